This design comes from an exercise in tuning for small area and a short achievable clock period on the open sky130 flow, not from production work. RTL that was checked went through simulation tests only; none was proved equivalent to the original. The runs stand in the order in which they began. Some may have run side by side, so a run need not build on the results above it, and the first need not be the original design. Not every run is shown, and edits may drop behaviour that the tests do not exercise. The RTL of runs 1 to 3, 5 to 11 and 13 was laid out without a check of its function.

### flow/config.mk
export PLATFORM = sky130hd
export DESIGN_NAME = TaskInjector
export DESIGN_NICKNAME = TaskInjector
export VERILOG_FILES = /design/flow/design.v
export SDC_FILE = /design/flow/constraint.sdc
export NUM_CORES = 4
export LEC_CHECK = 0
export CAP_MARGIN = 20
export CORE_MARGIN = 2
export CORE_UTILIZATION = 40
export SLEW_MARGIN = 20
### flow/constraint.sdc
create_clock -name core_clock -period 5.5 [get_ports {clk_i}]
set_input_delay 1.1000 -clock core_clock [delete_from_list [all_inputs] [get_ports {clk_i}]]
set_output_delay 1.1000 -clock core_clock [all_outputs]
set_load 0.01 [all_outputs]
### flow/design.v
package TaskInjectorPkg;
    parameter logic [7:0] NEW_APP                = 8'h00;
    parameter logic [7:0] APP_ALLOCATION_REQUEST = 8'h01;
    parameter logic [7:0] APP_MAPPING_COMPLETE   = 8'h02;
    parameter logic [7:0] TASK_TERMINATED        = 8'h06;
    parameter logic [7:0] REQUEST_FINISH         = 8'h10;
    parameter logic [7:0] DATA_AV          = 8'h40;
    parameter logic [7:0] MESSAGE_REQUEST  = 8'h41;
    parameter logic [7:0] TASK_ALLOCATION  = 8'h42;
    parameter logic [7:0] MESSAGE_DELIVERY = 8'h43;
    parameter logic [7:0] MIGRATION_DATA   = 8'h51;
endpackage
import TaskInjectorPkg::*;
module TaskInjector
#(
    parameter logic [31:0] INJECTOR_ADDRESS = 32'hE0000000,
    parameter              FLIT_SIZE        = 32,
    parameter              INJECT_MAPPER    = 0
)
(
    input  logic                     clk_i,
    input  logic                     rst_ni,
    input  logic                     src_eoa_i,
    input  logic                     src_rx_i,
    output logic                     src_credit_o,
    input  logic [(FLIT_SIZE - 1):0] src_data_i,
    input  logic [15:0]              mapper_address_i,
    output logic                     noc_tx_o,
    output logic                     noc_eop_o,
    input  logic                     noc_credit_i,
    output logic [(FLIT_SIZE - 1):0] noc_data_o,
    input  logic                     noc_rx_i,
    input  logic                     noc_eop_i,
    output logic                     noc_credit_o,
    input  logic [(FLIT_SIZE - 1):0] noc_data_i
);
    localparam MAX_IN_SIZE  = 260;  
    localparam MAX_OUT_SIZE = 9;  
    typedef enum logic [13:0] {
        INJECTOR_IDLE             = 14'b00000000000001,
        INJECTOR_RECEIVE_APP_HASH = 14'b00000000000010,
        INJECTOR_RECEIVE_TASK_CNT = 14'b00000000000100,
        INJECTOR_SEND_DESCRIPTOR  = 14'b00000000001000,
        INJECTOR_MAP              = 14'b00000000010000,
        INJECTOR_RECEIVE_TXT_SZ   = 14'b00000000100000,
        INJECTOR_RECEIVE_DATA_SZ  = 14'b00000001000000,
        INJECTOR_RECEIVE_BSS_SZ   = 14'b00000010000000,
        INJECTOR_RECEIVE_ENTRY    = 14'b00000100000000,
        INJECTOR_SEND_TASK        = 14'b00001000000000,
        INJECTOR_NEXT_TASK        = 14'b00010000000000,
        INJECTOR_WAIT_COMPLETE    = 14'b00100000000000,
        INJECTOR_SEND_EOA         = 14'b01000000000000,
        INJECTOR_FINISHED         = 14'b10000000000000
    } inject_fsm_t;
    inject_fsm_t inject_state;
    typedef enum logic [5:0] {
        SEND_IDLE         = 6'b000001,
        SEND_DATA_AV      = 6'b000010,
        SEND_REQUEST      = 6'b000100,
        SEND_WAIT_REQUEST = 6'b001000,
        SEND_PACKET       = 6'b010000,
        SEND_FINISHED     = 6'b100000
    } send_fsm_t;
    send_fsm_t send_state;
    logic [($clog2(MAX_OUT_SIZE+1)-1):0] out_header_idx;
    logic [($clog2(MAX_OUT_SIZE+1)-1):0] out_header_size;
    typedef enum logic [8:0] {
        RECEIVE_IDLE         = 9'b000000001,
        RECEIVE_PACKET       = 9'b000000010,
        RECEIVE_SERVICE      = 9'b000000100,
        RECEIVE_DELIVERY     = 9'b000001000,
        RECEIVE_DROP         = 9'b000010000,
        RECEIVE_WAIT_REQ     = 9'b000100000,
        RECEIVE_WAIT_DLVR    = 9'b001000000,
        RECEIVE_WAIT_ALLOC   = 9'b010000000,
        RECEIVE_MAP_COMPLETE = 9'b100000000 
    } receive_fsm_t;
    receive_fsm_t receive_state;
    /*verilator lint_off UNUSEDSIGNAL*/
    logic [(MAX_IN_SIZE * FLIT_SIZE - 1):0] in_buffer;
    logic [16:0] graph_size;
    logic [31:0] app_hash;
    logic [ 8:0] task_cnt;
    always_ff @(posedge clk_i or negedge rst_ni) begin
        if (!rst_ni) begin
            graph_size <= '0;
            task_cnt   <= '0;
        end
        else if (src_rx_i) begin
            case (inject_state)
                INJECTOR_IDLE:             graph_size <= src_data_i[16:0];
                INJECTOR_RECEIVE_TASK_CNT: task_cnt   <= src_data_i[8:0];
                default: ;
            endcase
        end
    end
    always_ff @(posedge clk_i) begin
        if (src_rx_i && inject_state == INJECTOR_RECEIVE_APP_HASH)
            app_hash <= src_data_i;
    end
    logic [7:0] current_task;
    always_ff @(posedge clk_i or negedge rst_ni) begin
        if (!rst_ni)
            current_task <= '0;
        else begin
            case (inject_state)
                INJECTOR_MAP:       current_task <= INJECT_MAPPER;
                INJECTOR_NEXT_TASK: current_task <= current_task + 1'b1;
                default: ;
            endcase
        end
    end
    inject_fsm_t inject_next_state;
    always_comb begin
        case (inject_state)
            INJECTOR_IDLE:
                inject_next_state = src_rx_i 
                    ? INJECTOR_RECEIVE_APP_HASH 
                    : src_eoa_i
                        ? INJECTOR_SEND_EOA
                        : INJECTOR_IDLE;
            INJECTOR_RECEIVE_APP_HASH:
                inject_next_state = src_rx_i 
                    ? INJECTOR_RECEIVE_TASK_CNT 
                    : INJECTOR_RECEIVE_APP_HASH;
            INJECTOR_RECEIVE_TASK_CNT:
                inject_next_state = src_rx_i 
                    ? INJECTOR_SEND_DESCRIPTOR 
                    : INJECTOR_RECEIVE_TASK_CNT;
            INJECTOR_SEND_DESCRIPTOR:
                inject_next_state = (send_state == SEND_FINISHED) 
                    ? INJECTOR_MAP 
                    : INJECTOR_SEND_DESCRIPTOR;
            INJECTOR_MAP:
                inject_next_state = !(receive_state == RECEIVE_WAIT_ALLOC) 
                    ? INJECTOR_MAP 
                    : (INJECT_MAPPER && task_cnt == 9'b1)
                        ? INJECTOR_WAIT_COMPLETE
                        : INJECTOR_RECEIVE_TXT_SZ;
            INJECTOR_RECEIVE_TXT_SZ:
                inject_next_state = src_rx_i 
                    ? INJECTOR_RECEIVE_DATA_SZ 
                    : INJECTOR_RECEIVE_TXT_SZ;
            INJECTOR_RECEIVE_DATA_SZ:
                inject_next_state = src_rx_i 
                    ? INJECTOR_RECEIVE_BSS_SZ 
                    : INJECTOR_RECEIVE_DATA_SZ;
            INJECTOR_RECEIVE_BSS_SZ:
                inject_next_state = src_rx_i 
                    ? INJECTOR_RECEIVE_ENTRY 
                    : INJECTOR_RECEIVE_BSS_SZ;
            INJECTOR_RECEIVE_ENTRY:
                inject_next_state = src_rx_i 
                    ? INJECTOR_SEND_TASK 
                    : INJECTOR_RECEIVE_ENTRY;
            INJECTOR_SEND_TASK:
                inject_next_state = !(send_state == SEND_FINISHED) 
                    ? INJECTOR_SEND_TASK
                    : (INJECT_MAPPER && task_cnt == '0)
                        ? INJECTOR_IDLE 
                        : INJECTOR_NEXT_TASK;
            INJECTOR_NEXT_TASK:
                inject_next_state = (current_task == 8'(task_cnt - 1'b1)) 
                    ? INJECTOR_WAIT_COMPLETE 
                    : INJECTOR_RECEIVE_TXT_SZ;
            INJECTOR_WAIT_COMPLETE:
                inject_next_state = (receive_state == RECEIVE_MAP_COMPLETE) 
                    ? INJECTOR_IDLE 
                    : INJECTOR_WAIT_COMPLETE;
            INJECTOR_SEND_EOA:
                inject_next_state = (send_state == SEND_FINISHED)
                    ? INJECTOR_FINISHED
                    : INJECTOR_SEND_EOA;
            INJECTOR_FINISHED:
                inject_next_state = INJECTOR_FINISHED;
            default:
                inject_next_state = INJECTOR_IDLE;
        endcase
    end
    always_ff @(posedge clk_i or negedge rst_ni) begin
        if (!rst_ni)
            inject_state <= INJECT_MAPPER 
                ? INJECTOR_RECEIVE_TXT_SZ 
                : INJECTOR_IDLE;
        else
            inject_state <= inject_next_state;
    end
    always_comb begin
        if (send_state == SEND_PACKET) begin
            if (
                out_header_idx == out_header_size 
            )
                src_credit_o = noc_credit_i;
            else
                src_credit_o = 1'b0;
        end
        else begin
            src_credit_o = (
                inject_state == INJECTOR_IDLE             ||
                inject_state == INJECTOR_RECEIVE_APP_HASH ||
                inject_state == INJECTOR_RECEIVE_TXT_SZ   ||
                inject_state == INJECTOR_RECEIVE_DATA_SZ  ||
                inject_state == INJECTOR_RECEIVE_BSS_SZ   ||
                inject_state == INJECTOR_RECEIVE_ENTRY    ||
                inject_state == INJECTOR_RECEIVE_TASK_CNT
            );
        end
    end
    always_ff @(posedge clk_i or negedge rst_ni) begin
        if (!rst_ni) begin
            out_header_idx <= '0;
        end
        else begin
            if ((send_state == SEND_IDLE || send_state == SEND_WAIT_REQUEST))
                out_header_idx <= '0;
            else if ((noc_tx_o && noc_credit_i) && out_header_idx != out_header_size) begin
                out_header_idx <= out_header_idx + 1'b1;
            end
        end
    end
    logic [(FLIT_SIZE - 1):0] out_total_size;
    logic [(MAX_OUT_SIZE - 1):0][(FLIT_SIZE - 1):0] out_header;
    always_ff @(posedge clk_i or negedge rst_ni) begin
        if (!rst_ni) begin
            out_header      <= '0;
            out_header_size <= '0;
        end
        else begin
            if (receive_state == RECEIVE_WAIT_REQ) begin
                out_header_size <= 3;
                out_total_size  <= 3;
                out_header      <= '0;
                out_header[0]   <= {8'h00, MESSAGE_REQUEST, in_buffer[(1)*FLIT_SIZE + 0 +: 16]};  
                out_header[1]   <= INJECTOR_ADDRESS;                              
                out_header[2]   <= {in_buffer[(2)*FLIT_SIZE + 16 +: 16], 16'hFFFF};               
            end
            else begin
                case (inject_state)  
                    INJECTOR_RECEIVE_TXT_SZ: begin
                        out_header_size <= 7;
                        out_total_size  <= ((src_data_i + 32'h00000003) & 32'hFFFFFFFC);  
                        out_header      <= '0;
                        out_header[0]   <= (INJECT_MAPPER && task_cnt == '0)  
                            ? {8'h00, TASK_ALLOCATION, mapper_address_i}
                            : {8'h00, TASK_ALLOCATION, in_buffer[(current_task + 6)*FLIT_SIZE + 0 +: 16]};
                        out_header[2]   <= src_data_i;                        
                        out_header[5]   <= (INJECT_MAPPER && task_cnt == '0)  
                            ? {16'h0000, 16'hFFFF}
                            : {in_buffer[(5)*FLIT_SIZE + 24 +: 8], current_task[7:0], mapper_address_i};
                        out_header[6]   <= (INJECT_MAPPER && task_cnt == '0)  
                            ? {16'h0000, 8'h00, 8'hFF}
                            : {16'h0000, 8'h00, 8'h00};
                    end
                    INJECTOR_RECEIVE_DATA_SZ: begin
                        out_header[3] <= src_data_i;  
                        if (src_rx_i)
                            out_total_size <= out_total_size + ((src_data_i + 32'h00000003) & 32'hFFFFFFFC);
                    end
                    INJECTOR_RECEIVE_BSS_SZ: begin
                        out_header[4] <= src_data_i;  
                        if (src_rx_i)
                            out_total_size <= {2'b0, out_total_size[(FLIT_SIZE - 1):2]};
                    end
                    INJECTOR_RECEIVE_ENTRY: begin
                        out_header[1] <= src_data_i;  
                        if (src_rx_i)
                            out_total_size <= out_total_size + 7;
                    end
                    INJECTOR_SEND_DESCRIPTOR,
                    INJECTOR_SEND_EOA:          begin   
                        case (send_state)
                            SEND_IDLE: begin
                                out_header_size <= 3;
                                out_total_size  <= 3;
                                out_header      <= '0;
                                out_header[0]   <= {8'h00, DATA_AV, mapper_address_i};  
                                out_header[1]   <= INJECTOR_ADDRESS;                    
                                out_header[2]   <= {16'hFFFF, 16'h0000};                
                            end
                            SEND_WAIT_REQUEST: begin
                                out_header      <= '0;
                                out_header[0]   <= {8'h00, MESSAGE_DELIVERY, in_buffer[(1)*FLIT_SIZE + 0 +: 16]};  
                                out_header[1]   <= INJECTOR_ADDRESS;                               
                                out_header[2]   <= {16'hFFFF, in_buffer[(2)*FLIT_SIZE + 0 +: 16]};                 
                                case (inject_state)
                                    INJECTOR_SEND_DESCRIPTOR: begin
                                        out_header_size <= 8;
                                        out_total_size  <= (32'({task_cnt, 1'b0}) + 32'(graph_size) + 8);
                                        out_header[4]   <= {(30'({task_cnt, 1'b0}) + 30'(graph_size) + 30'h3), 2'b0};
                                        out_header[5]   <= {8'(task_cnt), NEW_APP, 16'h0000};
                                        out_header[6]   <= INJECTOR_ADDRESS;
                                        out_header[7]   <= app_hash;
                                    end
                                    INJECTOR_SEND_EOA: begin
                                        out_header_size <= 6;
                                        out_total_size  <= 6;
                                        out_header[4]   <= 32'h00000004;
                                        out_header[5]   <= {8'h00, REQUEST_FINISH, 16'h0000};
                                    end
                                    default: ;
                                endcase
                            end
                            default: ;
                        endcase
                    end
                    default: ;
                endcase
            end
        end
    end
    logic [(FLIT_SIZE - 1):0] out_sent_cnt;
    always_ff @(posedge clk_i or negedge rst_ni) begin
        if (!rst_ni) begin
            out_sent_cnt <= '0;
        end
        else begin
            if ((send_state == SEND_IDLE || send_state == SEND_WAIT_REQUEST))
                out_sent_cnt <= '0;
            else if (noc_tx_o && noc_credit_i)
                out_sent_cnt <= out_sent_cnt + 1'b1;
        end
    end
    logic sent;
    assign sent      = (noc_tx_o && noc_credit_i) && (out_sent_cnt == (out_total_size - 1));
    assign noc_eop_o = sent;
    send_fsm_t send_next_state;
    always_comb begin
        case (send_state)
            SEND_IDLE: begin
                if (receive_state == RECEIVE_WAIT_REQ) begin
                    send_next_state = SEND_REQUEST;
                end
                else begin
                    case (inject_state)
                        INJECTOR_SEND_DESCRIPTOR,
                        INJECTOR_SEND_EOA: 
                            send_next_state = SEND_DATA_AV;
                        INJECTOR_SEND_TASK:
                            send_next_state = SEND_PACKET;
                        default: 
                            send_next_state = SEND_IDLE;
                    endcase
                end
            end
            SEND_DATA_AV:
                send_next_state = sent ? SEND_WAIT_REQUEST : SEND_DATA_AV;
            SEND_REQUEST:
                send_next_state = sent ? SEND_FINISHED : SEND_REQUEST;
            SEND_WAIT_REQUEST: 
                send_next_state = (receive_state == RECEIVE_WAIT_DLVR) 
                    ? SEND_PACKET 
                    : SEND_WAIT_REQUEST;
            SEND_PACKET:
                send_next_state = sent ? SEND_FINISHED : SEND_PACKET;
            SEND_FINISHED:
                send_next_state = SEND_IDLE;
            default:
                send_next_state = SEND_IDLE;
        endcase
    end
    always_ff @(posedge clk_i or negedge rst_ni) begin
        if (!rst_ni)
            send_state <= SEND_IDLE;
        else
            send_state <= send_next_state;
    end
    always_comb begin
        if (send_state == SEND_PACKET) begin
            if (
                out_header_idx == out_header_size 
            )
                noc_tx_o = src_rx_i;
            else
                noc_tx_o = 1'b1;
        end
        else begin
            noc_tx_o = (send_state == SEND_DATA_AV || send_state == SEND_REQUEST);
        end
    end
    always_comb begin
        if (out_header_idx != out_header_size)
            noc_data_o = out_header[out_header_idx];
        else
            noc_data_o = src_data_i;
    end
    logic [($clog2(MAX_IN_SIZE)):0] in_buffer_idx;
    logic [($clog2(MAX_IN_SIZE)):0] in_buffer_size;
    always_ff @(posedge clk_i or negedge rst_ni) begin
        if (!rst_ni) begin
            in_buffer_idx <= '0;
        end
        else begin
            if (receive_state == RECEIVE_IDLE)
                in_buffer_idx <= '0;
            else if (receive_state == RECEIVE_PACKET && noc_rx_i && noc_credit_o)
                in_buffer_idx <= in_buffer_idx + 1'b1;
        end
    end
    for (genvar gi = 0; gi < MAX_IN_SIZE; gi++) begin : gen_in_buffer
        always_ff @(posedge clk_i) begin
            if (receive_state == RECEIVE_PACKET && noc_rx_i && noc_credit_o && 32'(in_buffer_idx) == gi) begin
                in_buffer[gi*FLIT_SIZE +: FLIT_SIZE] <= noc_data_i;
            end
        end
    end
    receive_fsm_t receive_next_state;
    always_comb begin
        case (receive_state)
            RECEIVE_IDLE: begin
                if (send_state == SEND_WAIT_REQUEST) begin
                    receive_next_state = RECEIVE_PACKET;
                end
                else begin
                    case (inject_state)
                        INJECTOR_MAP,
                        INJECTOR_WAIT_COMPLETE:
                            receive_next_state = RECEIVE_PACKET;
                        default:
                            receive_next_state = RECEIVE_IDLE;
                    endcase
                end
            end
            RECEIVE_PACKET: begin
                if (noc_rx_i) begin
                    if (noc_eop_i)
                        receive_next_state = RECEIVE_SERVICE;
                    else if (32'(in_buffer_idx) == (MAX_IN_SIZE - 1))
                        receive_next_state = RECEIVE_DROP;
                    else
                        receive_next_state = RECEIVE_PACKET;
                end
                else begin
                    receive_next_state = RECEIVE_PACKET;
                end
            end
            RECEIVE_SERVICE: begin
                case (in_buffer[(0)*FLIT_SIZE + 16 +: 8])
                    DATA_AV:          receive_next_state = RECEIVE_WAIT_REQ;
                    MESSAGE_REQUEST:  receive_next_state = RECEIVE_WAIT_DLVR;
                    MESSAGE_DELIVERY: receive_next_state = RECEIVE_DELIVERY;
                    default:          receive_next_state = RECEIVE_IDLE;       
                endcase
            end
            RECEIVE_DELIVERY: begin
                case (in_buffer[(5)*FLIT_SIZE + 16 +: 8])
                    APP_ALLOCATION_REQUEST: 
                        receive_next_state = RECEIVE_WAIT_ALLOC;
                    APP_MAPPING_COMPLETE:
                        receive_next_state = RECEIVE_MAP_COMPLETE;
                    default:
                        receive_next_state = RECEIVE_IDLE;          
                endcase
            end
            RECEIVE_DROP:
                receive_next_state = (noc_eop_i) 
                    ? RECEIVE_IDLE 
                    : RECEIVE_DROP;
            RECEIVE_WAIT_REQ:
                receive_next_state = (send_state == SEND_FINISHED) 
                    ? RECEIVE_IDLE 
                    : RECEIVE_WAIT_REQ;
            RECEIVE_WAIT_DLVR:
                receive_next_state = (send_state == SEND_FINISHED)
                    ? RECEIVE_IDLE 
                    : RECEIVE_WAIT_DLVR;
            RECEIVE_WAIT_ALLOC:
                receive_next_state = (inject_state == INJECTOR_WAIT_COMPLETE) 
                    ? RECEIVE_IDLE 
                    : RECEIVE_WAIT_ALLOC;
            RECEIVE_MAP_COMPLETE: 
                receive_next_state = RECEIVE_IDLE;
            default:
                receive_next_state = RECEIVE_IDLE;
        endcase
    end
    always_ff @(posedge clk_i or negedge rst_ni) begin
        if (!rst_ni)
            receive_state <= RECEIVE_IDLE;
        else
            receive_state <= receive_next_state;
    end
    assign noc_credit_o = (
        receive_state == RECEIVE_PACKET ||
        receive_state == RECEIVE_DROP
    );
endmodule
### flow/run.sh
#!/bin/bash
# synth_recipe.tcl (not shown) runs the flow's synth.tcl, then flattens the netlist and writes it again
# the make line also repeats each setting of config.mk as NAME=value (left out here)
make -C /OpenROAD-flow-scripts/flow DESIGN_CONFIG=/design/flow/config.mk WORK_HOME=/design/flow/orfs CLKGATE_MAP_FILE= SYNTH_SCRIPT=/design/flow/synth_recipe.tcl finish
==> summary.txt, run 1 <==
status=no timing/DRC/antenna violations; die area=463000 µm²; drt total wl=610 mm; via/cell ratio=6.25; Remaining DRCs=0; Worst-Margin Slew=1.26 ns; drt first pass iters=6; Gate Count Post-Synth=10100; crit-path cells=xor2_1 -> nor4_2 -> buf_4 -> or2_2 -> o21ai_0 -> clkdlybuf4s50_1; CTS tree=built; Final Net Count=11000; crit path launch type=register; number of fill cells=38100; core box area=456000 µm²; worst hold path class=register to register; post-synth cell types=90; max capacitance violation total=0; detailed placement HPWL=386 mm; Crit Path Category=register to output port; Peak Freq=184 MHz; Ports=123; pin count of the biggest net entering global routing=167; number of global-route vias before repair=105000; share of cells above drive strength 1=0.240; clock latency (worst-skew pair)=1.04 ns; GPL Wtd Cong=0.943; Post-synth top flop=edfxtp_1; row cnt=248; GRT Util Overall=0.259; number of synthesized flops with an enable pin=4200; clock buffer depth=4; synth warn=1; first-pass GRT wire length=843 mm; worst path required time=4.40 ns; WP buf/inv=2; Pins Over Slew Limit=0; Initial DRC Count=16900; CP top delay family=buffers and inverters; Syn Std Cell Area=183000 µm²; Die Wd=680 µm; Area Growth Syn to Fin=15.6%; final number of hold-violating endpoints=0; Synthesized Nets=10200; Synth Register Bits=4525; hold path depth=1; Clock transition at path regs=0.06 ns; Slew headroom=0.160; CTS buffer count=449; Levels on crit path=6; Congestion Overflow GR=0; count of final setup violators=0; critical path's largest stage delay=0.59 ns; initial core utilization=0.401; Fin Clk Skew=0.0563 ns; chip height=680 µm; total negative slack=0 ns; wire per inst=35.5 µm; sinks on the clock net=4525; initial antenna violation count=52; hold slack=0.460 ns; slowest CP cell=clkdlybuf4s50_1; Mean Syn Cell Area=18.2 µm²; antenna viol nets, final=0; Setup crit end kind=output port; Port Buf Inserts=122; CP Max Fanout=40; Async SR Flop Fraction=0.0718; final core utilization=0.464; H-tree depth=5; Arr. time, crit path=4.35 ns; Final min period=5.45 ns; period utilization=0.990; RSZ-0062 raised after global routing=false; post-synthesis sequential area ratio=0.734; via count=107000; CTS root buffer=clkbuf_16; R2R depth=9
state kept, by name, summed over array words and instances (netlist names), 9 cells and up:
signal,cells
in_buffer,4136
graph_size,17
in_buffer_idx,10
task_cnt,9
app_hash,32
receive_state,9
inject_state,14
out_sent_cnt,32
out_header,212
out_total_size,32
per-stage QoR:
stage          std cells  area (µm²)  setup slack [ns]
2_1_floorplan      10100      183000             0.595
3_3_place_gp       16300      197000            -0.138
3_5_place_dp       16300      197000            -0.186
4_1_cts            17200      211000             0.106
5_1_grt            17200      211000            0.0292
6_report           17200      211000            0.0524
path summary, 6_finish.rpt:
path | from | endpoint | slack, ns
max | out_header_idx[3]$_DFFE_PN0P_ | noc_data_o[1] | 0.05
min | app_hash[8]$_DFFE_PP_ | out_header[232]$_DFFE_PN0P_ | 0.46
max reg2reg | current_task[1]$_DFFE_PN0P_ | out_header[11]$_DFFE_PN0P_ | 0.57
min reg2reg | app_hash[8]$_DFFE_PP_ | out_header[232]$_DFFE_PN0P_ | 0.46
max in group asynchronous | rst_ni | current_task[5]$_DFFE_PN0P_ | 3.09
min in group asynchronous | rst_ni | out_header[96]$_DFFE_PN0P_ | 0.61
repair_timing:
item,in CTS,in global routing
gates cloned,1,0
pin swaps,4,0
buffers inserted,15,0
endpoints found under the hold margin,8,0
hold buffers,1,0
setup endpoints to repair,1,1
resized for setup,17,1
layout by cell type (no fill, tap or decap), drive strengths merged, types with 88 or more instances in the layout:
cell type	count
dfrtp	322
nor3	93
nor2	549
xor2	94
mux2	88
clkinv	197
clkbuf	568
o221ai	137
o22ai	150
a22o	95
a22oi	110
a21oi	252
mux2i	515
xnor2	94
nand3	153
mux4	867
clkdlybuf4s50	104
buf	827
o21ai	316
edfxtp	4200
nand2	442
cell usage after synthesis, types with 21 or more instances:
master	count	area [µm²]
a22oi_1	110	826
and3_1	62	388
dfrtp_1	322	8060
a21o_1	26	195
nor3_1	91	455
buf_2	128	641
nand4_1	54	338
o211ai_1	28	210
edfxtp_1	4200	126000
xor2_1	94	823
and2_1	47	294
clkbuf_1	413	1550
mux2i_1	515	5150
a311oi_1	21	184
o221ai_1	137	1200
nor2b_1	42	263
or3_1	28	175
mux2_2	88	991
nand3_1	153	766
mux4_2	867	19500
xnor2_1	94	823
a22o_1	95	832
ha_1	62	776
nor4_1	33	206
o22ai_1	150	938
a211oi_1	38	285
nand2b_1	21	131
inv_1	58	218
buf_1	100	375
a221oi_1	73	639
nor2_1	549	2060
a21oi_1	252	1260
o21ai_0	314	1570
nand2_1	442	1660
a31oi_1	62	388
per-layer routing:
metal	up-vias	part of all wire	routed length [µm]	track usage
met5	-	0.00084	512	0.00375
li1	42500	-	-	-
met4	32	0.057	34600	0.124
met3	1281	0.11	69300	0.0590
met1	56700	0.38	231000	0.352
met2	6881	0.45	275000	0.395
kinds of logic after synthesis:
kind of cell / synth area share
XOR/XNOR: 0.00900
flip-flops: 0.734
adder cells (fa/ha/maj): 0.00457
buffers and inverters: 0.0160
AO/OA/AOI/OAI: 0.0552
multiplexers: 0.140
AND/OR/NAND/NOR: 0.0411
final cells by class:
type                       instances  area, µm²  area share
sequential                      4525     134000       0.635
multi-input combinational       4825      46600       0.220
clock buffer                     566      11900      0.0562
timing repair buffer             936       8250      0.0390
tap                             6000       7510      0.0355
clock inverter                   259       2570      0.0122
inverter                          61        245     0.00116
antenna                           24       60.1    0.000284
Power of run 1 is not shown: the default activity estimate is doubtful for this run.
==> inputs of run 2 (changes only) <==
==> flow/design.v (replaced) <==
package TaskInjectorPkg;
    parameter logic [7:0] NEW_APP                = 8'h00;
    parameter logic [7:0] APP_ALLOCATION_REQUEST = 8'h01;
    parameter logic [7:0] APP_MAPPING_COMPLETE   = 8'h02;
    parameter logic [7:0] TASK_TERMINATED        = 8'h06;
    parameter logic [7:0] REQUEST_FINISH         = 8'h10;
    parameter logic [7:0] DATA_AV          = 8'h40;
    parameter logic [7:0] MESSAGE_REQUEST  = 8'h41;
    parameter logic [7:0] TASK_ALLOCATION  = 8'h42;
    parameter logic [7:0] MESSAGE_DELIVERY = 8'h43;
    parameter logic [7:0] MIGRATION_DATA   = 8'h51;
endpackage
import TaskInjectorPkg::*;
module TaskInjector
#(
    parameter logic [31:0] INJECTOR_ADDRESS = 32'hE0000000,
    parameter              FLIT_SIZE        = 32,
    parameter              INJECT_MAPPER    = 0
)
(
    input  logic                     clk_i,
    input  logic                     rst_ni,
    input  logic                     src_eoa_i,
    input  logic                     src_rx_i,
    output logic                     src_credit_o,
    input  logic [(FLIT_SIZE - 1):0] src_data_i,
    input  logic [15:0]              mapper_address_i,
    output logic                     noc_tx_o,
    output logic                     noc_eop_o,
    input  logic                     noc_credit_i,
    output logic [(FLIT_SIZE - 1):0] noc_data_o,
    input  logic                     noc_rx_i,
    input  logic                     noc_eop_i,
    output logic                     noc_credit_o,
    input  logic [(FLIT_SIZE - 1):0] noc_data_i
);
    localparam MAX_IN_SIZE = 260;   
    localparam ADDR_FIRST  = 6;     
    localparam N_ADDR      = MAX_IN_SIZE - ADDR_FIRST;
    typedef enum logic [13:0] {
        INJECTOR_IDLE             = 14'b00000000000001,
        INJECTOR_RECEIVE_APP_HASH = 14'b00000000000010,
        INJECTOR_RECEIVE_TASK_CNT = 14'b00000000000100,
        INJECTOR_SEND_DESCRIPTOR  = 14'b00000000001000,
        INJECTOR_MAP              = 14'b00000000010000,
        INJECTOR_RECEIVE_TXT_SZ   = 14'b00000000100000,
        INJECTOR_RECEIVE_DATA_SZ  = 14'b00000001000000,
        INJECTOR_RECEIVE_BSS_SZ   = 14'b00000010000000,
        INJECTOR_RECEIVE_ENTRY    = 14'b00000100000000,
        INJECTOR_SEND_TASK        = 14'b00001000000000,
        INJECTOR_NEXT_TASK        = 14'b00010000000000,
        INJECTOR_WAIT_COMPLETE    = 14'b00100000000000,
        INJECTOR_SEND_EOA         = 14'b01000000000000,
        INJECTOR_FINISHED         = 14'b10000000000000
    } inject_fsm_t;
    typedef enum logic [5:0] {
        SEND_IDLE         = 6'b000001,
        SEND_DATA_AV      = 6'b000010,
        SEND_REQUEST      = 6'b000100,
        SEND_WAIT_REQUEST = 6'b001000,
        SEND_PACKET       = 6'b010000,
        SEND_FINISHED     = 6'b100000
    } send_fsm_t;
    typedef enum logic [8:0] {
        RECEIVE_IDLE         = 9'b000000001,
        RECEIVE_PACKET       = 9'b000000010,
        RECEIVE_SERVICE      = 9'b000000100,
        RECEIVE_DELIVERY     = 9'b000001000,
        RECEIVE_DROP         = 9'b000010000,
        RECEIVE_WAIT_REQ     = 9'b000100000,
        RECEIVE_WAIT_DLVR    = 9'b001000000,
        RECEIVE_WAIT_ALLOC   = 9'b010000000,
        RECEIVE_MAP_COMPLETE = 9'b100000000
    } receive_fsm_t;
    inject_fsm_t  inject_state,  inject_next_state;
    send_fsm_t    send_state,    send_next_state;
    receive_fsm_t receive_state, receive_next_state;
    logic pass_q;     
    logic tx_q;       
    logic credit_q;   
    logic last_q;     
    logic rx_en_q;    
    logic [31:0] hdr_q;   
    assign noc_tx_o     = pass_q ? src_rx_i     : tx_q;
    assign src_credit_o = pass_q ? noc_credit_i : credit_q;
    assign noc_eop_o    = noc_credit_i & last_q;
    assign noc_data_o   = pass_q ? src_data_i   : hdr_q;
    assign noc_credit_o = rx_en_q;
    logic accept;
    logic sent;
    assign accept = noc_tx_o & noc_credit_i;
    assign sent   = accept & last_q;
    logic [8:0]  in_idx;
    logic        in_wr;
    assign in_wr = (receive_state == RECEIVE_PACKET) && noc_rx_i;
    always_ff @(posedge clk_i or negedge rst_ni) begin
        if (!rst_ni)
            in_idx <= '0;
        else if (receive_state == RECEIVE_IDLE)
            in_idx <= '0;
        else if (in_wr)
            in_idx <= in_idx + 1'b1;
    end
    logic [1:0]  svc0;       
    logic [1:0]  svc5;       
    logic [7:0]  app_id;     
    logic [15:0] in_f1;      
    logic [31:0] in_f2;      
    always_ff @(posedge clk_i) begin
        if (in_wr && in_idx == 9'd0) begin
            case (noc_data_i[23:16])
                DATA_AV:          svc0 <= 2'd1;
                MESSAGE_REQUEST:  svc0 <= 2'd2;
                MESSAGE_DELIVERY: svc0 <= 2'd3;
                default:          svc0 <= 2'd0;
            endcase
        end
        if (in_wr && in_idx == 9'd1)
            in_f1 <= noc_data_i[15:0];
        if (in_wr && in_idx == 9'd2)
            in_f2 <= noc_data_i;
        if (in_wr && in_idx == 9'd5) begin
            app_id <= noc_data_i[31:24];
            case (noc_data_i[23:16])
                APP_ALLOCATION_REQUEST: svc5 <= 2'd1;
                APP_MAPPING_COMPLETE:   svc5 <= 2'd2;
                default:                svc5 <= 2'd0;
            endcase
        end
    end
    logic [15:0] ring [N_ADDR];
    logic [7:0]  wr_pos;       
    logic [7:0]  fetch_pos;    
    logic [7:0]  current_task;
    logic [15:0] task_addr;
    logic        ring_wr;
    logic        ring_keep;
    logic        fetch_next;   
    assign ring_wr   = in_wr && (in_idx >= 9'(ADDR_FIRST));
    assign ring_keep = (receive_state != RECEIVE_IDLE);
    for (genvar gi = 0; gi < N_ADDR; gi++) begin : gen_ring
        logic we;
        assign we = ring_wr && (wr_pos == 8'(gi));
        always_ff @(posedge clk_i) begin
            ring[gi] <= (noc_data_i[15:0] & {16{we}})
                      | (ring[(gi + 1) % N_ADDR] & {16{ring_keep}});
        end
    end
    function automatic logic [7:0] ring_dec(input logic [7:0] pos);
        if (pos == 8'd0)
            ring_dec = 8'(N_ADDR - 1);
        else
            ring_dec = pos - 1'b1;
    endfunction
    always_ff @(posedge clk_i or negedge rst_ni) begin
        if (!rst_ni) begin
            wr_pos    <= '0;
            fetch_pos <= '0;
        end
        else begin
            wr_pos <= ring_wr ? wr_pos : ring_dec(wr_pos);
            if (ring_wr && in_idx == 9'(ADDR_FIRST))
                fetch_pos <= wr_pos;
            else if (!fetch_next)
                fetch_pos <= ring_dec(fetch_pos);
        end
    end
    logic [15:0] ring_tap;
    always_comb begin
        ring_tap = '0;
        for (int i = 0; i < N_ADDR; i += 8)
            ring_tap = ring_tap | (ring[i] & {16{fetch_pos[7:3] == 5'(i / 8)}});
    end
    always_ff @(posedge clk_i) begin
        if (ring_wr && in_idx == 9'(ADDR_FIRST))
            task_addr <= noc_data_i[15:0];
        else if (fetch_pos[2:0] == 3'd0)
            task_addr <= ring_tap;
    end
    always_comb begin
        case (receive_state)
            RECEIVE_IDLE:
                receive_next_state = (
                    send_state == SEND_WAIT_REQUEST ||
                    inject_state == INJECTOR_MAP ||
                    inject_state == INJECTOR_WAIT_COMPLETE
                ) ? RECEIVE_PACKET : RECEIVE_IDLE;
            RECEIVE_PACKET: begin
                if (noc_rx_i) begin
                    if (noc_eop_i)
                        receive_next_state = RECEIVE_SERVICE;
                    else if (in_idx == 9'(MAX_IN_SIZE - 1))
                        receive_next_state = RECEIVE_DROP;
                    else
                        receive_next_state = RECEIVE_PACKET;
                end
                else begin
                    receive_next_state = RECEIVE_PACKET;
                end
            end
            RECEIVE_SERVICE: begin
                case (svc0)
                    2'd1:    receive_next_state = RECEIVE_WAIT_REQ;
                    2'd2:    receive_next_state = RECEIVE_WAIT_DLVR;
                    2'd3:    receive_next_state = RECEIVE_DELIVERY;
                    default: receive_next_state = RECEIVE_IDLE;
                endcase
            end
            RECEIVE_DELIVERY: begin
                case (svc5)
                    2'd1:    receive_next_state = RECEIVE_WAIT_ALLOC;
                    2'd2:    receive_next_state = RECEIVE_MAP_COMPLETE;
                    default: receive_next_state = RECEIVE_IDLE;
                endcase
            end
            RECEIVE_DROP:
                receive_next_state = noc_eop_i ? RECEIVE_IDLE : RECEIVE_DROP;
            RECEIVE_WAIT_REQ,
            RECEIVE_WAIT_DLVR:
                receive_next_state = (send_state == SEND_FINISHED) ? RECEIVE_IDLE : receive_state;
            RECEIVE_WAIT_ALLOC:
                receive_next_state = (inject_state == INJECTOR_WAIT_COMPLETE) ? RECEIVE_IDLE : RECEIVE_WAIT_ALLOC;
            default:
                receive_next_state = RECEIVE_IDLE;
        endcase
    end
    always_ff @(posedge clk_i or negedge rst_ni) begin
        if (!rst_ni) begin
            receive_state <= RECEIVE_IDLE;
            rx_en_q       <= 1'b0;
        end
        else begin
            receive_state <= receive_next_state;
            rx_en_q       <= (receive_next_state == RECEIVE_PACKET || receive_next_state == RECEIVE_DROP);
        end
    end
    logic [7:0]  task_cnt;
    logic [31:0] txt_sz;      
    logic [31:0] data_sz;     
    logic [31:0] bss_sz;      
    logic [31:0] entry;       
    always_ff @(posedge clk_i) begin
        if (src_rx_i) begin
            case (inject_state)
                INJECTOR_IDLE:             data_sz[16:0] <= src_data_i[16:0];
                INJECTOR_RECEIVE_APP_HASH: entry         <= src_data_i;
                INJECTOR_RECEIVE_TASK_CNT: task_cnt      <= src_data_i[7:0];
                INJECTOR_RECEIVE_TXT_SZ:   txt_sz        <= src_data_i;
                INJECTOR_RECEIVE_DATA_SZ:  data_sz       <= src_data_i;
                INJECTOR_RECEIVE_BSS_SZ:   bss_sz        <= src_data_i;
                INJECTOR_RECEIVE_ENTRY:    entry         <= src_data_i;
                default: ;
            endcase
        end
    end
    always_ff @(posedge clk_i or negedge rst_ni) begin
        if (!rst_ni)
            current_task <= '0;
        else begin
            case (inject_state)
                INJECTOR_MAP:       current_task <= '0;
                INJECTOR_NEXT_TASK: current_task <= current_task + 1'b1;
                default: ;
            endcase
        end
    end
    always_comb begin
        case (inject_state)
            INJECTOR_IDLE:
                inject_next_state = src_rx_i
                    ? INJECTOR_RECEIVE_APP_HASH
                    : src_eoa_i
                        ? INJECTOR_SEND_EOA
                        : INJECTOR_IDLE;
            INJECTOR_RECEIVE_APP_HASH:
                inject_next_state = src_rx_i ? INJECTOR_RECEIVE_TASK_CNT : INJECTOR_RECEIVE_APP_HASH;
            INJECTOR_RECEIVE_TASK_CNT:
                inject_next_state = src_rx_i ? INJECTOR_SEND_DESCRIPTOR : INJECTOR_RECEIVE_TASK_CNT;
            INJECTOR_SEND_DESCRIPTOR:
                inject_next_state = (send_state == SEND_FINISHED) ? INJECTOR_MAP : INJECTOR_SEND_DESCRIPTOR;
            INJECTOR_MAP:
                inject_next_state = (receive_state == RECEIVE_WAIT_ALLOC) ? INJECTOR_RECEIVE_TXT_SZ : INJECTOR_MAP;
            INJECTOR_RECEIVE_TXT_SZ:
                inject_next_state = src_rx_i ? INJECTOR_RECEIVE_DATA_SZ : INJECTOR_RECEIVE_TXT_SZ;
            INJECTOR_RECEIVE_DATA_SZ:
                inject_next_state = src_rx_i ? INJECTOR_RECEIVE_BSS_SZ : INJECTOR_RECEIVE_DATA_SZ;
            INJECTOR_RECEIVE_BSS_SZ:
                inject_next_state = src_rx_i ? INJECTOR_RECEIVE_ENTRY : INJECTOR_RECEIVE_BSS_SZ;
            INJECTOR_RECEIVE_ENTRY:
                inject_next_state = src_rx_i ? INJECTOR_SEND_TASK : INJECTOR_RECEIVE_ENTRY;
            INJECTOR_SEND_TASK:
                inject_next_state = (send_state == SEND_FINISHED) ? INJECTOR_NEXT_TASK : INJECTOR_SEND_TASK;
            INJECTOR_NEXT_TASK:
                inject_next_state = (current_task == 8'(task_cnt - 1'b1))
                    ? INJECTOR_WAIT_COMPLETE
                    : INJECTOR_RECEIVE_TXT_SZ;
            INJECTOR_WAIT_COMPLETE:
                inject_next_state = (receive_state == RECEIVE_MAP_COMPLETE) ? INJECTOR_IDLE : INJECTOR_WAIT_COMPLETE;
            INJECTOR_SEND_EOA:
                inject_next_state = (send_state == SEND_FINISHED) ? INJECTOR_FINISHED : INJECTOR_SEND_EOA;
            INJECTOR_FINISHED:
                inject_next_state = INJECTOR_FINISHED;
            default:
                inject_next_state = INJECTOR_IDLE;
        endcase
    end
    always_ff @(posedge clk_i or negedge rst_ni) begin
        if (!rst_ni)
            inject_state <= INJECTOR_IDLE;
        else
            inject_state <= inject_next_state;
    end
    always_comb begin
        case (send_state)
            SEND_IDLE: begin
                if (receive_state == RECEIVE_WAIT_REQ)
                    send_next_state = SEND_REQUEST;
                else if (inject_state == INJECTOR_SEND_DESCRIPTOR || inject_state == INJECTOR_SEND_EOA)
                    send_next_state = SEND_DATA_AV;
                else if (inject_state == INJECTOR_SEND_TASK)
                    send_next_state = SEND_PACKET;
                else
                    send_next_state = SEND_IDLE;
            end
            SEND_DATA_AV:
                send_next_state = sent ? SEND_WAIT_REQUEST : SEND_DATA_AV;
            SEND_REQUEST:
                send_next_state = sent ? SEND_FINISHED : SEND_REQUEST;
            SEND_WAIT_REQUEST:
                send_next_state = (receive_state == RECEIVE_WAIT_DLVR) ? SEND_PACKET : SEND_WAIT_REQUEST;
            SEND_PACKET:
                send_next_state = sent ? SEND_FINISHED : SEND_PACKET;
            default:
                send_next_state = SEND_IDLE;
        endcase
    end
    logic [3:0] hdr_idx, hdr_idx_next;
    logic [3:0] hdr_size;
    always_comb begin
        case (inject_state)
            INJECTOR_SEND_DESCRIPTOR: hdr_size = 4'd8;
            INJECTOR_SEND_EOA:        hdr_size = 4'd6;
            default:                  hdr_size = 4'd7;
        endcase
    end
    logic in_body;
    assign in_body = (hdr_idx == hdr_size);
    always_comb begin
        if (send_state == SEND_IDLE || send_state == SEND_WAIT_REQUEST)
            hdr_idx_next = '0;
        else if (accept && !(send_state == SEND_PACKET && in_body))
            hdr_idx_next = hdr_idx + 1'b1;
        else
            hdr_idx_next = hdr_idx;
    end
    logic [17:0] remain, remain_next;
    logic [17:0] remain_dec;
    logic [17:0] task_len;
    logic [17:0] app_len;
    assign remain_dec = remain - 1'b1;
    assign task_len = 18'(txt_sz[15:2]) + 18'(data_sz[15:2])
                    + 18'(|txt_sz[1:0]) + 18'(|data_sz[1:0]) + 18'd6;
    assign app_len  = 18'(data_sz[16:0]) + 18'({task_cnt, 1'b0}) + 18'd7;
    always_comb begin
        remain_next = remain;
        if (send_state == SEND_IDLE || send_state == SEND_WAIT_REQUEST) begin
            if (receive_state == RECEIVE_WAIT_REQ)
                remain_next = 18'd2;
            else begin
                case (inject_state)
                    INJECTOR_RECEIVE_BSS_SZ,
                    INJECTOR_RECEIVE_ENTRY:
                        remain_next = task_len;
                    INJECTOR_SEND_DESCRIPTOR:
                        remain_next = (send_state == SEND_IDLE) ? 18'd2 : app_len;
                    INJECTOR_SEND_EOA:
                        remain_next = (send_state == SEND_IDLE) ? 18'd2 : 18'd5;
                    default: ;
                endcase
            end
        end
        else if (accept)
            remain_next = remain_dec;
    end
    logic [31:0] hdr_adv;    
    logic [31:0] hdr_next;
    always_comb begin
        hdr_adv = '0;
        case (send_state)
            SEND_DATA_AV: begin
                case (hdr_idx)
                    4'd0:    hdr_adv = INJECTOR_ADDRESS;
                    default: hdr_adv = {16'hFFFF, 16'h0000};
                endcase
            end
            SEND_REQUEST: begin
                case (hdr_idx)
                    4'd0:    hdr_adv = INJECTOR_ADDRESS;
                    default: hdr_adv = {in_f2[31:16], 16'hFFFF};
                endcase
            end
            default: begin
                if (inject_state == INJECTOR_SEND_TASK) begin
                    case (hdr_idx)
                        4'd0:    hdr_adv = entry;
                        4'd1:    hdr_adv = txt_sz;
                        4'd2:    hdr_adv = data_sz;
                        4'd3:    hdr_adv = bss_sz;
                        4'd4:    hdr_adv = {app_id, current_task, mapper_address_i};
                        default: hdr_adv = '0;
                    endcase
                end
                else begin
                    case (hdr_idx)
                        4'd0:    hdr_adv = INJECTOR_ADDRESS;
                        4'd1:    hdr_adv = {16'hFFFF, in_f2[15:0]};
                        4'd2:    hdr_adv = '0;
                        4'd3:    hdr_adv = (inject_state == INJECTOR_SEND_EOA)
                                    ? 32'h00000004
                                    : {12'h000, remain_dec, 2'b00};
                        4'd4:    hdr_adv = (inject_state == INJECTOR_SEND_EOA)
                                    ? {8'h00, REQUEST_FINISH, 16'h0000}
                                    : {task_cnt, NEW_APP, 16'h0000};
                        4'd5:    hdr_adv = INJECTOR_ADDRESS;
                        default: hdr_adv = entry;
                    endcase
                end
            end
        endcase
    end
    assign fetch_next = (send_state == SEND_IDLE) && (receive_state != RECEIVE_WAIT_REQ)
                     && (inject_state == INJECTOR_SEND_TASK);
    always_comb begin
        hdr_next = hdr_q;
        case (send_state)
            SEND_IDLE: begin
                if (receive_state == RECEIVE_WAIT_REQ)
                    hdr_next = {8'h00, MESSAGE_REQUEST, in_f1};
                else if (inject_state == INJECTOR_SEND_TASK)
                    hdr_next = {8'h00, TASK_ALLOCATION, task_addr};
                else
                    hdr_next = {8'h00, DATA_AV, mapper_address_i};
            end
            SEND_WAIT_REQUEST:
                hdr_next = {8'h00, MESSAGE_DELIVERY, in_f1};
            default:
                if (accept)
                    hdr_next = hdr_adv;
        endcase
    end
    always_ff @(posedge clk_i) begin
        hdr_q <= hdr_next;
    end
    always_ff @(posedge clk_i or negedge rst_ni) begin
        if (!rst_ni) begin
            send_state <= SEND_IDLE;
            hdr_idx    <= '0;
            remain     <= '0;
            pass_q     <= 1'b0;
            tx_q       <= 1'b0;
            credit_q   <= 1'b1;
            last_q     <= 1'b0;
        end
        else begin
            send_state <= send_next_state;
            hdr_idx    <= hdr_idx_next;
            remain     <= remain_next;
            pass_q     <= (send_next_state == SEND_PACKET) && (hdr_idx_next == hdr_size);
            tx_q       <= ((send_next_state == SEND_PACKET) && (hdr_idx_next != hdr_size))
                       || send_next_state == SEND_DATA_AV
                       || send_next_state == SEND_REQUEST;
            credit_q   <= (send_next_state != SEND_PACKET) && (
                              inject_next_state == INJECTOR_IDLE             ||
                              inject_next_state == INJECTOR_RECEIVE_APP_HASH ||
                              inject_next_state == INJECTOR_RECEIVE_TXT_SZ   ||
                              inject_next_state == INJECTOR_RECEIVE_DATA_SZ  ||
                              inject_next_state == INJECTOR_RECEIVE_BSS_SZ   ||
                              inject_next_state == INJECTOR_RECEIVE_ENTRY    ||
                              inject_next_state == INJECTOR_RECEIVE_TASK_CNT
                          );
            last_q     <= (remain_next == '0);
        end
    end
endmodule
==> run 2 against run 1 <==
Net effect:
- hold slack got worse by 0.23 ns
- cell area decreased by 22%
- core utilization decreased by 0.22 points
- flip-flop and latch count decreased by 128
- critical path depth increased by 5
- sequential share of layout area decreased by 8.2 points
- critical path type is now register to register
- critical endpoint is now last_q$_DFF_PN0_
- largest cell class unchanged
==> summary.txt, run 2 <==
row cnt=219 (was 248); die area=363000 µm² (was 463000 µm²); Fin Clk Skew=0.0713 ns (was 0.0563 ns); H-tree depth=5 (unchanged); Mean Syn Cell Area=12.2 µm² (was 18.2 µm²); critical path's largest stage delay=0.55 ns (was 0.59 ns); Largest register FFs=4064 (was 4136); Initial DRC Count=12100 (was 16900); clock buffer depth=4 (unchanged); Synthesized Nets=11900 (was 10200); worst hold path class=input port to asynchronous set/reset pin (was register to register); Clock transition at path regs=0.06 ns (about the same); Post-synth top cells=a22o_1 (4135), dfxtp_1 (4064), clkbuf_1 (1311) (was edfxtp_1 (4200), mux4_2 (867), nor2_1 (549)); critical path's most frequent cell=o21ai_0; Syn Std Cell Area=143000 µm² (was 183000 µm²); hold-fix buffers at CTS=0 (was 1); number of synthesized flops with an enable pin=244 (was 4200); Remaining DRCs=0 (unchanged); via/cell ratio=6.15 (was 6.25); Final Net Count=11500 (was 11000); CTS root buffer=clkbuf_16 (unchanged); Setup crit end kind=register (was output port); PostCTS Resize Cnt=0 (was 17); Worst-Margin Slew=1.31 ns (was 1.26 ns); CTS buffer count=430 (was 449); GRT Util Overall=0.276 (was 0.259); number of fill cells=31900 (was 38100); cell taking the most area after synthesis=dfxtp_1 (was edfxtp_1); number of global-route vias before repair=96000 (was 105000); count of final setup violators=0 (unchanged); chip height=603 µm (was 680 µm); CP Max Fanout=4 (was 40); post-synthesis sequential area ratio=0.634 (was 0.734); Top reg by flops=ring (was in_buffer); Port Buf Inserts=122 (unchanged); Arr. time, crit path=5.23 ns (was 4.35 ns); Final min period=4.30 ns (was 5.45 ns); period utilization=0.781 (was 0.990); synth warn=2 (was 1); initial core utilization=0.403 (was 0.401); most common cell after layout, fill and taps aside=a22o_1 (was edfxtp_1); placed cell areas=149000 µm² (was 197000 µm²); most common cell in the synthesized netlist=a22o_1 (was edfxtp_1); commonest non-fill, non-tap cells in the layout=a22o_1 (4135), dfxtp_1 (4064), clkbuf_16 (437) (was edfxtp_1 (4200), mux4_2 (867), buf_4 (746)); worst path required time=6.43 ns (was 4.40 ns); Simple-Gate Fraction of Synth Area=0.0330 (was 0.0411); # placed instances=15700 (was 16300); hold slack=0.234 ns (was 0.460 ns); Post-Synth Adder-Cell Area=0.00600 (was 0.00457); post-synthesis compound-gate area fraction=0.283 (was 0.0552); setup bufs post-CTS=0 (was 15); mux cell area share after synthesis=0.00311 (was 0.140); Crit Path Category=register to register (was register to output port); drt total wl=520 mm (was 610 mm); wire per inst=31.5 µm (was 35.5 µm); Gate Count Post-Synth=11700 (was 10100); Post-Synth XOR/XNOR Area=0.00440 (was 0.00900); clock latency (worst-skew pair)=1.01 ns (was 1.04 ns); detailed placement HPWL=341 mm (was 386 mm); slowest CP cell=or4_1 (was clkdlybuf4s50_1); Pins Over Slew Limit=0 (unchanged); CTS tree=built (unchanged); top cell type's share of synthesized area=0.567 (was 0.689); core box area=356000 µm² (was 456000 µm²); crit path launch type=register (unchanged); max capacitance violation total=0 (unchanged); Die Wd=603 µm (was 680 µm); drt first pass iters=6 (unchanged); antenna viol nets, final=0 (unchanged); pin count of the biggest net entering global routing=275 (was 167); multi-input logic area=47400 µm² (was 46600 µm²); Post-synth top flop=dfxtp_1 (was edfxtp_1); via count=101000 (was 107000); Crit. Startpoint=data_sz[0]$_DFFE_PP_ (was out_header_idx[3]$_DFFE_PN0P_); crit-path cells=or2_2 -> fa_1 -> ha_1 -> a211oi_1 -> o21ai_0 -> a31oi_1 -> xor2_1 -> o21ai_0 -> or4_1 -> nor4_1 -> and4_1 (was xor2_1 -> nor4_2 -> buf_4 -> or2_2 -> o21ai_0 -> clkdlybuf4s50_1); Slew headroom=0.128 (was 0.160); final number of hold-violating endpoints=0 (unchanged); post-synth cell types=87 (was 90); Non-Filler Instances=16500 (was 17200); Synth Register Bits=4397 (was 4525); RSZ-0062 raised after global routing=false (unchanged); Peak Freq=233 MHz (was 184 MHz); total negative slack=0 ns (unchanged); status=no timing/DRC/antenna violations (unchanged); Area Growth Syn to Fin=14.7% (was 15.6%); sinks on the clock net=4397 (was 4525); final instance area=164000 µm² (was 211000 µm²); GPL Wtd Cong=1.01 (was 0.943); Ports=123 (unchanged); FF-to-FF Start=data_sz[0]$_DFFE_PP_ (was current_task[1]$_DFFE_PN0P_); share of cells above drive strength 1=0.106 (was 0.240); main combinational cell family by area after synthesis=compound AO/OA/AOI/OAI gates (was multiplexers); register area=90900 µm² (was 134000 µm²); initial antenna violation count=44 (was 52); Congestion Overflow GR=0 (unchanged); Synth area leaders=dfxtp_1 (57%), a22o_1 (25%), edfxtp_1 (5.1%), clkbuf_1 (3.4%), dfrtp_1 (1.5%) (was edfxtp_1 (69%), mux4_2 (11%), dfrtp_1 (4.4%), mux2i_1 (2.8%), nor2_1 (1.1%)); first-pass GRT wire length=735 mm (was 843 mm); Async SR Flop Fraction=0.0202 (was 0.0718)
-- run 2: cell families after synthesis --
kind of cell / Yosys count
AOI/OAI and AO/OA: 4775
xor gates and xnor gates: 72
adders and majority gates: 67
buffers and inverters: 1362
DFF: 4397
muxes: 40
and+or+nand+nor: 1000
-- run 2: cell type report --
cell class                 instances  area share
tap                             4751      0.0361
timing repair buffer             547      0.0308
sequential                      4397       0.553
antenna                           15    0.000228
multi-input combinational       5954       0.288
clock inverter                   149      0.0131
inverter                          32    0.000730
clock buffer                     644      0.0777
-- run 2: metal layers --
layer | track usage | vias up | routed length (µm) | part of all wire
li1 | - | 43900 | - | -
met1 | 0.366 | 51900 | 219000 | 0.42
met2 | 0.411 | 4466 | 223000 | 0.43
met3 | 0.0588 | 1053 | 42300 | 0.081
met4 | 0.166 | 26 | 35800 | 0.069
met5 | 0 | - | 185 | 0.00036
-- run 2: path summary, 6_finish.rpt --
kind | endpoint | slack [ns] | cells past startpoint
setup / recovery | last_q$_DFF_PN0_ | 1.20 | 11
hold / removal | pass_q$_DFF_PN0_ | 0.23 | 1
setup reg to reg | last_q$_DFF_PN0_ | 1.20 | 11
hold reg to reg | ring[108][12]$_DFF_P_ | 0.40 | 1
max in group asynchronous | inject_state[0]$_DFF_PN1_ | 4.15 | 2
min in group core_clock | in_f1[4]$_DFFE_PP_ | 0.33 | 1
-- run 2: per-stage QoR --
step / setup WS (ns) / util
after floorplan: 1.72 / -
after global routing: 0.979 / 0.462
after detailed placement: 1.09 / 0.419
after CTS: 1.22 / 0.461
after global placement: 1.05 / 0.419
final: 1.20 / 0.462
-- run 2: worst max-delay path, delay by kind of cell (launching register included) --
| kind | cells | cell delay [ns] |
|---|---|---|
| DFF | 1 | 0.45 |
| AOI/OAI and AO/OA | 4 | 1.18 |
| and+or+nand+nor | 4 | 1.61 |
| xor gates and xnor gates | 1 | 0.18 |
| adders and majority gates | 2 | 0.81 |
Power of run 2 is not shown: the default activity estimate is doubtful for this run.
==> inputs of run 3 (changes only) <==
==> flow/design.v (replaced) <==
package TaskInjectorPkg;
    parameter logic [7:0] NEW_APP                = 8'h00;
    parameter logic [7:0] APP_ALLOCATION_REQUEST = 8'h01;
    parameter logic [7:0] APP_MAPPING_COMPLETE   = 8'h02;
    parameter logic [7:0] TASK_TERMINATED        = 8'h06;
    parameter logic [7:0] REQUEST_FINISH         = 8'h10;
    parameter logic [7:0] DATA_AV          = 8'h40;
    parameter logic [7:0] MESSAGE_REQUEST  = 8'h41;
    parameter logic [7:0] TASK_ALLOCATION  = 8'h42;
    parameter logic [7:0] MESSAGE_DELIVERY = 8'h43;
    parameter logic [7:0] MIGRATION_DATA   = 8'h51;
endpackage
import TaskInjectorPkg::*;
module TaskInjector
#(
    parameter logic [31:0] INJECTOR_ADDRESS = 32'hE0000000,
    parameter              FLIT_SIZE        = 32,
    parameter              INJECT_MAPPER    = 0
)
(
    input  logic                     clk_i,
    input  logic                     rst_ni,
    input  logic                     src_eoa_i,
    input  logic                     src_rx_i,
    output logic                     src_credit_o,
    input  logic [(FLIT_SIZE - 1):0] src_data_i,
    input  logic [15:0]              mapper_address_i,
    output logic                     noc_tx_o,
    output logic                     noc_eop_o,
    input  logic                     noc_credit_i,
    output logic [(FLIT_SIZE - 1):0] noc_data_o,
    input  logic                     noc_rx_i,
    input  logic                     noc_eop_i,
    output logic                     noc_credit_o,
    input  logic [(FLIT_SIZE - 1):0] noc_data_i
);
    localparam MAX_IN_SIZE = 260;   
    localparam ADDR_FIRST  = 6;     
    localparam N_ADDR      = MAX_IN_SIZE - ADDR_FIRST;
    localparam I_IDLE     = 0;
    localparam I_HASH     = 1;
    localparam I_TASK_CNT = 2;
    localparam I_SEND_DSC = 3;
    localparam I_MAP      = 4;
    localparam I_TXT_SZ   = 5;
    localparam I_DATA_SZ  = 6;
    localparam I_BSS_SZ   = 7;
    localparam I_ENTRY    = 8;
    localparam I_SEND_TSK = 9;
    localparam I_NEXT_TSK = 10;
    localparam I_WAIT_CMP = 11;
    localparam I_SEND_EOA = 12;
    localparam I_FINISHED = 13;
    localparam S_IDLE     = 0;
    localparam S_DATA_AV  = 1;
    localparam S_REQUEST  = 2;
    localparam S_WAIT_REQ = 3;
    localparam S_PACKET   = 4;
    localparam S_FINISHED = 5;
    localparam R_IDLE     = 0;
    localparam R_PACKET   = 1;
    localparam R_SERVICE  = 2;
    localparam R_DELIVERY = 3;
    localparam R_DROP     = 4;
    localparam R_WAIT_REQ = 5;
    localparam R_WAIT_DLV = 6;
    localparam R_WAIT_ALC = 7;
    localparam R_MAP_CMP  = 8;
    logic [13:0] is_q, is_d;
    logic [5:0]  ss_q, ss_d;
    logic [8:0]  rs_q, rs_d;
    logic pass_q;     
    logic pass_dq;    
    logic tx_q;       
    logic credit_q;   
    logic last_q;     
    logic rx_en_q;    
    logic [31:0] hdr_q;   
    assign noc_tx_o     = (pass_q & src_rx_i)     | tx_q;
    assign src_credit_o = (pass_q & noc_credit_i) | credit_q;
    assign noc_eop_o    = noc_credit_i & last_q;
    assign noc_data_o   = (src_data_i & {FLIT_SIZE{pass_dq}}) | hdr_q;
    assign noc_credit_o = rx_en_q;
    logic accept;
    logic sent;
    assign accept = noc_tx_o & noc_credit_i;
    assign sent   = accept & last_q;
    logic [8:0] in_idx, in_idx_d;
    logic       in_wr;
    assign in_wr = rs_q[R_PACKET] && noc_rx_i;
    always_comb begin
        if (rs_q[R_IDLE])
            in_idx_d = '0;
        else if (in_wr)
            in_idx_d = in_idx + 1'b1;
        else
            in_idx_d = in_idx;
    end
    logic        svc0_av, svc0_req, svc0_dlv;   
    logic        svc5_alc, svc5_cmp;            
    logic [7:0]  app_id;                        
    logic [15:0] in_f1;                         
    logic [31:0] in_f2;                         
    always_ff @(posedge clk_i) begin
        if (in_wr && in_idx == 9'd0) begin
            svc0_av  <= (noc_data_i[23:16] == DATA_AV);
            svc0_req <= (noc_data_i[23:16] == MESSAGE_REQUEST);
            svc0_dlv <= (noc_data_i[23:16] == MESSAGE_DELIVERY);
        end
        if (in_wr && in_idx == 9'd1)
            in_f1 <= noc_data_i[15:0];
        if (in_wr && in_idx == 9'd2)
            in_f2 <= noc_data_i;
        if (in_wr && in_idx == 9'd5) begin
            app_id   <= noc_data_i[31:24];
            svc5_alc <= (noc_data_i[23:16] == APP_ALLOCATION_REQUEST);
            svc5_cmp <= (noc_data_i[23:16] == APP_MAPPING_COMPLETE);
        end
    end
    logic [15:0] ring [N_ADDR];
    logic [7:0]  wr_pos;       
    logic [7:0]  fetch_pos;    
    logic [15:0] task_addr;
    logic        ring_wr;      
    logic        ring_wr_q;    
    logic        first_q;      
    logic        ring_clr_q;   
    logic        fetch_next;   
    logic [15:0] din, din_n;
    assign ring_wr = in_wr && (in_idx >= 9'(ADDR_FIRST));
    always_ff @(posedge clk_i) begin
        din   <=  noc_data_i[15:0];
        din_n <= ~noc_data_i[15:0];
    end
    for (genvar gi = 0; gi < N_ADDR; gi++) begin : gen_ring
        logic sel;
        assign sel = ring_wr_q && (wr_pos == 8'((gi + 1) % N_ADDR));
        if (gi % 2 == 0) begin : g_even
            always_ff @(posedge clk_i)
                ring[gi] <= ~((din & {16{sel}}) | ring[(gi + 1) % N_ADDR]);
        end
        else begin : g_odd
            always_ff @(posedge clk_i)
                ring[gi] <= ~(({16{ring_clr_q}} | ring[(gi + 1) % N_ADDR]) & ({16{~sel}} | din_n));
        end
    end
    function automatic logic [7:0] ring_dec(input logic [7:0] pos);
        if (pos == 8'd0)
            ring_dec = 8'(N_ADDR - 1);
        else
            ring_dec = pos - 1'b1;
    endfunction
    always_ff @(posedge clk_i or negedge rst_ni) begin
        if (!rst_ni) begin
            wr_pos     <= '0;
            fetch_pos  <= '0;
            ring_wr_q  <= 1'b0;
            first_q    <= 1'b0;
            ring_clr_q <= 1'b1;
        end
        else begin
            wr_pos     <= ring_wr ? wr_pos : ring_dec(wr_pos);
            if (first_q)
                fetch_pos <= ring_dec(wr_pos);
            else if (!fetch_next)
                fetch_pos <= ring_dec(fetch_pos);
            ring_wr_q  <= ring_wr;
            first_q    <= ring_wr && (in_idx == 9'(ADDR_FIRST));
            ring_clr_q <= rs_d[R_IDLE] || (rs_d[R_PACKET] && in_idx_d == '0);
        end
    end
    logic [15:0] ring_tap;
    always_comb begin
        ring_tap = '0;
        for (int i = 0; i < N_ADDR; i += 8)
            ring_tap = ring_tap | (~ring[i] & {16{fetch_pos[7:3] == 5'(i / 8)}});
    end
    always_ff @(posedge clk_i) begin
        if (first_q)
            task_addr <= din;
        else if (fetch_pos[2:0] == 3'd0)
            task_addr <= ring_tap;
    end
    logic in_last;    
    assign in_last = (in_idx == 9'(MAX_IN_SIZE - 1));
    logic rx_start;
    assign rx_start = ss_q[S_WAIT_REQ] || is_q[I_MAP] || is_q[I_WAIT_CMP];
    always_comb begin
        rs_d = '0;
        rs_d[R_IDLE]     = (rs_q[R_IDLE] && !rx_start)
                        || (rs_q[R_SERVICE] && !svc0_av && !svc0_req && !svc0_dlv)
                        || (rs_q[R_DELIVERY] && !svc5_alc && !svc5_cmp)
                        || (rs_q[R_DROP] && noc_eop_i)
                        || ((rs_q[R_WAIT_REQ] || rs_q[R_WAIT_DLV]) && ss_q[S_FINISHED])
                        || (rs_q[R_WAIT_ALC] && is_q[I_WAIT_CMP])
                        || rs_q[R_MAP_CMP];
        rs_d[R_PACKET]   = (rs_q[R_IDLE] && rx_start)
                        || (rs_q[R_PACKET] && !(noc_rx_i && (noc_eop_i || in_last)));
        rs_d[R_SERVICE]  = rs_q[R_PACKET] && noc_rx_i && noc_eop_i;
        rs_d[R_DELIVERY] = rs_q[R_SERVICE] && svc0_dlv;
        rs_d[R_DROP]     = (rs_q[R_PACKET] && noc_rx_i && !noc_eop_i && in_last)
                        || (rs_q[R_DROP] && !noc_eop_i);
        rs_d[R_WAIT_REQ] = (rs_q[R_SERVICE] && svc0_av)
                        || (rs_q[R_WAIT_REQ] && !ss_q[S_FINISHED]);
        rs_d[R_WAIT_DLV] = (rs_q[R_SERVICE] && svc0_req)
                        || (rs_q[R_WAIT_DLV] && !ss_q[S_FINISHED]);
        rs_d[R_WAIT_ALC] = (rs_q[R_DELIVERY] && svc5_alc)
                        || (rs_q[R_WAIT_ALC] && !is_q[I_WAIT_CMP]);
        rs_d[R_MAP_CMP]  = rs_q[R_DELIVERY] && svc5_cmp;
    end
    always_ff @(posedge clk_i or negedge rst_ni) begin
        if (!rst_ni) begin
            rs_q    <= 9'(1 << R_IDLE);
            in_idx  <= '0;
            rx_en_q <= 1'b0;
        end
        else begin
            rs_q    <= rs_d;
            in_idx  <= in_idx_d;
            rx_en_q <= rs_d[R_PACKET] || rs_d[R_DROP];
        end
    end
    logic [7:0]  task_cnt;
    logic [7:0]  current_task;
    logic [31:0] txt_sz;      
    logic [31:0] data_sz;     
    logic [31:0] bss_sz;      
    logic [31:0] entry;       
    always_ff @(posedge clk_i) begin
        if (src_rx_i) begin
            if (is_q[I_IDLE])     data_sz[16:0] <= src_data_i[16:0];
            if (is_q[I_HASH])     entry         <= src_data_i;
            if (is_q[I_TASK_CNT]) task_cnt      <= src_data_i[7:0];
            if (is_q[I_TXT_SZ])   txt_sz        <= src_data_i;
            if (is_q[I_DATA_SZ])  data_sz       <= src_data_i;
            if (is_q[I_BSS_SZ])   bss_sz        <= src_data_i;
            if (is_q[I_ENTRY])    entry         <= src_data_i;
        end
    end
    logic last_task;
    assign last_task = (current_task == task_cnt - 1'b1);
    always_comb begin
        is_d = '0;
        is_d[I_IDLE]     = (is_q[I_IDLE] && !src_rx_i && !src_eoa_i)
                        || (is_q[I_WAIT_CMP] && rs_q[R_MAP_CMP]);
        is_d[I_HASH]     = (is_q[I_IDLE] && src_rx_i) || (is_q[I_HASH] && !src_rx_i);
        is_d[I_TASK_CNT] = (is_q[I_HASH] && src_rx_i) || (is_q[I_TASK_CNT] && !src_rx_i);
        is_d[I_SEND_DSC] = (is_q[I_TASK_CNT] && src_rx_i) || (is_q[I_SEND_DSC] && !ss_q[S_FINISHED]);
        is_d[I_MAP]      = (is_q[I_SEND_DSC] && ss_q[S_FINISHED]) || (is_q[I_MAP] && !rs_q[R_WAIT_ALC]);
        is_d[I_TXT_SZ]   = (is_q[I_MAP] && rs_q[R_WAIT_ALC])
                        || (is_q[I_TXT_SZ] && !src_rx_i)
                        || (is_q[I_NEXT_TSK] && !last_task);
        is_d[I_DATA_SZ]  = (is_q[I_TXT_SZ] && src_rx_i) || (is_q[I_DATA_SZ] && !src_rx_i);
        is_d[I_BSS_SZ]   = (is_q[I_DATA_SZ] && src_rx_i) || (is_q[I_BSS_SZ] && !src_rx_i);
        is_d[I_ENTRY]    = (is_q[I_BSS_SZ] && src_rx_i) || (is_q[I_ENTRY] && !src_rx_i);
        is_d[I_SEND_TSK] = (is_q[I_ENTRY] && src_rx_i) || (is_q[I_SEND_TSK] && !ss_q[S_FINISHED]);
        is_d[I_NEXT_TSK] = is_q[I_SEND_TSK] && ss_q[S_FINISHED];
        is_d[I_WAIT_CMP] = (is_q[I_NEXT_TSK] && last_task) || (is_q[I_WAIT_CMP] && !rs_q[R_MAP_CMP]);
        is_d[I_SEND_EOA] = (is_q[I_IDLE] && !src_rx_i && src_eoa_i) || (is_q[I_SEND_EOA] && !ss_q[S_FINISHED]);
        is_d[I_FINISHED] = (is_q[I_SEND_EOA] && ss_q[S_FINISHED]) || is_q[I_FINISHED];
    end
    always_ff @(posedge clk_i or negedge rst_ni) begin
        if (!rst_ni) begin
            is_q         <= 14'(1 << I_IDLE);
            current_task <= '0;
        end
        else begin
            is_q <= is_d;
            if (is_q[I_MAP])
                current_task <= '0;
            else if (is_q[I_NEXT_TSK])
                current_task <= current_task + 1'b1;
        end
    end
    logic send_msg;    
    assign send_msg = is_q[I_SEND_DSC] || is_q[I_SEND_EOA];
    always_comb begin
        ss_d = '0;
        ss_d[S_IDLE]     = (ss_q[S_IDLE] && !rs_q[R_WAIT_REQ] && !send_msg && !is_q[I_SEND_TSK])
                        || ss_q[S_FINISHED];
        ss_d[S_DATA_AV]  = (ss_q[S_IDLE] && !rs_q[R_WAIT_REQ] && send_msg)
                        || (ss_q[S_DATA_AV] && !sent);
        ss_d[S_REQUEST]  = (ss_q[S_IDLE] && rs_q[R_WAIT_REQ])
                        || (ss_q[S_REQUEST] && !sent);
        ss_d[S_WAIT_REQ] = (ss_q[S_DATA_AV] && sent)
                        || (ss_q[S_WAIT_REQ] && !rs_q[R_WAIT_DLV]);
        ss_d[S_PACKET]   = (ss_q[S_IDLE] && !rs_q[R_WAIT_REQ] && !send_msg && is_q[I_SEND_TSK])
                        || (ss_q[S_WAIT_REQ] && rs_q[R_WAIT_DLV])
                        || (ss_q[S_PACKET] && !sent);
        ss_d[S_FINISHED] = (ss_q[S_REQUEST] || ss_q[S_PACKET]) && sent;
    end
    logic [3:0] hdr_idx, hdr_idx_d;
    logic [3:0] hdr_size;
    assign hdr_size = is_q[I_SEND_DSC] ? 4'd8 : is_q[I_SEND_EOA] ? 4'd6 : 4'd7;
    always_comb begin
        if (ss_q[S_IDLE] || ss_q[S_WAIT_REQ])
            hdr_idx_d = '0;
        else if (accept && !pass_q)
            hdr_idx_d = hdr_idx + 1'b1;
        else
            hdr_idx_d = hdr_idx;
    end
    logic [17:0] remain, remain_d;
    logic [17:0] remain_dec;
    assign remain_dec = remain - 1'b1;
    always_comb begin
        remain_d = remain;
        if (is_q[I_SEND_DSC] && ss_q[S_IDLE])
            remain_d = 18'(data_sz[16:0]) + 18'({task_cnt, 1'b0}) + 18'd7;
        else if (is_q[I_DATA_SZ])
            remain_d = 18'(txt_sz[17:2]) + 18'(|txt_sz[1:0]) + 18'd6;
        else if (is_q[I_BSS_SZ] && src_rx_i)
            remain_d = remain + 18'(data_sz[17:2]) + 18'(|data_sz[1:0]);
        else if (ss_q[S_PACKET] && accept)
            remain_d = remain_dec;
    end
    logic last_d;
    always_comb begin
        if (ss_d[S_DATA_AV] || ss_d[S_REQUEST])
            last_d = (hdr_idx_d == 4'd2);
        else if (is_q[I_SEND_EOA])
            last_d = (hdr_idx_d == 4'd5);
        else if (ss_q[S_PACKET] && accept)
            last_d = (remain == 18'd1);
        else
            last_d = (remain == 18'd0);
    end
    logic [31:0] hdr_adv;
    always_comb begin
        hdr_adv = '0;
        if (ss_q[S_DATA_AV]) begin
            case (hdr_idx)
                4'd0:    hdr_adv = INJECTOR_ADDRESS;
                default: hdr_adv = {16'hFFFF, 16'h0000};
            endcase
        end
        else if (ss_q[S_REQUEST]) begin
            case (hdr_idx)
                4'd0:    hdr_adv = INJECTOR_ADDRESS;
                default: hdr_adv = {in_f2[31:16], 16'hFFFF};
            endcase
        end
        else if (is_q[I_SEND_TSK]) begin
            case (hdr_idx)
                4'd0:    hdr_adv = entry;
                4'd1:    hdr_adv = txt_sz;
                4'd2:    hdr_adv = data_sz;
                4'd3:    hdr_adv = bss_sz;
                4'd4:    hdr_adv = {app_id, current_task, mapper_address_i};
                default: hdr_adv = '0;
            endcase
        end
        else begin
            case (hdr_idx)
                4'd0:    hdr_adv = INJECTOR_ADDRESS;
                4'd1:    hdr_adv = {16'hFFFF, in_f2[15:0]};
                4'd2:    hdr_adv = '0;
                4'd3:    hdr_adv = is_q[I_SEND_EOA]
                            ? 32'h00000004
                            : {12'h000, remain_dec, 2'b00};
                4'd4:    hdr_adv = is_q[I_SEND_EOA]
                            ? {8'h00, REQUEST_FINISH, 16'h0000}
                            : {task_cnt, NEW_APP, 16'h0000};
                4'd5:    hdr_adv = INJECTOR_ADDRESS;
                4'd6:    hdr_adv = entry;
                default: hdr_adv = '0;
            endcase
        end
    end
    assign fetch_next = ss_q[S_IDLE] && !rs_q[R_WAIT_REQ] && is_q[I_SEND_TSK];
    logic [31:0] hdr_d;
    always_comb begin
        hdr_d = hdr_q;
        if (ss_q[S_IDLE]) begin
            if (rs_q[R_WAIT_REQ])
                hdr_d = {8'h00, MESSAGE_REQUEST, in_f1};
            else if (is_q[I_SEND_TSK])
                hdr_d = {8'h00, TASK_ALLOCATION, task_addr};
            else
                hdr_d = {8'h00, DATA_AV, mapper_address_i};
        end
        else if (ss_q[S_WAIT_REQ])
            hdr_d = {8'h00, MESSAGE_DELIVERY, in_f1};
        else if (accept)
            hdr_d = hdr_adv;
    end
    logic pass_d;
    assign pass_d = ss_d[S_PACKET] && (hdr_idx_d == hdr_size);
    always_ff @(posedge clk_i) begin
        hdr_q   <= hdr_d;
        pass_dq <= pass_d;
    end
    always_ff @(posedge clk_i or negedge rst_ni) begin
        if (!rst_ni) begin
            ss_q     <= 6'(1 << S_IDLE);
            hdr_idx  <= '0;
            remain   <= '0;
            pass_q   <= 1'b0;
            tx_q     <= 1'b0;
            credit_q <= 1'b1;
            last_q   <= 1'b0;
        end
        else begin
            ss_q     <= ss_d;
            hdr_idx  <= hdr_idx_d;
            remain   <= remain_d;
            pass_q   <= pass_d;
            tx_q     <= (ss_d[S_PACKET] && (hdr_idx_d != hdr_size))
                     || ss_d[S_DATA_AV] || ss_d[S_REQUEST];
            credit_q <= !ss_d[S_PACKET] && (
                            is_d[I_IDLE]   || is_d[I_HASH]    || is_d[I_TASK_CNT] ||
                            is_d[I_TXT_SZ] || is_d[I_DATA_SZ] || is_d[I_BSS_SZ]   ||
                            is_d[I_ENTRY]
                        );
            last_q   <= last_d;
        end
    end
endmodule
--- a/flow/config.mk
+++ b/flow/config.mk
@@ -6,6 +6,10 @@
 export NUM_CORES = 4
 export LEC_CHECK = 0
+export ABC_CLOCK_PERIOD_IN_PS = 2800
 export CAP_MARGIN = 20
 export CORE_MARGIN = 2
-export CORE_UTILIZATION = 40
+export CORE_UTILIZATION = 55
+export CTS_CLUSTER_DIAMETER = 60
+export CTS_CLUSTER_SIZE = 25
+export SETUP_SLACK_MARGIN = 2.6
 export SLEW_MARGIN = 20
==> run 3 against run 2 <==
Net effect:
- still clean
- synthesized cell count fell by 1.7%
- critical path depth rose by 1
- clock skew fell by 0.0021 ns
- critical path type unchanged
- largest cell class unchanged
- highest routed layer unchanged
==> summary.txt, run 3 <==
Synth area leaders=dfxtp_1 (63%), o22ai_1 (11%), a21oi_1 (8.4%), edfxtp_1 (5.7%), clkbuf_1 (3.0%) (was dfxtp_1 (57%), a22o_1 (25%), edfxtp_1 (5.1%), clkbuf_1 (3.4%), dfrtp_1 (1.5%)); antenna viol nets, final=0 (unchanged); most common cell after layout, fill and taps aside=dfxtp_1 (was a22o_1); RSZ-0062 raised after global routing=true (was false); Non-Filler Instances=14400 (was 16500); via/cell ratio=6.84 (was 6.15); Remaining DRCs=0 (unchanged); pin count of the biggest net entering global routing=195 (was 275); total negative slack=0 ns (unchanged); GRT Util Overall=0.420 (was 0.276); period utilization=0.578 (was 0.781); CP Max Fanout=2 (was 4); Synthesized Nets=11700 (was 11900); # placed instances=13900 (was 15700); worst path required time=6.26 ns (was 6.43 ns); drt first pass iters=6 (unchanged); most common cell in the synthesized netlist=dfxtp_1 (was a22o_1); placed cell areas=134000 µm² (was 149000 µm²); drt total wl=526 mm (was 520 mm); clock buffer depth=3 (was 4); slowest CP cell=edfxtp_1 (was or4_1); number of global-route vias before repair=90500 (was 96000); Final min period=3.18 ns (was 4.30 ns); Post-synth top flop=dfxtp_1 (unchanged); initial core utilization=0.553 (was 0.403); clock latency (worst-skew pair)=0.93 ns (was 1.01 ns); Slew headroom=0.177 (was 0.128); Top Usage Layer GRT=met2 (unchanged); Arr. time, crit path=3.94 ns (was 5.23 ns); CTS buffer count=220 (was 430); wire per inst=36.6 µm (was 31.5 µm); hold slack=0.153 ns (was 0.234 ns); Peak Freq=314 MHz (was 233 MHz); number of synthesized flops with an enable pin=245 (was 244); Crit Path Category=register to register (unchanged); Die Wd=490 µm (was 603 µm); GPL Wtd Cong=1.05 (was 1.01); synth warn=2 (unchanged); detailed placement HPWL=339 mm (was 341 mm); Area Growth Syn to Fin=9.77% (was 14.7%); Synth Register Bits=4433 (was 4397); die area=240000 µm² (was 363000 µm²); final number of hold-violating endpoints=0 (unchanged); final instance area=143000 µm² (was 164000 µm²); sinks on the clock net=4433 (was 4397); count of final setup violators=0 (unchanged); core box area=235000 µm² (was 356000 µm²); initial antenna violation count=56 (was 44); GR met1 Demand/Resource=0.576 (was 0.366); met2 Use GR=0.591 (was 0.411); Syn Std Cell Area=130000 µm² (was 143000 µm²); met3 Usage GRT=0.126 (was 0.0588); max capacitance violation total=0 (unchanged); Mean Syn Cell Area=11.3 µm² (was 12.2 µm²); chip height=490 µm (was 603 µm); Clock transition at path regs=0.09 ns (was 0.06 ns); first-pass GRT wire length=721 mm (was 735 mm); Final Net Count=11200 (was 11500); row cnt=178 (was 219); Congestion Overflow GR=0 (unchanged); Gate Count Post-Synth=11500 (was 11700); Pins Over Slew Limit=0 (unchanged); H-tree depth=4 (was 5); top cell type's share of synthesized area=0.630 (was 0.567); CTS root buffer=clkbuf_16 (unchanged); status=no timing/DRC/antenna violations (unchanged); worst hold path class=input port to asynchronous set/reset pin (unchanged); commonest non-fill, non-tap cells in the layout=dfxtp_1 (4064), o22ai_1 (2246), a21oi_1 (2184) (was a22o_1 (4135), dfxtp_1 (4064), clkbuf_16 (437)); Async SR Flop Fraction=0.0205 (was 0.0202); Fin Clk Skew=0.0692 ns (was 0.0713 ns); Ports=123 (unchanged); Port Buf Inserts=122 (unchanged); post-synthesis sequential area ratio=0.704 (was 0.634); Post-synth top cells=dfxtp_1 (4097), o22ai_1 (2258), a21oi_1 (2191) (was a22o_1 (4135), dfxtp_1 (4064), clkbuf_1 (1311)); Setup crit end kind=register (unchanged); post-synth cell types=80 (was 87); Worst-Margin Slew=1.24 ns (was 1.31 ns); CTS tree=built (unchanged); Largest register FFs=4064 (unchanged); critical path's largest stage delay=0.40 ns (was 0.55 ns); critical path's most frequent cell=fa_2 (was o21ai_0); share of cells above drive strength 1=0.0923 (was 0.106); Top reg by flops=ring (unchanged); via count=98300 (was 101000); Initial DRC Count=13700 (was 12100); crit-path cells=or2_4 -> fa_2 -> fa_2 -> a21o_1 -> a221oi_4 -> buf_4 -> buf_6 -> o21ai_4 -> a31oi_2 -> xor2_1 -> nor2_1 -> o41a_1 (was or2_2 -> fa_1 -> ha_1 -> a211oi_1 -> o21ai_0 -> a31oi_1 -> xor2_1 -> o21ai_0 -> or4_1 -> nor4_1 -> and4_1); cell taking the most area after synthesis=dfxtp_1 (unchanged); crit path launch type=register (unchanged)
run 3: cell count changes after synthesis, sizes merged, moves of 34 or more:
cell	previous run	this run
a22o	4135	4
inv	32	86
clkbuf	1313	1048
nand2	197	267
nor2	430	300
a21oi	118	2191
a221oi	90	42
nor4	25	59
nand4	68	20
a22oi	172	50
o22ai	26	2258
run 3: logic make-up after synthesis:
group	Yosys count	share of synthesized area
compound gates	4845	0.216
flops	4433	0.704
buf+inv	1179	0.0344
simple gates	875	0.0313
xor+xnor	85	0.00572
fa+ha+maj	56	0.00556
mux	39	0.00305
run 3: per-stage QoR:
step / setup WS, ns / util
3_5_place_dp: 1.56 / 0.569
3_3_place_gp: 1.49 / 0.568
2_1_floorplan: 2.55 / -
5_1_grt: 2.24 / 0.607
6_report: 2.32 / 0.607
4_1_cts: 2.20 / 0.603
run 3: timing repair:
| action | 4_1_cts | 5_1_grt |
|---|---|---|
| endpoints found under the setup margin | 2723 | 1567 |
| setup buffers | 54 | 24 |
| resized for setup | 447 | 143 |
| hold buffers | 0 | 0 |
| pin swaps | 44 | 37 |
| gates cloned | 3 | 1 |
run 3: cell type report:
cell class | count | area, µm²
Antenna cell | 34 | 85.1
Clock buffer | 244 | 5680
Clock inverter | 80 | 1130
Fill cell | 19100 | 92300
Inverter | 86 | 328
Multi-Input combinational cell | 5900 | 35600
Sequential cell | 4433 | 91800
Tap cell | 3150 | 3940
Timing Repair Buffer | 438 | 4240
run 3: metal layers:
metal	wire length, µm	up-vias
met5	360	-
li1	-	41200
met4	35400	40
met1	211000	49600
met3	62500	1309
met2	217000	6161
run 3: critical path: cells and delay by family (launching register included):
family,cells,cell delay [ns]
AO/OA/AOI/OAI,5,1.12
XOR/XNOR,1,0.16
adder cells (fa/ha/maj),2,0.74
buffers and inverters,2,0.27
flip-flops,1,0.40
AND/OR/NAND/NOR,2,0.35
run 3: final timing paths:
kind / startpoint / endpoint / slack, ns / cells past startpoint
setup / recovery: data_sz[1]$_DFFE_PP_ / remain[10]$_DFFE_PN0P_ / 2.32 / 12
hold / removal: rst_ni / hdr_idx[3]$_DFF_PN0_ / 0.15 / 1
setup reg to reg: data_sz[1]$_DFFE_PP_ / remain[10]$_DFFE_PN0P_ / 2.32 / 12
hold reg to reg: ring[177][12]$_DFF_P_ / ring[176][12]$_DFF_P_ / 0.35 / 1
max in group asynchronous: rst_ni / remain[4]$_DFFE_PN0P_ / 4.45 / 2
min in group core_clock: ring[177][12]$_DFF_P_ / ring[176][12]$_DFF_P_ / 0.35 / 1
Power of run 3 is not shown: the default activity estimate is doubtful for this run.
==> inputs of run 4 (changes only) <==
==> flow/design.v (replaced) <==
package TaskInjectorPkg;
    parameter logic [7:0] NEW_APP                = 8'h00;
    parameter logic [7:0] APP_ALLOCATION_REQUEST = 8'h01;
    parameter logic [7:0] APP_MAPPING_COMPLETE   = 8'h02;
    parameter logic [7:0] TASK_TERMINATED        = 8'h06;
    parameter logic [7:0] REQUEST_FINISH         = 8'h10;
    parameter logic [7:0] DATA_AV          = 8'h40;
    parameter logic [7:0] MESSAGE_REQUEST  = 8'h41;
    parameter logic [7:0] TASK_ALLOCATION  = 8'h42;
    parameter logic [7:0] MESSAGE_DELIVERY = 8'h43;
    parameter logic [7:0] MIGRATION_DATA   = 8'h51;
endpackage
import TaskInjectorPkg::*;
module TaskInjector
#(
    parameter logic [31:0] INJECTOR_ADDRESS = 32'hE0000000,
    parameter              FLIT_SIZE        = 32,
    parameter              INJECT_MAPPER    = 0
)
(
    input  logic                     clk_i,
    input  logic                     rst_ni,
    input  logic                     src_eoa_i,
    input  logic                     src_rx_i,
    output logic                     src_credit_o,
    input  logic [(FLIT_SIZE - 1):0] src_data_i,
    input  logic [15:0]              mapper_address_i,
    output logic                     noc_tx_o,
    output logic                     noc_eop_o,
    input  logic                     noc_credit_i,
    output logic [(FLIT_SIZE - 1):0] noc_data_o,
    input  logic                     noc_rx_i,
    input  logic                     noc_eop_i,
    output logic                     noc_credit_o,
    input  logic [(FLIT_SIZE - 1):0] noc_data_i
);
    localparam MAX_IN_SIZE = 260;   
    localparam ADDR_FIRST  = 6;     
    localparam N_ADDR      = MAX_IN_SIZE - ADDR_FIRST;
    typedef enum logic [13:0] {
        INJECTOR_IDLE             = 14'b00000000000001,
        INJECTOR_RECEIVE_APP_HASH = 14'b00000000000010,
        INJECTOR_RECEIVE_TASK_CNT = 14'b00000000000100,
        INJECTOR_SEND_DESCRIPTOR  = 14'b00000000001000,
        INJECTOR_MAP              = 14'b00000000010000,
        INJECTOR_RECEIVE_TXT_SZ   = 14'b00000000100000,
        INJECTOR_RECEIVE_DATA_SZ  = 14'b00000001000000,
        INJECTOR_RECEIVE_BSS_SZ   = 14'b00000010000000,
        INJECTOR_RECEIVE_ENTRY    = 14'b00000100000000,
        INJECTOR_SEND_TASK        = 14'b00001000000000,
        INJECTOR_NEXT_TASK        = 14'b00010000000000,
        INJECTOR_WAIT_COMPLETE    = 14'b00100000000000,
        INJECTOR_SEND_EOA         = 14'b01000000000000,
        INJECTOR_FINISHED         = 14'b10000000000000
    } inject_fsm_t;
    typedef enum logic [5:0] {
        SEND_IDLE         = 6'b000001,
        SEND_DATA_AV      = 6'b000010,
        SEND_REQUEST      = 6'b000100,
        SEND_WAIT_REQUEST = 6'b001000,
        SEND_PACKET       = 6'b010000,
        SEND_FINISHED     = 6'b100000
    } send_fsm_t;
    typedef enum logic [8:0] {
        RECEIVE_IDLE         = 9'b000000001,
        RECEIVE_PACKET       = 9'b000000010,
        RECEIVE_SERVICE      = 9'b000000100,
        RECEIVE_DELIVERY     = 9'b000001000,
        RECEIVE_DROP         = 9'b000010000,
        RECEIVE_WAIT_REQ     = 9'b000100000,
        RECEIVE_WAIT_DLVR    = 9'b001000000,
        RECEIVE_WAIT_ALLOC   = 9'b010000000,
        RECEIVE_MAP_COMPLETE = 9'b100000000
    } receive_fsm_t;
    inject_fsm_t  inject_state,  inject_next_state;
    send_fsm_t    send_state,    send_next_state;
    receive_fsm_t receive_state, receive_next_state;
    logic pass_q;     
    logic tx_q;       
    logic credit_q;   
    logic last_q;     
    logic rx_en_q;    
    logic [31:0] hdr_q;   
    assign noc_tx_o     = pass_q ? src_rx_i     : tx_q;
    assign src_credit_o = pass_q ? noc_credit_i : credit_q;
    assign noc_eop_o    = noc_credit_i & last_q;
    assign noc_data_o   = pass_q ? src_data_i   : hdr_q;
    assign noc_credit_o = rx_en_q;
    logic accept;
    logic sent;
    assign accept = noc_tx_o & noc_credit_i;
    assign sent   = accept & last_q;
    logic [8:0]  in_idx;
    logic        in_wr;
    assign in_wr = (receive_state == RECEIVE_PACKET) && noc_rx_i;
    logic [8:0]  in_idx_next;
    always_comb begin
        if (receive_state == RECEIVE_IDLE)
            in_idx_next = '0;
        else if (in_wr)
            in_idx_next = in_idx + 1'b1;
        else
            in_idx_next = in_idx;
    end
    always_ff @(posedge clk_i or negedge rst_ni) begin
        if (!rst_ni)
            in_idx <= '0;
        else
            in_idx <= in_idx_next;
    end
    logic [1:0]  svc0;       
    logic [1:0]  svc5;       
    logic [7:0]  app_id;     
    logic [15:0] in_f1;      
    logic [31:0] in_f2;      
    always_ff @(posedge clk_i) begin
        if (in_wr && in_idx == 9'd0) begin
            case (noc_data_i[23:16])
                DATA_AV:          svc0 <= 2'd1;
                MESSAGE_REQUEST:  svc0 <= 2'd2;
                MESSAGE_DELIVERY: svc0 <= 2'd3;
                default:          svc0 <= 2'd0;
            endcase
        end
        if (in_wr && in_idx == 9'd1)
            in_f1 <= noc_data_i[15:0];
        if (in_wr && in_idx == 9'd2)
            in_f2 <= noc_data_i;
        if (in_wr && in_idx == 9'd5) begin
            app_id <= noc_data_i[31:24];
            case (noc_data_i[23:16])
                APP_ALLOCATION_REQUEST: svc5 <= 2'd1;
                APP_MAPPING_COMPLETE:   svc5 <= 2'd2;
                default:                svc5 <= 2'd0;
            endcase
        end
    end
    logic [15:0] ring [N_ADDR];
    logic [7:0]  wr_pos;       
    logic [7:0]  fetch_pos;    
    logic [7:0]  current_task;
    logic [15:0] task_addr;
    logic        ring_wr;      
    logic        ring_wr_q;    
    logic        first_q;      
    logic        ring_clr_q;   
    logic        fetch_next;   
    logic [15:0] din, din_n;
    assign ring_wr = in_wr && (in_idx >= 9'(ADDR_FIRST));
    always_ff @(posedge clk_i) begin
        din   <=  noc_data_i[15:0];
        din_n <= ~noc_data_i[15:0];
    end
    always_ff @(posedge clk_i or negedge rst_ni) begin
        if (!rst_ni) begin
            ring_wr_q <= 1'b0;
            first_q   <= 1'b0;
        end
        else begin
            ring_wr_q <= ring_wr;
            first_q   <= ring_wr && (in_idx == 9'(ADDR_FIRST));
        end
    end
    for (genvar gi = 0; gi < N_ADDR; gi++) begin : gen_ring
        logic sel;
        assign sel = ring_wr_q && (wr_pos == 8'((gi + 1) % N_ADDR));
        if (gi % 2 == 0) begin : g_even
            always_ff @(posedge clk_i)
                ring[gi] <= ~((din & {16{sel}}) | ring[(gi + 1) % N_ADDR]);
        end
        else begin : g_odd
            always_ff @(posedge clk_i)
                ring[gi] <= ~(({16{ring_clr_q}} | ring[(gi + 1) % N_ADDR]) & ({16{~sel}} | din_n));
        end
    end
    function automatic logic [7:0] ring_dec(input logic [7:0] pos);
        if (pos == 8'd0)
            ring_dec = 8'(N_ADDR - 1);
        else
            ring_dec = pos - 1'b1;
    endfunction
    always_ff @(posedge clk_i or negedge rst_ni) begin
        if (!rst_ni) begin
            wr_pos    <= '0;
            fetch_pos <= '0;
        end
        else begin
            wr_pos <= ring_wr ? wr_pos : ring_dec(wr_pos);
            if (first_q)
                fetch_pos <= ring_dec(wr_pos);
            else if (!fetch_next)
                fetch_pos <= ring_dec(fetch_pos);
        end
    end
    logic [15:0] ring_tap;
    always_comb begin
        ring_tap = '0;
        for (int i = 0; i < N_ADDR; i += 8)
            ring_tap = ring_tap | (~ring[i] & {16{fetch_pos[7:3] == 5'(i / 8)}});
    end
    always_ff @(posedge clk_i) begin
        if (first_q)
            task_addr <= din;
        else if (fetch_pos[2:0] == 3'd0)
            task_addr <= ring_tap;
    end
    always_comb begin
        case (receive_state)
            RECEIVE_IDLE:
                receive_next_state = (
                    send_state == SEND_WAIT_REQUEST ||
                    inject_state == INJECTOR_MAP ||
                    inject_state == INJECTOR_WAIT_COMPLETE
                ) ? RECEIVE_PACKET : RECEIVE_IDLE;
            RECEIVE_PACKET: begin
                if (noc_rx_i) begin
                    if (noc_eop_i)
                        receive_next_state = RECEIVE_SERVICE;
                    else if (in_idx == 9'(MAX_IN_SIZE - 1))
                        receive_next_state = RECEIVE_DROP;
                    else
                        receive_next_state = RECEIVE_PACKET;
                end
                else begin
                    receive_next_state = RECEIVE_PACKET;
                end
            end
            RECEIVE_SERVICE: begin
                case (svc0)
                    2'd1:    receive_next_state = RECEIVE_WAIT_REQ;
                    2'd2:    receive_next_state = RECEIVE_WAIT_DLVR;
                    2'd3:    receive_next_state = RECEIVE_DELIVERY;
                    default: receive_next_state = RECEIVE_IDLE;
                endcase
            end
            RECEIVE_DELIVERY: begin
                case (svc5)
                    2'd1:    receive_next_state = RECEIVE_WAIT_ALLOC;
                    2'd2:    receive_next_state = RECEIVE_MAP_COMPLETE;
                    default: receive_next_state = RECEIVE_IDLE;
                endcase
            end
            RECEIVE_DROP:
                receive_next_state = noc_eop_i ? RECEIVE_IDLE : RECEIVE_DROP;
            RECEIVE_WAIT_REQ,
            RECEIVE_WAIT_DLVR:
                receive_next_state = (send_state == SEND_FINISHED) ? RECEIVE_IDLE : receive_state;
            RECEIVE_WAIT_ALLOC:
                receive_next_state = (inject_state == INJECTOR_WAIT_COMPLETE) ? RECEIVE_IDLE : RECEIVE_WAIT_ALLOC;
            default:
                receive_next_state = RECEIVE_IDLE;
        endcase
    end
    always_ff @(posedge clk_i or negedge rst_ni) begin
        if (!rst_ni) begin
            receive_state <= RECEIVE_IDLE;
            rx_en_q       <= 1'b0;
            ring_clr_q    <= 1'b1;
        end
        else begin
            receive_state <= receive_next_state;
            rx_en_q       <= (receive_next_state == RECEIVE_PACKET || receive_next_state == RECEIVE_DROP);
            ring_clr_q    <= (receive_next_state == RECEIVE_IDLE)
                          || (receive_next_state == RECEIVE_PACKET && in_idx_next == '0);
        end
    end
    logic [7:0]  task_cnt;
    logic [31:0] txt_sz;      
    logic [31:0] data_sz;     
    logic [31:0] bss_sz;      
    logic [31:0] entry;       
    always_ff @(posedge clk_i) begin
        if (src_rx_i) begin
            case (inject_state)
                INJECTOR_IDLE:             data_sz[16:0] <= src_data_i[16:0];
                INJECTOR_RECEIVE_APP_HASH: entry         <= src_data_i;
                INJECTOR_RECEIVE_TASK_CNT: task_cnt      <= src_data_i[7:0];
                INJECTOR_RECEIVE_TXT_SZ:   txt_sz        <= src_data_i;
                INJECTOR_RECEIVE_DATA_SZ:  data_sz       <= src_data_i;
                INJECTOR_RECEIVE_BSS_SZ:   bss_sz        <= src_data_i;
                INJECTOR_RECEIVE_ENTRY:    entry         <= src_data_i;
                default: ;
            endcase
        end
    end
    always_ff @(posedge clk_i or negedge rst_ni) begin
        if (!rst_ni)
            current_task <= '0;
        else begin
            case (inject_state)
                INJECTOR_MAP:       current_task <= '0;
                INJECTOR_NEXT_TASK: current_task <= current_task + 1'b1;
                default: ;
            endcase
        end
    end
    always_comb begin
        case (inject_state)
            INJECTOR_IDLE:
                inject_next_state = src_rx_i
                    ? INJECTOR_RECEIVE_APP_HASH
                    : src_eoa_i
                        ? INJECTOR_SEND_EOA
                        : INJECTOR_IDLE;
            INJECTOR_RECEIVE_APP_HASH:
                inject_next_state = src_rx_i ? INJECTOR_RECEIVE_TASK_CNT : INJECTOR_RECEIVE_APP_HASH;
            INJECTOR_RECEIVE_TASK_CNT:
                inject_next_state = src_rx_i ? INJECTOR_SEND_DESCRIPTOR : INJECTOR_RECEIVE_TASK_CNT;
            INJECTOR_SEND_DESCRIPTOR:
                inject_next_state = (send_state == SEND_FINISHED) ? INJECTOR_MAP : INJECTOR_SEND_DESCRIPTOR;
            INJECTOR_MAP:
                inject_next_state = (receive_state == RECEIVE_WAIT_ALLOC) ? INJECTOR_RECEIVE_TXT_SZ : INJECTOR_MAP;
            INJECTOR_RECEIVE_TXT_SZ:
                inject_next_state = src_rx_i ? INJECTOR_RECEIVE_DATA_SZ : INJECTOR_RECEIVE_TXT_SZ;
            INJECTOR_RECEIVE_DATA_SZ:
                inject_next_state = src_rx_i ? INJECTOR_RECEIVE_BSS_SZ : INJECTOR_RECEIVE_DATA_SZ;
            INJECTOR_RECEIVE_BSS_SZ:
                inject_next_state = src_rx_i ? INJECTOR_RECEIVE_ENTRY : INJECTOR_RECEIVE_BSS_SZ;
            INJECTOR_RECEIVE_ENTRY:
                inject_next_state = src_rx_i ? INJECTOR_SEND_TASK : INJECTOR_RECEIVE_ENTRY;
            INJECTOR_SEND_TASK:
                inject_next_state = (send_state == SEND_FINISHED) ? INJECTOR_NEXT_TASK : INJECTOR_SEND_TASK;
            INJECTOR_NEXT_TASK:
                inject_next_state = (current_task == 8'(task_cnt - 1'b1))
                    ? INJECTOR_WAIT_COMPLETE
                    : INJECTOR_RECEIVE_TXT_SZ;
            INJECTOR_WAIT_COMPLETE:
                inject_next_state = (receive_state == RECEIVE_MAP_COMPLETE) ? INJECTOR_IDLE : INJECTOR_WAIT_COMPLETE;
            INJECTOR_SEND_EOA:
                inject_next_state = (send_state == SEND_FINISHED) ? INJECTOR_FINISHED : INJECTOR_SEND_EOA;
            INJECTOR_FINISHED:
                inject_next_state = INJECTOR_FINISHED;
            default:
                inject_next_state = INJECTOR_IDLE;
        endcase
    end
    always_ff @(posedge clk_i or negedge rst_ni) begin
        if (!rst_ni)
            inject_state <= INJECTOR_IDLE;
        else
            inject_state <= inject_next_state;
    end
    always_comb begin
        case (send_state)
            SEND_IDLE: begin
                if (receive_state == RECEIVE_WAIT_REQ)
                    send_next_state = SEND_REQUEST;
                else if (inject_state == INJECTOR_SEND_DESCRIPTOR || inject_state == INJECTOR_SEND_EOA)
                    send_next_state = SEND_DATA_AV;
                else if (inject_state == INJECTOR_SEND_TASK)
                    send_next_state = SEND_PACKET;
                else
                    send_next_state = SEND_IDLE;
            end
            SEND_DATA_AV:
                send_next_state = sent ? SEND_WAIT_REQUEST : SEND_DATA_AV;
            SEND_REQUEST:
                send_next_state = sent ? SEND_FINISHED : SEND_REQUEST;
            SEND_WAIT_REQUEST:
                send_next_state = (receive_state == RECEIVE_WAIT_DLVR) ? SEND_PACKET : SEND_WAIT_REQUEST;
            SEND_PACKET:
                send_next_state = sent ? SEND_FINISHED : SEND_PACKET;
            default:
                send_next_state = SEND_IDLE;
        endcase
    end
    logic [3:0] hdr_idx, hdr_idx_next;
    logic [3:0] hdr_size;
    always_comb begin
        case (inject_state)
            INJECTOR_SEND_DESCRIPTOR: hdr_size = 4'd8;
            INJECTOR_SEND_EOA:        hdr_size = 4'd6;
            default:                  hdr_size = 4'd7;
        endcase
    end
    logic in_body;
    assign in_body = (hdr_idx == hdr_size);
    always_comb begin
        if (send_state == SEND_IDLE || send_state == SEND_WAIT_REQUEST)
            hdr_idx_next = '0;
        else if (accept && !(send_state == SEND_PACKET && in_body))
            hdr_idx_next = hdr_idx + 1'b1;
        else
            hdr_idx_next = hdr_idx;
    end
    logic [17:0] remain, remain_next;
    logic [17:0] remain_dec;
    logic [17:0] task_len;
    logic [17:0] app_len;
    assign remain_dec = remain - 1'b1;
    assign task_len = 18'(txt_sz[15:2]) + 18'(data_sz[15:2])
                    + 18'(|txt_sz[1:0]) + 18'(|data_sz[1:0]) + 18'd6;
    assign app_len  = 18'(data_sz[16:0]) + 18'({task_cnt, 1'b0}) + 18'd7;
    logic remain_load;    
    always_comb begin
        remain_next = remain;
        remain_load = 1'b0;
        if (send_state == SEND_IDLE || send_state == SEND_WAIT_REQUEST) begin
            if (receive_state == RECEIVE_WAIT_REQ) begin
                remain_next = 18'd2;
                remain_load = 1'b1;
            end
            else begin
                case (inject_state)
                    INJECTOR_RECEIVE_BSS_SZ,
                    INJECTOR_RECEIVE_ENTRY: begin
                        remain_next = task_len;
                        remain_load = 1'b1;
                    end
                    INJECTOR_SEND_DESCRIPTOR: begin
                        remain_next = (send_state == SEND_IDLE) ? 18'd2 : app_len;
                        remain_load = 1'b1;
                    end
                    INJECTOR_SEND_EOA: begin
                        remain_next = (send_state == SEND_IDLE) ? 18'd2 : 18'd5;
                        remain_load = 1'b1;
                    end
                    default: ;
                endcase
            end
        end
        else if (accept)
            remain_next = remain_dec;
    end
    logic last_next;
    always_comb begin
        if (remain_load)
            last_next = 1'b0;
        else if ((send_state != SEND_IDLE && send_state != SEND_WAIT_REQUEST) && accept)
            last_next = (remain == 18'd1);
        else
            last_next = last_q;
    end
    logic [31:0] hdr_adv;    
    logic [31:0] hdr_next;
    always_comb begin
        hdr_adv = '0;
        case (send_state)
            SEND_DATA_AV: begin
                case (hdr_idx)
                    4'd0:    hdr_adv = INJECTOR_ADDRESS;
                    default: hdr_adv = {16'hFFFF, 16'h0000};
                endcase
            end
            SEND_REQUEST: begin
                case (hdr_idx)
                    4'd0:    hdr_adv = INJECTOR_ADDRESS;
                    default: hdr_adv = {in_f2[31:16], 16'hFFFF};
                endcase
            end
            default: begin
                if (inject_state == INJECTOR_SEND_TASK) begin
                    case (hdr_idx)
                        4'd0:    hdr_adv = entry;
                        4'd1:    hdr_adv = txt_sz;
                        4'd2:    hdr_adv = data_sz;
                        4'd3:    hdr_adv = bss_sz;
                        4'd4:    hdr_adv = {app_id, current_task, mapper_address_i};
                        default: hdr_adv = '0;
                    endcase
                end
                else begin
                    case (hdr_idx)
                        4'd0:    hdr_adv = INJECTOR_ADDRESS;
                        4'd1:    hdr_adv = {16'hFFFF, in_f2[15:0]};
                        4'd2:    hdr_adv = '0;
                        4'd3:    hdr_adv = (inject_state == INJECTOR_SEND_EOA)
                                    ? 32'h00000004
                                    : {12'h000, remain_dec, 2'b00};
                        4'd4:    hdr_adv = (inject_state == INJECTOR_SEND_EOA)
                                    ? {8'h00, REQUEST_FINISH, 16'h0000}
                                    : {task_cnt, NEW_APP, 16'h0000};
                        4'd5:    hdr_adv = INJECTOR_ADDRESS;
                        default: hdr_adv = entry;
                    endcase
                end
            end
        endcase
    end
    assign fetch_next = (send_state == SEND_IDLE) && (receive_state != RECEIVE_WAIT_REQ)
                     && (inject_state == INJECTOR_SEND_TASK);
    always_comb begin
        hdr_next = hdr_q;
        case (send_state)
            SEND_IDLE: begin
                if (receive_state == RECEIVE_WAIT_REQ)
                    hdr_next = {8'h00, MESSAGE_REQUEST, in_f1};
                else if (inject_state == INJECTOR_SEND_TASK)
                    hdr_next = {8'h00, TASK_ALLOCATION, task_addr};
                else
                    hdr_next = {8'h00, DATA_AV, mapper_address_i};
            end
            SEND_WAIT_REQUEST:
                hdr_next = {8'h00, MESSAGE_DELIVERY, in_f1};
            default:
                if (accept)
                    hdr_next = hdr_adv;
        endcase
    end
    always_ff @(posedge clk_i) begin
        hdr_q <= hdr_next;
    end
    always_ff @(posedge clk_i or negedge rst_ni) begin
        if (!rst_ni) begin
            send_state <= SEND_IDLE;
            hdr_idx    <= '0;
            remain     <= '0;
            pass_q     <= 1'b0;
            tx_q       <= 1'b0;
            credit_q   <= 1'b1;
            last_q     <= 1'b0;
        end
        else begin
            send_state <= send_next_state;
            hdr_idx    <= hdr_idx_next;
            remain     <= remain_next;
            pass_q     <= (send_next_state == SEND_PACKET) && (hdr_idx_next == hdr_size);
            tx_q       <= ((send_next_state == SEND_PACKET) && (hdr_idx_next != hdr_size))
                       || send_next_state == SEND_DATA_AV
                       || send_next_state == SEND_REQUEST;
            credit_q   <= (send_next_state != SEND_PACKET) && (
                              inject_next_state == INJECTOR_IDLE             ||
                              inject_next_state == INJECTOR_RECEIVE_APP_HASH ||
                              inject_next_state == INJECTOR_RECEIVE_TXT_SZ   ||
                              inject_next_state == INJECTOR_RECEIVE_DATA_SZ  ||
                              inject_next_state == INJECTOR_RECEIVE_BSS_SZ   ||
                              inject_next_state == INJECTOR_RECEIVE_ENTRY    ||
                              inject_next_state == INJECTOR_RECEIVE_TASK_CNT
                          );
            last_q     <= last_next;
        end
    end
endmodule
==> flow/config.mk (replaced) <==
export PLATFORM = sky130hd
export DESIGN_NAME = TaskInjector
export DESIGN_NICKNAME = TaskInjector
export VERILOG_FILES = /design/flow/design.v
export SDC_FILE = /design/flow/constraint.sdc
export NUM_CORES = 4
export LEC_CHECK = 0
export ABC_CLOCK_PERIOD_IN_PS = 3000
export CAP_MARGIN = 20
export CORE_MARGIN = 2
export CORE_UTILIZATION = 50
export SETUP_SLACK_MARGIN = 2.4
export SLEW_MARGIN = 20
==> run 4 against run 3 <==
Net effect:
- critical path type is now register to output port
- clock skew rose by 0.012 ns
- hold slack improved by 0.037 ns
- still clean on timing, DRC and antenna
- highest routed layer unchanged
- core utilization fell by 2.7 points
- register-to-register slack got worse by 0.17 ns
- synthesized cell count rose by 0.90%
- largest cell class unchanged
- die area rose by 10%
- maximum frequency fell by 6.4%
==> summary.txt, run 4 <==
count of final setup violators=0 (unchanged); clock latency (worst-skew pair)=1.00 ns (was 0.93 ns); Initial DRC Count=13400 (was 13700); Top reg by flops=ring (unchanged); initial antenna violation count=62 (was 56); drt total wl=541 mm (was 526 mm); Async SR Flop Fraction=0.0208 (was 0.0205); Syn Std Cell Area=131000 µm² (was 130000 µm²); most common cell after layout, fill and taps aside=dfxtp_1 (unchanged); most common cell in the synthesized netlist=dfxtp_1 (unchanged); H-tree depth=5 (was 4); clock buffer depth=4 (was 3); number of synthesized flops with an enable pin=244 (was 245); worst hold path class=input port to asynchronous set/reset pin (unchanged); drt first pass iters=9 (was 6); row cnt=187 (was 178); total negative slack=0 ns (unchanged); post-synth cell types=83 (was 80); initial core utilization=0.503 (was 0.553); RSZ-0062 raised after global routing=true (unchanged); crit path launch type=register (unchanged); CTS root buffer=clkbuf_16 (unchanged); max capacitance violation total=0 (unchanged); wire per inst=35.7 µm (was 36.6 µm); detailed placement HPWL=344 mm (was 339 mm); Post-synth top flop=dfxtp_1 (unchanged); Arr. time, crit path=2.30 ns (was 3.94 ns); Synthesized Nets=11800 (was 11700); GPL Wtd Cong=1.15 (was 1.05); Fin Clk Skew=0.0810 ns (was 0.0692 ns); Remaining DRCs=0 (unchanged); antenna viol nets, final=0 (unchanged); Port Buf Inserts=122 (unchanged); CTS tree=built (unchanged); pin count of the biggest net entering global routing=215 (was 195); chip height=515 µm (was 490 µm); Die Wd=515 µm (was 490 µm); final number of hold-violating endpoints=0 (unchanged); Ports=123 (unchanged); CP Max Fanout=8 (was 2); Worst-Margin Slew=1.31 ns (was 1.24 ns); cell taking the most area after synthesis=dfxtp_1 (unchanged); Gate Count Post-Synth=11600 (was 11500); Area Growth Syn to Fin=15.5% (was 9.77%); Congestion Overflow GR=0 (unchanged); share of cells above drive strength 1=0.117 (was 0.0923); Pins Over Slew Limit=0 (unchanged); Post-synth top cells=dfxtp_1 (4096), o22ai_1 (2221), a21oi_1 (2152) (was dfxtp_1 (4097), o22ai_1 (2258), a21oi_1 (2191)); CTS buffer count=421 (was 220); Setup crit end kind=output port (was register); synth warn=2 (unchanged); first-pass GRT wire length=742 mm (was 721 mm); post-synthesis sequential area ratio=0.702 (was 0.704); GRT Util Overall=0.394 (was 0.420); Final Net Count=11500 (was 11200); worst path required time=4.40 ns (was 6.26 ns); Slew headroom=0.127 (was 0.177); Final min period=3.40 ns (was 3.18 ns); status=no timing/DRC/antenna violations (unchanged); via/cell ratio=6.63 (was 6.84); via count=100000 (was 98300); number of global-route vias before repair=93800 (was 90500); Largest register FFs=4064 (unchanged); top cell type's share of synthesized area=0.628 (was 0.630); Synth area leaders=dfxtp_1 (63%), o22ai_1 (11%), a21oi_1 (8.2%), edfxtp_1 (5.6%), clkbuf_1 (3.1%) (was dfxtp_1 (63%), o22ai_1 (11%), a21oi_1 (8.4%), edfxtp_1 (5.7%), clkbuf_1 (3.0%)); core box area=260000 µm² (was 235000 µm²); Mean Syn Cell Area=11.2 µm² (was 11.3 µm²); sinks on the clock net=4432 (was 4433); die area=265000 µm² (was 240000 µm²); Crit Path Category=register to output port (was register to register); commonest non-fill, non-tap cells in the layout=dfxtp_1 (4064), o22ai_1 (2216), a21oi_1 (2146) (was dfxtp_1 (4064), o22ai_1 (2246), a21oi_1 (2184)); Synth Register Bits=4432 (was 4433); period utilization=0.618 (was 0.578); Peak Freq=294 MHz (was 314 MHz); Clock transition at path regs=0.06 ns (was 0.09 ns)
-- run 4: layer usage --
metal	GRT usage	vias up	routed length, µm
met1	0.505	50500	210000
met4	0.264	38	42800
li1	-	42200	-
met3	0.134	1612	64600
met2	0.560	6185	223000
met5	0.00292	-	344
-- run 4: repair_timing --
action	CTS	global route
buffers inserted	42	21
endpoints found under the setup margin	1514	1798
gates resized for setup	282	148
gates cloned	4	0
pin swaps	23	29
hold buffers	0	0
-- run 4: through the flow --
stage                     setup slack (ns)  hold slack [ns]  std cells  cell area, µm²   util
after floorplan                       2.41            0.365      11600          131000      -
after global placement                1.63            0.365      14300          134000  0.517
after detailed placement              1.63            0.368      14300          134000  0.517
after CTS                             2.03            0.307      15100          150000  0.577
after global routing                  2.07            0.239      15100          151000  0.580
final                                 2.10            0.189      15200          151000  0.581
-- run 4: final cells by class --
cell class,instances,area (µm²)
Multi-Input combinational cell,6020,35700
Tap cell,3402,4260
Sequential cell,4432,91800
Clock buffer,593,12300
Clock inverter,181,2280
Inverter,70,263
Antenna cell,45,113
Timing Repair Buffer,412,4120
Fill cell,21300,109000
-- run 4: worst paths after layout --
| kind | from | to | slack (ns) | depth (start not counted) |
|---|---|---|---|---|
| min | rst_ni | receive_state[2]$_DFF_PN0_ | 0.19 | 1 |
| max in group asynchronous | rst_ni | send_state[0]$_DFF_PN1_ | 4.36 | 2 |
| min reg2reg | ring[33][14]$_DFF_P_ | ring[32][14]$_DFF_P_ | 0.31 | 1 |
| max reg2reg | txt_sz[0]$_DFFE_PP_ | remain[6]$_DFFE_PN0P_ | 2.15 | 15 |
| min in group core_clock | ring[33][14]$_DFF_P_ | ring[32][14]$_DFF_P_ | 0.31 | 1 |
| max | pass_q$_DFF_PN0_ | noc_data_o[4] | 2.10 | 5 |
-- run 4: cell families (layout without fill, tap and decap cells) --
family | after synthesis | count (layout) | synth area share
buffers and inverters | 1167 | 1256 | 0.0336
adders and majority gates | 68 | 68 | 0.00669
xor gates and xnor gates | 70 | 70 | 0.00469
AOI/OAI and AO/OA | 4788 | 4788 | 0.212
other | 0 | 45 | 0
DFF | 4432 | 4432 | 0.702
muxes | 46 | 46 | 0.00386
and+or+nand+nor | 1045 | 1048 | 0.0375
-- run 4: critical path, cell delays in order, from the launching register on --
cell and delay, ns:
dfrtp_4 0.51, buf_6 0.15, buf_16 0.14, buf_12 0.14, mux2_2 0.27, buf_6 0.12
Power of run 4 is not shown: the default activity estimate is doubtful for this run.
==> inputs of run 5 (changes only) <==
==> flow/design.v (replaced) <==
package TaskInjectorPkg;
    parameter logic [7:0] NEW_APP                = 8'h00;
    parameter logic [7:0] APP_ALLOCATION_REQUEST = 8'h01;
    parameter logic [7:0] APP_MAPPING_COMPLETE   = 8'h02;
    parameter logic [7:0] TASK_TERMINATED        = 8'h06;
    parameter logic [7:0] REQUEST_FINISH         = 8'h10;
    parameter logic [7:0] DATA_AV          = 8'h40;
    parameter logic [7:0] MESSAGE_REQUEST  = 8'h41;
    parameter logic [7:0] TASK_ALLOCATION  = 8'h42;
    parameter logic [7:0] MESSAGE_DELIVERY = 8'h43;
    parameter logic [7:0] MIGRATION_DATA   = 8'h51;
endpackage
import TaskInjectorPkg::*;
module TaskInjector
#(
    parameter logic [31:0] INJECTOR_ADDRESS = 32'hE0000000,
    parameter              FLIT_SIZE        = 32,
    parameter              INJECT_MAPPER    = 0
)
(
    input  logic                     clk_i,
    input  logic                     rst_ni,
    input  logic                     src_eoa_i,
    input  logic                     src_rx_i,
    output logic                     src_credit_o,
    input  logic [(FLIT_SIZE - 1):0] src_data_i,
    input  logic [15:0]              mapper_address_i,
    output logic                     noc_tx_o,
    output logic                     noc_eop_o,
    input  logic                     noc_credit_i,
    output logic [(FLIT_SIZE - 1):0] noc_data_o,
    input  logic                     noc_rx_i,
    input  logic                     noc_eop_i,
    output logic                     noc_credit_o,
    input  logic [(FLIT_SIZE - 1):0] noc_data_i
);
    localparam MAX_IN_SIZE = 260;   
    localparam ADDR_FIRST  = 6;     
    localparam N_ADDR      = MAX_IN_SIZE - ADDR_FIRST;
    localparam I_IDLE     = 0;
    localparam I_HASH     = 1;
    localparam I_TASK_CNT = 2;
    localparam I_SEND_DSC = 3;
    localparam I_MAP      = 4;
    localparam I_TXT_SZ   = 5;
    localparam I_DATA_SZ  = 6;
    localparam I_BSS_SZ   = 7;
    localparam I_ENTRY    = 8;
    localparam I_SEND_TSK = 9;
    localparam I_NEXT_TSK = 10;
    localparam I_WAIT_CMP = 11;
    localparam I_SEND_EOA = 12;
    localparam I_FINISHED = 13;
    localparam S_IDLE     = 0;
    localparam S_DATA_AV  = 1;
    localparam S_REQUEST  = 2;
    localparam S_WAIT_REQ = 3;
    localparam S_PACKET   = 4;
    localparam S_FINISHED = 5;
    localparam R_IDLE     = 0;
    localparam R_PACKET   = 1;
    localparam R_SERVICE  = 2;
    localparam R_DELIVERY = 3;
    localparam R_DROP     = 4;
    localparam R_WAIT_REQ = 5;
    localparam R_WAIT_DLV = 6;
    localparam R_WAIT_ALC = 7;
    localparam R_MAP_CMP  = 8;
    logic [13:0] is_q, is_d;
    logic [5:0]  ss_q, ss_d;
    logic [8:0]  rs_q, rs_d;
    logic pass_q;     
    logic pass_dq;    
    logic tx_dq;
    logic tx_q;       
    logic credit_q;   
    logic last_q;     
    logic rx_en_q;    
    logic [31:0] hdr_q;   
    logic [31:0] pm_q;    
    assign noc_tx_o     = (pass_q & src_rx_i)     | tx_q;
    assign src_credit_o = (pass_q & noc_credit_i) | credit_q;
    assign noc_eop_o    = noc_credit_i & last_q;
    assign noc_data_o   = (src_data_i & pm_q) | hdr_q;
    assign noc_credit_o = rx_en_q;
    logic accept;
    logic sent;
    assign accept = ((pass_dq & src_rx_i) | tx_dq) & noc_credit_i;
    assign sent   = accept & last_q;
    logic [8:0] in_idx, in_idx_d;
    logic       in_wr;
    assign in_wr = rs_q[R_PACKET] && noc_rx_i;
    always_comb begin
        if (rs_q[R_IDLE])
            in_idx_d = '0;
        else if (in_wr)
            in_idx_d = in_idx + 1'b1;
        else
            in_idx_d = in_idx;
    end
    logic        svc0_av, svc0_req, svc0_dlv;   
    logic        svc5_alc, svc5_cmp;            
    logic [7:0]  app_id;                        
    logic [15:0] in_f1;                         
    logic [31:0] in_f2;                         
    always_ff @(posedge clk_i) begin
        if (in_wr && in_idx == 9'd0) begin
            svc0_av  <= (noc_data_i[23:16] == DATA_AV);
            svc0_req <= (noc_data_i[23:16] == MESSAGE_REQUEST);
            svc0_dlv <= (noc_data_i[23:16] == MESSAGE_DELIVERY);
        end
        if (in_wr && in_idx == 9'd1)
            in_f1 <= noc_data_i[15:0];
        if (in_wr && in_idx == 9'd2)
            in_f2 <= noc_data_i;
        if (in_wr && in_idx == 9'd5) begin
            app_id   <= noc_data_i[31:24];
            svc5_alc <= (noc_data_i[23:16] == APP_ALLOCATION_REQUEST);
            svc5_cmp <= (noc_data_i[23:16] == APP_MAPPING_COMPLETE);
        end
    end
    logic [15:0] ring [N_ADDR];
    logic [7:0]  wr_pos;       
    logic [7:0]  fetch_pos;    
    logic [15:0] task_addr;
    logic        ring_wr;      
    logic        ring_clr_q;   
    logic        fetch_next;   
    logic [15:0] din, din2;    
    logic        din_v, din_first;     
    logic        pend_q, pend_first;   
    logic [7:0]  pend_pos;             
    function automatic logic [7:0] ring_dec(input logic [7:0] pos);
        if (pos == 8'd0)
            ring_dec = 8'(N_ADDR - 1);
        else
            ring_dec = pos - 1'b1;
    endfunction
    logic [7:0]  din_pos;      
    logic        din_now;      
    logic [7:0]  w_pos;
    logic        w_en, w_first;
    logic [15:0] w_data;
    assign ring_wr = in_wr && (in_idx >= 9'(ADDR_FIRST));
    assign din_pos = ring_dec(wr_pos);
    assign din_now = din_v && !din_pos[0];
    assign w_en    = pend_q || din_now;
    assign w_pos   = pend_q ? pend_pos   : din_pos;
    assign w_data  = pend_q ? din2       : din;
    assign w_first = pend_q ? pend_first : din_first;
    always_ff @(posedge clk_i) begin
        din      <= noc_data_i[15:0];
        din2     <= din;
        pend_pos <= ring_dec(din_pos);
    end
    for (genvar gi = 0; gi < N_ADDR; gi++) begin : gen_ring
        if (gi % 2 == 0) begin : g_even
            logic sel;
            assign sel = w_en && (w_pos[7:1] == 7'(gi / 2));
            always_ff @(posedge clk_i)
                ring[gi] <= ~((w_data & {16{sel}}) | ring[(gi + 1) % N_ADDR]);
        end
        else begin : g_odd
            always_ff @(posedge clk_i)
                ring[gi] <= ~({16{ring_clr_q}} | ring[(gi + 1) % N_ADDR]);
        end
    end
    always_ff @(posedge clk_i or negedge rst_ni) begin
        if (!rst_ni) begin
            wr_pos     <= '0;
            fetch_pos  <= '0;
            din_v      <= 1'b0;
            din_first  <= 1'b0;
            pend_q     <= 1'b0;
            pend_first <= 1'b0;
            ring_clr_q <= 1'b1;
        end
        else begin
            wr_pos     <= ring_wr ? wr_pos : ring_dec(wr_pos);
            if (din_first)
                fetch_pos <= din_pos;
            else if (!fetch_next)
                fetch_pos <= ring_dec(fetch_pos);
            din_v      <= ring_wr;
            din_first  <= ring_wr && (in_idx == 9'(ADDR_FIRST));
            pend_q     <= din_v && din_pos[0];
            pend_first <= din_first;
            ring_clr_q <= rs_d[R_IDLE] || (rs_d[R_PACKET] && in_idx_d == '0);
        end
    end
    logic [15:0] ring_tap;
    always_comb begin
        ring_tap = '0;
        for (int i = 0; i < N_ADDR; i += 8)
            ring_tap = ring_tap | (~ring[i] & {16{fetch_pos[7:3] == 5'(i / 8)}});
    end
    always_ff @(posedge clk_i) begin
        if (w_en && w_first)
            task_addr <= w_data;
        else if (fetch_pos[2:0] == 3'd0)
            task_addr <= ring_tap;
    end
    logic in_last;    
    assign in_last = (in_idx == 9'(MAX_IN_SIZE - 1));
    logic rx_start;
    assign rx_start = ss_q[S_WAIT_REQ] || is_q[I_MAP] || is_q[I_WAIT_CMP];
    always_comb begin
        rs_d = '0;
        rs_d[R_IDLE]     = (rs_q[R_IDLE] && !rx_start)
                        || (rs_q[R_SERVICE] && !svc0_av && !svc0_req && !svc0_dlv)
                        || (rs_q[R_DELIVERY] && !svc5_alc && !svc5_cmp)
                        || (rs_q[R_DROP] && noc_eop_i)
                        || ((rs_q[R_WAIT_REQ] || rs_q[R_WAIT_DLV]) && ss_q[S_FINISHED])
                        || (rs_q[R_WAIT_ALC] && is_q[I_WAIT_CMP])
                        || rs_q[R_MAP_CMP];
        rs_d[R_PACKET]   = (rs_q[R_IDLE] && rx_start)
                        || (rs_q[R_PACKET] && !(noc_rx_i && (noc_eop_i || in_last)));
        rs_d[R_SERVICE]  = rs_q[R_PACKET] && noc_rx_i && noc_eop_i;
        rs_d[R_DELIVERY] = rs_q[R_SERVICE] && svc0_dlv;
        rs_d[R_DROP]     = (rs_q[R_PACKET] && noc_rx_i && !noc_eop_i && in_last)
                        || (rs_q[R_DROP] && !noc_eop_i);
        rs_d[R_WAIT_REQ] = (rs_q[R_SERVICE] && svc0_av)
                        || (rs_q[R_WAIT_REQ] && !ss_q[S_FINISHED]);
        rs_d[R_WAIT_DLV] = (rs_q[R_SERVICE] && svc0_req)
                        || (rs_q[R_WAIT_DLV] && !ss_q[S_FINISHED]);
        rs_d[R_WAIT_ALC] = (rs_q[R_DELIVERY] && svc5_alc)
                        || (rs_q[R_WAIT_ALC] && !is_q[I_WAIT_CMP]);
        rs_d[R_MAP_CMP]  = rs_q[R_DELIVERY] && svc5_cmp;
    end
    always_ff @(posedge clk_i or negedge rst_ni) begin
        if (!rst_ni) begin
            rs_q    <= 9'(1 << R_IDLE);
            in_idx  <= '0;
            rx_en_q <= 1'b0;
        end
        else begin
            rs_q    <= rs_d;
            in_idx  <= in_idx_d;
            rx_en_q <= rs_d[R_PACKET] || rs_d[R_DROP];
        end
    end
    logic [7:0]  task_cnt;
    logic [7:0]  current_task;
    logic [31:0] txt_sz;      
    logic [31:0] data_sz;     
    logic [31:0] bss_sz;      
    logic [31:0] entry;       
    always_ff @(posedge clk_i) begin
        if (src_rx_i) begin
            if (is_q[I_IDLE])     data_sz[16:0] <= src_data_i[16:0];
            if (is_q[I_HASH])     entry         <= src_data_i;
            if (is_q[I_TASK_CNT]) task_cnt      <= src_data_i[7:0];
            if (is_q[I_TXT_SZ])   txt_sz        <= src_data_i;
            if (is_q[I_DATA_SZ])  data_sz       <= src_data_i;
            if (is_q[I_BSS_SZ])   bss_sz        <= src_data_i;
            if (is_q[I_ENTRY])    entry         <= src_data_i;
        end
    end
    logic last_task;
    assign last_task = (current_task == task_cnt - 1'b1);
    always_comb begin
        is_d = '0;
        is_d[I_IDLE]     = (is_q[I_IDLE] && !src_rx_i && !src_eoa_i)
                        || (is_q[I_WAIT_CMP] && rs_q[R_MAP_CMP]);
        is_d[I_HASH]     = (is_q[I_IDLE] && src_rx_i) || (is_q[I_HASH] && !src_rx_i);
        is_d[I_TASK_CNT] = (is_q[I_HASH] && src_rx_i) || (is_q[I_TASK_CNT] && !src_rx_i);
        is_d[I_SEND_DSC] = (is_q[I_TASK_CNT] && src_rx_i) || (is_q[I_SEND_DSC] && !ss_q[S_FINISHED]);
        is_d[I_MAP]      = (is_q[I_SEND_DSC] && ss_q[S_FINISHED]) || (is_q[I_MAP] && !rs_q[R_WAIT_ALC]);
        is_d[I_TXT_SZ]   = (is_q[I_MAP] && rs_q[R_WAIT_ALC])
                        || (is_q[I_TXT_SZ] && !src_rx_i)
                        || (is_q[I_NEXT_TSK] && !last_task);
        is_d[I_DATA_SZ]  = (is_q[I_TXT_SZ] && src_rx_i) || (is_q[I_DATA_SZ] && !src_rx_i);
        is_d[I_BSS_SZ]   = (is_q[I_DATA_SZ] && src_rx_i) || (is_q[I_BSS_SZ] && !src_rx_i);
        is_d[I_ENTRY]    = (is_q[I_BSS_SZ] && src_rx_i) || (is_q[I_ENTRY] && !src_rx_i);
        is_d[I_SEND_TSK] = (is_q[I_ENTRY] && src_rx_i) || (is_q[I_SEND_TSK] && !ss_q[S_FINISHED]);
        is_d[I_NEXT_TSK] = is_q[I_SEND_TSK] && ss_q[S_FINISHED];
        is_d[I_WAIT_CMP] = (is_q[I_NEXT_TSK] && last_task) || (is_q[I_WAIT_CMP] && !rs_q[R_MAP_CMP]);
        is_d[I_SEND_EOA] = (is_q[I_IDLE] && !src_rx_i && src_eoa_i) || (is_q[I_SEND_EOA] && !ss_q[S_FINISHED]);
        is_d[I_FINISHED] = (is_q[I_SEND_EOA] && ss_q[S_FINISHED]) || is_q[I_FINISHED];
    end
    always_ff @(posedge clk_i or negedge rst_ni) begin
        if (!rst_ni) begin
            is_q         <= 14'(1 << I_IDLE);
            current_task <= '0;
        end
        else begin
            is_q <= is_d;
            if (is_q[I_MAP])
                current_task <= '0;
            else if (is_q[I_NEXT_TSK])
                current_task <= current_task + 1'b1;
        end
    end
    logic send_msg;    
    assign send_msg = is_q[I_SEND_DSC] || is_q[I_SEND_EOA];
    always_comb begin
        ss_d = '0;
        ss_d[S_IDLE]     = (ss_q[S_IDLE] && !rs_q[R_WAIT_REQ] && !send_msg && !is_q[I_SEND_TSK])
                        || ss_q[S_FINISHED];
        ss_d[S_DATA_AV]  = (ss_q[S_IDLE] && !rs_q[R_WAIT_REQ] && send_msg)
                        || (ss_q[S_DATA_AV] && !sent);
        ss_d[S_REQUEST]  = (ss_q[S_IDLE] && rs_q[R_WAIT_REQ])
                        || (ss_q[S_REQUEST] && !sent);
        ss_d[S_WAIT_REQ] = (ss_q[S_DATA_AV] && sent)
                        || (ss_q[S_WAIT_REQ] && !rs_q[R_WAIT_DLV]);
        ss_d[S_PACKET]   = (ss_q[S_IDLE] && !rs_q[R_WAIT_REQ] && !send_msg && is_q[I_SEND_TSK])
                        || (ss_q[S_WAIT_REQ] && rs_q[R_WAIT_DLV])
                        || (ss_q[S_PACKET] && !sent);
        ss_d[S_FINISHED] = (ss_q[S_REQUEST] || ss_q[S_PACKET]) && sent;
    end
    logic [3:0] hdr_idx, hdr_idx_d;
    logic [3:0] hdr_size;
    assign hdr_size = is_q[I_SEND_DSC] ? 4'd8 : is_q[I_SEND_EOA] ? 4'd6 : 4'd7;
    always_comb begin
        if (ss_q[S_IDLE] || ss_q[S_WAIT_REQ])
            hdr_idx_d = '0;
        else if (accept && !pass_q)
            hdr_idx_d = hdr_idx + 1'b1;
        else
            hdr_idx_d = hdr_idx;
    end
    logic [17:0] remain, remain_d;
    logic [17:0] remain_dec;
    assign remain_dec = remain - 1'b1;
    logic [18:0] txt_words_x, task_words_x;
    logic [17:0] txt_words, task_words;
    assign txt_words_x  = {txt_sz[17:2], (|txt_sz[1:0])} + {18'd6, (|txt_sz[1:0])};
    assign task_words_x = {remain, (|data_sz[1:0])} + {data_sz[17:2], (|data_sz[1:0])};
    assign txt_words    = txt_words_x[18:1];
    assign task_words   = task_words_x[18:1];
    always_comb begin
        remain_d = remain;
        if (is_q[I_SEND_DSC] && ss_q[S_IDLE])
            remain_d = 18'(data_sz[16:0]) + 18'({task_cnt, 1'b0}) + 18'd7;
        else if (is_q[I_DATA_SZ])
            remain_d = txt_words;
        else if (is_q[I_BSS_SZ] && src_rx_i)
            remain_d = task_words;
        else if (ss_q[S_PACKET] && accept)
            remain_d = remain_dec;
    end
    logic last_d;
    always_comb begin
        if (ss_d[S_DATA_AV] || ss_d[S_REQUEST])
            last_d = (hdr_idx_d == 4'd2);
        else if (is_q[I_SEND_EOA])
            last_d = (hdr_idx_d == 4'd5);
        else if (ss_q[S_PACKET] && accept)
            last_d = (remain == 18'd1);
        else
            last_d = (remain == 18'd0);
    end
    logic [31:0] hdr_adv;
    always_comb begin
        hdr_adv = '0;
        if (ss_q[S_DATA_AV]) begin
            case (hdr_idx)
                4'd0:    hdr_adv = INJECTOR_ADDRESS;
                default: hdr_adv = {16'hFFFF, 16'h0000};
            endcase
        end
        else if (ss_q[S_REQUEST]) begin
            case (hdr_idx)
                4'd0:    hdr_adv = INJECTOR_ADDRESS;
                default: hdr_adv = {in_f2[31:16], 16'hFFFF};
            endcase
        end
        else if (is_q[I_SEND_TSK]) begin
            case (hdr_idx)
                4'd0:    hdr_adv = entry;
                4'd1:    hdr_adv = txt_sz;
                4'd2:    hdr_adv = data_sz;
                4'd3:    hdr_adv = bss_sz;
                4'd4:    hdr_adv = {app_id, current_task, mapper_address_i};
                default: hdr_adv = '0;
            endcase
        end
        else begin
            case (hdr_idx)
                4'd0:    hdr_adv = INJECTOR_ADDRESS;
                4'd1:    hdr_adv = {16'hFFFF, in_f2[15:0]};
                4'd2:    hdr_adv = '0;
                4'd3:    hdr_adv = is_q[I_SEND_EOA]
                            ? 32'h00000004
                            : {12'h000, remain_dec, 2'b00};
                4'd4:    hdr_adv = is_q[I_SEND_EOA]
                            ? {8'h00, REQUEST_FINISH, 16'h0000}
                            : {task_cnt, NEW_APP, 16'h0000};
                4'd5:    hdr_adv = INJECTOR_ADDRESS;
                4'd6:    hdr_adv = entry;
                default: hdr_adv = '0;
            endcase
        end
    end
    assign fetch_next = ss_q[S_IDLE] && !rs_q[R_WAIT_REQ] && is_q[I_SEND_TSK];
    logic [31:0] hdr_d;
    always_comb begin
        hdr_d = hdr_q;
        if (ss_q[S_IDLE]) begin
            if (rs_q[R_WAIT_REQ])
                hdr_d = {8'h00, MESSAGE_REQUEST, in_f1};
            else if (is_q[I_SEND_TSK])
                hdr_d = {8'h00, TASK_ALLOCATION, task_addr};
            else
                hdr_d = {8'h00, DATA_AV, mapper_address_i};
        end
        else if (ss_q[S_WAIT_REQ])
            hdr_d = {8'h00, MESSAGE_DELIVERY, in_f1};
        else if (accept)
            hdr_d = hdr_adv;
    end
    logic pass_d, tx_d;
    assign pass_d = ss_d[S_PACKET] && (hdr_idx_d == hdr_size);
    assign tx_d   = (ss_d[S_PACKET] && (hdr_idx_d != hdr_size))
                 || ss_d[S_DATA_AV] || ss_d[S_REQUEST];
    always_ff @(posedge clk_i) begin
        hdr_q   <= hdr_d;
        pm_q    <= hdr_d | {32{pass_d}};
        pass_dq <= pass_d;
        tx_dq   <= tx_d;
    end
    always_ff @(posedge clk_i or negedge rst_ni) begin
        if (!rst_ni) begin
            ss_q     <= 6'(1 << S_IDLE);
            hdr_idx  <= '0;
            remain   <= '0;
            pass_q   <= 1'b0;
            tx_q     <= 1'b0;
            credit_q <= 1'b1;
            last_q   <= 1'b0;
        end
        else begin
            ss_q     <= ss_d;
            hdr_idx  <= hdr_idx_d;
            remain   <= remain_d;
            pass_q   <= pass_d;
            tx_q     <= tx_d;
            credit_q <= !ss_d[S_PACKET] && (
                            is_d[I_IDLE]   || is_d[I_HASH]    || is_d[I_TASK_CNT] ||
                            is_d[I_TXT_SZ] || is_d[I_DATA_SZ] || is_d[I_BSS_SZ]   ||
                            is_d[I_ENTRY]
                        );
            last_q   <= last_d;
        end
    end
endmodule
--- a/flow/config.mk
+++ b/flow/config.mk
@@ -6,8 +6,10 @@
 export NUM_CORES = 4
 export LEC_CHECK = 0
-export ABC_CLOCK_PERIOD_IN_PS = 3000
+export ABC_CLOCK_PERIOD_IN_PS = 2000
 export CAP_MARGIN = 20
 export CORE_MARGIN = 2
-export CORE_UTILIZATION = 50
-export SETUP_SLACK_MARGIN = 2.4
+export CORE_UTILIZATION = 55
+export CTS_CLUSTER_DIAMETER = 60
+export CTS_CLUSTER_SIZE = 25
+export SETUP_SLACK_MARGIN = 2.75
 export SLEW_MARGIN = 20
==> run 5 against run 4 <==
Net effect:
- register-to-register slack improved by 0.12 ns
- still clean
- global-route usage fell by 0.66 points
- critical endpoint is now task_addr[9]$_DFFE_PP_
- maximum frequency rose by 5.2%
- clock-buffer cell count is 338 lower
- clock skew fell by 0.052 ns
- cell area shrank 4.1%
- largest cell class unchanged
- highest routed layer unchanged
- wire length down 14%
- first-iteration DRC count is 21% lower
- via count fell by 14%
- cell count is 4.3% lower
==> summary.txt, run 5 <==
status=no timing/DRC/antenna violations (unchanged); count of final setup violators=0 (unchanged); initial core utilization=0.554 (was 0.503); crit path launch type=register (unchanged); detailed placement HPWL=287 mm (was 344 mm); row cnt=174 (was 187); Clock transition at path regs=0.10 ns (was 0.06 ns); post-synthesis sequential area ratio=0.740 (was 0.702); GR met1 Demand/Resource=0.527 (was 0.505); GPL Wtd Cong=1.07 (was 1.15); Arr. time, crit path=3.88 ns (was 2.30 ns); Mean Syn Cell Area=11.2 µm² (about the same); period utilization=0.587 (was 0.618); drt first pass iters=9 (unchanged); number of global-route vias before repair=78900 (was 93800); Fin Clk Skew=0.0293 ns (was 0.0810 ns); Synthesized Nets=11300 (was 11800); number of synthesized flops with an enable pin=213 (was 244); Top Usage Layer GRT=met2 (unchanged); Die Wd=480 µm (was 515 µm); die area=230000 µm² (was 265000 µm²); number of fill cells=17600 (was 21300); Worst-Margin Slew=1.19 ns (was 1.31 ns); Remaining DRCs=0 (unchanged); via/cell ratio=5.96 (was 6.63); cell taking the most area after synthesis=dfxtp_1 (unchanged); Async SR Flop Fraction=0.0208 (about the same); Post-synth top flop=dfxtp_1 (unchanged); total negative slack=0 ns (unchanged); CTS buffer count=219 (was 421); Ports=123 (unchanged); share of cells above drive strength 1=0.138 (was 0.117); post-synthesis compound-gate area fraction=0.124 (was 0.212); CTS tree=built (unchanged); Area Growth Syn to Fin=16.0% (was 15.5%); Slew headroom=0.208 (was 0.127); Synth Register Bits=4475 (was 4432); Top reg by flops=ring (unchanged); Largest register FFs=4064 (unchanged); met3 Usage GRT=0.110 (was 0.134); clock buffer depth=3 (was 4); met2 Use GR=0.555 (was 0.560); wire per inst=32.2 µm (was 35.7 µm); most common cell after layout, fill and taps aside=dfxtp_1 (unchanged); Gate Count Post-Synth=11100 (was 11600); top cell type's share of synthesized area=0.670 (was 0.628); Post-synth top cells=dfxtp_1 (4169), nor2_1 (2207), a21oi_1 (2125) (was dfxtp_1 (4096), o22ai_1 (2221), a21oi_1 (2152)); Peak Freq=310 MHz (was 294 MHz); Post-Synth Adder-Cell Area=0.00554 (was 0.00669); Setup crit end kind=register (was output port); pin count of the biggest net entering global routing=213 (was 215); Congestion Overflow GR=0 (unchanged); Synth area leaders=dfxtp_1 (67%), a21oi_1 (8.5%), nor2_1 (6.6%), edfxtp_1 (5.1%), clkbuf_1 (1.8%) (was dfxtp_1 (63%), o22ai_1 (11%), a21oi_1 (8.2%), edfxtp_1 (5.6%), clkbuf_1 (3.1%)); final number of hold-violating endpoints=0 (unchanged); Port Buf Inserts=122 (unchanged); Final min period=3.23 ns (was 3.40 ns); clock latency (worst-skew pair)=0.91 ns (was 1.00 ns); antenna viol nets, final=0 (unchanged); H-tree depth=4 (was 5); Pins Over Slew Limit=0 (unchanged); R2R depth=9 (was 15); initial antenna violation count=46 (was 62); Post-Synth XOR/XNOR Area=0.00590 (was 0.00469); via count=86400 (was 100000); synth warn=2 (unchanged); main combinational cell family by area after synthesis=compound AO/OA/AOI/OAI gates (unchanged); worst hold path class=input port to asynchronous set/reset pin (unchanged); GRT Util Overall=0.387 (was 0.394); first-pass GRT wire length=624 mm (was 742 mm); post-synth cell types=83 (unchanged); Simple-Gate Fraction of Synth Area=0.0947 (was 0.0375); sinks on the clock net=4475 (was 4432); worst path required time=6.15 ns (was 4.40 ns); most common cell in the synthesized netlist=dfxtp_1 (unchanged); Final Net Count=11500 (about the same); mux cell area share after synthesis=0.00568 (was 0.00386); CP Max Fanout=8 (unchanged); max capacitance violation total=0 (unchanged); CTS root buffer=clkbuf_16 (unchanged); Initial DRC Count=10600 (was 13400); chip height=480 µm (was 515 µm); core box area=225000 µm² (was 260000 µm²); RSZ-0062 raised after global routing=true (unchanged); drt total wl=467 mm (was 541 mm); commonest non-fill, non-tap cells in the layout=dfxtp_1 (4168), nor2_1 (2169), a21oi_1 (2021) (was dfxtp_1 (4064), o22ai_1 (2216), a21oi_1 (2146)); Syn Std Cell Area=125000 µm² (was 131000 µm²); Crit Path Category=register to register (was register to output port)
==> run 5: changes by cell type after synthesis, sizes merged, moves of 35 or more <==
cell / change
nand3: -41
o22ai: -1982
nor3: -53
nand2b: +35
a21o: +36
nand2: -67
buf: +104
clkbuf: -481
nor2: +1966
dfxtp: +73
==> run 5: kinds of logic after synthesis <==
group                      Yosys count
DFF                               4475
buffers and inverters              778
adders and majority gates           54
xor gates and xnor gates            84
and+or+nand+nor                   2860
AOI/OAI and AO/OA                 2809
muxes                               66
==> run 5: final timing paths <==
check	startpoint	to	slack [ns]
hold reg to reg	ring[86][6]$_DFF_P_	ring[85][6]$_DFF_P_	0.37
hold / removal	rst_ni	pass_q$_DFF_PN0_	0.28
max in group asynchronous	rst_ni	pend_q$_DFF_PN0_	4.02
min in group core_clock	ring[86][6]$_DFF_P_	ring[85][6]$_DFF_P_	0.37
setup reg to reg	fetch_pos[4]$_DFFE_PN0P_	task_addr[9]$_DFFE_PP_	2.27
setup / recovery	fetch_pos[4]$_DFFE_PN0P_	task_addr[9]$_DFFE_PP_	2.27
==> run 5: per-stage QoR <==
stage / cell area [µm²] / utilization / hold slack [ns] / std cells / setup WS, ns
after detailed placement: 129000 / 0.573 / 0.357 / 13700 / 1.56
after global routing: 145000 / 0.642 / 0.307 / 14500 / 2.39
after CTS: 140000 / 0.624 / 0.273 / 14300 / 2.46
after floorplan: 125000 / - / 0.327 / 11100 / 2.75
final: 145000 / 0.642 / 0.275 / 14500 / 2.27
after global placement: 129000 / 0.573 / 0.355 / 13700 / 1.46
==> run 5: repair_timing <==
action                     in CTS  in global routing
setup endpoints to repair    2193               1681
buffers inserted              187                178
hold buffers                    0                  0
pin swaps                     121                179
gates cloned                   27                 32
gates resized for setup       790                465
==> run 5: routing by layer <==
layer	vias to the layer above	share of wire	routed length [µm]
li1	37700	-	-
met1	43400	0.40	189000
met2	4251	0.42	195000
met3	1023	0.11	51600
met4	40	0.068	31800
met5	-	0.00069	323
==> run 5: area by class of cell <==
type                    instances  area (µm²)  share of cell area
inverters                      58         224             0.00155
flip-flops and latches       4475       92200               0.638
repair buffers                739        8210              0.0568
well taps                    2992        3740              0.0259
clock inverters                70         932             0.00645
diodes                         17        42.5            0.000294
multi-input cells            5900       33400               0.231
clock buffers                 255        5790              0.0401
==> run 5: critical path: stages (launching register included) <==
cell	delay (ns)
dfrtp_2	0.48
buf_4	0.16
nor2b_4	0.08
nand2_4	0.17
buf_6	0.20
o22ai_1	0.19
or4_4	0.48
nor4_4	0.17
nand4_1	0.54
mux2_4	0.49
Power of run 5 is not shown: the default activity estimate is doubtful for this run.
==> inputs of run 6 (changes only) <==
==> flow/flow/run.sh (new file) <==
#!/bin/bash
# The standard layout (standard.sh), unchanged except that the input and
# output port buffers are plain buffers (buf_4) instead of the delay buffer
# that buffer_ports picks on its own. The make output goes to standard_flow.log;
# ORFS keeps each step's log under orfs/logs/.
set -euo pipefail
export BUFFER_PORTS_ARGS="-buffer_cell sky130_fd_sc_hd__buf_4"
bash standard.sh > standard_flow.log 2>&1
==> flow/standard.sh (new file) <==
#!/bin/bash
# synth_recipe.tcl (not shown) runs the flow's synth.tcl, then flattens the netlist and writes it again
# the make line also repeats each setting of config.mk as NAME=value (left out here)
make -C /OpenROAD-flow-scripts/flow DESIGN_CONFIG=/design/flow/config.mk WORK_HOME=/design/flow/orfs CLKGATE_MAP_FILE= SYNTH_SCRIPT=/design/flow/synth_recipe.tcl "${@:-finish}"
removed: flow/run.sh
==> run 6 against run 5 <==
Net effect:
- maximum frequency up 0.96%
- register-to-register slack better by 0.03 ns
- setup slack better by 0.031 ns
- first-iteration DRC count up 0.23%
- critical path type unchanged
- critical endpoint is now task_addr[11]$_DFFE_PP_
- highest routed layer unchanged
==> summary.txt, run 6 <==
via/cell ratio=6.01 (was 5.96); most common cell after layout, fill and taps aside=dfxtp_1 (unchanged); Remaining DRCs=0 (unchanged); commonest non-fill, non-tap cells in the layout=dfxtp_1 (4169), nor2_1 (2158), a21oi_1 (1552) (was dfxtp_1 (4168), nor2_1 (2169), a21oi_1 (2021)); CTS root buffer=clkbuf_16 (unchanged); most common cell in the synthesized netlist=dfxtp_1 (unchanged); Die Wd=480 µm (unchanged); CP Max Fanout=8 (unchanged); worst hold path class=input port to asynchronous set/reset pin (unchanged); drt first pass iters=6 (was 9); clock latency (worst-skew pair)=0.93 ns (was 0.91 ns); chip height=480 µm (unchanged); total negative slack=0 ns (unchanged); slowest CP cell=nand4_1 (unchanged); Synthesized Nets=11300 (unchanged); final number of hold-violating endpoints=0 (unchanged); WP buf/inv=2 (unchanged); Syn Std Cell Area=125000 µm² (unchanged); top cell type's share of synthesized area=0.670 (unchanged); Top reg by flops=ring (unchanged); crit path launch type=register (unchanged); detailed placement HPWL=297 mm (was 287 mm); Setup crit end kind=register (unchanged); Synth Register Bits=4475 (unchanged); crit-path cells=and3b_2 -> buf_6 -> nand2_2 -> buf_4 -> o22ai_1 -> nor4_4 -> nand4_1 -> mux2_4 (was buf_4 -> nor2b_4 -> nand2_4 -> buf_6 -> o22ai_1 -> or4_4 -> nor4_4 -> nand4_1 -> mux2_4); Crit Path Category=register to register (unchanged); hold-fix buffers at CTS=0 (unchanged); Ports=123 (unchanged); sinks on the clock net=4475 (unchanged); share of cells above drive strength 1=0.182 (was 0.138); CP top delay family=simple AND/OR/NAND/NOR gates (unchanged); number of global-route vias before repair=79000 (was 78900); CTS tree=built (unchanged); Pins Over Slew Limit=0 (unchanged); clock buffer depth=3 (unchanged); critical path's largest stage delay=0.50 ns (was 0.54 ns); Final Net Count=11600 (was 11500); post-synthesis sequential area ratio=0.740 (unchanged); Largest register FFs=4064 (unchanged); initial core utilization=0.554 (unchanged); Fin Clk Skew=0.0502 ns (was 0.0293 ns); synth warn=2 (unchanged); Peak Freq=313 MHz (was 310 MHz); post-synth cell types=83 (unchanged); Synth area leaders=dfxtp_1 (67%), a21oi_1 (8.5%), nor2_1 (6.6%), edfxtp_1 (5.1%), clkbuf_1 (1.8%) (unchanged); Gate Count Post-Synth=11100 (unchanged); number of fill cells=17300 (was 17600); drt total wl=475 mm (was 467 mm); Initial DRC Count=10600 (about the same); via count=87400 (was 86400); status=no timing/DRC/antenna violations (unchanged); antenna viol nets, final=0 (unchanged); Levels on crit path=8 (was 9); Congestion Overflow GR=0 (unchanged); worst path required time=6.12 ns (was 6.15 ns); Post-synth top cells=dfxtp_1 (4169), nor2_1 (2207), a21oi_1 (2125) (unchanged); Final min period=3.20 ns (was 3.23 ns); CTS buffer count=220 (was 219); period utilization=0.581 (was 0.587); cell taking the most area after synthesis=dfxtp_1 (unchanged); H-tree depth=4 (unchanged); row cnt=174 (unchanged); initial antenna violation count=58 (was 46); Mean Syn Cell Area=11.2 µm² (unchanged); Slew headroom=0.213 (was 0.208); Arr. time, crit path=3.82 ns (was 3.88 ns); count of final setup violators=0 (unchanged); Async SR Flop Fraction=0.0208 (unchanged); die area=230000 µm² (unchanged); first-pass GRT wire length=617 mm (was 624 mm); R2R depth=8 (was 9); pin count of the biggest net entering global routing=158 (was 213); GPL Wtd Cong=1.09 (was 1.07); wire per inst=32.7 µm (was 32.2 µm); Clock transition at path regs=0.08 ns (was 0.10 ns); GRT Util Overall=0.381 (was 0.387); RSZ-0062 raised after global routing=true (unchanged); Port Buf Inserts=122 (unchanged); number of synthesized flops with an enable pin=213 (unchanged); core box area=225000 µm² (unchanged); Area Growth Syn to Fin=18.3% (was 16.0%); Post-synth top flop=dfxtp_1 (unchanged); Worst-Margin Slew=1.18 ns (was 1.19 ns); max capacitance violation total=0 (unchanged)
-- run 6: layout make-up --
| cell class | instances | area [µm²] | share of cell area |
|---|---|---|---|
| inverters | 58 | 226 | 0.00154 |
| clock inverters | 68 | 1010 | 0.00686 |
| diodes | 21 | 52.6 | 0.000356 |
| well taps | 2992 | 3740 | 0.0254 |
| multi-input cells | 5893 | 34700 | 0.236 |
| repair buffers | 786 | 9740 | 0.0661 |
| flip-flops and latches | 4475 | 92200 | 0.625 |
| clock buffers | 246 | 5720 | 0.0388 |
-- run 6: final timing paths --
path | from | end | slack, ns
max in group asynchronous | rst_ni | pend_q$_DFF_PN0_ | 4.00
setup reg to reg | fetch_pos[6]$_DFFE_PN0P_ | task_addr[11]$_DFFE_PP_ | 2.30
hold reg to reg | ring[207][2]$_DFF_P_ | ring[206][2]$_DFF_P_ | 0.36
min in group core_clock | noc_data_i[0] | din[0]$_DFF_P_ | 0.33
setup / recovery | fetch_pos[6]$_DFFE_PN0P_ | task_addr[11]$_DFFE_PP_ | 2.30
hold / removal | rst_ni | hdr_idx[0]$_DFF_PN0_ | 0.31
-- run 6: kinds of logic (layout without fill, tap and decap cells) --
group / count (synthesis) / after routing / synth area share
flip-flops: 4475 / 4475 / 0.740
AND/OR/NAND/NOR: 2860 / 2865 / 0.0947
AO/OA/AOI/OAI: 2809 / 2810 / 0.124
buffers and inverters: 778 / 1158 / 0.0247
XOR/XNOR: 84 / 84 / 0.00590
multiplexers: 66 / 80 / 0.00568
adder cells (fa/ha/maj): 54 / 54 / 0.00554
other: 0 / 21 / 0
-- run 6: through the flow --
| stage | cells | area, µm² | hold WS, ns | setup WS [ns] | util |
|---|---|---|---|---|---|
| global route | 14500 | 147000 | 0.303 | 2.36 | 0.655 |
| CTS | 14200 | 140000 | 0.292 | 2.36 | 0.620 |
| detailed placement | 13700 | 129000 | 0.357 | 1.46 | 0.571 |
| global placement | 13700 | 129000 | 0.354 | 1.34 | 0.571 |
| floorplan | 11100 | 125000 | 0.327 | 2.75 | - |
| finish | 14500 | 147000 | 0.306 | 2.30 | 0.655 |
-- run 6: timing repair --
action	in CTS	in global routing
cloned	15	72
setup endpoints to repair	2158	1669
gates resized for setup	432	1026
buffers inserted	171	217
pin swaps	132	582
-- run 6: routing by layer --
metal / track usage / up-vias / share of wire
met5: 0 / - / 0.00073
met4: 0.231 / 24 / 0.077
met3: 0.0981 / 1252 / 0.11
met2: 0.552 / 4709 / 0.42
met1: 0.514 / 43700 / 0.39
li1: - / 37800 / -
-- run 6: worst register-to-register path: cells and delay by family, from the launching register on --
kind	cells	cell delay (ns)
mux	1	0.48
compound gates	1	0.16
simple gates	4	1.42
buf+inv	2	0.38
flops	1	0.47
Power of run 6 is not shown: the default activity estimate is doubtful for this run.
==> inputs of run 7 (changes only) <==
--- a/flow/design.v
+++ b/flow/design.v
@@ -70,4 +70,10 @@
     logic [5:0]  ss_q, ss_d;
     logic [8:0]  rs_q, rs_d;
+    logic [13:0] is_r;
+    logic [5:0]  ss_r;
+    logic [8:0]  rs_r;
+    assign is_q = is_r ^ 14'(1 << I_IDLE);
+    assign ss_q = ss_r ^ 6'(1 << S_IDLE);
+    assign rs_q = rs_r ^ 9'(1 << R_IDLE);
     logic pass_q;     
     logic pass_dq;    
@@ -91,4 +97,5 @@
     logic       in_wr;
     assign in_wr = rs_q[R_PACKET] && noc_rx_i;
+    logic at0_q, at1_q, at2_q, at5_q, at_addr_q, at_last_q;
     always_comb begin
         if (rs_q[R_IDLE])
@@ -104,15 +111,33 @@
     logic [15:0] in_f1;                         
     logic [31:0] in_f2;                         
+    always_ff @(posedge clk_i or negedge rst_ni) begin
+        if (!rst_ni) begin
+            at0_q     <= 1'b0;
+            at1_q     <= 1'b0;
+            at2_q     <= 1'b0;
+            at5_q     <= 1'b0;
+            at_addr_q <= 1'b0;
+            at_last_q <= 1'b0;
+        end
+        else begin
+            at0_q     <= rs_d[R_PACKET] && in_idx_d == 9'd0;
+            at1_q     <= rs_d[R_PACKET] && in_idx_d == 9'd1;
+            at2_q     <= rs_d[R_PACKET] && in_idx_d == 9'd2;
+            at5_q     <= rs_d[R_PACKET] && in_idx_d == 9'd5;
+            at_addr_q <= rs_d[R_PACKET] && in_idx_d >= 9'(ADDR_FIRST);
+            at_last_q <= in_idx_d == 9'(MAX_IN_SIZE - 1);
+        end
+    end
     always_ff @(posedge clk_i) begin
-        if (in_wr && in_idx == 9'd0) begin
+        if (noc_rx_i && at0_q) begin
             svc0_av  <= (noc_data_i[23:16] == DATA_AV);
             svc0_req <= (noc_data_i[23:16] == MESSAGE_REQUEST);
             svc0_dlv <= (noc_data_i[23:16] == MESSAGE_DELIVERY);
         end
-        if (in_wr && in_idx == 9'd1)
+        if (noc_rx_i && at1_q)
             in_f1 <= noc_data_i[15:0];
-        if (in_wr && in_idx == 9'd2)
+        if (noc_rx_i && at2_q)
             in_f2 <= noc_data_i;
-        if (in_wr && in_idx == 9'd5) begin
+        if (noc_rx_i && at5_q) begin
             app_id   <= noc_data_i[31:24];
             svc5_alc <= (noc_data_i[23:16] == APP_ALLOCATION_REQUEST);
@@ -130,4 +155,5 @@
     logic        din_v, din_first;     
     logic        pend_q, pend_first;   
+    logic        din_v_seen;           
     logic [7:0]  pend_pos;             
     function automatic logic [7:0] ring_dec(input logic [7:0] pos);
@@ -142,5 +168,5 @@
     logic        w_en, w_first;
     logic [15:0] w_data;
-    assign ring_wr = in_wr && (in_idx >= 9'(ADDR_FIRST));
+    assign ring_wr = noc_rx_i && at_addr_q;
     assign din_pos = ring_dec(wr_pos);
     assign din_now = din_v && !din_pos[0];
@@ -174,33 +200,50 @@
             pend_q     <= 1'b0;
             pend_first <= 1'b0;
+            din_v_seen <= 1'b0;
             ring_clr_q <= 1'b1;
         end
         else begin
             wr_pos     <= ring_wr ? wr_pos : ring_dec(wr_pos);
-            if (din_first)
-                fetch_pos <= din_pos;
-            else if (!fetch_next)
-                fetch_pos <= ring_dec(fetch_pos);
+            fetch_pos  <= fetch_pos_d;
             din_v      <= ring_wr;
-            din_first  <= ring_wr && (in_idx == 9'(ADDR_FIRST));
+            din_first  <= ring_wr && !din_v_seen;
             pend_q     <= din_v && din_pos[0];
             pend_first <= din_first;
+            din_v_seen <= (din_v_seen || ring_wr) && !rs_q[R_IDLE];
             ring_clr_q <= rs_d[R_IDLE] || (rs_d[R_PACKET] && in_idx_d == '0);
         end
     end
+    localparam N_TAP = (N_ADDR + 7) / 8;
+    logic [N_TAP-1:0] tap_q;
+    logic [7:0]       fetch_pos_d;
+    always_comb begin
+        if (din_first)
+            fetch_pos_d = din_pos;
+        else if (!fetch_next)
+            fetch_pos_d = ring_dec(fetch_pos);
+        else
+            fetch_pos_d = fetch_pos;
+    end
+    always_ff @(posedge clk_i or negedge rst_ni) begin
+        if (!rst_ni)
+            tap_q <= '0;
+        else
+            for (int m = 0; m < N_TAP; m++)
+                tap_q[m] <= (fetch_pos_d == 8'(8 * m));
+    end
     logic [15:0] ring_tap;
     always_comb begin
         ring_tap = '0;
-        for (int i = 0; i < N_ADDR; i += 8)
-            ring_tap = ring_tap | (~ring[i] & {16{fetch_pos[7:3] == 5'(i / 8)}});
+        for (int m = 0; m < N_TAP; m++)
+            ring_tap = ring_tap | (~ring[8 * m] & {16{tap_q[m]}});
     end
     always_ff @(posedge clk_i) begin
         if (w_en && w_first)
             task_addr <= w_data;
-        else if (fetch_pos[2:0] == 3'd0)
+        else if (|tap_q)
             task_addr <= ring_tap;
     end
     logic in_last;    
-    assign in_last = (in_idx == 9'(MAX_IN_SIZE - 1));
+    assign in_last = at_last_q;
     logic rx_start;
     assign rx_start = ss_q[S_WAIT_REQ] || is_q[I_MAP] || is_q[I_WAIT_CMP];
@@ -230,10 +273,10 @@
     always_ff @(posedge clk_i or negedge rst_ni) begin
         if (!rst_ni) begin
-            rs_q    <= 9'(1 << R_IDLE);
+            rs_r    <= '0;
             in_idx  <= '0;
             rx_en_q <= 1'b0;
         end
         else begin
-            rs_q    <= rs_d;
+            rs_r    <= rs_d ^ 9'(1 << R_IDLE);
             in_idx  <= in_idx_d;
             rx_en_q <= rs_d[R_PACKET] || rs_d[R_DROP];
@@ -281,9 +324,9 @@
     always_ff @(posedge clk_i or negedge rst_ni) begin
         if (!rst_ni) begin
-            is_q         <= 14'(1 << I_IDLE);
+            is_r         <= '0;
             current_task <= '0;
         end
         else begin
-            is_q <= is_d;
+            is_r <= is_d ^ 14'(1 << I_IDLE);
             if (is_q[I_MAP])
                 current_task <= '0;
@@ -315,5 +358,5 @@
         if (ss_q[S_IDLE] || ss_q[S_WAIT_REQ])
             hdr_idx_d = '0;
-        else if (accept && !pass_q)
+        else if (accept && !pass_dq)
             hdr_idx_d = hdr_idx + 1'b1;
         else
@@ -331,6 +374,8 @@
     always_comb begin
         remain_d = remain;
-        if (is_q[I_SEND_DSC] && ss_q[S_IDLE])
-            remain_d = 18'(data_sz[16:0]) + 18'({task_cnt, 1'b0}) + 18'd7;
+        if (is_q[I_HASH])
+            remain_d = 18'(data_sz[16:0]) + 18'd7;
+        else if (is_q[I_SEND_DSC] && ss_q[S_IDLE])
+            remain_d = remain + 18'({task_cnt, 1'b0});
         else if (is_q[I_DATA_SZ])
             remain_d = txt_words;
@@ -410,17 +455,18 @@
             hdr_d = hdr_adv;
     end
+    logic hdr_end_q;
     logic pass_d, tx_d;
-    assign pass_d = ss_d[S_PACKET] && (hdr_idx_d == hdr_size);
-    assign tx_d   = (ss_d[S_PACKET] && (hdr_idx_d != hdr_size))
-                 || ss_d[S_DATA_AV] || ss_d[S_REQUEST];
+    assign pass_d = ss_d[S_PACKET] && (pass_dq || (accept && hdr_end_q));
+    assign tx_d   = (ss_d[S_PACKET] && !pass_d) || ss_d[S_DATA_AV] || ss_d[S_REQUEST];
     always_ff @(posedge clk_i) begin
         hdr_q   <= hdr_d;
         pm_q    <= hdr_d | {32{pass_d}};
-        pass_dq <= pass_d;
-        tx_dq   <= tx_d;
+        pass_dq   <= pass_d;
+        tx_dq     <= tx_d;
+        hdr_end_q <= (hdr_idx_d == hdr_size - 1'b1);
     end
     always_ff @(posedge clk_i or negedge rst_ni) begin
         if (!rst_ni) begin
-            ss_q     <= 6'(1 << S_IDLE);
+            ss_r     <= '0;
             hdr_idx  <= '0;
             remain   <= '0;
@@ -431,5 +477,5 @@
         end
         else begin
-            ss_q     <= ss_d;
+            ss_r     <= ss_d ^ 6'(1 << S_IDLE);
             hdr_idx  <= hdr_idx_d;
             remain   <= remain_d;
==> flow/run.sh (new file) <==
#!/bin/bash
# synth_recipe.tcl (not shown) runs the flow's synth.tcl, then flattens the netlist and writes it again
# the make line also repeats each setting of config.mk as NAME=value (left out here)
make -C /OpenROAD-flow-scripts/flow DESIGN_CONFIG=/design/flow/config.mk WORK_HOME=/design/flow/orfs CLKGATE_MAP_FILE= SYNTH_SCRIPT=/design/flow/synth_recipe.tcl finish
--- a/flow/config.mk
+++ b/flow/config.mk
@@ -6,5 +6,5 @@
 export NUM_CORES = 4
 export LEC_CHECK = 0
-export ABC_CLOCK_PERIOD_IN_PS = 2000
+export ABC_CLOCK_PERIOD_IN_PS = 1500
 export CAP_MARGIN = 20
 export CORE_MARGIN = 2
removed: flow/flow/run.sh
removed: flow/standard.sh
==> run 7 against run 6 <==
Net effect:
- still clean
- synthesized cell count increased by 1.0%
- clock-buffer cell count increased by 14
- sequential share of layout area grew 1.5 points
- hold slack got worse by 0.15 ns
- cell area fell by 1.2%
- die area up 0.88%
- critical path depth decreased by 3
- clock skew is 0.035 ns higher
- non-clock buffer count fell by 67
- via count rose by 0.56%
- maximum frequency up 6.0%
==> summary.txt, run 7 <==
status=no timing/DRC/antenna violations (unchanged); final number of hold-violating endpoints=0 (unchanged); Fin Clk Skew=0.0851 ns (was 0.0502 ns); total negative slack=0 ns (unchanged); post-synth cell types=85 (was 83); drt first pass iters=6 (unchanged); wire per inst=32.6 µm (was 32.7 µm); post-synthesis sequential area ratio=0.741 (was 0.740); top cell type's share of synthesized area=0.664 (was 0.670); Largest register FFs=4064 (unchanged); via count=87900 (was 87400); R2R depth=5 (was 8); commonest non-fill, non-tap cells in the layout=dfxtp_1 (4155), nor2_1 (2209), a21oi_1 (1851) (was dfxtp_1 (4169), nor2_1 (2158), a21oi_1 (1552)); post-synthesis compound-gate area fraction=0.126 (was 0.124); Synthesized Nets=11400 (was 11300); Worst-Margin Slew=1.19 ns (was 1.18 ns); Ports=123 (unchanged); Post-synth top cells=dfxtp_1 (4170), nor2_1 (2332), a21oi_1 (2161) (was dfxtp_1 (4169), nor2_1 (2207), a21oi_1 (2125)); hold slack=0.159 ns (was 0.306 ns); detailed placement HPWL=311 mm (was 297 mm); Remaining DRCs=0 (unchanged); initial antenna violation count=58 (unchanged); Post-synth top flop=dfxtp_1 (unchanged); Synth area leaders=dfxtp_1 (66%), a21oi_1 (8.6%), nor2_1 (7.0%), edfxtp_1 (5.1%), dfrtp_1 (2.6%) (was dfxtp_1 (67%), a21oi_1 (8.5%), nor2_1 (6.6%), edfxtp_1 (5.1%), clkbuf_1 (1.8%)); H-tree depth=4 (unchanged); sinks on the clock net=4515 (was 4475); Clock transition at path regs=0.10 ns (was 0.08 ns); first-pass GRT wire length=633 mm (was 617 mm); Crit Path Category=register to register (unchanged); Simple-Gate Fraction of Synth Area=0.0931 (was 0.0947); Initial DRC Count=10700 (was 10600); period utilization=0.549 (was 0.581); Mean Syn Cell Area=11.2 µm² (about the same); pin count of the biggest net entering global routing=182 (was 158); die area=232000 µm² (was 230000 µm²); Crit. Startpoint=tap_q[19]$_DFF_PN0_ (was fetch_pos[6]$_DFFE_PN0P_); Synth Register Bits=4515 (was 4475); RR Endpoint=task_addr[7]$_DFFE_PP_ (was task_addr[11]$_DFFE_PP_); Post-Synth XOR/XNOR Area=0.00662 (was 0.00590); Syn Std Cell Area=126000 µm² (was 125000 µm²); synth warn=2 (unchanged); Slew headroom=0.208 (was 0.213); clock buffer depth=3 (unchanged); GPL Wtd Cong=1.08 (was 1.09); worst path required time=6.19 ns (was 6.12 ns); Arr. time, crit path=3.71 ns (was 3.82 ns); main combinational cell family by area after synthesis=compound AO/OA/AOI/OAI gates (unchanged); worst reg2reg setup slack=2.48 ns (was 2.30 ns); Pins Over Slew Limit=0 (unchanged); via/cell ratio=6.02 (was 6.01); Setup crit end kind=register (unchanged); Final min period=3.02 ns (was 3.20 ns); CP Max Fanout=10 (was 8); Port Buf Inserts=122 (unchanged); CTS root buffer=clkbuf_16 (unchanged); number of global-route vias before repair=79900 (was 79000); worst hold path class=input port to asynchronous set/reset pin (unchanged); count of final setup violators=0 (unchanged); CTS buffer count=223 (was 220); RSZ-0062 raised after global routing=true (unchanged); Final Net Count=11600 (about the same); number of synthesized flops with an enable pin=213 (unchanged); max capacitance violation total=0 (unchanged); number of fill cells=17800 (was 17300); Peak Freq=331 MHz (was 313 MHz); most common cell in the synthesized netlist=dfxtp_1 (unchanged); Post-Synth Adder-Cell Area=0.00440 (was 0.00554); crit-path cells=clkinvlp_4 -> buf_4 -> o22ai_1 -> nor4_1 -> a41oi_4 (was and3b_2 -> buf_6 -> nand2_2 -> buf_4 -> o22ai_1 -> nor4_4 -> nand4_1 -> mux2_4); mux cell area share after synthesis=0.00368 (was 0.00568); antenna viol nets, final=0 (unchanged); drt total wl=476 mm (was 475 mm); slowest CP cell=o22ai_1 (was nand4_1); GRT Util Overall=0.391 (was 0.381); Congestion Overflow GR=0 (unchanged); critical path's largest stage delay=0.88 ns (was 0.50 ns); share of cells above drive strength 1=0.146 (was 0.182); Top reg by flops=ring (unchanged); initial core utilization=0.553 (was 0.554); hold-fix buffers at CTS=0 (unchanged); clock latency (worst-skew pair)=0.94 ns (was 0.93 ns); Die Wd=482 µm (was 480 µm); Gate Count Post-Synth=11200 (was 11100); core box area=227000 µm² (was 225000 µm²); chip height=482 µm (was 480 µm); crit path launch type=register (unchanged); Area Growth Syn to Fin=15.8% (was 18.3%); CTS tree=built (unchanged); FF-to-FF Start=tap_q[19]$_DFF_PN0_ (was fetch_pos[6]$_DFFE_PN0P_); cell taking the most area after synthesis=dfxtp_1 (unchanged); most common cell after layout, fill and taps aside=dfxtp_1 (unchanged); row cnt=175 (was 174); Async SR Flop Fraction=0.0292 (was 0.0208)
==> run 7: changes by cell type after synthesis, sizes merged, moves of 30 or more <==
| cell | before | now |
|---|---|---|
| nand2 | 244 | 179 |
| nor2 | 2289 | 2349 |
| dfrtp | 88 | 130 |
| a21oi | 2125 | 2162 |
| clkbuf | 591 | 626 |
| o22ai | 239 | 205 |
| buf | 129 | 96 |
| inv | 57 | 87 |
==> run 7: layer usage <==
layer / up-vias / GRT usage / share of wire
met3: 1071 / 0.101 / 0.10
met4: 32 / 0.220 / 0.067
met1: 44400 / 0.524 / 0.40
met5: - / 0 / 0.00043
li1: 38000 / - / -
met2: 4390 / 0.577 / 0.43
==> run 7: repair_timing <==
item	in CTS	in global routing
setup buffers	124	140
gates cloned	23	54
gates resized for setup	716	819
pin swaps	98	357
setup endpoints to repair	2216	1815
==> run 7: worst max path at each step <==
| stage | cells after the start | to | slack [ns] |
|---|---|---|---|
| floorplan | 12 | ring[172][10]$_DFF_P_ | 2.68 |
| global placement | 9 | ring[184][6]$_DFF_P_ | 1.08 |
| detailed placement | 8 | pm_q[31]$_DFF_P_ | 1.40 |
| CTS | 11 | tap_q[20]$_DFF_PN0_ | 2.68 |
| global route | 9 | remain[10]$_DFFE_PN0P_ | 2.51 |
| finish | 5 | task_addr[7]$_DFFE_PP_ | 2.48 |
==> run 7: critical path, delay by kind of cell (launching register included) <==
family                 cells  cell delay [ns]
AOI/OAI and AO/OA          2             1.30
buffers and inverters      2             0.78
DFF                        1             0.44
and+or+nand+nor            1             0.22
==> run 7: cell type report <==
class,instances,area [µm²],share of cell area
clock buffers,260,5870,0.0403
clock inverters,68,1110,0.00760
diodes,27,67.6,0.000464
flip-flops and latches,4515,93200,0.640
multi-input cells,5922,33200,0.228
inverters,89,422,0.00290
repair buffers,719,8020,0.0550
well taps,3009,3760,0.0258
==> run 7: kinds of logic after synthesis <==
logic type               Yosys count
buffers and inverters            811
XOR/XNOR                          95
flip-flops                      4515
adder cells (fa/ha/maj)           43
AO/OA/AOI/OAI                   2856
AND/OR/NAND/NOR                 2877
multiplexers                      44
==> run 7: metrics by stage <==
step | util | worst slack, ns | std cells | instance area (µm²)
floorplan | - | 2.68 | 11200 | 126000
global placement | 0.574 | 1.08 | 13900 | 131000
detailed placement | 0.575 | 1.40 | 13900 | 131000
CTS | 0.618 | 2.68 | 14400 | 141000
global route | 0.641 | 2.51 | 14600 | 146000
finish | 0.641 | 2.48 | 14600 | 146000
Power of run 7 is not shown: the default activity estimate is doubtful for this run.
==> inputs of run 8 (changes only) <==
--- a/flow/design.v
+++ b/flow/design.v
@@ -366,20 +366,26 @@
     logic [17:0] remain_dec;
     assign remain_dec = remain - 1'b1;
-    logic [18:0] txt_words_x, task_words_x;
-    logic [17:0] txt_words, task_words;
-    assign txt_words_x  = {txt_sz[17:2], (|txt_sz[1:0])} + {18'd6, (|txt_sz[1:0])};
-    assign task_words_x = {remain, (|data_sz[1:0])} + {data_sz[17:2], (|data_sz[1:0])};
-    assign txt_words    = txt_words_x[18:1];
-    assign task_words   = task_words_x[18:1];
+    logic [18:0] txt_words_x, len_x;
+    logic [17:0] txt_words;
+    logic [17:0] len_q;
+    logic        data_rnd;
+    assign data_rnd    = |data_sz[1:0];
+    assign txt_words_x = {txt_sz[17:2], (|txt_sz[1:0])} + {18'd6, (|txt_sz[1:0])};
+    assign txt_words   = txt_words_x[18:1];
+    assign len_x       = is_q[I_BSS_SZ]
+                       ? {remain, data_rnd} + {data_sz[17:2], data_rnd}
+                       : {remain, 1'b0} + {9'd0, task_cnt, 2'b00};
+    always_ff @(posedge clk_i) begin
+        if (is_q[I_BSS_SZ] || (is_q[I_SEND_DSC] && ss_q[S_IDLE]))
+            len_q <= len_x[18:1];
+    end
     always_comb begin
         remain_d = remain;
         if (is_q[I_HASH])
             remain_d = 18'(data_sz[16:0]) + 18'd7;
-        else if (is_q[I_SEND_DSC] && ss_q[S_IDLE])
-            remain_d = remain + 18'({task_cnt, 1'b0});
         else if (is_q[I_DATA_SZ])
             remain_d = txt_words;
-        else if (is_q[I_BSS_SZ] && src_rx_i)
-            remain_d = task_words;
+        else if (is_q[I_ENTRY] || (is_q[I_SEND_DSC] && ss_q[S_WAIT_REQ]))
+            remain_d = len_q;
         else if (ss_q[S_PACKET] && accept)
             remain_d = remain_dec;
==> run 8 against run 7 <==
Net effect:
- die area up 2.8%
- cell area up 16%
- wire length up 6.2%
- sequential share of layout area down 8.4 points
- hold slack better by 0.075 ns
- cell count up 5.8%
- setup slack worse by 0.16 ns
- flip-flop and latch count up 18
- maximum frequency down 5.0%
- critical path type unchanged
- highest routed layer unchanged
==> summary.txt, run 8 <==
share of cells above drive strength 1=0.325 (was 0.146); Setup crit end kind=register (unchanged); commonest non-fill, non-tap cells in the layout=dfxtp_1 (4139), nor2_1 (2188), a21oi_2 (1759) (was dfxtp_1 (4155), nor2_1 (2209), a21oi_1 (1851)); CTS tree=built (unchanged); period utilization=0.577 (was 0.549); Async SR Flop Fraction=0.0291 (was 0.0292); post-synthesis sequential area ratio=0.725 (was 0.741); Mean Syn Cell Area=11.2 µm² (about the same); Post-synth top cells=dfxtp_1 (4170), nor2_1 (2256), a21oi_1 (2148) (was dfxtp_1 (4170), nor2_1 (2332), a21oi_1 (2161)); Pins Over Slew Limit=0 (unchanged); Syn Std Cell Area=129000 µm² (was 126000 µm²); die area=239000 µm² (was 232000 µm²); Fin Clk Skew=0.0482 ns (was 0.0851 ns); chip height=489 µm (was 482 µm); clock buffer depth=3 (unchanged); number of global-route vias before repair=89100 (was 79900); Congestion Overflow GR=0 (unchanged); met3 wire len=57.8 mm (was 49.1 mm); RSZ-0062 raised after global routing=true (unchanged); synth warn=2 (unchanged); Remaining DRCs=0 (unchanged); most common cell in the synthesized netlist=dfxtp_1 (unchanged); Peak Freq=315 MHz (was 331 MHz); crit path launch type=register (unchanged); CP Max Fanout=48 (was 10); first-pass GRT wire length=676 mm (was 633 mm); Initial DRC Count=12000 (was 10700); count of final setup violators=0 (unchanged); core box area=233000 µm² (was 227000 µm²); Synth Register Bits=4533 (was 4515); worst hold path class=input port to asynchronous set/reset pin (unchanged); top cell type's share of synthesized area=0.646 (was 0.664); wire per inst=32.7 µm (was 32.6 µm); initial antenna violation count=43 (was 58); cell taking the most area after synthesis=dfxtp_1 (unchanged); Port Buf Inserts=122 (unchanged); total negative slack=0 ns (unchanged); Metal-1 WL=196 mm (was 190 mm); number of fill cells=15300 (was 17800); met2 wire length=215 mm (was 205 mm); GRT Util Overall=0.400 (was 0.391); Clock transition at path regs=0.10 ns (about the same); most common cell after layout, fill and taps aside=dfxtp_1 (unchanged); hold slack=0.234 ns (was 0.159 ns); Synthesized Nets=11700 (was 11400); pin count of the biggest net entering global routing=246 (was 182); post-synth cell types=103 (was 85); drt total wl=506 mm (was 476 mm); Top reg by flops=ring (unchanged); Crit Path Category=register to register (unchanged); max layer used=met5 (unchanged); sinks on the clock net=4533 (was 4515); max capacitance violation total=0 (unchanged); Largest register FFs=4064 (unchanged); Slew headroom=0.222 (was 0.208); worst path required time=6.29 ns (was 6.19 ns); Arr. time, crit path=3.97 ns (was 3.71 ns); Worst-Margin Slew=1.17 ns (was 1.19 ns); Synth area leaders=dfxtp_1 (65%), a21oi_1 (8.3%), nor2_1 (6.5%), edfxtp_1 (5.4%), dfrtp_1 (2.5%) (was dfxtp_1 (66%), a21oi_1 (8.6%), nor2_1 (7.0%), edfxtp_1 (5.1%), dfrtp_1 (2.6%)); final number of hold-violating endpoints=0 (unchanged); Final Net Count=12300 (was 11600); antenna viol nets, final=0 (unchanged); initial core utilization=0.554 (was 0.553); via/cell ratio=6.18 (was 6.02); H-tree depth=4 (unchanged); number of synthesized flops with an enable pin=231 (was 213); detailed placement HPWL=228 mm (was 311 mm); clock latency (worst-skew pair)=0.93 ns (was 0.94 ns); Ports=123 (unchanged); via count=95500 (was 87900); Final min period=3.18 ns (was 3.02 ns); row cnt=177 (was 175); drt first pass iters=7 (was 6); GPL Wtd Cong=0.936 (was 1.08); Area Growth Syn to Fin=30.5% (was 15.8%); status=no timing/DRC/antenna violations (unchanged); Post-synth top flop=dfxtp_1 (unchanged); Gate Count Post-Synth=11500 (was 11200); CTS root buffer=clkbuf_16 (unchanged); CTS buffer count=222 (was 223); Die Wd=489 µm (was 482 µm)
==> run 8: logic make-up after synthesis <==
logic type,synth area share
flip-flops,0.725
AND/OR/NAND/NOR,0.102
AO/OA/AOI/OAI,0.126
buffers and inverters,0.0297
XOR/XNOR,0.00677
multiplexers,0.00612
adder cells (fa/ha/maj),0.00428
==> run 8: final timing paths <==
path	start	to	slack (ns)	cells after the start
min in group core_clock	din[11]$_DFF_P_	din2[11]$_DFF_P_	0.33	0
setup / recovery	wr_pos[6]$_DFFE_PN0N_	ring[6][12]$_DFF_P_	2.32	11
hold / removal	rst_ni	in_idx[7]$_DFF_PN0_	0.23	1
setup reg to reg	wr_pos[6]$_DFFE_PN0N_	ring[6][12]$_DFF_P_	2.32	11
hold reg to reg	din[11]$_DFF_P_	din2[11]$_DFF_P_	0.33	0
max in group asynchronous	rst_ni	pend_q$_DFF_PN0_	4.12	2
==> run 8: area by class of cell <==
cell class | instances | area [µm²] | share of cell area
Antenna cell | 46 | 115 | 0.000682
Clock buffer | 256 | 5860 | 0.0347
Clock inverter | 74 | 976 | 0.00578
Inverter | 99 | 703 | 0.00417
Multi-Input combinational cell | 6152 | 43000 | 0.255
Sequential cell | 4533 | 93800 | 0.556
Tap cell | 3132 | 3920 | 0.0232
Timing Repair Buffer | 1164 | 20400 | 0.121
Timing Repair inverter | 1 | 5.00 | 0.0000297
==> run 8: through the flow <==
step	setup slack [ns]	cells	utilization	cell area (µm²)
floorplan	2.66	11500	-	129000
global placement	1.40	14200	0.570	133000
detailed placement	1.31	14200	0.570	133000
CTS	2.52	15200	0.694	162000
global route	2.35	15400	0.723	169000
finish	2.32	15500	0.724	169000
==> run 8: routing by layer <==
metal | GRT usage | vias up
met5 | 0.00161 | -
met4 | 0.221 | 18
met3 | 0.108 | 1703
met2 | 0.588 | 6002
met1 | 0.535 | 47600
li1 | - | 40200
==> run 8: timing repair <==
action	CTS	global route
endpoints found under the hold margin	0	0
gates cloned	292	24
buffers inserted	385	168
pin swaps	868	764
endpoints found under the setup margin	2250	2155
hold buffers	0	0
resized for setup	3151	904
==> run 8: critical path, cell delays in order, from the launching register on <==
cell     delay [ns]
dfrtp_1        0.56
nor3_1         0.60
nand3_2        0.21
o21ai_2        0.12
buf_6          0.16
buf_4          0.13
buf_4          0.14
nand3_4        0.08
o21ai_4        0.30
buf_4          0.18
buf_12         0.28
a21oi_1        0.16
Power of run 8 is not shown: the default activity estimate is doubtful for this run.
==> inputs of run 9 (changes only) <==
--- a/flow/design.v
+++ b/flow/design.v
@@ -121,10 +121,12 @@
         end
         else begin
-            at0_q     <= rs_d[R_PACKET] && in_idx_d == 9'd0;
-            at1_q     <= rs_d[R_PACKET] && in_idx_d == 9'd1;
-            at2_q     <= rs_d[R_PACKET] && in_idx_d == 9'd2;
-            at5_q     <= rs_d[R_PACKET] && in_idx_d == 9'd5;
-            at_addr_q <= rs_d[R_PACKET] && in_idx_d >= 9'(ADDR_FIRST);
-            at_last_q <= in_idx_d == 9'(MAX_IN_SIZE - 1);
+            at0_q     <= rs_d[R_PACKET] && (rs_q[R_IDLE] || (!in_wr && in_idx == 9'd0));
+            at1_q     <= rs_d[R_PACKET] && !rs_q[R_IDLE] && (in_wr ? in_idx == 9'd0 : in_idx == 9'd1);
+            at2_q     <= rs_d[R_PACKET] && !rs_q[R_IDLE] && (in_wr ? in_idx == 9'd1 : in_idx == 9'd2);
+            at5_q     <= rs_d[R_PACKET] && !rs_q[R_IDLE] && (in_wr ? in_idx == 9'd4 : in_idx == 9'd5);
+            at_addr_q <= rs_d[R_PACKET] && !rs_q[R_IDLE]
+                      && (in_wr ? in_idx >= 9'(ADDR_FIRST - 1) : in_idx >= 9'(ADDR_FIRST));
+            at_last_q <= !rs_q[R_IDLE]
+                      && (in_wr ? in_idx == 9'(MAX_IN_SIZE - 2) : in_idx == 9'(MAX_IN_SIZE - 1));
         end
     end
@@ -152,9 +154,7 @@
     logic        ring_clr_q;   
     logic        fetch_next;   
-    logic [15:0] din, din2;    
+    logic [15:0] din;          
     logic        din_v, din_first;     
-    logic        pend_q, pend_first;   
     logic        din_v_seen;           
-    logic [7:0]  pend_pos;             
     function automatic logic [7:0] ring_dec(input logic [7:0] pos);
         if (pos == 8'd0)
@@ -163,27 +163,24 @@
             ring_dec = pos - 1'b1;
     endfunction
-    logic [7:0]  din_pos;      
-    logic        din_now;      
-    logic [7:0]  w_pos;
-    logic        w_en, w_first;
-    logic [15:0] w_data;
+    logic [7:0]  din_pos;
+    logic        pend_d, now_d;
+    logic        w_en_q, w_first_q;    
+    logic [6:0]  w_pos_q;              
+    logic [15:0] w_data_q;
     assign ring_wr = noc_rx_i && at_addr_q;
     assign din_pos = ring_dec(wr_pos);
-    assign din_now = din_v && !din_pos[0];
-    assign w_en    = pend_q || din_now;
-    assign w_pos   = pend_q ? pend_pos   : din_pos;
-    assign w_data  = pend_q ? din2       : din;
-    assign w_first = pend_q ? pend_first : din_first;
+    assign pend_d  = din_v && din_pos[0];
+    assign now_d   = ring_wr && !din_pos[0];
     always_ff @(posedge clk_i) begin
         din      <= noc_data_i[15:0];
-        din2     <= din;
-        pend_pos <= ring_dec(din_pos);
+        w_data_q <= pend_d ? din : noc_data_i[15:0];
+        w_pos_q  <= din_pos[7:1];
     end
     for (genvar gi = 0; gi < N_ADDR; gi++) begin : gen_ring
         if (gi % 2 == 0) begin : g_even
             logic sel;
-            assign sel = w_en && (w_pos[7:1] == 7'(gi / 2));
+            assign sel = w_en_q && (w_pos_q == 7'(gi / 2));
             always_ff @(posedge clk_i)
-                ring[gi] <= ~((w_data & {16{sel}}) | ring[(gi + 1) % N_ADDR]);
+                ring[gi] <= ~((w_data_q & {16{sel}}) | ring[(gi + 1) % N_ADDR]);
         end
         else begin : g_odd
@@ -198,6 +195,6 @@
             din_v      <= 1'b0;
             din_first  <= 1'b0;
-            pend_q     <= 1'b0;
-            pend_first <= 1'b0;
+            w_en_q     <= 1'b0;
+            w_first_q  <= 1'b0;
             din_v_seen <= 1'b0;
             ring_clr_q <= 1'b1;
@@ -208,8 +205,8 @@
             din_v      <= ring_wr;
             din_first  <= ring_wr && !din_v_seen;
-            pend_q     <= din_v && din_pos[0];
-            pend_first <= din_first;
+            w_en_q     <= pend_d || now_d;
+            w_first_q  <= pend_d ? din_first : (ring_wr && !din_v_seen);
             din_v_seen <= (din_v_seen || ring_wr) && !rs_q[R_IDLE];
-            ring_clr_q <= rs_d[R_IDLE] || (rs_d[R_PACKET] && in_idx_d == '0);
+            ring_clr_q <= rs_d[R_IDLE] || rs_q[R_IDLE];
         end
     end
@@ -230,5 +227,7 @@
         else
             for (int m = 0; m < N_TAP; m++)
-                tap_q[m] <= (fetch_pos_d == 8'(8 * m));
+                tap_q[m] <= din_first  ? (wr_pos == 8'(8 * m + 1))
+                          : fetch_next ? (fetch_pos == 8'(8 * m))
+                          :              (fetch_pos == 8'(8 * m + 1));
     end
     logic [15:0] ring_tap;
@@ -239,6 +238,6 @@
     end
     always_ff @(posedge clk_i) begin
-        if (w_en && w_first)
-            task_addr <= w_data;
+        if (w_en_q && w_first_q)
+            task_addr <= w_data_q;
         else if (|tap_q)
             task_addr <= ring_tap;
==> run 9 against run 8 <==
Net effect:
- critical path depth decreased by 7
- wire length shrank 11%
- flip-flop and latch count unchanged
- via count down 10%
- core utilization is 12 points lower
- non-clock buffer count is 733 lower
- clock-buffer cell count down 5
- cell count is 7.0% lower
- first-iteration DRC count decreased by 17%
- clock skew increased by 0.035 ns
- highest routed layer unchanged
==> summary.txt, run 9 <==
FF-to-FF Start=w_pos_q[0]$_DFF_P_ (was wr_pos[6]$_DFFE_PN0N_); Post-synth top cells=dfxtp_1 (4170), nor2_1 (2308), a21oi_1 (2206) (was dfxtp_1 (4170), nor2_1 (2256), a21oi_1 (2148)); Final min period=2.96 ns (was 3.18 ns); worst setup margin=2.54 ns (was 2.32 ns); final core utilization=0.607 (was 0.724); Die Wd=484 µm (was 489 µm); worst path required time=6.21 ns (was 6.29 ns); Port Buf Inserts=122 (unchanged); crit path launch type=register (unchanged); CTS tree=built (unchanged); detailed placement HPWL=311 mm (was 228 mm); clock buffer depth=3 (unchanged); clock latency (worst-skew pair)=0.94 ns (was 0.93 ns); sinks on the clock net=4533 (unchanged); via count=85900 (was 95500); via/cell ratio=5.97 (was 6.18); initial antenna violation count=40 (was 43); number of synthesized flops with an enable pin=231 (unchanged); core box area=229000 µm² (was 233000 µm²); GPL Wtd Cong=1.04 (was 0.936); Synth Register Bits=4533 (unchanged); Syn Std Cell Area=127000 µm² (was 129000 µm²); Top reg by flops=ring (unchanged); pin count of the biggest net entering global routing=180 (was 246); CTS root buffer=clkbuf_16 (unchanged); top cell type's share of synthesized area=0.660 (was 0.646); commonest non-fill, non-tap cells in the layout=dfxtp_1 (4109), nor2_1 (2249), a21oi_1 (2198) (was dfxtp_1 (4139), nor2_1 (2188), a21oi_2 (1759)); post-synth cell types=91 (was 103); number of fill cells=18600 (was 15300); Final Net Count=11400 (was 12300); CTS buffer count=224 (was 222); number of global-route vias before repair=79600 (was 89100); Remaining DRCs=0 (unchanged); Crit Path Category=register to register (unchanged); Crit. Startpoint=w_pos_q[0]$_DFF_P_ (was wr_pos[6]$_DFFE_PN0N_); Synthesized Nets=11500 (was 11700); drt total wl=449 mm (was 506 mm); RSZ-0062 raised after global routing=true (unchanged); Clock transition at path regs=0.09 ns (was 0.10 ns); GRT Util Overall=0.373 (was 0.400); Synth area leaders=dfxtp_1 (66%), a21oi_1 (8.7%), nor2_1 (6.8%), edfxtp_1 (5.5%), dfrtp_1 (2.6%) (was dfxtp_1 (65%), a21oi_1 (8.3%), nor2_1 (6.5%), edfxtp_1 (5.4%), dfrtp_1 (2.5%)); Congestion Overflow GR=0 (unchanged); post-synthesis sequential area ratio=0.741 (was 0.725); cell taking the most area after synthesis=dfxtp_1 (unchanged); Mean Syn Cell Area=11.2 µm² (about the same); share of cells above drive strength 1=0.0867 (was 0.325); worst hold path class=input port to asynchronous set/reset pin (unchanged); Initial DRC Count=9914 (was 12000); Area Growth Syn to Fin=10.0% (was 30.5%); CP Max Fanout=16 (was 48); Arr. time, crit path=3.67 ns (was 3.97 ns); die area=234000 µm² (was 239000 µm²); Gate Count Post-Synth=11300 (was 11500); Largest register FFs=4064 (unchanged); most common cell in the synthesized netlist=dfxtp_1 (unchanged); total negative slack=0 ns (unchanged); Fin Clk Skew=0.0830 ns (was 0.0482 ns); Ports=123 (unchanged); row cnt=176 (was 177); Slew headroom=0.204 (was 0.222); H-tree depth=4 (unchanged); most common cell after layout, fill and taps aside=dfxtp_1 (unchanged); period utilization=0.538 (was 0.577); max capacitance violation total=0 (unchanged); Post-synth top flop=dfxtp_1 (unchanged); pre-CTS setup slack=1.41 ns (was 1.31 ns); count of final setup violators=0 (unchanged); antenna viol nets, final=0 (unchanged); wire per inst=31.2 µm (was 32.7 µm); initial core utilization=0.552 (was 0.554); Peak Freq=338 MHz (was 315 MHz); Setup crit end kind=register (unchanged); first-pass GRT wire length=618 mm (was 676 mm); Worst-Margin Slew=1.19 ns (was 1.17 ns); final number of hold-violating endpoints=0 (unchanged); Async SR Flop Fraction=0.0291 (unchanged); Pins Over Slew Limit=0 (unchanged); chip height=484 µm (was 489 µm); drt first pass iters=10 (was 7); status=no timing/DRC/antenna violations (unchanged); synth warn=2 (unchanged)
run 9: worst paths after layout:
path,end,slack [ns],cells after the start
setup / recovery,ring[162][1]$_DFF_P_,2.54,4
hold / removal,in_idx[6]$_DFFE_PN0P_,0.19,1
setup reg to reg,ring[162][1]$_DFF_P_,2.54,4
hold reg to reg,ring[129][10]$_DFF_P_,0.31,1
max in group asynchronous,tap_q[5]$_DFF_PN0_,4.21,2
min in group core_clock,ring[129][10]$_DFF_P_,0.31,1
run 9: stage by stage:
stage / std cells / hold slack (ns) / area (µm²)
2_1_floorplan: 11300 / 0.363 / 127000
3_3_place_gp: 14000 / 0.363 / 131000
3_5_place_dp: 14000 / 0.365 / 131000
4_1_cts: 14300 / 0.191 / 138000
5_1_grt: 14400 / 0.210 / 139000
6_report: 14400 / 0.192 / 139000
run 9: layout make-up:
| type | count | area (µm²) | share of cell area |
|---|---|---|---|
| clock inverter | 62 | 991 | 0.00712 |
| timing repair buffer | 431 | 3780 | 0.0271 |
| sequential | 4533 | 93900 | 0.674 |
| inverter | 81 | 385 | 0.00277 |
| antenna | 19 | 47.5 | 0.000342 |
| tap | 3026 | 3790 | 0.0272 |
| multi-input combinational | 5975 | 30500 | 0.219 |
| clock buffer | 251 | 5860 | 0.0421 |
run 9: what timing repair did:
item / 4_1_cts / 5_1_grt
cloned: 3 / 2
resized for setup: 467 / 104
endpoints found under the setup margin: 472 / 353
setup buffers: 38 / 45
hold buffers: 0 / 0
pin swaps: 19 / 23
run 9: cells by family (layout without fill, tap and decap cells):
group                      after synthesis  in the layout  synth area share
AOI/OAI and AO/OA                     2931           2932             0.126
xor gates and xnor gates                99             99           0.00685
adders and majority gates               46             46           0.00467
buffers and inverters                  830            825            0.0249
DFF                                   4533           4533             0.741
muxes                                   54             54           0.00454
other                                    0             19                 0
and+or+nand+nor                       2842           2844            0.0917
run 9: per-layer routing:
metal | part of all wire | GRT usage
met2 | 0.42 | 0.539
met4 | 0.058 | 0.188
met1 | 0.42 | 0.523
met5 | 0.00014 | 0
met3 | 0.10 | 0.0908
run 9: critical path, cell delays in order, from the launching register on:
cell     delay [ns]
dfxtp_1        0.56
nor2b_1        0.39
nand2_1        0.77
nor2_4         0.87
a21oi_1        0.16
Power of run 9 is not shown: the default activity estimate is doubtful for this run.
==> inputs of run 10 (changes only) <==
--- a/flow/design.v
+++ b/flow/design.v
@@ -166,5 +166,6 @@
     logic        pend_d, now_d;
     logic        w_en_q, w_first_q;    
-    logic [6:0]  w_pos_q;              
+    logic [15:0] w_hi_q;               
+    logic [7:0]  w_lo_q;               
     logic [15:0] w_data_q;
     assign ring_wr = noc_rx_i && at_addr_q;
@@ -175,10 +176,11 @@
         din      <= noc_data_i[15:0];
         w_data_q <= pend_d ? din : noc_data_i[15:0];
-        w_pos_q  <= din_pos[7:1];
+        for (int h = 0; h < 16; h++)
+            w_hi_q[h] <= (din_pos[7:4] == 4'(h));
     end
     for (genvar gi = 0; gi < N_ADDR; gi++) begin : gen_ring
         if (gi % 2 == 0) begin : g_even
             logic sel;
-            assign sel = w_en_q && (w_pos_q == 7'(gi / 2));
+            assign sel = w_hi_q[gi / 16] && w_lo_q[(gi / 2) % 8];
             always_ff @(posedge clk_i)
                 ring[gi] <= ~((w_data_q & {16{sel}}) | ring[(gi + 1) % N_ADDR]);
@@ -196,4 +198,5 @@
             din_first  <= 1'b0;
             w_en_q     <= 1'b0;
+            w_lo_q     <= '0;
             w_first_q  <= 1'b0;
             din_v_seen <= 1'b0;
@@ -206,4 +209,6 @@
             din_first  <= ring_wr && !din_v_seen;
             w_en_q     <= pend_d || now_d;
+            for (int l = 0; l < 8; l++)
+                w_lo_q[l] <= (pend_d || now_d) && (din_pos[3:1] == 3'(l));
             w_first_q  <= pend_d ? din_first : (ring_wr && !din_v_seen);
             din_v_seen <= (din_v_seen || ring_wr) && !rs_q[R_IDLE];
@@ -222,4 +227,6 @@
             fetch_pos_d = fetch_pos;
     end
+    logic first_w_d;
+    assign first_w_d = pend_d ? din_first : (now_d && !din_v_seen);
     always_ff @(posedge clk_i or negedge rst_ni) begin
         if (!rst_ni)
@@ -227,19 +234,36 @@
         else
             for (int m = 0; m < N_TAP; m++)
-                tap_q[m] <= din_first  ? (wr_pos == 8'(8 * m + 1))
-                          : fetch_next ? (fetch_pos == 8'(8 * m))
-                          :              (fetch_pos == 8'(8 * m + 1));
-    end
-    logic [15:0] ring_tap;
+                tap_q[m] <= !first_w_d
+                         && (din_first  ? (wr_pos == 8'(8 * m + 1))
+                           : fetch_next ? (fetch_pos == 8'(8 * m))
+                           :              (fetch_pos == 8'(8 * m + 1)));
+    end
+    localparam N_GRP = 4;
+    localparam GRP_TAPS = (N_TAP + N_GRP - 1) / N_GRP;
+    logic [15:0] grp_d [N_GRP];
+    logic [15:0] grp_q [N_GRP];
+    logic        tap_hit_q;
     always_comb begin
-        ring_tap = '0;
-        for (int m = 0; m < N_TAP; m++)
-            ring_tap = ring_tap | (~ring[8 * m] & {16{tap_q[m]}});
+        for (int j = 0; j < N_GRP; j++) begin
+            grp_d[j] = '0;
+            for (int m = j * GRP_TAPS; m < (j + 1) * GRP_TAPS && m < N_TAP; m++)
+                grp_d[j] = grp_d[j] | (~ring[8 * m] & {16{tap_q[m]}});
+        end
+    end
+    always_ff @(posedge clk_i) begin
+        for (int j = 0; j < N_GRP; j++)
+            grp_q[j] <= grp_d[j];
+    end
+    always_ff @(posedge clk_i or negedge rst_ni) begin
+        if (!rst_ni)
+            tap_hit_q <= 1'b0;
+        else
+            tap_hit_q <= |tap_q;
     end
     always_ff @(posedge clk_i) begin
         if (w_en_q && w_first_q)
             task_addr <= w_data_q;
-        else if (|tap_q)
-            task_addr <= ring_tap;
+        else if (tap_hit_q)
+            task_addr <= grp_q[0] | grp_q[1] | grp_q[2] | grp_q[3];
     end
     logic in_last;    
==> flow/flow/run.sh (new file) <==
#!/bin/bash
# The standard layout (standard.sh), unchanged except that the input and
# output port buffers are plain buffers (buf_4) instead of the delay buffer
# that buffer_ports picks on its own. The make output goes to standard_flow.log;
# ORFS keeps each step's log under orfs/logs/.
set -euo pipefail
export BUFFER_PORTS_ARGS="-buffer_cell sky130_fd_sc_hd__buf_4"
bash standard.sh > standard_flow.log 2>&1
==> flow/standard.sh (new file) <==
#!/bin/bash
# synth_recipe.tcl (not shown) runs the flow's synth.tcl, then flattens the netlist and writes it again
# the make line also repeats each setting of config.mk as NAME=value (left out here)
make -C /OpenROAD-flow-scripts/flow DESIGN_CONFIG=/design/flow/config.mk WORK_HOME=/design/flow/orfs CLKGATE_MAP_FILE= SYNTH_SCRIPT=/design/flow/synth_recipe.tcl "${@:-finish}"
--- a/flow/config.mk
+++ b/flow/config.mk
@@ -14,2 +14,3 @@
 export SETUP_SLACK_MARGIN = 2.75
 export SLEW_MARGIN = 20
+export TNS_END_PERCENT = 5
removed: flow/run.sh
==> run 10 against run 9 <==
Net effect:
- global-route usage shrank 6.2 points
- via count down 3.1%
- critical endpoint is now remain[15]$_DFFE_PN0P_
- critical path depth is 2 higher
- setup slack improved by 0.059 ns
- still clean on timing, DRC and antenna
- synthesized cell count grew 2.5%
- largest cell class unchanged
==> summary.txt, run 10 <==
Area Growth Syn to Fin=7.79% (was 10.0%); pin count of the biggest net entering global routing=201 (was 180); count of final setup violators=0 (unchanged); Syn Std Cell Area=130000 µm² (was 127000 µm²); via count=83200 (was 85900); GRT Util Overall=0.311 (was 0.373); chip height=489 µm (was 484 µm); antenna viol nets, final=0 (unchanged); Post-synth top cells=dfxtp_1 (4243), nor2_1 (2220), a21oi_1 (2136) (was dfxtp_1 (4170), nor2_1 (2308), a21oi_1 (2206)); Simple-Gate Fraction of Synth Area=0.0953 (was 0.0917); drt total wl=381 mm (was 449 mm); final number of hold-violating endpoints=0 (unchanged); Post-synth top flop=dfxtp_1 (unchanged); Worst-Margin Slew=1.24 ns (was 1.19 ns); synth warn=4 (was 2); most common cell in the synthesized netlist=dfxtp_1 (unchanged); worst path required time=6.28 ns (was 6.21 ns); GPL Wtd Cong=0.919 (was 1.04); Initial DRC Count=8345 (was 9914); total negative slack=0 ns (unchanged); Gate Count Post-Synth=11600 (was 11300); period utilization=0.527 (was 0.538); CTS tree=built (unchanged); clock buffer depth=3 (unchanged); Congestion Overflow GR=0 (unchanged); most common cell after layout, fill and taps aside=dfxtp_1 (unchanged); met3 Usage GRT=0.0436 (was 0.0908); top cell type's share of synthesized area=0.656 (was 0.660); via/cell ratio=5.75 (was 5.97); worst hold path class=input port to asynchronous set/reset pin (unchanged); row cnt=178 (was 176); final core utilization=0.595 (was 0.607); Port Buf Inserts=122 (unchanged); Fin Clk Skew=0.0723 ns (was 0.0830 ns); main combinational cell family by area after synthesis=compound AO/OA/AOI/OAI gates (unchanged); Setup crit end kind=register (unchanged); core box area=235000 µm² (was 229000 µm²); Die Wd=489 µm (was 484 µm); Post-Synth Adder-Cell Area=0.00456 (was 0.00467); hold slack=0.154 ns (was 0.192 ns); post-synth cell types=80 (was 91); Synth Register Bits=4615 (was 4533); H-tree depth=4 (unchanged); Synth area leaders=dfxtp_1 (66%), a21oi_1 (8.3%), nor2_1 (6.4%), edfxtp_1 (5.4%), dfrtp_1 (2.7%) (was dfxtp_1 (66%), a21oi_1 (8.7%), nor2_1 (6.8%), edfxtp_1 (5.5%), dfrtp_1 (2.6%)); Top Usage Layer GRT=met2 (unchanged); Top reg by flops=ring (unchanged); status=no timing/DRC/antenna violations (unchanged); Final min period=2.90 ns (was 2.96 ns); clock latency (worst-skew pair)=0.92 ns (was 0.94 ns); Clock transition at path regs=0.08 ns (was 0.09 ns); drt first pass iters=7 (was 10); number of global-route vias before repair=78400 (was 79600); share of cells above drive strength 1=0.0592 (was 0.0867); Async SR Flop Fraction=0.0306 (was 0.0291); Final Net Count=11300 (was 11400); commonest non-fill, non-tap cells in the layout=dfxtp_1 (4227), nor2_1 (2219), a21oi_1 (2131) (was dfxtp_1 (4109), nor2_1 (2249), a21oi_1 (2198)); Arr. time, crit path=3.68 ns (was 3.67 ns); Largest register FFs=4064 (unchanged); max capacitance violation total=0 (unchanged); Crit Path Category=register to register (unchanged); post-synthesis compound-gate area fraction=0.125 (was 0.126); mux cell area share after synthesis=0.00404 (was 0.00454); Pins Over Slew Limit=0 (unchanged); detailed placement HPWL=247 mm (was 311 mm); GR met1 Demand/Resource=0.449 (was 0.523); initial antenna violation count=26 (was 40); post-synthesis sequential area ratio=0.737 (was 0.741); RSZ-0062 raised after global routing=true (unchanged); CTS buffer count=225 (was 224); biggest regs=ring: 4064 flops, grp_q: 64 flops; Ports=123 (unchanged); Mean Syn Cell Area=11.1 µm² (was 11.2 µm²); pre-CTS setup slack=1.64 ns (was 1.41 ns); CP Max Fanout=10 (was 16); number of synthesized flops with an enable pin=231 (unchanged); cell taking the most area after synthesis=dfxtp_1 (unchanged); worst setup margin=2.60 ns (was 2.54 ns); Slew headroom=0.171 (was 0.204); met2 Use GR=0.483 (was 0.539); CTS root buffer=clkbuf_16 (unchanged); Synthesized Nets=11800 (was 11500); Peak Freq=345 MHz (was 338 MHz); crit path launch type=register (unchanged); die area=239000 µm² (was 234000 µm²); wire per inst=26.3 µm (was 31.2 µm); hold-fix buffers at CTS=0 (unchanged); first-pass GRT wire length=549 mm (was 618 mm); sinks on the clock net=4615 (was 4533); Remaining DRCs=0 (unchanged); Post-Synth XOR/XNOR Area=0.00575 (was 0.00685); initial core utilization=0.552 (about the same)
[run 10: cell count changes after synthesis, moves of 22 or more]
cell / delta
dfxtp_1: +73
buf_2: -24
or4_1: +52
a222oi_1: +28
and2_1: +129
nor2_1: -88
o211ai_1: +22
clkbuf_1: +154
nor4_1: -27
a21oi_1: -70
[run 10: through the flow]
stage,cells,area (µm²)
detailed placement,14100,132000
global route,14500,140000
finish,14500,140000
CTS,14400,139000
global placement,14100,132000
floorplan,11600,130000
[run 10: timing repair]
action / CTS / global route
gates resized for setup: 33 / 27
buffers inserted: 10 / 13
pin swaps: 1 / 5
setup endpoints to repair: 87 / 86
cloned: 0 / 0
[run 10: path summary, 6_finish.rpt]
check	start	to	depth (start not counted)	slack, ns
min reg2reg	ring[58][13]$_DFF_P_	ring[57][13]$_DFF_P_	1	0.33
max reg2reg	remain[9]$_DFFE_PN0P_	remain[15]$_DFFE_PN0P_	6	2.60
max in group asynchronous	rst_ni	w_lo_q[7]$_DFF_PN0_	2	3.96
min in group core_clock	ring[58][13]$_DFF_P_	ring[57][13]$_DFF_P_	1	0.33
min	rst_ni	rx_en_q$_DFF_PN0_	1	0.15
max	remain[9]$_DFFE_PN0P_	remain[15]$_DFFE_PN0P_	6	2.60
[run 10: logic make-up (layout without fill, tap and decap cells)]
group,Yosys count,in the layout
xor gates and xnor gates,85,85
and+or+nand+nor,2925,2925
AOI/OAI and AO/OA,2927,2927
adders and majority gates,46,46
buffers and inverters,974,663
other,0,6
muxes,50,50
DFF,4615,4615
[run 10: metal layers]
layer | up-vias | part of all wire
li1 | 38000 | -
met1 | 41900 | 0.45
met2 | 2774 | 0.45
met3 | 603 | 0.066
met4 | 6 | 0.035
met5 | - | 0.00051
[run 10: layout make-up]
type	instances	area, µm²
diodes	6	15.0
clock buffers	256	5920
clock inverters	68	1060
fillers	19600	95100
inverters	89	334
multi-input cells	6033	30700
flip-flops and latches	4615	95500
well taps	3150	3940
repair buffers	250	2160
[run 10: critical path: stages (launching register included)]
cell and delay, ns:
dfrtp_1 0.54, or3_1 0.54, or4_4 0.62, or4_4 0.47, a31oi_4 0.24, mux2i_1 0.14
a221oi_2 0.27
Power of run 10 is not shown: the default activity estimate is doubtful for this run.
==> inputs of run 11 (changes only) <==
==> flow/run.sh (new file) <==
#!/bin/bash
# synth_recipe.tcl (not shown) runs the flow's synth.tcl, then flattens the netlist and writes it again
# the make line also repeats each setting of config.mk as NAME=value (left out here)
make -C /OpenROAD-flow-scripts/flow DESIGN_CONFIG=/design/flow/config.mk WORK_HOME=/design/flow/orfs CLKGATE_MAP_FILE= SYNTH_SCRIPT=/design/flow/synth_recipe.tcl finish
removed: flow/flow/run.sh
removed: flow/standard.sh
==> run 11 against run 10 <==
Net effect:
- still clean
- non-clock buffer count grew 11
- flip-flop and latch count is the same
- wire length grew 0.62%
- setup slack lost 0.035 ns
- global-route usage grew 0.17 points
- cell area grew 0.34%
- synthesized area is the same
- critical path depth shrank 3
- largest cell class unchanged
==> summary.txt, run 11 <==
status=no timing/DRC/antenna violations (unchanged); detailed placement HPWL=248 mm (was 247 mm); synth warn=4 (unchanged); GRT Util Overall=0.313 (was 0.311); core box area=235000 µm² (unchanged); Crit Path Category=input port to output port (was register to register); Async SR Flop Fraction=0.0306 (unchanged); max capacitance violation total=0 (unchanged); count of final setup violators=0 (unchanged); CTS root buffer=clkbuf_16 (unchanged); crit path launch type=input port (was register); number of fill cells=19500 (was 19600); GPL Wtd Cong=0.916 (was 0.919); total negative slack=0 ns (unchanged); Post-synth top flop=dfxtp_1 (unchanged); Worst-Margin Slew=1.14 ns (was 1.24 ns); Post-synth top cells=dfxtp_1 (4243), nor2_1 (2220), a21oi_1 (2136) (unchanged); Peak Freq=341 MHz (was 345 MHz); pin count of the biggest net entering global routing=196 (was 201); via count=83700 (was 83200); Slew headroom=0.242 (was 0.171); CTS buffer count=225 (unchanged); period utilization=0.534 (was 0.527); most common cell in the synthesized netlist=dfxtp_1 (unchanged); die area=239000 µm² (unchanged); clock buffer depth=3 (unchanged); worst path required time=4.40 ns (was 6.28 ns); post-synthesis sequential area ratio=0.737 (unchanged); commonest non-fill, non-tap cells in the layout=dfxtp_1 (4210), nor2_1 (2219), a21oi_1 (2132) (was dfxtp_1 (4227), nor2_1 (2219), a21oi_1 (2131)); post-synth cell types=80 (unchanged); drt first pass iters=7 (unchanged); Largest register FFs=4064 (unchanged); Fin Clk Skew=0.0756 ns (was 0.0723 ns); Top reg by flops=ring (unchanged); most common cell after layout, fill and taps aside=dfxtp_1 (unchanged); Final min period=2.94 ns (was 2.90 ns); Final Net Count=11400 (was 11300); Congestion Overflow GR=0 (unchanged); antenna viol nets, final=0 (unchanged); share of cells above drive strength 1=0.0531 (was 0.0592); Port Buf Inserts=122 (unchanged); top cell type's share of synthesized area=0.656 (unchanged); Clock transition at path regs=0.10 ns (was 0.08 ns); Mean Syn Cell Area=11.1 µm² (unchanged); clock latency (worst-skew pair)=0.93 ns (was 0.92 ns); Ports=123 (unchanged); H-tree depth=4 (unchanged); row cnt=178 (unchanged); Synthesized Nets=11800 (unchanged); cell taking the most area after synthesis=dfxtp_1 (unchanged); sinks on the clock net=4615 (unchanged); final number of hold-violating endpoints=0 (unchanged); Arr. time, crit path=1.84 ns (was 3.68 ns); Area Growth Syn to Fin=8.16% (was 7.79%); wire per inst=26.4 µm (was 26.3 µm); worst hold path class=input port to asynchronous set/reset pin (unchanged); RSZ-0062 raised after global routing=true (unchanged); hold-fix buffers at CTS=0 (unchanged); Setup crit end kind=output port (was register); initial core utilization=0.552 (unchanged); number of global-route vias before repair=78800 (was 78400); Initial DRC Count=8091 (was 8345); biggest regs=ring: 4064 flops, grp_q: 64 flops (unchanged); Gate Count Post-Synth=11600 (unchanged); CP Max Fanout=6 (was 10); drt total wl=383 mm (was 381 mm); number of synthesized flops with an enable pin=231 (unchanged); initial antenna violation count=38 (was 26); CTS tree=built (unchanged); Syn Std Cell Area=130000 µm² (unchanged); chip height=489 µm (unchanged); Remaining DRCs=0 (unchanged); Synth area leaders=dfxtp_1 (66%), a21oi_1 (8.3%), nor2_1 (6.4%), edfxtp_1 (5.4%), dfrtp_1 (2.7%) (unchanged); Synth Register Bits=4615 (unchanged); first-pass GRT wire length=552 mm (was 549 mm); via/cell ratio=5.77 (was 5.75); Die Wd=489 µm (unchanged); Pins Over Slew Limit=0 (unchanged)
## run 11: cell counts after synthesis
Identical to the previous run, type by type.
## run 11: final timing paths
check,slack [ns],depth (start not counted),startpoint,endpoint
setup / recovery,2.56,3,src_data_i[2],noc_data_o[2]
setup reg to reg,2.59,7,remain[1]$_DFFE_PN0P_,hdr_q[17]$_DFF_P_
hold / removal,0.09,1,rst_ni,at5_q$_DFF_PN0_
hold reg to reg,0.33,1,ring[138][5]$_DFF_P_,ring[137][5]$_DFF_P_
max in group asynchronous,4.28,2,rst_ni,fetch_pos[3]$_DFFE_PN0P_
min in group core_clock,0.33,1,ring[138][5]$_DFF_P_,ring[137][5]$_DFF_P_
## run 11: cells by family after synthesis
group,synth area share
buf+inv,0.0284
xor+xnor,0.00575
compound gates,0.125
simple gates,0.0953
mux,0.00404
flops,0.737
fa+ha+maj,0.00456
## run 11: final cells by class
cell class	count	area [µm²]	area share
Timing Repair Buffer	261	2560	0.0183
Tap cell	3150	3940	0.0281
Clock buffer	256	5880	0.0420
Inverter	89	340	0.00243
Multi-Input combinational cell	6034	30700	0.219
Sequential cell	4615	95500	0.682
Antenna cell	21	52.6	0.000375
Clock inverter	72	1140	0.00814
## run 11: critical path, stage by stage
cell and delay (ns):
clkdlybuf4s15_2 0.25, a21o_1 0.21, dlygate4sd2_1 0.28
## run 11: repair_timing
item	4_1_cts	5_1_grt
setup endpoints to repair	120	107
resized for setup	199	33
gates cloned	3	0
buffers inserted	9	12
pin swaps	4	4
## run 11: stage by stage
| step | hold slack, ns | cell area, µm² | utilization | worst slack (ns) | instances |
|---|---|---|---|---|---|
| floorplan | 0.363 | 130000 | - | 2.65 | 11600 |
| global placement | 0.363 | 133000 | 0.565 | 1.30 | 14100 |
| detailed placement | 0.365 | 133000 | 0.565 | 1.19 | 14100 |
| CTS | 0.0404 | 140000 | 0.596 | 2.51 | 14500 |
| global route | 0.0536 | 140000 | 0.597 | 2.54 | 14500 |
| finish | 0.0868 | 140000 | 0.597 | 2.56 | 14500 |
## run 11: metal layers
layer | track usage | routed length (µm)
met1 | 0.442 | 171000
met2 | 0.491 | 173000
met4 | 0.109 | 14700
met3 | 0.0475 | 24100
met5 | 0 | 100
Power of run 11 is not shown: the default activity estimate is doubtful for this run.
==> inputs of run 12 (changes only) <==
--- a/flow/design.v
+++ b/flow/design.v
@@ -80,5 +80,5 @@
     logic tx_dq;
     logic tx_q;       
-    logic credit_q;   
+    logic credit_nq; 
     logic last_q;     
     logic rx_en_q;    
@@ -86,5 +86,5 @@
     logic [31:0] pm_q;    
     assign noc_tx_o     = (pass_q & src_rx_i)     | tx_q;
-    assign src_credit_o = (pass_q & noc_credit_i) | credit_q;
+    assign src_credit_o = (pass_q & noc_credit_i) | ~credit_nq;
     assign noc_eop_o    = noc_credit_i & last_q;
     assign noc_data_o   = (src_data_i & pm_q) | hdr_q;
@@ -502,5 +502,5 @@
             pass_q   <= 1'b0;
             tx_q     <= 1'b0;
-            credit_q <= 1'b1;
+            credit_nq <= 1'b0;
             last_q   <= 1'b0;
         end
@@ -511,9 +511,9 @@
             pass_q   <= pass_d;
             tx_q     <= tx_d;
-            credit_q <= !ss_d[S_PACKET] && (
+            credit_nq <= !(!ss_d[S_PACKET] && (
                             is_d[I_IDLE]   || is_d[I_HASH]    || is_d[I_TASK_CNT] ||
                             is_d[I_TXT_SZ] || is_d[I_DATA_SZ] || is_d[I_BSS_SZ]   ||
                             is_d[I_ENTRY]
-                        );
+                        ));
             last_q   <= last_d;
         end
==> flow/flow/run.sh (new file) <==
#!/bin/bash
# The standard layout (standard.sh), unchanged except that the input and
# output port buffers are plain buffers (buf_4) instead of the delay buffer
# that buffer_ports picks on its own. The make output goes to standard_flow.log;
# ORFS keeps each step's log under orfs/logs/.
set -euo pipefail
export BUFFER_PORTS_ARGS="-buffer_cell sky130_fd_sc_hd__buf_4"
bash standard.sh > standard_flow.log 2>&1
==> flow/standard.sh (new file) <==
#!/bin/bash
# synth_recipe.tcl (not shown) runs the flow's synth.tcl, then flattens the netlist and writes it again
# the make line also repeats each setting of config.mk as NAME=value (left out here)
make -C /OpenROAD-flow-scripts/flow DESIGN_CONFIG=/design/flow/config.mk WORK_HOME=/design/flow/orfs CLKGATE_MAP_FILE= SYNTH_SCRIPT=/design/flow/synth_recipe.tcl "${@:-finish}"
removed: flow/run.sh
==> run 12 against run 11 <==
Net effect:
- hold slack improved by 0.11 ns
- cell count decreased by 0.14%
- flip-flop and latch count unchanged
- still clean on timing, DRC and antenna
- register-to-register slack improved by 0.02 ns
- cell area decreased by 0.24%
- critical path depth increased by 6
- sequential share of layout area increased by 0.15 points
==> summary.txt, run 12 <==
initial core utilization=0.552 (about the same); post-synth cell types=80 (unchanged); Slew headroom=0.177 (was 0.242); period utilization=0.525 (was 0.534); Worst-Margin Slew=1.23 ns (was 1.14 ns); top cell type's share of synthesized area=0.656 (about the same); detailed placement HPWL=243 mm (was 248 mm); wire per inst=26.0 µm (was 26.4 µm); multi-input logic area=30700 µm² (about the same); Final Net Count=11300 (was 11400); crit-path cells=buf_4 -> ha_4 -> buf_4 -> a222oi_1 -> o221ai_1 -> a311o_1 -> and3_1 -> a41oi_1 -> o311ai_0 (was clkdlybuf4s15_2 -> a21o_1 -> dlygate4sd2_1); pin count of the biggest net entering global routing=228 (was 196); CP Max Fanout=20 (was 6); die area=239000 µm² (about the same); crit path launch type=register (was input port); Mean Syn Cell Area=11.1 µm² (about the same); GRT Util Overall=0.307 (was 0.313); sinks on the clock net=4615 (unchanged); Post-synth top cells=dfxtp_1 (4243), nor2_1 (2220), a21oi_1 (2136) (unchanged); first-pass GRT wire length=543 mm (was 552 mm); worst path required time=6.20 ns (was 4.40 ns); CP top delay family=compound AO/OA/AOI/OAI gates (was buffers and inverters); Final min period=2.89 ns (was 2.94 ns); chip height=489 µm (about the same); cell taking the most area after synthesis=dfxtp_1 (unchanged); total negative slack=0 ns (unchanged); drt first pass iters=8 (was 7); Initial DRC Count=7899 (was 8091); Peak Freq=346 MHz (was 341 MHz); Setup crit end kind=register (was output port); biggest regs=ring: 4064 flops, grp_q: 64 flops (unchanged); register area=95500 µm² (about the same); clock buffer depth=3 (unchanged); post-synthesis sequential area ratio=0.737 (about the same); CTS root buffer=clkbuf_16 (unchanged); status=no timing/DRC/antenna violations (unchanged); Pins Over Slew Limit=0 (unchanged); drt total wl=376 mm (was 383 mm); commonest non-fill, non-tap cells in the layout=dfxtp_1 (4227), nor2_1 (2218), a21oi_1 (2133) (was dfxtp_1 (4210), nor2_1 (2219), a21oi_1 (2132)); count of final setup violators=0 (unchanged); Port Buf Inserts=122 (unchanged); row cnt=178 (unchanged); antenna viol nets, final=0 (unchanged); number of fill cells=19800 (was 19500); RR Endpoint=pm_q[12]$_DFF_P_ (was hdr_q[17]$_DFF_P_); core box area=235000 µm² (unchanged); Clock transition at path regs=0.08 ns (was 0.10 ns); most common cell in the synthesized netlist=dfxtp_1 (unchanged); critical path's largest stage delay=0.44 ns (was 0.28 ns); Arr. time, crit path=3.59 ns (was 1.84 ns); RSZ-0062 raised after global routing=true (unchanged); Congestion Overflow GR=0 (unchanged); critical path's most frequent cell=buf_4; CTS tree=built (unchanged); Area Growth Syn to Fin=7.89% (was 8.16%); slowest CP cell=dfrtp_2 (was dlygate4sd2_1); Synthesized Nets=11800 (about the same); CTS buffer count=227 (was 225); hold-fix buffers at CTS=0 (unchanged); Async SR Flop Fraction=0.0306 (unchanged); most common cell after layout, fill and taps aside=dfxtp_1 (unchanged); GPL Wtd Cong=0.904 (was 0.916); clock latency (worst-skew pair)=0.92 ns (was 0.93 ns); share of cells above drive strength 1=0.0577 (was 0.0531); max capacitance violation total=0 (unchanged); final number of hold-violating endpoints=0 (unchanged); Ports=123 (unchanged); Die Wd=489 µm (about the same); Remaining DRCs=0 (unchanged); FF-to-FF Start=hdr_idx[0]$_DFF_PN0_ (was remain[1]$_DFFE_PN0P_); Largest register FFs=4064 (unchanged); pre-CTS setup slack=1.74 ns (was 1.19 ns); worst hold path class=input port to asynchronous set/reset pin (unchanged); number of synthesized flops with an enable pin=231 (unchanged); Crit Path Category=register to register (was input port to output port); Syn Std Cell Area=130000 µm² (about the same); via count=82800 (was 83700); via/cell ratio=5.72 (was 5.77); initial antenna violation count=24 (was 38); Post-synth top flop=dfxtp_1 (unchanged); WP buf/inv=2 (unchanged); worst reg2reg setup slack=2.61 ns (was 2.59 ns); Fin Clk Skew=0.0832 ns (was 0.0756 ns); synth warn=4 (unchanged); H-tree depth=4 (unchanged); R2R depth=9 (was 7); Gate Count Post-Synth=11600 (about the same); worst setup margin=2.61 ns (was 2.56 ns); Synth area leaders=dfxtp_1 (66%), a21oi_1 (8.3%), nor2_1 (6.4%), edfxtp_1 (5.4%), dfrtp_1 (2.7%) (unchanged); Synth Register Bits=4615 (unchanged); number of global-route vias before repair=78300 (was 78800); Top reg by flops=ring (unchanged)
## run 12: cell types whose count changed after synthesis
cell and change:
a21o_1 -1, dfstp_2 -1, nand2_1 +2, clkbuf_1 -1, dfrtp_1 +1, buf_1 +1, a31oi_1 -1, a31o_2 +1
## run 12: cells by family (layout without fill, tap and decap cells)
| group | after synthesis | count (layout) | share of synthesized area |
|---|---|---|---|
| AO/OA/AOI/OAI | 2926 | 2926 | 0.125 |
| XOR/XNOR | 85 | 85 | 0.00575 |
| adder cells (fa/ha/maj) | 46 | 46 | 0.00456 |
| buffers and inverters | 974 | 658 | 0.0284 |
| flip-flops | 4615 | 4615 | 0.737 |
| multiplexers | 50 | 50 | 0.00404 |
| other | 0 | 20 | 0 |
| AND/OR/NAND/NOR | 2927 | 2927 | 0.0954 |
## run 12: area by class of cell
class / count / area share
antenna: 20 / 0.000358
clock buffer: 264 / 0.0433
clock inverter: 68 / 0.00786
inverter: 89 / 0.00241
multi-input combinational: 6034 / 0.220
sequential: 4615 / 0.683
tap: 3150 / 0.0282
timing repair buffer: 237 / 0.0150
## run 12: how the worst max path moves through the flow
stage	end	slack, ns	from	cells past startpoint
after floorplan	remain[5]$_DFFE_PN0P_	2.65	src_rx_i	8
after global placement	pm_q[12]$_DFF_P_	1.77	hdr_idx[0]$_DFF_PN0_	8
after detailed placement	pm_q[12]$_DFF_P_	1.74	hdr_idx[0]$_DFF_PN0_	8
after CTS	len_q[17]$_DFFE_PP_	2.50	task_cnt[0]$_DFFE_PP_	9
after global routing	w_lo_q[3]$_DFF_PN0_	2.51	wr_pos[4]$_DFFE_PN0N_	7
final	pm_q[12]$_DFF_P_	2.61	hdr_idx[0]$_DFF_PN0_	9
## run 12: routing by layer
metal / global-route usage / part of all wire / vias to the layer above
li1: - / - / 38000
met1: 0.442 / 0.45 / 41800
met2: 0.481 / 0.45 / 2485
met3: 0.0412 / 0.062 / 560
met4: 0.0994 / 0.036 / 0
met5: 0 / 0 / -
## run 12: what timing repair did
item / CTS / global route
pin swaps: 4 / 4
gates resized for setup: 26 / 28
setup endpoints to repair: 112 / 114
cloned: 0 / 0
setup buffers: 7 / 11
## run 12: per-stage QoR
stage	utilization	instances	cell area [µm²]	hold WS, ns
after floorplan	-	11600	130000	0.363
final	0.595	14500	140000	0.198
after global placement	0.563	14100	132000	0.363
after detailed placement	0.563	14100	132000	0.365
after CTS	0.594	14400	139000	0.197
after global routing	0.595	14500	140000	0.235
Power of run 12 is not shown: the default activity estimate is doubtful for this run.
==> inputs of run 13 (changes only) <==
--- a/flow/design.v
+++ b/flow/design.v
@@ -239,5 +239,5 @@
                            :              (fetch_pos == 8'(8 * m + 1)));
     end
-    localparam N_GRP = 4;
+    localparam N_GRP = 2;
     localparam GRP_TAPS = (N_TAP + N_GRP - 1) / N_GRP;
     logic [15:0] grp_d [N_GRP];
@@ -265,5 +265,5 @@
             task_addr <= w_data_q;
         else if (tap_hit_q)
-            task_addr <= grp_q[0] | grp_q[1] | grp_q[2] | grp_q[3];
+            task_addr <= grp_q[0] | grp_q[1];
     end
     logic in_last;    
@@ -375,14 +375,13 @@
         ss_d[S_FINISHED] = (ss_q[S_REQUEST] || ss_q[S_PACKET]) && sent;
     end
-    logic [3:0] hdr_idx, hdr_idx_d;
-    logic [3:0] hdr_size;
-    assign hdr_size = is_q[I_SEND_DSC] ? 4'd8 : is_q[I_SEND_EOA] ? 4'd6 : 4'd7;
+    logic [8:0] hdr_oh, hdr_oh_d, hdr_r;
+    assign hdr_oh = hdr_r ^ 9'd1;
     always_comb begin
         if (ss_q[S_IDLE] || ss_q[S_WAIT_REQ])
-            hdr_idx_d = '0;
+            hdr_oh_d = 9'd1;
         else if (accept && !pass_dq)
-            hdr_idx_d = hdr_idx + 1'b1;
+            hdr_oh_d = {hdr_oh[7:0], 1'b0};
         else
-            hdr_idx_d = hdr_idx;
+            hdr_oh_d = hdr_oh;
     end
     logic [17:0] remain, remain_d;
@@ -406,9 +405,11 @@
         remain_d = remain;
         if (is_q[I_HASH])
-            remain_d = 18'(data_sz[16:0]) + 18'd7;
+            remain_d = 18'(data_sz[16:0]) + 18'd3;
         else if (is_q[I_DATA_SZ])
             remain_d = txt_words;
-        else if (is_q[I_ENTRY] || (is_q[I_SEND_DSC] && ss_q[S_WAIT_REQ]))
+        else if (is_q[I_ENTRY])
             remain_d = len_q;
+        else if (is_q[I_SEND_DSC] && ss_q[S_WAIT_REQ])
+            remain_d = len_q + 18'd4;
         else if (ss_q[S_PACKET] && accept)
             remain_d = remain_dec;
@@ -417,7 +418,7 @@
     always_comb begin
         if (ss_d[S_DATA_AV] || ss_d[S_REQUEST])
-            last_d = (hdr_idx_d == 4'd2);
+            last_d = hdr_oh_d[2];
         else if (is_q[I_SEND_EOA])
-            last_d = (hdr_idx_d == 4'd5);
+            last_d = hdr_oh_d[5];
         else if (ss_q[S_PACKET] && accept)
             last_d = (remain == 18'd1);
@@ -425,47 +426,45 @@
             last_d = (remain == 18'd0);
     end
-    logic [31:0] hdr_adv;
+    logic [31:0] hdr_w [8];    
     always_comb begin
-        hdr_adv = '0;
+        for (int k = 0; k < 8; k++)
+            hdr_w[k] = '0;
         if (ss_q[S_DATA_AV]) begin
-            case (hdr_idx)
-                4'd0:    hdr_adv = INJECTOR_ADDRESS;
-                default: hdr_adv = {16'hFFFF, 16'h0000};
-            endcase
+            hdr_w[0] = INJECTOR_ADDRESS;
+            hdr_w[1] = {16'hFFFF, 16'h0000};
         end
         else if (ss_q[S_REQUEST]) begin
-            case (hdr_idx)
-                4'd0:    hdr_adv = INJECTOR_ADDRESS;
-                default: hdr_adv = {in_f2[31:16], 16'hFFFF};
-            endcase
+            hdr_w[0] = INJECTOR_ADDRESS;
+            hdr_w[1] = {in_f2[31:16], 16'hFFFF};
         end
         else if (is_q[I_SEND_TSK]) begin
-            case (hdr_idx)
-                4'd0:    hdr_adv = entry;
-                4'd1:    hdr_adv = txt_sz;
-                4'd2:    hdr_adv = data_sz;
-                4'd3:    hdr_adv = bss_sz;
-                4'd4:    hdr_adv = {app_id, current_task, mapper_address_i};
-                default: hdr_adv = '0;
-            endcase
+            hdr_w[0] = entry;
+            hdr_w[1] = txt_sz;
+            hdr_w[2] = data_sz;
+            hdr_w[3] = bss_sz;
+            hdr_w[4] = {app_id, current_task, mapper_address_i};
         end
         else begin
-            case (hdr_idx)
-                4'd0:    hdr_adv = INJECTOR_ADDRESS;
-                4'd1:    hdr_adv = {16'hFFFF, in_f2[15:0]};
-                4'd2:    hdr_adv = '0;
-                4'd3:    hdr_adv = is_q[I_SEND_EOA]
-                            ? 32'h00000004
-                            : {12'h000, remain_dec, 2'b00};
-                4'd4:    hdr_adv = is_q[I_SEND_EOA]
-                            ? {8'h00, REQUEST_FINISH, 16'h0000}
-                            : {task_cnt, NEW_APP, 16'h0000};
-                4'd5:    hdr_adv = INJECTOR_ADDRESS;
-                4'd6:    hdr_adv = entry;
-                default: hdr_adv = '0;
-            endcase
+            hdr_w[0] = INJECTOR_ADDRESS;
+            hdr_w[1] = {16'hFFFF, in_f2[15:0]};
+            hdr_w[3] = is_q[I_SEND_EOA] ? 32'h00000004 : {12'h000, len_q, 2'b00};
+            hdr_w[4] = is_q[I_SEND_EOA] ? {8'h00, REQUEST_FINISH, 16'h0000}
+                                        : {task_cnt, NEW_APP, 16'h0000};
+            hdr_w[5] = INJECTOR_ADDRESS;
+            hdr_w[6] = entry;
         end
     end
-    assign fetch_next = ss_q[S_IDLE] && !rs_q[R_WAIT_REQ] && is_q[I_SEND_TSK];
+    logic [31:0] hdr_adv;
+    always_comb begin
+        hdr_adv = '0;
+        for (int k = 0; k < 8; k++)
+            hdr_adv = hdr_adv | (hdr_w[k] & {32{hdr_oh[k]}});
+    end
+    always_ff @(posedge clk_i or negedge rst_ni) begin
+        if (!rst_ni)
+            fetch_next <= 1'b0;
+        else
+            fetch_next <= ss_d[S_IDLE] && !rs_d[R_WAIT_REQ] && is_d[I_SEND_TSK];
+    end
     logic [31:0] hdr_d;
     always_comb begin
@@ -493,10 +492,10 @@
         pass_dq   <= pass_d;
         tx_dq     <= tx_d;
-        hdr_end_q <= (hdr_idx_d == hdr_size - 1'b1);
+        hdr_end_q <= is_q[I_SEND_DSC] ? hdr_oh_d[7] : is_q[I_SEND_EOA] ? hdr_oh_d[5] : hdr_oh_d[6];
     end
     always_ff @(posedge clk_i or negedge rst_ni) begin
         if (!rst_ni) begin
             ss_r     <= '0;
-            hdr_idx  <= '0;
+            hdr_r    <= '0;
             remain   <= '0;
             pass_q   <= 1'b0;
@@ -507,5 +506,5 @@
         else begin
             ss_r     <= ss_d ^ 6'(1 << S_IDLE);
-            hdr_idx  <= hdr_idx_d;
+            hdr_r    <= hdr_oh_d ^ 9'd1;
             remain   <= remain_d;
             pass_q   <= pass_d;
--- a/flow/config.mk
+++ b/flow/config.mk
@@ -6,5 +6,5 @@
 export NUM_CORES = 4
 export LEC_CHECK = 0
-export ABC_CLOCK_PERIOD_IN_PS = 1500
+export ABC_CLOCK_PERIOD_IN_PS = 1000
 export CAP_MARGIN = 20
 export CORE_MARGIN = 2
==> run 13 against run 12 <==
Net effect:
- still clean
- core utilization is 0.10 points higher
- first-iteration DRC count rose by 11%
- cell area decreased by 0.58%
- clock skew shrank 0.047 ns
- setup slack got worse by 0.042 ns
- synthesized area shrank 0.41%
- critical path type unchanged
- largest cell class unchanged
==> summary.txt, run 13 <==
Initial DRC Count=8773 (was 7899); Top reg by flops=ring (unchanged); Largest register FFs=4064 (unchanged); number of fill cells=19600 (was 19800); met2 wire length=169 mm (was 170 mm); hold-fix buffers at CTS=0 (unchanged); worst reg2reg setup slack=2.57 ns (was 2.61 ns); clock latency (worst-skew pair)=0.91 ns (was 0.92 ns); sinks on the clock net=4588 (was 4615); synth warn=5 (was 4); CTS buffer count=226 (was 227); post-synthesis sequential area ratio=0.736 (was 0.737); GPL Wtd Cong=0.941 (was 0.904); number of synthesized flops with an enable pin=231 (unchanged); RSZ-0062 raised after global routing=true (unchanged); Post-synth top flop=dfxtp_1 (unchanged); Remaining DRCs=0 (unchanged); most common cell in the synthesized netlist=dfxtp_1 (unchanged); Mean Syn Cell Area=11.1 µm² (about the same); Pins Over Slew Limit=0 (unchanged); met3 wire len=28.0 mm (was 23.4 mm); max layer used=met5 (was met4); number of global-route vias before repair=78100 (was 78300); wire per inst=26.7 µm (was 26.0 µm); max capacitance violation total=0 (unchanged); Peak Freq=341 MHz (was 346 MHz); GRT Util Overall=0.318 (was 0.307); drt first pass iters=6 (was 8); drt total wl=387 mm (was 376 mm); Metal-1 WL=178 mm (was 169 mm); Port Buf Inserts=122 (unchanged); register area=95000 µm² (was 95500 µm²); share of cells above drive strength 1=0.0588 (was 0.0577); antenna viol nets, final=0 (unchanged); most common cell after layout, fill and taps aside=dfxtp_1 (unchanged); Area Growth Syn to Fin=7.71% (was 7.89%); first-pass GRT wire length=554 mm (was 543 mm); CTS root buffer=clkbuf_16 (unchanged); Fin Clk Skew=0.0363 ns (was 0.0832 ns); status=no timing/DRC/antenna violations (unchanged); crit path launch type=register (unchanged); Final Net Count=11400 (was 11300); Clock transition at path regs=0.08 ns (about the same); clock buffer depth=3 (unchanged); critical path's most frequent cell=a21oi_2 (was buf_4); crit-path cells=inv_2 -> ha_4 -> inv_1 -> fa_1 -> a21oi_2 -> o21ai_0 -> a21oi_2 -> o22a_2 -> o21ai_2 -> a311o_1 -> a31oi_1 (was buf_4 -> ha_4 -> buf_4 -> a222oi_1 -> o221ai_1 -> a311o_1 -> and3_1 -> a41oi_1 -> o311ai_0); Arr. time, crit path=3.66 ns (was 3.59 ns); CP Max Fanout=4 (was 20); initial antenna violation count=31 (was 24); final number of hold-violating endpoints=0 (unchanged); top cell type's share of synthesized area=0.654 (was 0.656); Worst-Margin Slew=1.14 ns (was 1.23 ns); Congestion Overflow GR=0 (unchanged); Async SR Flop Fraction=0.0318 (was 0.0306); slowest CP cell=edfxtp_1 (was dfrtp_2); pin count of the biggest net entering global routing=196 (was 228); initial core utilization=0.554 (was 0.552); Final min period=2.93 ns (was 2.89 ns); worst path required time=6.23 ns (was 6.20 ns); row cnt=177 (was 178); Post-synth top cells=dfxtp_1 (4211), nor2_1 (2357), a21oi_1 (2187) (was dfxtp_1 (4243), nor2_1 (2220), a21oi_1 (2136)); Ports=123 (unchanged); total negative slack=0 ns (unchanged); count of final setup violators=0 (unchanged); CTS tree=built (unchanged); Synth Register Bits=4588 (was 4615); via count=83300 (was 82800); Syn Std Cell Area=129000 µm² (was 130000 µm²); multi-input logic area=30500 µm² (was 30700 µm²); H-tree depth=4 (unchanged); die area=238000 µm² (was 239000 µm²); worst hold path class=input port to asynchronous set/reset pin (unchanged); cell taking the most area after synthesis=dfxtp_1 (unchanged); period utilization=0.533 (was 0.525); hold slack=0.247 ns (was 0.198 ns); core box area=233000 µm² (was 235000 µm²); Slew headroom=0.240 (was 0.177); Gate Count Post-Synth=11600 (about the same); Setup crit end kind=register (unchanged); post-synth cell types=93 (was 80); Die Wd=488 µm (was 489 µm); detailed placement HPWL=247 mm (was 243 mm); Synthesized Nets=11800 (about the same); critical path's largest stage delay=0.47 ns (was 0.44 ns); via/cell ratio=5.75 (was 5.72); Crit Path Category=register to register (unchanged); chip height=488 µm (was 489 µm); Synth area leaders=dfxtp_1 (65%), a21oi_1 (8.5%), nor2_1 (6.9%), edfxtp_1 (5.4%), dfrtp_1 (2.8%) (was dfxtp_1 (66%), a21oi_1 (8.3%), nor2_1 (6.4%), edfxtp_1 (5.4%), dfrtp_1 (2.7%)); commonest non-fill, non-tap cells in the layout=dfxtp_1 (4195), nor2_1 (2354), a21oi_1 (2185) (was dfxtp_1 (4227), nor2_1 (2218), a21oi_1 (2133))
## run 13: changes by cell type after synthesis, moves of 15 or more
cell and delta:
nor2_1 +137, or4_1 -67, a21oi_1 +51, clkbuf_1 -51
o21ai_0 +42, buf_2 +34, dfxtp_1 -32, nand2_1 -23
nand4bb_1 +19, a22oi_1 -17, o221ai_1 -15
## run 13: per-layer routing
metal	vias to the layer above	GRT usage
met1	42000	0.472
met2	2837	0.479
met5	-	0
li1	37900	-
met4	4	0.0913
met3	525	0.0504
## run 13: logic make-up after synthesis
group,after synthesis,synth area share
compound gates,2937,0.125
xor+xnor,90,0.00617
fa+ha+maj,43,0.00429
buf+inv,956,0.0287
flops,4588,0.736
mux,50,0.00408
simple gates,2981,0.0965
## run 13: cell type report
| cell class | count | share of cell area |
|---|---|---|
| antenna | 8 | 0.000144 |
| clock buffer | 261 | 0.0430 |
| clock inverter | 73 | 0.00792 |
| inverter | 87 | 0.00235 |
| multi-input combinational | 6101 | 0.219 |
| sequential | 4588 | 0.684 |
| tap | 3132 | 0.0282 |
| timing repair buffer | 240 | 0.0156 |
## run 13: worst max-delay path: cells and delay by family (launching register included)
kind	cells	cell delay [ns]
fa+ha+maj	2	0.59
compound gates	7	1.49
buf+inv	2	0.20
flops	1	0.47
## run 13: repair_timing
item | in CTS | in global routing
setup endpoints to repair | 23 | 34
pin swaps | 2 | 4
buffers inserted | 2 | 9
gates resized for setup | 5 | 6
hold endpoints to repair | 0 | 0
## run 13: path summary, 6_finish.rpt
check,start,to,depth (start not counted)
hold / removal,rst_ni,hdr_oh[3]$_DFFE_PN0P_,2
setup reg to reg,data_sz[0]$_DFFE_PP_,len_q[15]$_DFFE_PP_,11
max in group asynchronous,rst_ni,w_lo_q[4]$_DFF_PN0_,2
setup / recovery,data_sz[0]$_DFFE_PP_,len_q[15]$_DFFE_PP_,11
min in group core_clock,noc_data_i[3],din[3]$_DFF_P_,1
hold reg to reg,ring[236][14]$_DFF_P_,ring[235][14]$_DFF_P_,1
## run 13: metrics by stage
stage	util	cell area (µm²)	std cells	setup slack, ns
2_1_floorplan	-	129000	11600	2.64
3_3_place_gp	0.565	132000	14100	2.21
3_5_place_dp	0.565	132000	14100	2.19
4_1_cts	0.596	139000	14500	2.58
5_1_grt	0.596	139000	14500	2.53
6_report	0.596	139000	14500	2.57
Power of run 13 is not shown: the default activity estimate is doubtful for this run.
==> inputs of run 14 (changes only) <==
--- a/flow/design.v
+++ b/flow/design.v
@@ -388,17 +388,28 @@
     logic [17:0] remain_dec;
     assign remain_dec = remain - 1'b1;
-    logic [18:0] txt_words_x, len_x;
+    logic [18:0] txt_words_x;
     logic [17:0] txt_words;
     logic [17:0] len_q;
-    logic        data_rnd;
-    assign data_rnd    = |data_sz[1:0];
+    logic        len_c_q;
+    logic        len_lo_step, len_hi_step;
+    logic [17:0] len_add;      
+    logic        len_cin;
+    logic [9:0]  len_lo;
+    logic [8:0]  len_hi;
     assign txt_words_x = {txt_sz[17:2], (|txt_sz[1:0])} + {18'd6, (|txt_sz[1:0])};
     assign txt_words   = txt_words_x[18:1];
-    assign len_x       = is_q[I_BSS_SZ]
-                       ? {remain, data_rnd} + {data_sz[17:2], data_rnd}
-                       : {remain, 1'b0} + {9'd0, task_cnt, 2'b00};
+    assign len_lo_step = is_q[I_BSS_SZ] || (is_q[I_SEND_DSC] && ss_q[S_IDLE]);
+    assign len_hi_step = is_q[I_ENTRY]  || (is_q[I_SEND_DSC] && ss_q[S_DATA_AV]);
+    assign len_add     = is_q[I_SEND_DSC] ? 18'({task_cnt, 1'b0}) : 18'(data_sz[17:2]);
+    assign len_cin     = !is_q[I_SEND_DSC] && (|data_sz[1:0]);
+    assign len_lo      = 10'(remain[8:0]) + 10'(len_add[8:0]) + 10'(len_cin);
+    assign len_hi      = remain[17:9] + len_add[17:9] + 9'(len_c_q);
     always_ff @(posedge clk_i) begin
-        if (is_q[I_BSS_SZ] || (is_q[I_SEND_DSC] && ss_q[S_IDLE]))
-            len_q <= len_x[18:1];
+        if (len_lo_step) begin
+            len_q[8:0] <= len_lo[8:0];
+            len_c_q    <= len_lo[9];
+        end
+        if (len_hi_step)
+            len_q[17:9] <= len_hi;
     end
     always_comb begin
@@ -408,5 +419,5 @@
         else if (is_q[I_DATA_SZ])
             remain_d = txt_words;
-        else if (is_q[I_ENTRY])
+        else if (is_q[I_SEND_TSK] && ss_q[S_IDLE])
             remain_d = len_q;
         else if (is_q[I_SEND_DSC] && ss_q[S_WAIT_REQ])
==> run 14 against run 13 <==
Net effect:
- non-clock buffer count fell by 10
- synthesized area down 0.67%
- first-iteration DRC count down 3.8%
- critical path type unchanged
- largest cell class unchanged
==> summary.txt, run 14 <==
period utilization=0.527 (was 0.533); via count=82900 (was 83300); initial core utilization=0.552 (was 0.554); Die Wd=487 µm (was 488 µm); CTS root buffer=clkbuf_16 (unchanged); setup bufs post-CTS=0 (was 2); cell taking the most area after synthesis=dfxtp_1 (unchanged); hold slack=0.208 ns (was 0.247 ns); CTS buffer count=228 (was 226); Congestion Overflow GR=0 (unchanged); wire per inst=27.6 µm (was 26.7 µm); Slew headroom=0.215 (was 0.240); met3 Usage GRT=0.0597 (was 0.0504); CP Max Fanout=16 (was 4); drt first pass iters=9 (was 6); share of cells above drive strength 1=0.0601 (was 0.0588); Arr. time, crit path=3.52 ns (was 3.66 ns); Gate Count Post-Synth=11500 (was 11600); top cell type's share of synthesized area=0.658 (was 0.654); synth warn=5 (unchanged); post-synthesis sequential area ratio=0.741 (was 0.736); pin count of the biggest net entering global routing=153 (was 196); H-tree depth=4 (unchanged); via/cell ratio=5.83 (was 5.75); CTS tree=built (unchanged); worst hold path class=input port to asynchronous set/reset pin (unchanged); crit path launch type=register (unchanged); Final Net Count=11200 (was 11400); clock latency (worst-skew pair)=0.91 ns (about the same); critical path's largest stage delay=0.76 ns (was 0.47 ns); row cnt=177 (unchanged); sinks on the clock net=4589 (was 4588); first-pass GRT wire length=562 mm (was 554 mm); initial antenna violation count=35 (was 31); slowest CP cell=inv_1 (was edfxtp_1); antenna viol nets, final=0 (unchanged); met2 Use GR=0.501 (was 0.479); crit-path cells=inv_1 -> o22ai_1 -> nor4_1 -> nand4bb_1 (was inv_2 -> ha_4 -> inv_1 -> fa_1 -> a21oi_2 -> o21ai_0 -> a21oi_2 -> o22a_2 -> o21ai_2 -> a311o_1 -> a31oi_1); Initial DRC Count=8444 (was 8773); Area Growth Syn to Fin=7.81% (was 7.71%); worst path required time=6.12 ns (was 6.23 ns); core box area=232000 µm² (was 233000 µm²); drt total wl=392 mm (was 387 mm); Synth area leaders=dfxtp_1 (66%), a21oi_1 (8.2%), nor2_1 (6.7%), edfxtp_1 (5.4%), dfrtp_1 (2.8%) (was dfxtp_1 (65%), a21oi_1 (8.5%), nor2_1 (6.9%), edfxtp_1 (5.4%), dfrtp_1 (2.8%)); Non-Filler Instances=14200 (was 14500); most common cell after layout, fill and taps aside=dfxtp_1 (unchanged); Setup crit end kind=register (unchanged); WP buf/inv=1 (was 2); GR met1 Demand/Resource=0.452 (was 0.472); Worst-Margin Slew=1.18 ns (was 1.14 ns); number of synthesized flops with an enable pin=232 (was 231); Ports=123 (unchanged); die area=237000 µm² (was 238000 µm²); GPL Wtd Cong=0.965 (was 0.941); Synthesized Nets=11600 (was 11800); post-synth cell types=82 (was 93); count of final setup violators=0 (unchanged); CP top delay family=simple AND/OR/NAND/NOR gates (was compound AO/OA/AOI/OAI gates); Largest register FFs=4064 (unchanged); most common cell in the synthesized netlist=dfxtp_1 (unchanged); Clock transition at path regs=0.09 ns (was 0.08 ns); RSZ-0062 raised after global routing=true (unchanged); Post-synth top cells=dfxtp_1 (4211), nor2_1 (2291), a21oi_1 (2101) (was dfxtp_1 (4211), nor2_1 (2357), a21oi_1 (2187)); Mean Syn Cell Area=11.2 µm² (was 11.1 µm²); Post-synth top flop=dfxtp_1 (unchanged); Fin Clk Skew=0.0480 ns (was 0.0363 ns); Syn Std Cell Area=128000 µm² (was 129000 µm²); Peak Freq=345 MHz (was 341 MHz); Crit Path Category=register to register (unchanged); hold-fix buffers at CTS=0 (unchanged); max capacitance violation total=0 (unchanged); Async SR Flop Fraction=0.0318 (about the same); Final min period=2.90 ns (was 2.93 ns); GRT Util Overall=0.324 (was 0.318); clock buffer depth=3 (unchanged); Top reg by flops=ring (unchanged); Port Buf Inserts=122 (unchanged); chip height=487 µm (was 488 µm); status=no timing/DRC/antenna violations (unchanged); total negative slack=0 ns (unchanged); final number of hold-violating endpoints=0 (unchanged); detailed placement HPWL=254 mm (was 247 mm); final core utilization=0.595 (was 0.596); commonest non-fill, non-tap cells in the layout=dfxtp_1 (4195), nor2_1 (2289), a21oi_1 (2099) (was dfxtp_1 (4195), nor2_1 (2354), a21oi_1 (2185)); number of global-route vias before repair=78700 (was 78100); Remaining DRCs=0 (unchanged); Pins Over Slew Limit=0 (unchanged); Top Usage Layer GRT=met2 (unchanged); Synth Register Bits=4589 (was 4588); # placed instances=13900 (was 14100)
[run 14: cell types whose count changed after synthesis, moves of 20 or more]
cell,change
buf_2,-27
clkbuf_1,+27
and3_1,-20
nor2_1,-66
a21oi_1,-86
mux2_2,+21
o21ai_0,-34
[run 14: layout make-up]
type | count | area (µm²)
sequential | 4589 | 95000
fill | 19400 | 94000
multi-input combinational | 5925 | 29700
clock buffer | 268 | 6120
tap | 3043 | 3810
timing repair buffer | 230 | 2100
clock inverter | 74 | 1010
inverter | 83 | 312
antenna | 13 | 32.5
[run 14: logic make-up (layout without fill, tap and decap cells)]
logic type | Yosys count | after routing | synth area share
AO/OA/AOI/OAI | 2824 | 2824 | 0.121
XOR/XNOR | 71 | 71 | 0.00485
adder cells (fa/ha/maj) | 35 | 35 | 0.00365
buffers and inverters | 944 | 655 | 0.0277
flip-flops | 4589 | 4589 | 0.741
multiplexers | 55 | 55 | 0.00471
other | 0 | 13 | 0
AND/OR/NAND/NOR | 2940 | 2940 | 0.0969
[run 14: through the flow]
step	worst slack (ns)	cell area, µm²
after floorplan	2.65	128000
after global placement	2.29	131000
after detailed placement	2.25	131000
after CTS	2.65	138000
after global routing	2.53	138000
final	2.60	138000
[run 14: what timing repair did]
item | CTS | global route
resized for setup | 7 | 8
pin swaps | 0 | 0
setup endpoints to repair | 80 | 87
[run 14: path summary, 6_finish.rpt]
check | end | slack, ns | startpoint | depth (start not counted)
max | grp_q[0][15]$_DFF_P_ | 2.60 | tap_q[8]$_DFF_PN0_ | 4
min | hdr_oh[4]$_DFFE_PN0P_ | 0.21 | rst_ni | 1
max reg2reg | grp_q[0][15]$_DFF_P_ | 2.60 | tap_q[8]$_DFF_PN0_ | 4
min reg2reg | ring[114][1]$_DFF_P_ | 0.36 | ring[115][1]$_DFF_P_ | 1
max in group asynchronous | tap_q[7]$_DFF_PN0_ | 4.18 | rst_ni | 2
min in group core_clock | din[4]$_DFF_P_ | 0.35 | noc_data_i[4] | 1
[run 14: per-layer routing]
layer | wire length (µm) | up-vias
met3 | 30500 | 731
li1 | - | 37300
met1 | 168000 | 41600
met5 | 159 | -
met2 | 175000 | 3234
met4 | 18400 | 18
[run 14: worst reg2reg max path, delay by kind of cell (launching register included)]
| family | cells | cell delay (ns) |
|---|---|---|
| AND/OR/NAND/NOR | 2 | 1.04 |
| buffers and inverters | 1 | 0.76 |
| flip-flops | 1 | 0.42 |
| AO/OA/AOI/OAI | 1 | 0.41 |
Power of run 14 is not shown: the default activity estimate is doubtful for this run.
==> inputs of run 15 (changes only) <==
--- a/flow/config.mk
+++ b/flow/config.mk
@@ -9,5 +9,5 @@
 export CAP_MARGIN = 20
 export CORE_MARGIN = 2
-export CORE_UTILIZATION = 55
+export CORE_UTILIZATION = 62
 export CTS_CLUSTER_DIAMETER = 60
 export CTS_CLUSTER_SIZE = 25
==> run 15 against run 14 <==
Net effect:
- clock-buffer cell count fell by 25
- register-to-register slack improved by 0.07 ns
- critical path type unchanged
- critical endpoint is now w_lo_q[5]$_DFF_PN0_
- global-route usage rose by 2.8 points
- maximum frequency rose by 2.3%
- cell area fell by 0.83%
- sequential share of layout area rose by 0.58 points
- flip-flop and latch count did not move
- first-iteration DRC count rose by 14%
- synthesized area did not move
- core utilization rose by 7.3 points
==> summary.txt, run 15 <==
Clock transition at path regs=0.09 ns (about the same); # placed instances=13500 (was 13900); clock latency (worst-skew pair)=0.92 ns (was 0.91 ns); sinks on the clock net=4589 (unchanged); Fin Clk Skew=0.0483 ns (was 0.0480 ns); pin count of the biggest net entering global routing=199 (was 153); Post-Synth Adder-Cell Area=0.00365 (unchanged); crit path launch type=register (unchanged); initial core utilization=0.625 (was 0.552); met2 wire length=169 mm (was 175 mm); row cnt=166 (was 177); H-tree depth=4 (unchanged); post-synth cell types=82 (unchanged); core box area=205000 µm² (was 232000 µm²); Congestion Overflow GR=0 (unchanged); Synth Register Bits=4589 (unchanged); Worst-Margin Slew=1.11 ns (was 1.18 ns); drt first pass iters=12 (was 9); via count=83400 (was 82900); Synthesized Nets=11600 (unchanged); Crit Path Category=register to register (unchanged); count of final setup violators=0 (unchanged); Mean Syn Cell Area=11.2 µm² (unchanged); initial antenna violation count=26 (was 35); Async SR Flop Fraction=0.0318 (unchanged); Syn Std Cell Area=128000 µm² (unchanged); Post-synth top cells=dfxtp_1 (4211), nor2_1 (2291), a21oi_1 (2101) (unchanged); Synth area leaders=dfxtp_1 (66%), a21oi_1 (8.2%), nor2_1 (6.7%), edfxtp_1 (5.4%), dfrtp_1 (2.8%) (unchanged); CTS tree=built (unchanged); CTS buffer count=220 (was 228); Final min period=2.83 ns (was 2.90 ns); register area=95000 µm² (about the same); drt total wl=379 mm (was 392 mm); max layer used=met5 (unchanged); Peak Freq=353 MHz (was 345 MHz); main combinational cell family by area after synthesis=compound AO/OA/AOI/OAI gates (unchanged); Gate Count Post-Synth=11500 (unchanged); Area Growth Syn to Fin=6.92% (was 7.81%); share of cells above drive strength 1=0.0561 (was 0.0601); Port Buf Inserts=122 (unchanged); number of fill cells=15700 (was 19400); wire per inst=27.4 µm (was 27.6 µm); Top reg by flops=ring (unchanged); Slew headroom=0.257 (was 0.215); Remaining DRCs=0 (unchanged); Metal-1 WL=155 mm (was 168 mm); via/cell ratio=6.04 (was 5.83); Non-Filler Instances=13800 (was 14200); final number of hold-violating endpoints=0 (unchanged); total negative slack=0 ns (unchanged); CP Max Fanout=18 (was 16); antenna viol nets, final=0 (unchanged); chip height=459 µm (was 487 µm); CTS root buffer=clkbuf_16 (unchanged); met3 wire len=31.9 mm (was 30.5 mm); mux cell area share after synthesis=0.00471 (unchanged); clock buffer depth=3 (unchanged); period utilization=0.514 (was 0.527); top cell type's share of synthesized area=0.658 (unchanged); worst hold path class=input port to asynchronous set/reset pin (unchanged); most common cell in the synthesized netlist=dfxtp_1 (unchanged); most common cell after layout, fill and taps aside=dfxtp_1 (unchanged); Largest register FFs=4064 (unchanged); worst path required time=6.27 ns (was 6.12 ns); Initial DRC Count=9659 (was 8444); GRT Util Overall=0.352 (was 0.324); Pins Over Slew Limit=0 (unchanged); number of synthesized flops with an enable pin=232 (unchanged); multi-input logic area=29800 µm² (was 29700 µm²); synth warn=5 (unchanged); Post-synth top flop=dfxtp_1 (unchanged); Die Wd=459 µm (was 487 µm); Post-Synth XOR/XNOR Area=0.00485 (unchanged); Simple-Gate Fraction of Synth Area=0.0969 (unchanged); RSZ-0062 raised after global routing=true (unchanged); die area=210000 µm² (was 237000 µm²); status=no timing/DRC/antenna violations (unchanged); max capacitance violation total=0 (unchanged); Final Net Count=11100 (was 11200); post-synthesis compound-gate area fraction=0.121 (unchanged); Ports=123 (unchanged); first-pass GRT wire length=545 mm (was 562 mm); number of global-route vias before repair=78600 (was 78700); commonest non-fill, non-tap cells in the layout=dfxtp_1 (4195), nor2_1 (2290), a21oi_1 (2099) (was dfxtp_1 (4195), nor2_1 (2289), a21oi_1 (2099)); post-synthesis sequential area ratio=0.741 (unchanged); detailed placement HPWL=243 mm (was 254 mm); Arr. time, crit path=3.60 ns (was 3.52 ns); Setup crit end kind=register (unchanged); cell taking the most area after synthesis=dfxtp_1 (unchanged); GPL Wtd Cong=0.968 (was 0.965)
==> run 15: changes by cell type in the layout (fill, tap and decap cells not counted), moves of 3 or more <==
cell	delta
clkinv_8	-7
buf_4	-26
clkbuf_16	-13
clkinv_1	-3
clkbuf_8	-5
inv_8	-6
clkbuf_1	-7
==> run 15: stage by stage <==
step / instance area [µm²] / setup WS, ns / util / hold slack, ns
4_1_cts: 137000 / 2.64 / 0.668 / 0.281
2_1_floorplan: 128000 / 2.65 / - / 0.363
5_1_grt: 137000 / 2.54 / 0.668 / 0.291
3_5_place_dp: 130000 / 2.09 / 0.635 / 0.365
6_report: 137000 / 2.67 / 0.668 / 0.241
3_3_place_gp: 130000 / 2.05 / 0.635 / 0.363
==> run 15: critical path, cell delays in order, from the launching register on <==
cell and delay (ns):
dfrtp_1 0.44, inv_1 0.14, ha_1 0.19, or3b_2 0.52
o21ai_2 0.36, nand2_2 0.41, o21a_1 0.30, nor4_1 0.34
==> run 15: logic make-up (layout without fill, tap and decap cells) <==
family                     Yosys count  count (layout)
AOI/OAI and AO/OA                 2824            2824
xor gates and xnor gates            71              71
adders and majority gates           35              35
buffers and inverters              944             593
DFF                               4589            4589
muxes                               55              55
other                                0              15
and+or+nand+nor                   2940            2940
==> run 15: timing repair <==
item	4_1_cts	5_1_grt
hold buffers	0	0
endpoints found under the setup margin	94	48
setup buffers	3	0
gates resized for setup	9	4
==> run 15: routing by layer <==
layer | global-route usage | vias up
met5 | 0 | -
met4 | 0.181 | 10
met3 | 0.0643 | 870
met2 | 0.543 | 3729
met1 | 0.478 | 41500
li1 | - | 37200
==> run 15: layout make-up <==
class | instances | share of cell area
sequential | 4589 | 0.694
multi-input combinational | 5925 | 0.217
clock buffer | 243 | 0.0416
tap | 2688 | 0.0246
timing repair buffer | 204 | 0.0139
clock inverter | 63 | 0.00665
inverter | 83 | 0.00230
antenna | 15 | 0.000274
==> run 15: final timing paths <==
check                      cells past startpoint                   from                     to  slack [ns]
min reg2reg                                    1   ring[191][9]$_DFF_P_   ring[190][9]$_DFF_P_        0.36
max in group asynchronous                      2                 rst_ni    w_lo_q[2]$_DFF_PN0_        4.25
max                                            7  wr_pos[0]$_DFFE_PN0N_    w_lo_q[5]$_DFF_PN0_        2.67
max reg2reg                                    7  wr_pos[0]$_DFFE_PN0N_    w_lo_q[5]$_DFF_PN0_        2.67
min in group core_clock                        1          noc_data_i[0]         din[0]$_DFF_P_        0.30
min                                            1                 rst_ni  hdr_oh[1]$_DFFE_PN0P_        0.24
Power of run 15 is not shown: the default activity estimate is doubtful for this run.
==> inputs of run 16 (changes only) <==
--- a/flow/config.mk
+++ b/flow/config.mk
@@ -9,8 +9,8 @@
 export CAP_MARGIN = 20
 export CORE_MARGIN = 2
-export CORE_UTILIZATION = 62
+export CORE_UTILIZATION = 70
 export CTS_CLUSTER_DIAMETER = 60
 export CTS_CLUSTER_SIZE = 25
-export SETUP_SLACK_MARGIN = 2.75
+export SETUP_SLACK_MARGIN = 2.9
 export SLEW_MARGIN = 20
 export TNS_END_PERCENT = 5
==> run 16 against run 15 <==
Net effect:
- via count grew 1.5%
- clock-buffer cell count is 1 higher
- core utilization up 8.0 points
- cell count down 2.0%
- flip-flop and latch count unchanged
- still clean
- critical endpoint is now noc_data_o[1]
- global-route usage rose by 4.1 points
- setup slack better by 0.092 ns
==> summary.txt, run 16 <==
status=no timing/DRC/antenna violations (unchanged); Ports=123 (unchanged); crit-path cells=buf_4 -> a21o_1 -> buf_4 (was inv_1 -> ha_1 -> or3b_2 -> o21ai_2 -> nand2_2 -> o21a_1 -> nor4_1); Die Wd=432 µm (was 459 µm); antenna viol nets, final=0 (unchanged); core box area=182000 µm² (was 205000 µm²); die area=186000 µm² (was 210000 µm²); CTS buffer count=218 (was 220); number of global-route vias before repair=79800 (was 78600); most common cell after layout, fill and taps aside=dfxtp_1 (unchanged); drt total wl=374 mm (was 379 mm); clock buffer depth=3 (unchanged); Final min period=2.74 ns (was 2.83 ns); Clock transition at path regs=0.09 ns (about the same); sinks on the clock net=4589 (unchanged); Post-synth top cells=dfxtp_1 (4211), nor2_1 (2291), a21oi_1 (2101) (unchanged); detailed placement HPWL=240 mm (was 243 mm); final number of hold-violating endpoints=0 (unchanged); worst path required time=4.40 ns (was 6.27 ns); Syn Std Cell Area=128000 µm² (unchanged); Post-synth top flop=dfxtp_1 (unchanged); share of cells above drive strength 1=0.0571 (was 0.0561); max capacitance violation total=0 (unchanged); Pins Over Slew Limit=0 (unchanged); critical path's largest stage delay=0.22 ns (was 0.52 ns); pre-CTS setup slack=2.32 ns (was 2.09 ns); row cnt=157 (was 166); Mean Syn Cell Area=11.2 µm² (unchanged); Crit Path Category=input port to output port (was register to register); most common cell in the synthesized netlist=dfxtp_1 (unchanged); drt first pass iters=10 (was 12); Remaining DRCs=0 (unchanged); critical path's most frequent cell=buf_4; Area Growth Syn to Fin=6.56% (was 6.92%); count of final setup violators=0 (unchanged); Synth area leaders=dfxtp_1 (66%), a21oi_1 (8.2%), nor2_1 (6.7%), edfxtp_1 (5.4%), dfrtp_1 (2.8%) (unchanged); CTS root buffer=clkbuf_16 (unchanged); initial core utilization=0.702 (was 0.625); Setup crit end kind=output port (was register); CTS tree=built (unchanged); worst hold path class=input port to asynchronous set/reset pin (unchanged); number of synthesized flops with an enable pin=232 (unchanged); Peak Freq=365 MHz (was 353 MHz); worst setup margin=2.76 ns (was 2.67 ns); Congestion Overflow GR=0 (unchanged); CP Max Fanout=6 (was 18); Synth Register Bits=4589 (unchanged); Gate Count Post-Synth=11500 (unchanged); met2 wire length=165 mm (was 169 mm); cell taking the most area after synthesis=dfxtp_1 (unchanged); Async SR Flop Fraction=0.0318 (unchanged); Final Net Count=11200 (was 11100); # placed instances=13200 (was 13500); GRT Util Overall=0.393 (was 0.352); chip height=432 µm (was 459 µm); total negative slack=0 ns (unchanged); Metal-1 WL=147 mm (was 155 mm); commonest non-fill, non-tap cells in the layout=dfxtp_1 (4195), nor2_1 (2288), a21oi_1 (2098) (was dfxtp_1 (4195), nor2_1 (2290), a21oi_1 (2099)); RSZ-0062 raised after global routing=true (unchanged); wire per inst=27.6 µm (was 27.4 µm); Slew headroom=0.211 (was 0.257); Worst-Margin Slew=1.18 ns (was 1.11 ns); max layer used=met5 (unchanged); Top reg by flops=ring (unchanged); Largest register FFs=4064 (unchanged); Synthesized Nets=11600 (unchanged); period utilization=0.498 (was 0.514); Arr. time, crit path=1.64 ns (was 3.60 ns); clock latency (worst-skew pair)=0.92 ns (about the same); crit path launch type=input port (was register); met3 wire len=36.2 mm (was 31.9 mm); GPL Wtd Cong=1.02 (was 0.968); synth warn=5 (unchanged); Non-Filler Instances=13500 (was 13800); via count=84600 (was 83400); slowest CP cell=a21o_1 (was or3b_2); initial antenna violation count=25 (was 26); pin count of the biggest net entering global routing=224 (was 199); first-pass GRT wire length=536 mm (was 545 mm); Fin Clk Skew=0.0503 ns (was 0.0483 ns); post-synthesis sequential area ratio=0.741 (unchanged); H-tree depth=4 (unchanged); top cell type's share of synthesized area=0.658 (unchanged); post-synth cell types=82 (unchanged); Initial DRC Count=10700 (was 9659); via/cell ratio=6.25 (was 6.04); Port Buf Inserts=122 (unchanged)
[run 16: repair_timing]
| action | in CTS | in global routing |
|---|---|---|
| gates resized for setup | 1 | 36 |
| hold buffers | 0 | 0 |
| pin swaps | 1 | 9 |
| buffers inserted | 2 | 6 |
| endpoints found under the setup margin | 123 | 302 |
[run 16: stage by stage]
step / util / area, µm² / hold WS (ns)
after floorplan: - / 128000 / 0.363
after global placement: 0.712 / 130000 / 0.363
after detailed placement: 0.712 / 130000 / 0.365
after CTS: 0.747 / 136000 / 0.112
after global routing: 0.748 / 136000 / 0.140
final: 0.748 / 137000 / 0.128
[run 16: per-layer routing]
layer / GRT usage / vias to the layer above
li1: - / 37200
met1: 0.534 / 42100
met2: 0.595 / 4317
met5: 0 / -
met3: 0.0727 / 957
met4: 0.231 / 10
[run 16: final timing paths]
| check | slack, ns | cells after the start | endpoint | startpoint |
|---|---|---|---|---|
| max | 2.76 | 3 | noc_data_o[1] | src_data_i[1] |
| min | 0.13 | 1 | hdr_oh[4]$_DFFE_PN0P_ | rst_ni |
| max reg2reg | 2.80 | 7 | w_hi_q[15]$_DFF_P_ | wr_pos[0]$_DFFE_PN0N_ |
| min reg2reg | 0.35 | 1 | ring[227][12]$_DFF_P_ | ring[228][12]$_DFF_P_ |
| max in group asynchronous | 4.10 | 2 | w_lo_q[6]$_DFF_PN0_ | rst_ni |
| min in group core_clock | 0.33 | 1 | din[10]$_DFF_P_ | noc_data_i[10] |
[run 16: final cells by class]
cell class,count,area [µm²]
clock inverters,50,646
repair buffers,219,1960
multi-input cells,5925,29800
fillers,11900,46000
flip-flops and latches,4589,95000
inverters,83,312
clock buffers,244,5720
diodes,43,108
well taps,2385,2980
[run 16: kinds of logic after synthesis]
kind of cell	share of synthesized area
and+or+nand+nor	0.0969
xor gates and xnor gates	0.00485
buffers and inverters	0.0277
AOI/OAI and AO/OA	0.121
muxes	0.00471
DFF	0.741
adders and majority gates	0.00365
[run 16: critical path: cells and delay by family]
| kind | cells | cell delay, ns |
|---|---|---|
| AO/OA/AOI/OAI | 1 | 0.22 |
| buffers and inverters | 2 | 0.32 |
Power of run 16 is not shown: the default activity estimate is doubtful for this run.
==> inputs of run 17 (changes only) <==
--- a/flow/config.mk
+++ b/flow/config.mk
@@ -9,5 +9,5 @@
 export CAP_MARGIN = 20
 export CORE_MARGIN = 2
-export CORE_UTILIZATION = 70
+export CORE_UTILIZATION = 78
 export CTS_CLUSTER_DIAMETER = 60
 export CTS_CLUSTER_SIZE = 25
==> run 17 against run 16 <==
Net effect:
- flip-flop and latch count did not move
- first-iteration DRC count increased by 48%
- sequential share of layout area grew 0.089 points
- die area down 10%
- cell count shrank 1.3%
- largest cell class unchanged
==> summary.txt, run 17 <==
worst path required time=6.13 ns (was 4.40 ns); Initial DRC Count=15800 (was 10700); Slew headroom=0.0613 (was 0.211); Fin Clk Skew=0.0594 ns (was 0.0503 ns); antenna viol nets, final=0 (unchanged); chip height=409 µm (was 432 µm); CP Max Fanout=16 (was 6); critical path's largest stage delay=0.67 ns (was 0.22 ns); clock buffer depth=3 (unchanged); Peak Freq=341 MHz (was 365 MHz); Largest register FFs=4064 (unchanged); via/cell ratio=6.89 (was 6.25); count of final setup violators=0 (unchanged); top cell type's share of synthesized area=0.658 (unchanged); wire per inst=31.8 µm (was 27.6 µm); crit path launch type=register (was input port); Area Growth Syn to Fin=6.42% (was 6.56%); cell taking the most area after synthesis=dfxtp_1 (unchanged); Ports=123 (unchanged); initial core utilization=0.786 (was 0.702); pin count of the biggest net entering global routing=206 (was 224); detailed placement HPWL=249 mm (was 240 mm); crit-path cells=inv_1 -> o22ai_1 -> nor4_1 -> nand4bb_1 (was buf_4 -> a21o_1 -> buf_4); number of synthesized flops with an enable pin=232 (unchanged); Post-synth top flop=dfxtp_1 (unchanged); Gate Count Post-Synth=11500 (unchanged); number of fill cells=7507 (was 11900); core box area=163000 µm² (was 182000 µm²); number of global-route vias before repair=89900 (was 79800); die area=168000 µm² (was 186000 µm²); Final min period=2.93 ns (was 2.74 ns); worst hold path class=input port to asynchronous set/reset pin (unchanged); Worst-Margin Slew=1.41 ns (was 1.18 ns); RSZ-0062 raised after global routing=true (unchanged); Top reg by flops=ring (unchanged); worst reg2reg setup slack=2.57 ns (was 2.80 ns); CP top delay family=simple AND/OR/NAND/NOR gates (was buffers and inverters); Pins Over Slew Limit=0 (unchanged); Post-Synth Adder-Cell Area=0.00365 (unchanged); worst setup margin=2.57 ns (was 2.76 ns); Synthesized Nets=11600 (unchanged); sinks on the clock net=4589 (unchanged); Remaining DRCs=0 (unchanged); most common cell after layout, fill and taps aside=dfxtp_1 (unchanged); Post-synth top cells=dfxtp_1 (4211), nor2_1 (2291), a21oi_1 (2101) (unchanged); post-synthesis compound-gate area fraction=0.121 (unchanged); most common cell in the synthesized netlist=dfxtp_1 (unchanged); mux cell area share after synthesis=0.00471 (unchanged); hold slack=0.0702 ns (was 0.128 ns); status=no timing/DRC/antenna violations (unchanged); max capacitance violation total=0 (unchanged); Arr. time, crit path=3.57 ns (was 1.64 ns); CTS tree=built (unchanged); Synth area leaders=dfxtp_1 (66%), a21oi_1 (8.2%), nor2_1 (6.7%), edfxtp_1 (5.4%), dfrtp_1 (2.8%) (unchanged); main combinational cell family by area after synthesis=compound AO/OA/AOI/OAI gates (unchanged); period utilization=0.533 (was 0.498); Final Net Count=11200 (about the same); initial antenna violation count=49 (was 25); Setup crit end kind=register (was output port); Syn Std Cell Area=128000 µm² (unchanged); GPL Wtd Cong=0.992 (was 1.02); final number of hold-violating endpoints=0 (unchanged); Die Wd=409 µm (was 432 µm); GRT Util Overall=0.494 (was 0.393); Crit Path Category=register to register (was input port to output port); CTS buffer count=214 (was 218); Congestion Overflow GR=0 (unchanged); commonest non-fill, non-tap cells in the layout=dfxtp_1 (4195), nor2_1 (2288), a21oi_1 (2099) (was dfxtp_1 (4195), nor2_1 (2288), a21oi_1 (2098)); drt first pass iters=14 (was 10); Simple-Gate Fraction of Synth Area=0.0969 (unchanged); Port Buf Inserts=122 (unchanged); hold-fix buffers at CTS=0 (unchanged); drt total wl=426 mm (was 374 mm); row cnt=148 (was 157); synth warn=5 (unchanged); post-synth cell types=82 (unchanged); clock latency (worst-skew pair)=0.92 ns (about the same); post-synthesis sequential area ratio=0.741 (unchanged); WP buf/inv=1 (was 2); H-tree depth=4 (unchanged); Async SR Flop Fraction=0.0318 (unchanged); Clock transition at path regs=0.09 ns (about the same); total negative slack=0 ns (unchanged); Post-Synth XOR/XNOR Area=0.00485 (unchanged); slowest CP cell=inv_1 (was a21o_1); share of cells above drive strength 1=0.0577 (was 0.0571); first-pass GRT wire length=601 mm (was 536 mm); CTS root buffer=clkbuf_16 (unchanged); Synth Register Bits=4589 (unchanged); via count=92100 (was 84600); pre-CTS setup slack=2.31 ns (was 2.32 ns); Mean Syn Cell Area=11.2 µm² (unchanged)
[run 17: cell counts after synthesis]
Identical to the previous run, type by type.
[run 17: final timing paths]
kind	start	endpoint	cells after the start
setup / recovery	tap_q[7]$_DFF_PN0_	grp_q[0][6]$_DFF_P_	4
hold / removal	rst_ni	in_idx[7]$_DFFE_PN0P_	1
setup reg to reg	tap_q[7]$_DFF_PN0_	grp_q[0][6]$_DFF_P_	4
hold reg to reg	ring[222][15]$_DFF_P_	ring[221][15]$_DFF_P_	1
max in group asynchronous	rst_ni	w_lo_q[0]$_DFF_PN0_	2
min in group core_clock	noc_data_i[11]	din[11]$_DFF_P_	1
[run 17: metrics by stage]
step	area, µm²	cells	util
after floorplan	128000	11500	-
after global placement	130000	13000	0.795
after detailed placement	130000	13000	0.795
after CTS	136000	13300	0.834
after global routing	136000	13300	0.836
final	136000	13400	0.837
[run 17: per-layer routing]
metal,wire (µm),track usage
met3,56600,0.152
met1,141000,0.592
met4,43300,0.414
met5,219,0.00402
met2,185000,0.734
[run 17: final cells by class]
class	count	area, µm²	area share
clock buffer	240	5620	0.0412
tap	2175	2720	0.0200
multi-input combinational	5925	29800	0.218
clock inverter	36	532	0.00390
antenna	72	180	0.00132
timing repair buffer	247	2200	0.0161
inverter	83	312	0.00229
sequential	4589	95000	0.697
[run 17: what timing repair did]
action,in CTS,in global routing
endpoints found under the setup margin,145,334
pin swaps,3,7
resized for setup,14,14
buffers inserted,5,22
[run 17: cells by family after synthesis]
group	count (synthesis)
flops	4589
simple gates	2940
compound gates	2824
buf+inv	944
xor+xnor	71
mux	55
fa+ha+maj	35
Power of run 17 is not shown: the default activity estimate is doubtful for this run.

[re-timing with driven ports]
No port has a modelled driver above. Below, the same layouts with a new extraction and two added sets of constraints. Step 1 assumes that a clkbuf_16 drives the clock port and a buf_2 every other input. Step 2, shift: input delay + t, output delay - t, t = (earliest + latest rising clock arrival at the registers) / 2. This alone moves slack from input paths to output paths. Three values: no drivers, after step 1, after step 2; two values: the first two.
run | shift t [ns] | setup WS [ns] | slew at the worst register clock pin (ns)
run 1 | 1.127 | 0.052 / -0.072 / -0.353 | 0.07 / 0.07
run 2 | 1.084 | 1.203 / 1.203 / 1.124 | 0.07 / 0.07
run 3 | 0.992 | 2.319 / 2.235 / 2.131 | 0.10 / 0.10
run 4 | 1.061 | 2.102 / 2.005 / 1.496 | 0.07 / 0.07
run 5 | 0.992 | 2.271 / 2.271 / 1.987 | 0.10 / 0.10
run 6 | 0.996 | 2.302 / 2.302 / 2.046 | 0.10 / 0.10
run 7 | 1.000 | 2.482 / 2.482 / 1.990 | 0.11 / 0.11
run 8 | 1.006 | 2.324 / 2.324 / 2.323 | 0.11 / 0.11
run 9 | 0.993 | 2.541 / 2.541 / 2.184 | 0.10 / 0.10
run 10 | 0.972 | 2.600 / 2.562 / 1.876 | 0.10 / 0.10
run 11 | 0.978 | 2.564 / 2.533 / 1.924 | 0.10 / 0.10
run 12 | 0.968 | 2.611 / 2.610 / 2.031 | 0.10 / 0.10
run 13 | 0.985 | 2.570 / 2.570 / 2.191 | 0.10 / 0.10
run 14 | 0.980 | 2.604 / 2.603 / 2.262 | 0.10 / 0.10
run 15 | 0.989 | 2.671 / 2.581 / 2.295 | 0.10 / 0.10
run 16 | 0.983 | 2.763 / 2.685 / 2.368 | 0.10 / 0.10
run 17 | 0.990 | 2.570 / 2.570 / 2.291 | 0.11 / 0.11
With both steps, setup timing fails in run 1, where it was met with ideal ports. For run 10, which loses most, drivers alone change the setup slack by -0.038 ns; drivers and shift together by -0.724 ns.
